Background: an optimization exercise with open tools, aiming at small area. Do not read the settings as production practice.
Only simulation tests tie the RTL to the original design; equivalence was not proved.
Runs are listed by start time; runs that overlapped did not see each other's results, and the first one shown may already differ from the original design.
Not every run is shown, and edits may drop behaviour that the tests do not exercise.
The flow treats the clock pin as an ideal source, which a real chip does not have.
No activity file was given, so power comes from the tool's default toggle rates.

<file path="design/flow/design.v">
`timescale 1ns / 1ps
module hx711driver (
    input clk,
    input reset,
    input logic ce,  
    input logic [15:0] dvsr,  
    input logic start,
    output logic [23:0] dout,
    output logic hx711_done_tick,
    output logic ready,
    output logic sclk,
    input logic hx711_in
);
typedef enum {idle, cpha_delay, p0, p1, g0, g1} state_type;
state_type state_reg;
state_type state_next;
logic p_clk;
logic [15:0] c_reg;
logic [15:0] c_next;
logic hx711_clk_reg;
logic hx711_clk_next;
logic ready_i;
logic hx711_done_tick_i;
logic [5:0] n_reg;
logic [5:0] n_next;
logic [23:0] si_reg;
logic [23:0] si_next;
always_ff @(posedge clk, posedge reset)
    if (reset) begin
        state_reg <= idle;
        si_reg <= 0;
        n_reg <= 0;
        c_reg <= 0;
        hx711_clk_reg <= 0;
    end
    else if (ce) begin
        state_reg <= state_next;
        si_reg <= si_next;
        n_reg <= n_next;
        c_reg <= c_next;
        hx711_clk_reg <= hx711_clk_next;
    end
always_comb
begin
    state_next = state_reg;  
    ready_i = 0;
    hx711_done_tick_i = 0;
    si_next = si_reg;
    n_next = n_reg;
    c_next = c_reg;
    case (state_reg)
        idle: begin
                ready_i = 1;  
                if (start & !hx711_in) begin  
                    n_next = 0;  
                    c_next =0;   
                    state_next = cpha_delay;  
                end
            end
        cpha_delay: begin
                if (c_reg==dvsr) begin  
                    state_next = p0;  
                    c_next = 0;   
                end
                else
                    c_next = c_reg + 1;  
            end
        p0: begin
                if (c_reg==dvsr) begin  
                    state_next = p1;   
                    si_next = {si_reg[22:0], hx711_in};  
                    c_next = 0;  
                end
                else
                    c_next = c_reg + 1;   
            end
        p1: begin
                if (c_reg==dvsr) begin  
                    if (n_reg==23) begin  
                        state_next = g0;  
                        c_next = 0;  
                    end
                    else begin
                        state_next = p0;   
                        n_next = n_reg + 1;   
                        c_next = 0;   
                    end
                end
                else
                    c_next = c_reg + 1;  
            end
        g0: begin
                if (c_reg==dvsr) begin  
                    state_next = g1;  
                    c_next = 0;  
                end
                else
                    c_next = c_reg + 1;   
            end
        g1: begin
                if (c_reg==dvsr) begin  
                    hx711_done_tick_i = 1;   
                    state_next = idle;   
                end
                else
                    c_next = c_reg + 1;  
            end
     endcase
end
assign ready = ready_i;
assign hx711_done_tick = hx711_done_tick_i;
assign p_clk = (state_next==p0) || (state_next == g0);
assign hx711_clk_next = p_clk;
assign dout = si_reg;
assign sclk = hx711_clk_reg;
endmodule
`timescale 1ns / 1ps
module seven_seg_driver (
    input logic clock,
    input logic reset,
    input logic [23:0] binary_in,
    output logic [7:0] segments_out,  
    output logic [7:0] anodes_out      
);
    logic [15:0] refresh_counter;
    logic refresh_tick;
    always_ff @(posedge clock, posedge reset) begin
        if (reset) begin
            refresh_counter <= '0;
            refresh_tick <= 1'b0;
        end else begin
            refresh_tick <= 1'b0;  
            if (refresh_counter == 16'd1023) begin
                refresh_counter <= '0;
                refresh_tick <= 1'b1;
            end else begin
                refresh_counter <= refresh_counter + 1;
            end
        end
    end
    logic [31:0] bcd_digits;  
    always_comb begin
        logic [23:0] bin_copy;
        logic [31:0] bcd_temp;
        bin_copy = binary_in;
        bcd_temp = '0;
        for (int i = 0; i < 24; i++) begin
            for (int j = 0; j < 8; j++) begin
                if (bcd_temp[ (j*4) +: 4 ] > 4) begin
                bcd_temp[ (j*4) +: 4 ] = bcd_temp[ (j*4) +: 4 ] + 3;
                end
            end
            {bcd_temp, bin_copy} = {bcd_temp, bin_copy} << 1;
        end
        bcd_digits = bcd_temp;  
    end
    logic [2:0] digit_selector;  
    logic [3:0] current_bcd_digit;  
    always_ff @(posedge clock, posedge reset) begin
        if (reset) begin
            digit_selector <= '0;
        end else if (refresh_tick) begin
            digit_selector <= digit_selector + 1;  
        end
    end
    always_comb begin
        case (digit_selector)
            3'd0:    current_bcd_digit = bcd_digits[3:0];    
            3'd1:    current_bcd_digit = bcd_digits[7:4];    
            3'd2:    current_bcd_digit = bcd_digits[11:8];   
            3'd3:    current_bcd_digit = bcd_digits[15:12];  
            3'd4:    current_bcd_digit = bcd_digits[19:16];  
            3'd5:    current_bcd_digit = bcd_digits[23:20];  
            3'd6:    current_bcd_digit = bcd_digits[27:24];  
            3'd7:    current_bcd_digit = bcd_digits[31:28];  
            default: current_bcd_digit = 4'b1111;          
        endcase
    end
    always_comb begin
        case (current_bcd_digit)
            4'd0:    segments_out = 8'b00000011;  
            4'd1:    segments_out = 8'b10011111;  
            4'd2:    segments_out = 8'b00100101;  
            4'd3:    segments_out = 8'b00001101;  
            4'd4:    segments_out = 8'b10011001;  
            4'd5:    segments_out = 8'b01001001;  
            4'd6:    segments_out = 8'b01000001;  
            4'd7:    segments_out = 8'b00011111;  
            4'd8:    segments_out = 8'b00000001;  
            4'd9:    segments_out = 8'b00001001;  
            default: segments_out = 8'b11111111;  
        endcase
    end
    always_comb begin
        case (digit_selector)
            3'd0:    anodes_out = 8'b11111110;  
            3'd1:    anodes_out = 8'b11111101;  
            3'd2:    anodes_out = 8'b11111011;  
            3'd3:    anodes_out = 8'b11110111;  
            3'd4:    anodes_out = 8'b11101111;  
            3'd5:    anodes_out = 8'b11011111;  
            3'd6:    anodes_out = 8'b10111111;  
            3'd7:    anodes_out = 8'b01111111;  
            default: anodes_out = 8'b11111111;  
        endcase
    end
endmodule
`timescale 1ns / 1ps
module top_nexys_a7 (
    input logic clock,       
    input logic reset,
    input logic hx711_data_in,
    output logic hx711_sclk_out,
    output logic [5:0] states_led,
    output logic [7:0] DDP,
    output logic [7:0] AN
);
    logic clock50MHz;
    always_ff @(posedge clock, posedge reset) begin
        if (reset) clock50MHz <= 0;
        else       clock50MHz <= ~clock50MHz;
    end
    logic ce_50;
    assign ce_50 = ~clock50MHz;
    logic hx711_data_sync1, hx711_data_sync2;
    always_ff @(posedge clock) begin
        if (ce_50) begin
            hx711_data_sync1 <= hx711_data_in;
            hx711_data_sync2 <= hx711_data_sync1;
        end
    end
    logic [23:0] s_hx711_raw_bits; 
    logic        s_hx711_tick;     
    hx711driver inst_hx711_driver (
        .clk(clock), 
        .reset(reset), 
        .ce(ce_50),
        .dvsr(16'd50), 
        .start(1'b1), 
        .dout(s_hx711_raw_bits), 
        .hx711_done_tick(s_hx711_tick),
        .ready(), 
        .sclk(hx711_sclk_out), 
        .hx711_in(hx711_data_sync2) 
    );
    logic signed [31:0] data_signed;
    assign data_signed = {{8{s_hx711_raw_bits[23]}}, s_hx711_raw_bits};
    logic s_tick_sync_r, s_tick_rising;
    always_ff @(posedge clock) s_tick_sync_r <= s_hx711_tick;
    assign s_tick_rising = s_hx711_tick && !s_tick_sync_r; 
    localparam int CLOCKS_PER_SECOND = 100_000;
    localparam int THRESHOLD = 50;                      
    localparam int NOISE_LIMIT = 15000; 
    int timer_1sec;
    logic signed [63:0] accumulator_sum; 
    int sample_count;
    int consecutive_outliers;
    logic signed [31:0] current_second_avg;
    logic signed [31:0] previous_second_avg;
    logic signed [31:0] display_stable_val;
    logic signed [31:0] r_sample_captured;  
    typedef enum logic [3:0] {
        ST_IDLE,          
        ST_SAMPLE_CALC,   
        ST_SAMPLE_CHECK,  
        ST_SAMPLE_ACCUM,  
        ST_PREP_DIV,      
        ST_DIVIDE,        
        ST_UPDATE,        
        ST_CLEANUP        
    } state_t;
    state_t state;
    logic [63:0] div_dividend;
    logic [63:0] div_remainder;
    logic [31:0] div_divisor;
    logic [31:0] div_quotient;
    logic [6:0]  div_counter;
    logic        div_sign_bit;
    logic signed [31:0] r_diff;
    logic [31:0] r_abs_diff;
    logic        r_is_valid_sample;
    always_ff @(posedge clock, posedge reset) begin
        if (reset) begin
            timer_1sec <= '0;
            accumulator_sum <= '0;
            sample_count <= '0;
            current_second_avg <= '0;
            previous_second_avg <= '0;
            display_stable_val <= '0;
            states_led <= '0;
            state <= ST_IDLE;
            div_dividend <= 0; 
            div_remainder <= 0; 
            div_divisor <= 0;
            div_quotient <= 0; 
            div_counter <= 0; 
            div_sign_bit <= 0;
            consecutive_outliers <= 0;
            r_sample_captured <= 0;
            r_diff <= 0;
            r_abs_diff <= 0;
            r_is_valid_sample <= 0;
        end
        else begin
            case (state)
                ST_IDLE: begin
                    if (s_tick_rising) begin
                        r_sample_captured <= data_signed;  
                        state <= ST_SAMPLE_CALC;           
                    end 
                    else if (timer_1sec == CLOCKS_PER_SECOND - 1) begin
                        timer_1sec <= 0;
                        state <= ST_PREP_DIV;
                    end 
                    else begin
                        timer_1sec <= timer_1sec + 1;
                    end
                end
                ST_SAMPLE_CALC: begin
                    if (timer_1sec != CLOCKS_PER_SECOND - 1) timer_1sec <= timer_1sec + 1;
                    r_diff <= r_sample_captured - current_second_avg;
                    state <= ST_SAMPLE_CHECK;
                end
                ST_SAMPLE_CHECK: begin
                    if (timer_1sec != CLOCKS_PER_SECOND - 1) timer_1sec <= timer_1sec + 1;
                    if (r_diff < 0) r_abs_diff <= unsigned'(-r_diff);
                    else            r_abs_diff <= unsigned'(r_diff);
                    state <= ST_SAMPLE_ACCUM;
                end
                ST_SAMPLE_ACCUM: begin
                    if (timer_1sec != CLOCKS_PER_SECOND - 1) timer_1sec <= timer_1sec + 1;
                    if (r_abs_diff < NOISE_LIMIT || current_second_avg == 0 || consecutive_outliers >= 3) begin
                        accumulator_sum <= accumulator_sum + r_sample_captured;
                        sample_count <= sample_count + 1;
                        consecutive_outliers <= 0;
                    end else begin
                        consecutive_outliers <= consecutive_outliers + 1;
                    end
                    state <= ST_IDLE;  
                end
                ST_PREP_DIV: begin
                    if (sample_count == 0) begin
                        current_second_avg <= 0;
                        state <= ST_UPDATE;
                    end else begin
                        if (accumulator_sum < 0) begin
                            div_dividend <= unsigned'(-accumulator_sum);
                            div_sign_bit <= 1'b1;
                        end else begin
                            div_dividend <= unsigned'(accumulator_sum);
                            div_sign_bit <= 1'b0;
                        end
                        div_divisor   <= unsigned'(sample_count);
                        div_remainder <= 0;
                        div_quotient  <= 0;
                        div_counter   <= 63; 
                        state <= ST_DIVIDE;
                    end
                end
                ST_DIVIDE: begin
                    div_remainder = (div_remainder << 1) | (div_dividend[div_counter]);
                    if (div_remainder >= div_divisor) begin
                        div_remainder = div_remainder - div_divisor;
                        div_quotient[div_counter] = 1'b1; 
                    end
                    if (div_counter == 0) state <= ST_UPDATE;
                    else div_counter <= div_counter - 1;
                end
                ST_UPDATE: begin
                    logic signed [31:0] temp_avg;
                    if (div_sign_bit) temp_avg = signed'(-div_quotient);
                    else              temp_avg = signed'(div_quotient);
                    current_second_avg <= temp_avg;
                    display_stable_val <= temp_avg;
                    if ((previous_second_avg - temp_avg) > THRESHOLD) states_led <= 6'b101101; 
                    else states_led <= 6'b000000;
                    state <= ST_CLEANUP;
                end
                ST_CLEANUP: begin
                    previous_second_avg <= current_second_avg;
                    accumulator_sum <= 0;
                    sample_count <= 0;
                    state <= ST_IDLE; 
                end
                default: state <= ST_IDLE;
            endcase
        end
    end
    logic [23:0] final_display_number;
    always_comb begin
        if (display_stable_val < 0) final_display_number = unsigned'(-display_stable_val);
        else                        final_display_number = unsigned'(display_stable_val);
    end
    seven_seg_driver inst_display (
        .clock(clock),                  
        .reset(reset),                
        .binary_in(final_display_number),   
        .segments_out(DDP),           
        .anodes_out(AN)               
    );
endmodule
</file>
<file path="design/flow/run.sh">
#!/bin/bash
# synth_recipe.tcl (not shown) runs the flow's synth.tcl, then flattens the netlist and writes it again
# the make line also repeats each setting of config.mk as NAME=value (left out here)
make -C /OpenROAD-flow-scripts/flow DESIGN_CONFIG=/design/flow/config.mk WORK_HOME=/design/flow/orfs CLKGATE_MAP_FILE= SYNTH_SCRIPT=/design/flow/synth_recipe.tcl finish
</file>
<file path="design/flow/constraint.sdc">
create_clock -name core_clock -period 40.0 [get_ports {clock}]
set_input_delay 8.0000 -clock core_clock [delete_from_list [all_inputs] [get_ports {clock}]]
set_output_delay 8.0000 -clock core_clock [all_outputs]
set_load 0.01 [all_outputs]
</file>
<file path="design/flow/config.mk">
export PLATFORM = sky130hd
export DESIGN_NAME = top_nexys_a7
export DESIGN_NICKNAME = top_nexys_a7
export VERILOG_FILES = /design/flow/design.v
export SDC_FILE = /design/flow/constraint.sdc
export NUM_CORES = 4
export LEC_CHECK = 0
export CAP_MARGIN = 20
export CORE_MARGIN = 2
export CORE_UTILIZATION = 40
export SLEW_MARGIN = 20
</file>
==> notes.md, run 1 <==
- Status: finished clean
- Core Rows: around 130
- Endpoints failing hold: 0
- Buf/Inv on CP: 12
- Initial Utilization: 0.402
- Period utilization: 0.899
- Die footprint: 133000 um^2
- Drt first pass iters: 9
- P&R area growth vs syn: 7.38%
- Top flop regs: accumulator_sum x64, div_dividend x64, div_remainder x63
- Initial antenna violation count: 0
- Largest net degree at the start of global routing: around 140
- Critical path startpoint category: register
- Detail-routed via count per cell: ~5.7
- Vias: 44215
- # fillers: roughly 13000
- GRT Total Usage: 0.182
- Max-capacitance violation count: 0
- Cell area after synthesis: approximately 52000 um^2
- CTS Buffer Depth: 3
- Post-route DRC: 0
- CTS Hold Buffers Added: 0
- Antenna diode count: 0
- Final clock skew: between 0.03 and 0.04 ns
- Skew-Pair Late Insertion Delay: approximately 0.63 ns
- Synthesized flop and latch total: 640
- Clk root buf: clkbuf_16
- Crit. End Element: output port
- Min Tclk post-route: approximately 36 ns
- EDFF count, synth: 2
- H-tree levels: 3
- Wire per inst: around 16 um
- Top Ports: 26
- DRT antenna net count: 0
- Most common cell after layout, fill and taps aside: dfrtp_1
- PortBufs: 22
- CTS sink count: 640
- Mapped Cells: roughly 6200
- Setup Buffers After CTS: 0
- GPL Wtd Cong: about 0.85
- Largest fanout on the critical path: 15
- Final WL: 123000 um
- Starting DRT DRC Count: approximately 2900
- Multi-input logic area: around 34000 um^2
- Total negative slack: 0 ns
- Overflow after GRT: 0
- Arr. time, crit path: ~28 ns
- Synth Warn #: 3
- Most frequent cells in the layout: 635 x dfrtp_1, 552 x nand2_1, 513 x o21ai_0
- Main synth FF type: dfrtp_1
- Register area share after synthesis: 0.308
- Hold crit path type: register to register
- Finished Core Util: 0.432
- Vias in the first global route: 41784
- Slowest cell on crit path: nor4b_1
- Worst-Margin Slew: roughly 1.1 ns
- HPWL Detailed: roughly 89000 um
- Headroom to the max-slew limit: 0.290
- Setup Crit Path Kind: register to output port
- Die height: around 360 um
- Post_cts resized: 0
- Critical Path RT: roughly 32 ns
- Sequential Area: between 15000 and 20000 um^2
- Max stage delay on crit path: between 0.6 and 0.7 ns
- Fmax: between 20 and 30 MHz
- Cell repeated most along the worst path: ha_1
- Async SR Flop Fraction: 0.995
- CTS buffer count: 69
- Nets: roughly 6300
- Share of cells above drive strength 1: 0.0800
- Die X: roughly 360 um
- Fin. max-slew vios: 0
- Syn Area/Cell: 8.45 um^2
- Worst-path clk slew: 0.06 ns
- Delay-heaviest family, CP: compound AO/OA/AOI/OAI gates
- CTS tree: yes
- Core area: approximately 130000 um^2
- RSZ-0062 raised after global routing: false
- Setup-failing EPs final: 0
- First-pass GRT wire length: between 200000 and 250000 um
- Netlist cell types: 145
-- final cells by class --
type                    count  share of cell area
inverters                 261              0.0177
repair buffers             60             0.00935
clock inverters            17             0.00377
clock buffers             102              0.0371
multi-input cells        4956               0.606
flip-flops and latches    640               0.287
well taps                1742              0.0390
-- worst paths after layout --
path,startpoint,end,slack [ns],cells after the start
worst max register to register,accumulator_sum[1],accumulator_sum[63],29.44,50
max in group asynchronous,reset,inst_hx711_driver.n_reg[2],29.09,5
min in group asynchronous,reset,div_remainder[22],7.93,2
worst min register to register,inst_hx711_driver.state_reg[22],inst_hx711_driver.state_reg[22],0.37,0
worst max-delay path,display_stable_val[0],DDP[3],4.03,114
worst min-delay path,inst_hx711_driver.state_reg[22],inst_hx711_driver.state_reg[22],0.37,0
-- layer usage --
layer,vias to the layer above,track usage,part of all wire
li1,22284,-,-
met1,21190,0.251,0.49
met2,602,0.306,0.47
met3,139,0.0163,0.026
met4,0,0.0482,0.021
met5,-,0,0
-- worst register-to-register path: cells and delay by family (launching register included) --
family          cells  cell delay, ns
compound gates     45            9.27
xor+xnor            1            0.08
fa+ha+maj           1            0.31
flops               1            0.43
simple gates        3            0.38
-- Yosys cell counts (23+ instances only) --
master | number | area (um^2)
buf_2 | 28 | 140
o211ai_1 | 49 | 368
clkbuf_1 | 233 | 875
nor2b_1 | 29 | 181
inv_1 | 253 | 950
or2_2 | 33 | 206
a211oi_1 | 56 | 420
nand3_1 | 276 | 1380
or4_1 | 31 | 233
mux2_2 | 90 | 1010
xor2_1 | 254 | 2220
or3_1 | 82 | 513
a21oi_1 | 344 | 1720
a31oi_1 | 56 | 350
a31o_2 | 28 | 245
ha_1 | 282 | 3530
o21a_1 | 26 | 195
dfrtp_1 | 637 | 15900
a21o_1 | 193 | 1450
o21ai_0 | 513 | 2570
and2_1 | 54 | 338
mux2i_1 | 80 | 801
nor2_1 | 479 | 1800
nand2b_1 | 74 | 463
nor4_1 | 80 | 500
nor3_1 | 134 | 671
o21ai_1 | 45 | 225
mux4_2 | 23 | 518
nand4_1 | 72 | 450
nand2_1 | 553 | 2080
o22ai_1 | 24 | 150
and3_1 | 79 | 494
xnor2_1 | 233 | 2040
o31ai_1 | 84 | 631
a211o_1 | 25 | 219
-- metrics by stage --
stage               area [um^2]  hold slack (ns)  cells  worst slack (ns)
floorplan                 52000            0.400   6153              9.13
global placement          53500            0.357   7659              5.60
detailed placement        53500            0.360   7659              5.03
CTS                       55800            0.373   7778              4.25
global route              55800            0.379   7778              1.41
finish                    55800            0.367   7778              4.03
-- logic make-up after synthesis --
logic type	share of synthesized area
muxes	0.0496
AOI/OAI and AO/OA	0.245
DFF	0.308
buffers and inverters	0.0425
and+or+nand+nor	0.201
other	0.000144
adders and majority gates	0.0700
xor gates and xnor gates	0.0836
Power of run 1 is not shown: the default activity estimate is doubtful for this run.
==> run 2, diff against run 1 <==
==> design/flow/design.v (replaced) <==
`timescale 1ns / 1ps
module hx711driver (
    input  logic        clk,
    input  logic        reset,
    input  logic        ce,
    input  logic        hx711_in,
    output logic [23:0] dout,
    output logic        hx711_done_tick,
    output logic        sclk
);
    logic [5:0]  ph;
    logic [5:0]  c;
    logic [23:0] si;
    logic c_end, active;
    assign active = |ph;
    assign c_end  = (c == 6'd50);
    always_ff @(posedge clk, posedge reset)
        if (reset) begin
            ph <= '0;
            c  <= '0;
        end else if (ce) begin
            if (!active) begin
                c <= '0;
                if (!hx711_in) ph <= 6'd1;
            end else if (c_end) begin
                c  <= '0;
                ph <= (ph == 6'd51) ? 6'd0 : ph + 6'd1;
            end else
                c <= c + 6'd1;
        end
    always_ff @(posedge clk)
        if (ce && c_end && active && !ph[0] && ph != 6'd50)
            si <= {si[22:0], hx711_in};
    assign dout = si;
    assign hx711_done_tick = (ph == 6'd51) && c_end;
    assign sclk = active && !ph[0];
endmodule
`timescale 1ns / 1ps
module seven_seg_driver (
    input  logic        clock,
    input  logic        reset,
    input  logic [27:0] bcd_in,
    input  logic        load,
    output logic        ce,             
    output logic [7:0]  segments_out,
    output logic [7:0]  anodes_out
);
    logic [9:0]  refresh_counter;
    logic        refresh_tick;
    logic [2:0]  digit_selector;
    logic [27:0] bcd;
    always_ff @(posedge clock, posedge reset)
        if (reset) begin
            refresh_counter <= '0;
            refresh_tick    <= 1'b0;
            digit_selector  <= '0;
            bcd             <= '0;
        end else begin
            refresh_counter <= refresh_counter + 10'd1;
            refresh_tick    <= &refresh_counter;
            if (refresh_tick) digit_selector <= digit_selector + 3'd1;
            if (load) bcd <= bcd_in;
        end
    assign ce = ~refresh_counter[0];
    logic [3:0] digit;
    always_comb
        case (digit_selector)
            3'd0: digit = bcd[3:0];
            3'd1: digit = bcd[7:4];
            3'd2: digit = bcd[11:8];
            3'd3: digit = bcd[15:12];
            3'd4: digit = bcd[19:16];
            3'd5: digit = bcd[23:20];
            3'd6: digit = bcd[27:24];
            default: digit = 4'd0;
        endcase
    always_comb
        case (digit)
            4'd0:    segments_out = 8'b00000011;
            4'd1:    segments_out = 8'b10011111;
            4'd2:    segments_out = 8'b00100101;
            4'd3:    segments_out = 8'b00001101;
            4'd4:    segments_out = 8'b10011001;
            4'd5:    segments_out = 8'b01001001;
            4'd6:    segments_out = 8'b01000001;
            4'd7:    segments_out = 8'b00011111;
            4'd8:    segments_out = 8'b00000001;
            4'd9:    segments_out = 8'b00001001;
            default: segments_out = 8'b11111111;
        endcase
    assign anodes_out = ~(8'd1 << digit_selector);
endmodule
`timescale 1ns / 1ps
module top_nexys_a7 (
    input  logic       clock,
    input  logic       reset,
    input  logic       hx711_data_in,
    output logic       hx711_sclk_out,
    output logic [5:0] states_led,
    output logic [7:0] DDP,
    output logic [7:0] AN
);
    logic ce;
    logic sync1, sync2;
    always_ff @(posedge clock)
        if (ce) begin
            sync1 <= hx711_data_in;
            sync2 <= sync1;
        end
    logic [23:0] si;
    logic        done;
    hx711driver inst_hx711_driver (
        .clk(clock), .reset(reset), .ce(ce), .hx711_in(sync2),
        .dout(si), .hx711_done_tick(done), .sclk(hx711_sclk_out));
    logic tick;
    assign tick = done & ~ce;
    localparam logic [2:0] ST_IDLE = 3'd0, ST_S1 = 3'd1, ST_S2 = 3'd2, ST_S3 = 3'd3,
                           ST_PREP = 3'd4, ST_DIV = 3'd5, ST_UPD = 3'd6, ST_CLN = 3'd7;
    logic [2:0]  state;
    logic [16:0] timer;         
    logic [28:0] acc;           
    logic [4:0]  cnt;           
    logic [1:0]  outl;          
    logic [23:0] mag;           
    logic        sgn;           
    logic        led;
    logic [4:0]  rem;           
    logic signed [6:0] pcmp;    
    logic [27:0] wb;            
    logic tmax;
    assign tmax = timer[16] & timer[15] & timer[10] & timer[9] & timer[7]
                & timer[4] & timer[3] & timer[2] & timer[1] & timer[0];
    wire in_idle = (state == ST_IDLE);
    wire in_smp  = (state == ST_S1) | (state == ST_S2) | (state == ST_S3);
    wire in_s3   = (state == ST_S3);
    wire in_prep = (state == ST_PREP);
    wire in_div  = (state == ST_DIV);
    wire in_upd  = (state == ST_UPD);
    wire in_cln  = (state == ST_CLN);
    logic signed [24:0] diff;
    assign diff = {si[23], si} + ({1'b0, mag} ^ {25{~sgn}}) + {24'd0, ~sgn};
    logic accept;
    assign accept = (diff < 25'sd15000 && diff > -25'sd15000) || (mag == 24'd0) || (&outl);
    logic [28:0] addb, asum;
    assign addb = in_prep ? {29{1'b1}} : {{5{si[23]}}, si};
    assign asum = acc + addb;
    logic [4:0] k;
    assign k = ~timer[4:0];
    logic dbit;
    assign dbit = timer[5] && (timer[4:0] >= 5'd3) && (acc[k] ^ acc[28]);
    logic [5:0] rt;
    assign rt = {rem, dbit};
    logic qbit;
    assign qbit = (rt >= {1'b0, cnt});
    logic [5:0] rsub;
    assign rsub = rt - {1'b0, cnt};
    logic mshift;
    assign mshift = in_div & timer[5] & (timer[4] | timer[3]);
    logic xo;
    assign xo = mag[23];
    logic sn;
    assign sn = acc[28];
    logic signed [2:0] dx, dy, delta;
    assign dx = {2'b0, xo};
    assign dy = {2'b0, qbit};
    assign delta = (sgn ? -dx : dx) + (sn ? dy : -dy);
    logic signed [8:0] pn;
    assign pn = 2 * pcmp + delta;
    function automatic [27:0] dd(input [27:0] w, input b);
        logic [27:0] t;
        t = w;
        for (int j = 0; j < 6; j++)
            if (t[j*4 +: 4] >= 4'd5) t[j*4 +: 4] = t[j*4 +: 4] + 4'd3;
        dd = {t[26:0], b};
    endfunction
    always_ff @(posedge clock, posedge reset)
        if (reset) begin
            state <= ST_IDLE;
            timer <= '0;
            acc   <= '0;
            cnt   <= '0;
            outl  <= '0;
            mag   <= '0;
            sgn   <= 1'b0;
            led   <= 1'b0;
        end else begin
            if ((in_idle & ~tick & tmax) | in_upd)
                timer <= '0;
            else if ((in_idle & ~tick) | (in_smp & ~tmax) | in_div)
                timer <= timer + 17'd1;
            case (state)
                ST_IDLE: if (tick) state <= ST_S1; else if (tmax) state <= ST_PREP;
                ST_S1:   state <= ST_S2;
                ST_S2:   state <= ST_S3;
                ST_S3:   state <= ST_IDLE;
                ST_PREP: state <= (cnt == 5'd0) ? ST_UPD : ST_DIV;
                ST_DIV:  if (timer[5:0] == 6'd63) state <= ST_UPD;
                ST_UPD:  state <= ST_CLN;
                default: state <= ST_IDLE;
            endcase
            if (in_s3) begin
                if (accept) begin
                    acc  <= asum;
                    cnt  <= cnt + 5'd1;
                    outl <= '0;
                end else
                    outl <= outl + 2'd1;
            end
            if (in_prep & acc[28]) acc <= asum;
            if (in_cln) begin
                acc <= '0;
                cnt <= '0;
            end
            if (mshift) mag <= {mag[22:0], qbit};
            if (in_upd) begin
                led <= 1'b0;
                if (cnt != 5'd0) begin
                    sgn <= sn;
                    led <= (pcmp >= 7'sd51);
                end
            end
        end
    always_ff @(posedge clock) begin
        if (in_prep) begin
            rem  <= '0;
            pcmp <= '0;
            wb   <= '0;
        end else begin
            rem <= qbit ? rsub[4:0] : rt[4:0];
            wb  <= dd(wb, qbit);
            if (mshift) begin
                if (pcmp < 0)        pcmp <= -7'sd1;
                else if (pn >= 51)   pcmp <= 7'sd51;
                else if (pn < 0)     pcmp <= -7'sd1;
                else                 pcmp <= pn[6:0];
            end
        end
    end
    assign states_led = {led, 1'b0, led, led, 1'b0, led};
    seven_seg_driver inst_display (
        .clock(clock), .reset(reset), .bcd_in(wb), .load(in_upd && cnt != 5'd0),
        .ce(ce), .segments_out(DDP), .anodes_out(AN));
endmodule
==> notes.md, run 2 <==
- Crit. End Element: output port
- RSZ-0062 raised after global routing: false
- Reg2Reg Setup Slack: between 30 and 40 ns
- Setup Crit Path Kind: register to output port
- Arr. time, crit path: 3.76 ns
- GRT Total Usage: 0.168
- Headroom to the max-slew limit: 0.282
- Top cell type's share of synthesized area: 0.263
- Min Hold Slack: roughly 0.42 ns
- Die height: ~180 um
- Top flop regs: acc x29, inst_display.bcd x28, wb x28
- Nets: between 1000 and 1500
- Starting DRT DRC Count: approximately 600
- Overflow after GRT: 0
- Skew-Pair Late Insertion Delay: about 0.5 ns
- Main synth FF type: dfrtp_1
- Core area: about 32000 um^2
- CTS tree: yes
- Setup Buffers After CTS: 0
- Initial antenna violation count: 0
- Max FFs per register: 29
- Status: finished clean
- CTS sink count: 202
- Synth Warn #: 3
- Die footprint: about 34000 um^2
- Synth top cells by count: 155 x nand2_1, 136 x dfrtp_1, 115 x nor2_1, 100 x ha_1, 91 x a21oi_1
- Wire per inst: about 16 um
- Fin. max-slew vios: 0
- Share of cells above drive strength 1: 0.0956
- Endpoints failing hold: 0
- CP startpoint: inst_display.digit_selector[2]
- GPL Wtd Cong: 0.807
- Most common cell after layout, fill and taps aside: nand2_1
- Final clock skew: approximately 0.010 ns
- First-pass GRT wire length: about 47000 um
- Min Tclk post-route: between 10 and 15 ns
- Worst-path clk slew: about 0.060 ns
- Largest register by flop count: acc
- HPWL Detailed: about 20000 um
- H-tree levels: 1
- Synth area leader: dfrtp_1
- CTS Hold Buffers Added: 0
- Post-route DRC: 0
- Area contributors post-synth: dfrtp_1 26%, ha_1 9.7%, dfxtp_1 6.2%
- Setup-failing EPs final: 0
- Largest net degree at the start of global routing: between 70 and 80
- Critical path startpoint category: register
- # fillers: 2998
- Syn Area/Cell: approximately 9.4 um^2
- Top Ports: 26
- Largest fanout on the critical path: 17
- Clk root buf: clkbuf_16
- Total negative slack: 0 ns
- Initial Utilization: 0.408
- Hold crit path type: register to register
- Path depth of the worst reg2reg path: 30
- End of the worst register-to-register path: pcmp[1]
- Netlist cell types: 85
- CTS Buffer Depth: 3
- Async SR Flop Fraction: 0.673
- CTS buffer count: 24
- PortBufs: 22
- Detail-routed via count per cell: between 5 and 6
- P&R area growth vs syn: 10.6%
- Critical Path RT: 32.00 ns
- EDFF count, synth: 26
- Register area share after synthesis: 0.385
- Mapped Cells: 1376
- Synthesized flop and latch total: approximately 200
- Vias in the first global route: between 9000 and 10000
- Die X: 184 um
- Critical path destination: DDP[4]
- DRT antenna net count: 0
- Period utilization: 0.294
- Most frequent cell after synthesis: nand2_1
- Drt first pass iters: 5
- Max-capacitance violation count: 0
- Cell area after synthesis: around 13000 um^2
- Reg2reg start: timer[0]
- Vias: approximately 9700
- Worst-Margin Slew: between 1 and 1.5 ns
- Most frequent cells in the layout: 155 x nand2_1, 136 x dfrtp_1, 112 x nor2_1
- Post_cts resized: 0
- Fmax: 85.0 MHz
- Multi-input logic area: around 7500 um^2
- Antenna diode count: 0
- Final WL: 28000 um
- Sequential Area: 4980 um^2
- Core Rows: between 60 and 70
==> run 2: layout make-up <==
type | instances | area share
Clock buffer | 32 | 0.0476
Clock inverter | 12 | 0.00786
Inverter | 54 | 0.0145
Multi-Input combinational cell | 1070 | 0.525
Sequential cell | 202 | 0.348
Tap cell | 402 | 0.0351
Timing Repair Buffer | 32 | 0.0213
==> run 2: worst min-delay path by stage <==
stage          cells after the start    end  startpoint  slack, ns
4_1_cts                            0  sync2       sync1       0.42
2_1_floorplan                      0  sync2       sync1       0.40
3_3_place_gp                       0  sync2       sync1       0.41
3_5_place_dp                       0  sync2       sync1       0.41
5_1_grt                            0  sync2       sync1       0.44
6_report                           0  sync2       sync1       0.42
==> run 2: logic make-up (layout without fill, tap and decap cells) <==
| kind of cell | after synthesis | in the layout | synth area share |
|---|---|---|---|
| buffers and inverters | 105 | 130 | 0.0354 |
| flip-flops | 202 | 202 | 0.385 |
| other | 2 | 3 | 0.000580 |
| AND/OR/NAND/NOR | 482 | 482 | 0.180 |
| XOR/XNOR | 110 | 110 | 0.0744 |
| AO/OA/AOI/OAI | 282 | 282 | 0.141 |
| adder cells (fa/ha/maj) | 105 | 105 | 0.104 |
| multiplexers | 88 | 88 | 0.0798 |
==> run 2: layer usage <==
metal,track usage,routed length [um],part of all wire,vias to the layer above
met5,0,0,0,-
met4,0.0326,432,0.015,0
met3,0.0226,868,0.031,27
met2,0.283,13000,0.46,109
met1,0.233,13800,0.49,4607
li1,-,-,-,4910
==> run 2: critical path, cell delays in order (launching register included) <==
cell and delay [ns]:
dfrtp_1 0.69, inv_1 0.20, ha_1 0.32, a221oi_1 0.68, inv_1 0.28, nor2_1 0.25
o21bai_1 0.17, a22oi_1 0.13, clkdlybuf4s50_1 0.52
==> run 2: metrics by stage <==
step	instances	worst slack, ns	utilization	cell area, um^2
floorplan	1377	28.36	-	13000
global placement	1758	28.85	0.426	13500
detailed placement	1758	28.77	0.426	13500
CTS	1802	28.19	0.451	14300
global route	1804	27.88	0.451	14300
finish	1804	28.24	0.451	14300
Power of run 2 is not shown: the default activity estimate is doubtful for this run.
==> run 3, diff against run 2 <==
--- a/design/flow/design.v
+++ b/design/flow/design.v
@@ -12,7 +12,16 @@
     logic [5:0]  c;
     logic [23:0] si;
-    logic c_end, active;
-    assign active = |ph;
-    assign c_end  = (c == 6'd50);
+    logic c_end, active, ph_last;
+    assign active  = |ph;
+    assign c_end   = c[5] & c[4] & c[1];             
+    assign ph_last = ph[5] & ph[4] & ph[1] & ph[0];   
+    logic [6:0] cc, pc;
+    assign cc[0] = 1'b1;
+    assign pc[0] = 1'b1;
+    genvar i;
+    for (i = 0; i < 6; i++) begin : g_inc
+        assign cc[i+1] = cc[i] & c[i];
+        assign pc[i+1] = pc[i] & ph[i];
+    end
     always_ff @(posedge clk, posedge reset)
         if (reset) begin
@@ -25,14 +34,14 @@
             end else if (c_end) begin
                 c  <= '0;
-                ph <= (ph == 6'd51) ? 6'd0 : ph + 6'd1;
+                ph <= ph_last ? 6'd0 : (ph ^ pc[5:0]);
             end else
-                c <= c + 6'd1;
+                c <= c ^ cc[5:0];
         end
     always_ff @(posedge clk)
-        if (ce && c_end && active && !ph[0] && ph != 6'd50)
+        if (ce && c_end && active && !ph[0] && !(ph[5] & ph[4] & ph[1]))
             si <= {si[22:0], hx711_in};
     assign dout = si;
-    assign hx711_done_tick = (ph == 6'd51) && c_end;
-    assign sclk = active && !ph[0];
+    assign hx711_done_tick = ph_last & c_end;
+    assign sclk = active & ~ph[0];
 endmodule
 `timescale 1ns / 1ps
@@ -50,4 +59,15 @@
     logic [2:0]  digit_selector;
     logic [27:0] bcd;
+    logic [10:0] rc;
+    assign rc[0] = 1'b1;
+    genvar i;
+    for (i = 0; i < 10; i++) begin : g_inc
+        assign rc[i+1] = rc[i] & refresh_counter[i];
+    end
+    logic [3:0] dc;
+    assign dc[0] = refresh_tick;
+    for (i = 0; i < 3; i++) begin : g_dinc
+        assign dc[i+1] = dc[i] & digit_selector[i];
+    end
     always_ff @(posedge clock, posedge reset)
         if (reset) begin
@@ -57,7 +77,7 @@
             bcd             <= '0;
         end else begin
-            refresh_counter <= refresh_counter + 10'd1;
-            refresh_tick    <= &refresh_counter;
-            if (refresh_tick) digit_selector <= digit_selector + 3'd1;
+            refresh_counter <= refresh_counter ^ rc[9:0];
+            refresh_tick    <= rc[10];
+            digit_selector  <= digit_selector ^ dc[2:0];
             if (load) bcd <= bcd_in;
         end
@@ -89,7 +109,46 @@
             default: segments_out = 8'b11111111;
         endcase
-    assign anodes_out = ~(8'd1 << digit_selector);
+    always_comb
+        case (digit_selector)
+            3'd0: anodes_out = 8'b11111110;
+            3'd1: anodes_out = 8'b11111101;
+            3'd2: anodes_out = 8'b11111011;
+            3'd3: anodes_out = 8'b11110111;
+            3'd4: anodes_out = 8'b11101111;
+            3'd5: anodes_out = 8'b11011111;
+            3'd6: anodes_out = 8'b10111111;
+            default: anodes_out = 8'b01111111;
+        endcase
 endmodule
 `timescale 1ns / 1ps
+module rca #(parameter int W = 8) (
+    input  logic [W-1:0] a,
+    input  logic [W-1:0] b,
+    input  logic         cin,
+    output logic [W-1:0] s,
+    output logic         cout
+);
+    logic [W:0] c;
+    assign c[0] = cin;
+    genvar i;
+    for (i = 0; i < W; i++) begin : g_bit
+        assign s[i]   = a[i] ^ b[i] ^ c[i];
+        assign c[i+1] = (a[i] & b[i]) | (c[i] & (a[i] ^ b[i]));
+    end
+    assign cout = c[W];
+endmodule
+module rinc #(parameter int W = 8) (
+    input  logic [W-1:0] a,
+    input  logic         cin,
+    output logic [W-1:0] s
+);
+    logic [W:0] c;
+    assign c[0] = cin;
+    genvar i;
+    for (i = 0; i < W; i++) begin : g_bit
+        assign s[i]   = a[i] ^ c[i];
+        assign c[i+1] = a[i] & c[i];
+    end
+endmodule
 module top_nexys_a7 (
     input  logic       clock,
@@ -126,52 +185,93 @@
     logic        led;
     logic [4:0]  rem;           
-    logic signed [6:0] pcmp;    
+    logic [5:0]  pv;            
+    logic        pneg;
     logic [27:0] wb;            
-    logic tmax;
+    logic tmax;                 
     assign tmax = timer[16] & timer[15] & timer[10] & timer[9] & timer[7]
                 & timer[4] & timer[3] & timer[2] & timer[1] & timer[0];
-    wire in_idle = (state == ST_IDLE);
-    wire in_smp  = (state == ST_S1) | (state == ST_S2) | (state == ST_S3);
-    wire in_s3   = (state == ST_S3);
-    wire in_prep = (state == ST_PREP);
-    wire in_div  = (state == ST_DIV);
-    wire in_upd  = (state == ST_UPD);
-    wire in_cln  = (state == ST_CLN);
-    logic signed [24:0] diff;
-    assign diff = {si[23], si} + ({1'b0, mag} ^ {25{~sgn}}) + {24'd0, ~sgn};
+    logic in_idle, in_smp, in_s3, in_prep, in_div, in_upd, in_cln;
+    assign in_idle = (state == ST_IDLE);
+    assign in_smp  = (state == ST_S1) | (state == ST_S2) | (state == ST_S3);
+    assign in_s3   = (state == ST_S3);
+    assign in_prep = (state == ST_PREP);
+    assign in_div  = (state == ST_DIV);
+    assign in_upd  = (state == ST_UPD);
+    assign in_cln  = (state == ST_CLN);
+    logic [24:0] diff;
+    logic        diff_co;
+    rca #(25) u_diff (.a({si[23], si}), .b({1'b0, mag} ^ {25{~sgn}}), .cin(~sgn),
+                      .s(diff), .cout(diff_co));
+    logic [13:0] dlo;
+    assign dlo = diff[13:0];
+    logic lo_lt, lo_gt;
+    assign lo_lt = (dlo < 14'd15000);
+    assign lo_gt = (dlo > 14'd1384);
+    logic d_small;
+    assign d_small = diff[24] ? ((&diff[23:14]) & lo_gt) : (~(|diff[23:14]) & lo_lt);
     logic accept;
-    assign accept = (diff < 25'sd15000 && diff > -25'sd15000) || (mag == 24'd0) || (&outl);
+    assign accept = d_small | ~(|mag) | (&outl);
     logic [28:0] addb, asum;
+    logic        asum_co;
     assign addb = in_prep ? {29{1'b1}} : {{5{si[23]}}, si};
-    assign asum = acc + addb;
+    rca #(29) u_acc (.a(acc), .b(addb), .cin(1'b0), .s(asum), .cout(asum_co));
+    logic t_inc, t_clr;
+    assign t_clr = (in_idle & ~tick & tmax) | in_upd;
+    assign t_inc = (in_idle & ~tick) | (in_smp & ~tmax) | in_div;
+    logic [16:0] timer_n;
+    rinc #(17) u_tinc (.a(timer), .cin(t_inc), .s(timer_n));
+    logic [4:0] cnt_n;
+    rinc #(5) u_cinc (.a(cnt), .cin(1'b1), .s(cnt_n));
     logic [4:0] k;
     assign k = ~timer[4:0];
     logic dbit;
-    assign dbit = timer[5] && (timer[4:0] >= 5'd3) && (acc[k] ^ acc[28]);
-    logic [5:0] rt;
+    assign dbit = timer[5] & (timer[4] | timer[3] | timer[2] | (timer[1] & timer[0]))
+                & (acc[k] ^ acc[28]);
+    logic [5:0] rt, rsub;
     assign rt = {rem, dbit};
     logic qbit;
-    assign qbit = (rt >= {1'b0, cnt});
-    logic [5:0] rsub;
-    assign rsub = rt - {1'b0, cnt};
+    rca #(6) u_dsub (.a(rt), .b(~{1'b0, cnt}), .cin(1'b1), .s(rsub), .cout(qbit));
     logic mshift;
     assign mshift = in_div & timer[5] & (timer[4] | timer[3]);
-    logic xo;
+    logic xo, sn;
     assign xo = mag[23];
-    logic sn;
     assign sn = acc[28];
-    logic signed [2:0] dx, dy, delta;
-    assign dx = {2'b0, xo};
-    assign dy = {2'b0, qbit};
-    assign delta = (sgn ? -dx : dx) + (sn ? dy : -dy);
-    logic signed [8:0] pn;
-    assign pn = 2 * pcmp + delta;
-    function automatic [27:0] dd(input [27:0] w, input b);
-        logic [27:0] t;
-        t = w;
-        for (int j = 0; j < 6; j++)
-            if (t[j*4 +: 4] >= 4'd5) t[j*4 +: 4] = t[j*4 +: 4] + 4'd3;
-        dd = {t[26:0], b};
+    logic [1:0] dpos;   
+    logic       dneg;   
+    always_comb begin
+        if (!sgn && sn) begin         
+            dpos = {1'b0, xo} + {1'b0, qbit};
+            dneg = 1'b0;
+        end else if (!sgn) begin      
+            dpos = {1'b0, xo};
+            dneg = qbit;
+        end else begin                
+            dpos = {1'b0, qbit};
+            dneg = xo;
+        end
+    end
+    logic [7:0] pt;
+    rca #(8) u_pcmp (.a({1'b0, pv, dpos[0]}), .b({8{dneg}}), .cin(1'b0), .s(pt), .cout());
+    logic [7:0] pt2;
+    assign pt2 = dpos[1] ? {pt[7:1] + 7'd1, pt[0]} : pt;
+    logic p_neg_n, p_big_n;
+    assign p_neg_n = pt2[7];
+    assign p_big_n = ~pt2[7] & (pt2[6:0] >= 7'd51);
+    function automatic [3:0] add3(input [3:0] d);
+        case (d)
+            4'd5: add3 = 4'd8;
+            4'd6: add3 = 4'd9;
+            4'd7: add3 = 4'd10;
+            4'd8: add3 = 4'd11;
+            4'd9: add3 = 4'd12;
+            default: add3 = d;
+        endcase
     endfunction
+    logic [27:0] wb_adj;
+    genvar gi;
+    for (gi = 0; gi < 6; gi++) begin : g_dd
+        assign wb_adj[gi*4 +: 4] = add3(wb[gi*4 +: 4]);
+    end
+    assign wb_adj[27:24] = wb[27:24];
     always_ff @(posedge clock, posedge reset)
         if (reset) begin
@@ -185,8 +285,5 @@
             led   <= 1'b0;
         end else begin
-            if ((in_idle & ~tick & tmax) | in_upd)
-                timer <= '0;
-            else if ((in_idle & ~tick) | (in_smp & ~tmax) | in_div)
-                timer <= timer + 17'd1;
+            timer <= t_clr ? 17'd0 : timer_n;
             case (state)
                 ST_IDLE: if (tick) state <= ST_S1; else if (tmax) state <= ST_PREP;
@@ -195,5 +292,5 @@
                 ST_S3:   state <= ST_IDLE;
                 ST_PREP: state <= (cnt == 5'd0) ? ST_UPD : ST_DIV;
-                ST_DIV:  if (timer[5:0] == 6'd63) state <= ST_UPD;
+                ST_DIV:  if (&timer[5:0]) state <= ST_UPD;
                 ST_UPD:  state <= ST_CLN;
                 default: state <= ST_IDLE;
@@ -202,8 +299,8 @@
                 if (accept) begin
                     acc  <= asum;
-                    cnt  <= cnt + 5'd1;
+                    cnt  <= cnt_n;
                     outl <= '0;
                 end else
-                    outl <= outl + 2'd1;
+                    outl <= {outl[1] | outl[0], ~outl[0]};
             end
             if (in_prep & acc[28]) acc <= asum;
@@ -217,5 +314,5 @@
                 if (cnt != 5'd0) begin
                     sgn <= sn;
-                    led <= (pcmp >= 7'sd51);
+                    led <= ~pneg & (pv == 6'd51) & ~(sgn & ~sn);
                 end
             end
@@ -224,14 +321,13 @@
         if (in_prep) begin
             rem  <= '0;
-            pcmp <= '0;
+            pv   <= '0;
+            pneg <= 1'b0;
             wb   <= '0;
         end else begin
             rem <= qbit ? rsub[4:0] : rt[4:0];
-            wb  <= dd(wb, qbit);
-            if (mshift) begin
-                if (pcmp < 0)        pcmp <= -7'sd1;
-                else if (pn >= 51)   pcmp <= 7'sd51;
-                else if (pn < 0)     pcmp <= -7'sd1;
-                else                 pcmp <= pn[6:0];
+            wb  <= {wb_adj[26:0], qbit};
+            if (mshift && !pneg && pv != 6'd51) begin
+                pneg <= p_neg_n;
+                pv   <= p_big_n ? 6'd51 : pt2[5:0];
             end
         end
==> notes.md, run 3 <==
- Status: finished clean
- Die height: approximately 170 um
- Overflow after GRT: 0
- Post_cts resized: 0
- Initial Utilization: 0.403
- Top cell type's share of synthesized area: 0.296
- Total negative slack: 0 ns
- Synth area leader: dfrtp_1
- Wire per inst: roughly 16 um
- Slowest cell on crit path: dfrtp_1
- CTS tree: yes
- Most frequent cells in the layout: 136 x dfrtp_1, 84 x a21oi_1, 60 x fa_1
- H-tree levels: 1
- End of the worst register-to-register path: acc[28]
- DRT antenna net count: 0
- Cell area after synthesis: 11500 um^2
- Setup Crit Path Kind: register to register
- Arr. time, crit path: ~14 ns
- Crit. End Element: register
- CTS Hold Buffers Added: 0
- Die footprint: about 30000 um^2
- Area contributors post-synth: dfrtp_1 30%, fa_1 10%, dfxtp_1 7.0%
- Main synth FF type: dfrtp_1
- CTS Buffer Depth: 3
- Cell repeated most along the worst path: fa_1
- Most frequent cell after synthesis: dfrtp_1
- Largest register by flop count: acc
- Netlist cell types: 79
- Nets: ~1200
- Share of cells above drive strength 1: 0.143
- Setup-failing EPs final: 0
- Register area share after synthesis: 0.433
- P&R area growth vs syn: 11.0%
- Max FFs per register: 29
- Vias: roughly 7500
- Synth top cells by count: 136 x dfrtp_1, 84 x a21oi_1, 60 x fa_1, 58 x mux2_2, 56 x inv_1
- Endpoints failing hold: 0
- Path depth of the worst reg2reg path: 37
- Reg2Reg Setup Slack: around 26 ns
- Initial antenna violation count: 0
- Critical Path RT: 40.42 ns
- Final clock skew: 0.0187 ns
- Max stage delay on crit path: 0.60 ns
- Starting DRT DRC Count: 499
- Async SR Flop Fraction: 0.673
- Delay-heaviest family, CP: adder cells
- CTS buffer count: 24
- Fmax: around 73 MHz
- Top Ports: 26
- Setup Buffers After CTS: 0
- GPL Wtd Cong: slightly below 0.8
- Critical path startpoint category: register
- Headroom to the max-slew limit: 0.280
- Hold wc startpoint: sync1
- # fillers: 2701
- Number of cells on the worst hold path: 0
- Worst-path clk slew: 0.06 ns
- Drt first pass iters: 4
- Post-route DRC: 0
- Most common cell after layout, fill and taps aside: dfrtp_1
- Synthesized flop and latch total: 202
- GRT Total Usage: 0.154
- Reg2reg start: state[2]
- Largest net degree at the start of global routing: 73
- Final WL: between 20000 and 25000 um
- Vias in the first global route: about 7600
- PortBufs: 22
- HPWL Detailed: 15700 um
- Min Tclk post-route: between 10 and 15 ns
- Clk root buf: clkbuf_16
- Skew-Pair Late Insertion Delay: 0.53 ns
- Period utilization: 0.341
- Core Rows: between 60 and 70
- Syn Area/Cell: about 11 um^2
- Detail-routed via count per cell: between 5 and 6
- Synth Warn #: 3
- Core area: around 29000 um^2
- Mapped Cells: roughly 1000
- CTS sink count: just over 200
- EDFF count, synth: 26
- Fin. max-slew vios: 0
- Largest fanout on the critical path: 58
- Worst-Margin Slew: 1.08 ns
- Max-capacitance violation count: 0
- Buf/Inv on CP: 2
- Hold crit path type: register to register
- Hold Path End: sync2
- RSZ-0062 raised after global routing: false
- First-pass GRT wire length: between 30000 and 40000 um
- Top flop regs: acc x29, inst_display.bcd x28, wb x28
- Antenna diode count: 0
- Die X: approximately 170 um
[run 3: changes by cell type after synthesis, sizes merged, moves of 27 or more]
| cell | before | now |
|---|---|---|
| nor2 | 115 | 49 |
| xor2 | 37 | 6 |
| nand2b | 50 | 11 |
| ha | 100 | 50 |
| nor3 | 33 | 6 |
| xnor2 | 73 | 29 |
| fa | 5 | 60 |
| nand2 | 155 | 48 |
[run 3: final cells by class]
cell class | count | area (um^2) | area share
well taps | 384 | 480 | 0.0376
clock buffers | 33 | 684 | 0.0536
multi-input cells | 728 | 6010 | 0.471
clock inverters | 10 | 109 | 0.00852
flip-flops and latches | 202 | 4980 | 0.390
inverters | 58 | 223 | 0.0174
repair buffers | 29 | 280 | 0.0219
[run 3: how the worst max path moves through the flow]
stage / startpoint / endpoint / cells after the start
2_1_floorplan: state[2] / acc[28] / 37
3_3_place_gp: state[2] / acc[28] / 37
3_5_place_dp: state[2] / acc[28] / 37
4_1_cts: state[2] / acc[28] / 37
5_1_grt: state[2] / acc[28] / 37
6_report: state[2] / acc[28] / 37
[run 3: cells by family (layout without fill, tap and decap cells)]
family / after synthesis / in the layout / synth area share
AOI/OAI and AO/OA: 226 / 226 / 0.122
xor gates and xnor gates: 36 / 36 / 0.0286
adders and majority gates: 110 / 110 / 0.159
buffers and inverters: 118 / 130 / 0.0463
DFF: 202 / 202 / 0.433
muxes: 88 / 88 / 0.0843
other: 2 / 3 / 0.000653
and+or+nand+nor: 265 / 265 / 0.126
[run 3: layer usage]
layer  vias to the layer above  track usage  wire, um
met5                         -            0         0
met4                         0       0.0431       496
met3                        40       0.0263       823
met2                       105        0.253     10400
met1                      3726        0.211     10900
li1                       3668            -         -
[run 3: stage by stage]
stage	setup slack, ns	std cells	hold WS (ns)	utilization	instance area (um^2)
4_1_cts	26.26	1443	0.421	0.447	12800
6_report	26.37	1444	0.417	0.447	12800
3_3_place_gp	26.36	1400	0.409	0.419	12000
2_1_floorplan	27.28	1048	0.400	-	11500
3_5_place_dp	26.36	1400	0.408	0.419	12000
5_1_grt	25.77	1444	0.440	0.447	12800
[run 3: worst register-to-register path: cells and delay by family (launching register included)]
kind | cells | cell delay, ns
adders and majority gates | 28 | 11.29
and+or+nand+nor | 3 | 0.71
AOI/OAI and AO/OA | 2 | 0.25
buffers and inverters | 2 | 0.41
xor gates and xnor gates | 2 | 0.28
DFF | 1 | 0.60
Power of run 3 is not shown: the default activity estimate is doubtful for this run.
==> run 4, diff against run 3 <==
--- a/design/flow/design.v
+++ b/design/flow/design.v
@@ -25,16 +25,16 @@
     end
     always_ff @(posedge clk, posedge reset)
-        if (reset) begin
+        if (reset)
             ph <= '0;
-            c  <= '0;
-        end else if (ce) begin
+        else if (ce) begin
             if (!active) begin
-                c <= '0;
                 if (!hx711_in) ph <= 6'd1;
-            end else if (c_end) begin
-                c  <= '0;
+            end else if (c_end)
                 ph <= ph_last ? 6'd0 : (ph ^ pc[5:0]);
-            end else
-                c <= c ^ cc[5:0];
+        end
+    always_ff @(posedge clk)
+        if (ce) begin
+            if (!active || c_end) c <= '0;
+            else                  c <= c ^ cc[5:0];
         end
     always_ff @(posedge clk)
@@ -49,7 +49,11 @@
     input  logic        clock,
     input  logic        reset,
-    input  logic [27:0] bcd_in,
-    input  logic        load,
-    output logic        ce,             
+    input  logic [23:0] om,       
+    input  logic        sgn,
+    input  logic        qbit,     
+    input  logic        conv_q,   
+    input  logic        clr_q,    
+    input  logic        load,     
+    output logic        ce,       
     output logic [7:0]  segments_out,
     output logic [7:0]  anodes_out
@@ -58,5 +62,7 @@
     logic        refresh_tick;
     logic [2:0]  digit_selector;
-    logic [27:0] bcd;
+    logic [27:0] wb;
+    logic        clean;
+    logic [3:0]  cur, nxt;
     logic [10:0] rc;
     assign rc[0] = 1'b1;
@@ -70,4 +76,54 @@
         assign dc[i+1] = dc[i] & digit_selector[i];
     end
+    logic [2:0] dsel_n, dsel_n1;      
+    assign dsel_n = digit_selector ^ dc[2:0];
+    logic [3:0] dc1;
+    assign dc1[0] = 1'b1;
+    for (i = 0; i < 3; i++) begin : g_dinc1
+        assign dc1[i+1] = dc1[i] & dsel_n[i];
+    end
+    assign dsel_n1 = dsel_n ^ dc1[2:0];
+    logic [4:0] j;
+    assign j = refresh_counter[4:0];
+    logic per_clr;
+    assign per_clr = ~(j[4] | j[3]);
+    logic bin;
+    logic [31:0] om_pad;
+    assign om_pad = {8'b0, om};
+    assign bin = conv_q ? qbit : (om_pad[~j] ^ sgn);
+    logic wclr;
+    assign wclr = conv_q ? clr_q : per_clr;
+    logic valid;
+    assign valid = clean & ~(|j);
+    function automatic [3:0] add3(input [3:0] d);
+        case (d)
+            4'd5: add3 = 4'd8;
+            4'd6: add3 = 4'd9;
+            4'd7: add3 = 4'd10;
+            4'd8: add3 = 4'd11;
+            4'd9: add3 = 4'd12;
+            default: add3 = d;
+        endcase
+    endfunction
+    logic [27:0] wb_adj;
+    for (i = 0; i < 6; i++) begin : g_dd
+        assign wb_adj[i*4 +: 4] = add3(wb[i*4 +: 4]);
+    end
+    assign wb_adj[27:24] = wb[27:24];
+    function automatic [3:0] digit_of(input [27:0] w, input [2:0] s);
+        case (s)
+            3'd0: digit_of = w[3:0];
+            3'd1: digit_of = w[7:4];
+            3'd2: digit_of = w[11:8];
+            3'd3: digit_of = w[15:12];
+            3'd4: digit_of = w[19:16];
+            3'd5: digit_of = w[23:20];
+            3'd6: digit_of = w[27:24];
+            default: digit_of = 4'd0;
+        endcase
+    endfunction
+    logic [3:0] dig_a, dig_b;
+    assign dig_a = digit_of(wb, dsel_n);
+    assign dig_b = digit_of(wb, dsel_n1);
     always_ff @(posedge clock, posedge reset)
         if (reset) begin
@@ -75,26 +131,22 @@
             refresh_tick    <= 1'b0;
             digit_selector  <= '0;
-            bcd             <= '0;
+            clean           <= 1'b0;
+            cur             <= '0;
         end else begin
             refresh_counter <= refresh_counter ^ rc[9:0];
             refresh_tick    <= rc[10];
-            digit_selector  <= digit_selector ^ dc[2:0];
-            if (load) bcd <= bcd_in;
+            digit_selector  <= dsel_n;
+            if (conv_q)       clean <= 1'b0;
+            else if (per_clr) clean <= 1'b1;
+            if (load | valid)      cur <= dig_a;
+            else if (refresh_tick) cur <= nxt;
         end
+    always_ff @(posedge clock) begin
+        wb <= wclr ? 28'd0 : {wb_adj[26:0], bin};
+        if (load | valid) nxt <= dig_b;
+    end
     assign ce = ~refresh_counter[0];
-    logic [3:0] digit;
-    always_comb
-        case (digit_selector)
-            3'd0: digit = bcd[3:0];
-            3'd1: digit = bcd[7:4];
-            3'd2: digit = bcd[11:8];
-            3'd3: digit = bcd[15:12];
-            3'd4: digit = bcd[19:16];
-            3'd5: digit = bcd[23:20];
-            3'd6: digit = bcd[27:24];
-            default: digit = 4'd0;
-        endcase
     always_comb
-        case (digit)
+        case (cur)
             4'd0:    segments_out = 8'b00000011;
             4'd1:    segments_out = 8'b10011111;
@@ -151,4 +203,20 @@
     end
 endmodule
+module lt_const #(parameter int W = 8, parameter logic [W-1:0] K = '0) (
+    input  logic [W-1:0] a,
+    output logic         lt
+);
+    logic [W:0] c;
+    assign c[0] = 1'b0;
+    genvar i;
+    for (i = 0; i < W; i++) begin : g_bit
+        if (K[i]) begin : g_one
+            assign c[i+1] = ~a[i] | c[i];
+        end else begin : g_zero
+            assign c[i+1] = ~a[i] & c[i];
+        end
+    end
+    assign lt = c[W];
+endmodule
 module top_nexys_a7 (
     input  logic       clock,
@@ -181,11 +249,11 @@
     logic [4:0]  cnt;           
     logic [1:0]  outl;          
-    logic [23:0] mag;           
+    logic [23:0] om;            
     logic        sgn;           
+    logic        zero;          
     logic        led;
     logic [4:0]  rem;           
     logic [5:0]  pv;            
     logic        pneg;
-    logic [27:0] wb;            
     logic tmax;                 
     assign tmax = timer[16] & timer[15] & timer[10] & timer[9] & timer[7]
@@ -199,21 +267,21 @@
     assign in_upd  = (state == ST_UPD);
     assign in_cln  = (state == ST_CLN);
+    logic cnt_nz;
+    assign cnt_nz = |cnt;
     logic [24:0] diff;
-    logic        diff_co;
-    rca #(25) u_diff (.a({si[23], si}), .b({1'b0, mag} ^ {25{~sgn}}), .cin(~sgn),
-                      .s(diff), .cout(diff_co));
-    logic [13:0] dlo;
-    assign dlo = diff[13:0];
-    logic lo_lt, lo_gt;
-    assign lo_lt = (dlo < 14'd15000);
-    assign lo_gt = (dlo > 14'd1384);
+    rca #(25) u_diff (.a({si[23], si}), .b(~{sgn, om}), .cin(~sgn), .s(diff), .cout());
+    logic lo_lt, lo_le;
+    lt_const #(14, 14'd15000) u_lt (.a(diff[13:0]), .lt(lo_lt));
+    lt_const #(14, 14'd1385)  u_le (.a(diff[13:0]), .lt(lo_le));
     logic d_small;
-    assign d_small = diff[24] ? ((&diff[23:14]) & lo_gt) : (~(|diff[23:14]) & lo_lt);
+    assign d_small = diff[24] ? ((&diff[23:14]) & ~lo_le) : (~(|diff[23:14]) & lo_lt);
     logic accept;
-    assign accept = d_small | ~(|mag) | (&outl);
+    assign accept = d_small | zero | (&outl);
+    logic en_s, en_p;
+    assign en_s = in_s3 & accept;
+    assign en_p = in_prep & acc[28];
     logic [28:0] addb, asum;
-    logic        asum_co;
-    assign addb = in_prep ? {29{1'b1}} : {{5{si[23]}}, si};
-    rca #(29) u_acc (.a(acc), .b(addb), .cin(1'b0), .s(asum), .cout(asum_co));
+    assign addb = ({{5{si[23]}}, si} & {29{en_s}}) | {29{en_p}};
+    rca #(29) u_acc (.a(acc), .b(addb), .cin(1'b0), .s(asum), .cout());
     logic t_inc, t_clr;
     assign t_clr = (in_idle & ~tick & tmax) | in_upd;
@@ -222,10 +290,12 @@
     rinc #(17) u_tinc (.a(timer), .cin(t_inc), .s(timer_n));
     logic [4:0] cnt_n;
-    rinc #(5) u_cinc (.a(cnt), .cin(1'b1), .s(cnt_n));
+    rinc #(5) u_cinc (.a(cnt), .cin(en_s), .s(cnt_n));
     logic [4:0] k;
     assign k = ~timer[4:0];
+    logic [31:0] acc_pad;
+    assign acc_pad = {3'b0, acc};
     logic dbit;
     assign dbit = timer[5] & (timer[4] | timer[3] | timer[2] | (timer[1] & timer[0]))
-                & (acc[k] ^ acc[28]);
+                & (acc_pad[k] ^ acc[28]);
     logic [5:0] rt, rsub;
     assign rt = {rem, dbit};
@@ -235,55 +305,31 @@
     assign mshift = in_div & timer[5] & (timer[4] | timer[3]);
     logic xo, sn;
-    assign xo = mag[23];
+    assign xo = om[23] ^ sgn;
     assign sn = acc[28];
-    logic [1:0] dpos;   
-    logic       dneg;   
-    always_comb begin
-        if (!sgn && sn) begin         
-            dpos = {1'b0, xo} + {1'b0, qbit};
-            dneg = 1'b0;
-        end else if (!sgn) begin      
-            dpos = {1'b0, xo};
-            dneg = qbit;
-        end else begin                
-            dpos = {1'b0, qbit};
-            dneg = xo;
-        end
-    end
-    logic [7:0] pt;
-    rca #(8) u_pcmp (.a({1'b0, pv, dpos[0]}), .b({8{dneg}}), .cin(1'b0), .s(pt), .cout());
+    logic [2:0] delta;
+    always_comb
+        case ({sgn, sn, xo, qbit})
+            4'b0100, 4'b0000, 4'b0011,
+            4'b1000, 4'b1011, 4'b1100, 4'b1111: delta = 3'b000;
+            4'b0110, 4'b0101, 4'b0010,
+            4'b1001, 4'b1101:                   delta = 3'b001;
+            4'b0111:                            delta = 3'b010;
+            default:                            delta = 3'b111;   
+        endcase
     logic [7:0] pt2;
-    assign pt2 = dpos[1] ? {pt[7:1] + 7'd1, pt[0]} : pt;
-    logic p_neg_n, p_big_n;
+    rca #(8) u_pcmp (.a({1'b0, pv, 1'b0}), .b({{5{delta[2]}}, delta}), .cin(1'b0), .s(pt2), .cout());
+    logic p_neg_n, p_big_n, pt_lt51;
+    lt_const #(7, 7'd51) u_p51 (.a(pt2[6:0]), .lt(pt_lt51));
     assign p_neg_n = pt2[7];
-    assign p_big_n = ~pt2[7] & (pt2[6:0] >= 7'd51);
-    function automatic [3:0] add3(input [3:0] d);
-        case (d)
-            4'd5: add3 = 4'd8;
-            4'd6: add3 = 4'd9;
-            4'd7: add3 = 4'd10;
-            4'd8: add3 = 4'd11;
-            4'd9: add3 = 4'd12;
-            default: add3 = d;
-        endcase
-    endfunction
-    logic [27:0] wb_adj;
-    genvar gi;
-    for (gi = 0; gi < 6; gi++) begin : g_dd
-        assign wb_adj[gi*4 +: 4] = add3(wb[gi*4 +: 4]);
-    end
-    assign wb_adj[27:24] = wb[27:24];
+    assign p_big_n = ~pt2[7] & ~pt_lt51;
     always_ff @(posedge clock, posedge reset)
         if (reset) begin
             state <= ST_IDLE;
-            timer <= '0;
-            acc   <= '0;
-            cnt   <= '0;
             outl  <= '0;
-            mag   <= '0;
+            om    <= '0;
             sgn   <= 1'b0;
+            zero  <= 1'b1;
             led   <= 1'b0;
         end else begin
-            timer <= t_clr ? 17'd0 : timer_n;
             case (state)
                 ST_IDLE: if (tick) state <= ST_S1; else if (tmax) state <= ST_PREP;
@@ -291,5 +337,5 @@
                 ST_S2:   state <= ST_S3;
                 ST_S3:   state <= ST_IDLE;
-                ST_PREP: state <= (cnt == 5'd0) ? ST_UPD : ST_DIV;
+                ST_PREP: state <= cnt_nz ? ST_DIV : ST_UPD;
                 ST_DIV:  if (&timer[5:0]) state <= ST_UPD;
                 ST_UPD:  state <= ST_CLN;
@@ -297,20 +343,15 @@
             endcase
             if (in_s3) begin
-                if (accept) begin
-                    acc  <= asum;
-                    cnt  <= cnt_n;
-                    outl <= '0;
-                end else
-                    outl <= {outl[1] | outl[0], ~outl[0]};
+                if (accept) outl <= '0;
+                else        outl <= {outl[1] | outl[0], ~outl[0]};
             end
-            if (in_prep & acc[28]) acc <= asum;
-            if (in_cln) begin
-                acc <= '0;
-                cnt <= '0;
+            if (in_prep & cnt_nz) zero <= 1'b1;
+            if (mshift) begin
+                om   <= {om[22:0], qbit ^ sn};
+                zero <= zero & ~qbit;
             end
-            if (mshift) mag <= {mag[22:0], qbit};
             if (in_upd) begin
                 led <= 1'b0;
-                if (cnt != 5'd0) begin
+                if (cnt_nz) begin
                     sgn <= sn;
                     led <= ~pneg & (pv == 6'd51) & ~(sgn & ~sn);
@@ -319,12 +360,15 @@
         end
     always_ff @(posedge clock) begin
+        timer <= (t_clr | reset) ? 17'd0 : timer_n;
+        acc   <= (in_cln | reset) ? 29'd0 : asum;
+        cnt   <= (in_cln | reset) ? 5'd0 : cnt_n;
+    end
+    always_ff @(posedge clock) begin
         if (in_prep) begin
             rem  <= '0;
             pv   <= '0;
             pneg <= 1'b0;
-            wb   <= '0;
         end else begin
             rem <= qbit ? rsub[4:0] : rt[4:0];
-            wb  <= {wb_adj[26:0], qbit};
             if (mshift && !pneg && pv != 6'd51) begin
                 pneg <= p_neg_n;
@@ -335,5 +379,6 @@
     assign states_led = {led, 1'b0, led, led, 1'b0, led};
     seven_seg_driver inst_display (
-        .clock(clock), .reset(reset), .bcd_in(wb), .load(in_upd && cnt != 5'd0),
+        .clock(clock), .reset(reset), .om(om), .sgn(sgn), .qbit(qbit),
+        .conv_q(in_prep | in_div | in_upd), .clr_q(in_prep), .load(in_upd & cnt_nz),
         .ce(ce), .segments_out(DDP), .anodes_out(AN));
 endmodule
==> notes.md, run 4 <==
- Starting DRT DRC Count: approximately 460
- Top cell type's share of synthesized area: 0.179
- HPWL Detailed: between 10000 and 15000 um
- DRT antenna net count: 0
- Netlist cell types: 67
- Vias in the first global route: about 6600
- Most frequent cells in the layout: 92 x inv_1, 91 x dfxtp_1, 83 x nor2_1
- CTS tree: yes
- Skew-Pair Late Insertion Delay: approximately 0.44 ns
- H-tree levels: 4
- Overflow after GRT: 0
- Most frequent cell after synthesis: inv_1
- Arr. time, crit path: about 25 ns
- Largest net degree at the start of global routing: 58
- Endpoints failing hold: 0
- Synth area leader: dfxtp_1
- Worst-Margin Slew: 1.06 ns
- Worst-path clk slew: roughly 0.07 ns
- Initial antenna violation count: 0
- Antenna diode count: 0
- Async SR Flop Fraction: 0.310
- Die X: roughly 160 um
- Post-route DRC: 0
- CTS buffer count: 17
- Max stage delay on crit path: about 0.68 ns
- Initial Utilization: 0.406
- Mapped Cells: 972
- Core area: ~25000 um^2
- Die footprint: 26700 um^2
- Nets: about 1100
- Hold crit path type: register to register
- Max FFs per register: 29
- Die height: 163 um
- Wire per inst: roughly 15 um
- Synth top cells by count: 93 x inv_1, 91 x dfxtp_1, 83 x nor2_1, 73 x a21oi_1, 70 x o21ai_0
- GPL Wtd Cong: ~0.8
- Final WL: roughly 19000 um
- Main synth FF type: dfxtp_1
- Status: finished clean
- Setup Crit Path Kind: register to register
- CTS Hold Buffers Added: 0
- Syn Area/Cell: between 10 and 15 um^2
- Total negative slack: 0 ns
- Post_cts resized: 0
- Min Tclk post-route: between 20 and 25 ns
- Critical Path RT: around 40 ns
- Synthesized flop and latch total: between 150 and 200
- CTS Buffer Depth: 2
- # fillers: 2381
- Max-capacitance violation count: 0
- RSZ-0062 raised after global routing: false
- Core Rows: just under 60
- Largest fanout on the critical path: 26
- Cell repeated most along the worst path: fa_1
- CTS sink count: between 150 and 200
- Delay-heaviest family, CP: adder cells
- First-pass GRT wire length: approximately 34000 um
- Largest register by flop count: acc
- Most common cell after layout, fill and taps aside: inv_1
- Slowest cell on crit path: and2_1
- Buf/Inv on CP: 6
- Vias: 6630
- PortBufs: 22
- GRT Total Usage: 0.159
- Setup-failing EPs final: 0
- Headroom to the max-slew limit: 0.293
- Fmax: slightly above 40 MHz
- Synth Warn #: 3
- Multi-input logic area: about 5200 um^2
- Clk root buf: clkbuf_16
- EDFF count, synth: 36
- Critical path startpoint category: register
- Detail-routed via count per cell: ~5.1
- Period utilization: 0.608
- Crit. End Element: register
- Final clock skew: around 0.020 ns
- Sequential Area: 4330 um^2
- Drt first pass iters: 5
- Share of cells above drive strength 1: 0.0809
- Setup Buffers After CTS: 0
- Top Ports: 26
- Cell area after synthesis: roughly 10000 um^2
- P&R area growth vs syn: 9.72%
- Area contributors post-synth: dfxtp_1 18%, dfrtp_1 14%, fa_1 12%
- Fin. max-slew vios: 0
- Register area share after synthesis: 0.426
- Top flop regs: acc x29, inst_display.wb x28
run 4: kinds of logic after synthesis:
family	share of synthesized area
flops	0.426
xor+xnor	0.0162
simple gates	0.130
buf+inv	0.0635
other cells	0.000739
compound gates	0.112
mux	0.0688
fa+ha+maj	0.183
run 4: layer usage:
| metal | vias to the layer above | global-route usage | wire, um |
|---|---|---|---|
| li1 | 3290 | - | - |
| met1 | 3241 | 0.224 | 9460 |
| met2 | 88 | 0.255 | 9170 |
| met3 | 11 | 0.0279 | 564 |
| met4 | 0 | 0.0398 | 182 |
| met5 | - | 0 | 0 |
run 4: path summary, 6_finish.rpt:
kind,start,to,slack (ns),cells past startpoint
worst min-delay path,sync1,sync2,0.43,0
min in group asynchronous,reset,led,8.22,3
worst min register to register,sync1,sync2,0.43,0
max in group asynchronous,reset,om[2],31.27,3
worst max-delay path,sgn,acc[28],15.67,66
worst max register to register,sgn,acc[28],15.67,66
run 4: cell type report:
cell class / instances / area share
well taps: 330 / 0.0370
flip-flops and latches: 184 / 0.388
inverters: 94 / 0.0321
multi-input cells: 641 / 0.466
clock inverters: 11 / 0.00886
repair buffers: 26 / 0.0224
clock buffers: 21 / 0.0452
run 4: stage by stage:
| stage | utilization | hold WS [ns] | setup WS, ns | instances | cell area [um^2] |
|---|---|---|---|---|---|
| after detailed placement | 0.422 | 0.416 | 15.73 | 1275 | 10600 |
| after global placement | 0.422 | 0.410 | 16.01 | 1275 | 10600 |
| after global routing | 0.446 | 0.457 | 14.58 | 1307 | 11200 |
| after CTS | 0.446 | 0.434 | 15.57 | 1307 | 11200 |
| final | 0.446 | 0.433 | 15.67 | 1307 | 11200 |
| after floorplan | - | 0.400 | 17.33 | 973 | 10200 |
Power of run 4 is not shown: the default activity estimate is doubtful for this run.
==> run 5, diff against run 4 <==
--- a/design/flow/config.mk
+++ b/design/flow/config.mk
@@ -9,3 +9,4 @@
 export CORE_MARGIN = 2
 export CORE_UTILIZATION = 40
+export CTS_BUF_LIST = sky130_fd_sc_hd__clkbuf_8
 export SLEW_MARGIN = 20
==> notes.md, run 5 <==
- Core area: ~25000 um^2
- Headroom to the max-slew limit: 0.283
- Crit. End Element: register
- Top cell type's share of synthesized area: 0.179
- GRT Total Usage: 0.158
- CTS tree: yes
- Nets: 1080
- Setup Crit Path Kind: register to register
- H-tree levels: 4
- RSZ-0062 raised after global routing: false
- EDFF count, synth: 36
- Cell repeated most along the worst path: fa_1
- Worst setup margin: between 15 and 20 ns
- Initial Utilization: 0.406
- Mapped Cells: about 1000
- PortBufs: 22
- Hold crit path type: register to register
- Final WL: between 15000 and 20000 um
- Synth Area in Compound Gates: 0.112
- GPL Wtd Cong: between 0.8 and 0.9
- Most common cell after layout, fill and taps aside: inv_1
- Post_cts resized: 0
- Period utilization: 0.607
- Vias: 6572
- Setup-failing EPs final: 0
- Fmax: approximately 41 MHz
- P&R area growth vs syn: 7.99%
- Area contributors post-synth: dfxtp_1 18%, dfrtp_1 14%, fa_1 12%
- Antenna diode count: 0
- Synth Warn #: 3
- DRT antenna net count: 0
- HPWL Detailed: about 14000 um
- Die X: 163 um
- Die height: roughly 160 um
- CTS Buffer Depth: 2
- Largest family of logic cells by synthesized area: adder cells
- Post-route DRC: 0
- Most frequent cells in the layout: 93 x inv_1, 91 x dfxtp_1, 83 x nor2_1
- Delay-heaviest family, CP: adder cells
- Mux contribution to synthesized area: 0.0688
- Fin. max-slew vios: 0
- Starting DRT DRC Count: 373
- Pre-CTS setup slack: between 15 and 20 ns
- Overflow after GRT: 0
- Fin cells: between 1000 and 1500
- Core Rows: 58
- Register area share after synthesis: 0.426
- Final clock skew: roughly 0.018 ns
- Finished Core Util: 0.439
- Main synth FF type: dfxtp_1
- Worst-Margin Slew: 1.07 ns
- Setup Buffers After CTS: 0
- Worst-path clk slew: 0.11 ns
- Inst Count DP: approximately 1300
- Total negative slack: 0 ns
- Synthesized flop and latch total: approximately 180
- Critical path startpoint category: register
- Slowest cell on crit path: and2_1
- Largest fanout on the critical path: 26
- CTS Hold Buffers Added: 0
- Skew-Pair Late Insertion Delay: 0.48 ns
- Max stage delay on crit path: between 0.6 and 0.7 ns
- Vias in the first global route: roughly 6600
- Endpoints failing hold: 0
- Die footprint: 26700 um^2
- Critical Path RT: a little over 40 ns
- Top Ports: 26
- CTS sink count: roughly 180
- Netlist cell types: 67
- First-pass GRT wire length: about 34000 um
- Min Tclk post-route: around 24 ns
- Status: finished clean
- Post-synthesis simple-gate area fraction: 0.130
- CTS buffer count: 17
- Wire per inst: between 10 and 15 um
- Top flop regs: acc x29, inst_display.wb x28
- Cell area after synthesis: slightly above 10000 um^2
- Syn Area/Cell: ~10 um^2
- Largest net degree at the start of global routing: 58
- Async SR Flop Fraction: 0.310
- Max FFs per register: 29
- Most frequent cell after synthesis: inv_1
- Synth top cells by count: 93 x inv_1, 91 x dfxtp_1, 83 x nor2_1, 73 x a21oi_1, 70 x o21ai_0
- Detail-routed via count per cell: just over 5
- Share of cells above drive strength 1: 0.0809
- Synth area leader: dfxtp_1
- Max-capacitance violation count: 0
- Initial antenna violation count: 0
- Largest register by flop count: acc
- Clk root buf: clkbuf_8
- Adder-Cell Fraction of Synth Area: 0.183
- Buf/Inv on CP: 6
- Xor and xnor area share after synthesis: 0.0162
- Arr. time, crit path: 24.70 ns
- Drt first pass iters: 4
run 5: final cells by class:
cell class	instances	area [um^2]
fill	2413	14100
multi-input combinational	641	5200
sequential	184	4330
tap	330	413
inverter	94	358
timing repair buffer	26	250
clock buffer	17	234
clock inverter	15	193
run 5: logic make-up (layout without fill, tap and decap cells):
family | after synthesis | count (layout)
and+or+nand+nor | 267 | 267
AOI/OAI and AO/OA | 196 | 196
DFF | 184 | 184
buffers and inverters | 148 | 152
adders and majority gates | 113 | 113
muxes | 47 | 47
xor gates and xnor gates | 15 | 15
other | 2 | 3
run 5: worst paths after layout:
check                      startpoint       to  slack (ns)  depth (start not counted)
hold reg to reg                 sync1    sync2        0.44                          0
setup reg to reg                  sgn  acc[28]       15.72                         66
setup / recovery                  sgn  acc[28]       15.72                         66
max in group asynchronous       reset    om[1]       31.31                          3
min in group asynchronous       reset      led        8.18                          3
hold / removal                  sync1    sync2        0.44                          0
run 5: routing by layer:
metal	share of wire	wire [um]	vias up	global-route usage
met5	0	0	-	0
met4	0.011	214	0	0.0430
met3	0.026	502	14	0.0282
met2	0.47	8960	62	0.250
met1	0.50	9580	3205	0.225
li1	-	-	3291	-
run 5: stage by stage:
step           hold WS (ns)  instance area (um^2)
2_1_floorplan         0.400                 10200
3_3_place_gp          0.410                 10600
3_5_place_dp          0.416                 10600
4_1_cts               0.442                 11000
5_1_grt               0.466                 11000
6_report              0.439                 11000
Power of run 5 is not shown: the default activity estimate is doubtful for this run.
==> run 6, diff against run 5 <==
==> design/flow/flow/run.sh (new file) <==
#!/bin/bash
# Standard layout (standard synthesis unchanged), with three layout options:
# port buffers use the smallest buffer, the clock tree uses clkbuf_8 without
# dummy loads, and global routing recovers area on paths with slack.
set -uo pipefail
bash standard.sh \
  RECOVER_POWER=100 \
  "CTS_ARGS=-sink_clustering_enable -repair_clock_nets -buf_list sky130_fd_sc_hd__clkbuf_8 -dont_use_dummy_load" \
  "BUFFER_PORTS_ARGS=-buffer_cell sky130_fd_sc_hd__buf_1" \
  finish > flow_make.log 2>&1
status=$?
cp -r orfs/logs flow_logs 2>/dev/null || true
exit $status
==> design/flow/standard.sh (new file) <==
#!/bin/bash
# synth_recipe.tcl (not shown) runs the flow's synth.tcl, then flattens the netlist and writes it again
# the make line also repeats each setting of config.mk as NAME=value (left out here)
make -C /OpenROAD-flow-scripts/flow DESIGN_CONFIG=/design/flow/config.mk WORK_HOME=/design/flow/orfs CLKGATE_MAP_FILE= SYNTH_SCRIPT=/design/flow/synth_recipe.tcl "${@:-finish}"
--- a/design/flow/config.mk
+++ b/design/flow/config.mk
@@ -6,7 +6,7 @@
 export NUM_CORES = 4
 export LEC_CHECK = 0
+export ABC_AREA = 1
 export CAP_MARGIN = 20
 export CORE_MARGIN = 2
 export CORE_UTILIZATION = 40
-export CTS_BUF_LIST = sky130_fd_sc_hd__clkbuf_8
 export SLEW_MARGIN = 20
removed: design/flow/run.sh
==> notes.md, run 6 <==
- Status: complete, but fails checks
- Failing Checks: max-capacitance violations, max-slew violations
- Main synth FF type: dfxtp_1
- First-pass GRT wire length: ~34000 um
- Share of cells above drive strength 1: 0.0242
- Fmax: 41.9 MHz
- Adder-Cell Fraction of Synth Area: 0.185
- Nets: approximately 1300
- Final WL: 19700 um
- Syn Area/Cell: just under 9 um^2
- VDD IR max: 0.0145 mV
- Vias: just over 7000
- Initial antenna violation count: 0
- Cell area after synthesis: just over 10000 um^2
- Arr. time, crit path: ~24 ns
- Post-route DRC: 0
- Most frequent cell after synthesis: inv_1
- Die height: between 150 and 200 um
- Initial Utilization: 0.404
- Netlist cell types: 50
- Sequential power share: 0.654
- Synth area leader: dfxtp_1
- Setup-failing EPs final: 0
- H-tree levels: 4
- Die footprint: ~27000 um^2
- Largest fanout on the critical path: 23
- Largest net degree at the start of global routing: 60
- Internal power: between 0.2 and 0.25 mW
- Max-capacitance violation count: 3
- Area contributors post-synth: dfxtp_1 18%, dfrtp_1 14%, fa_1 12%
- Min Tclk post-route: around 24 ns
- Starting DRT DRC Count: between 400 and 500
- Fin. max-slew vios: ~140
- Xor and xnor area share after synthesis: 0.00694
- CTS sink count: around 180
- PwrDens: between 20 and 30 nW/um^2
- Setup Crit Path Kind: register to register
- Drt first pass iters: 5
- Hold crit path type: register to register
- Cell repeated most along the worst path: fa_1
- Top Ports: 26
- Worst setup margin: between 15 and 20 ns
- Max stage delay on crit path: around 0.56 ns
- PortBufs: 22
- CTS tree: yes
- HPWL Detailed: 14900 um
- Wire per inst: around 13 um
- Post_cts resized: 0
- Overflow after GRT: 0
- Async SR Flop Fraction: 0.310
- Top flop regs: acc x29, inst_display.wb x28
- Most common cell after layout, fill and taps aside: inv_1
- Number of cells on the worst hold path: 0
- CTS buffer count: 17
- Worst-path clk slew: approximately 0.080 ns
- Critical path startpoint category: register
- Mux contribution to synthesized area: 0
- Clk root buf: clkbuf_8
- Synth Warn #: 3
- CTS Buffer Depth: 2
- Period utilization: 0.596
- Crit. End Element: register
- Largest family of logic cells by synthesized area: adder cells
- Setup Buffers After CTS: 0
- Endpoints failing hold: 0
- Psw: 0.0625 mW
- Pleak: approximately 4.2 nW
- Core Rows: just under 60
- CTS Hold Buffers Added: 0
- Headroom to the max-slew limit: -1.20
- RSZ-0062 raised after global routing: false
- Synthesized flop and latch total: 184
- Register area share after synthesis: 0.429
- Final clock skew: 0.0452 ns
- Vias in the first global route: around 7000
- Core area: approximately 25000 um^2
- Die X: around 160 um
- Worst-Margin Slew: about 3.3 ns
- DRT antenna net count: 0
- Max FFs per register: 29
- Pre-CTS setup slack: between 15 and 20 ns
- Mapped Cells: roughly 1100
- Top cell type's share of synthesized area: 0.180
- EDFF count, synth: 36
- Critical Path RT: about 40 ns
- GRT Total Usage: 0.161
- P&R area growth vs syn: 5.05%
- Total negative slack: 0 ns
- Combinational power share: 0.018
- GPL Wtd Cong: 0.907
- Post-synthesis simple-gate area fraction: 0.153
- Clock power share: 0.328
- Synth Area in Compound Gates: 0.120
- Most frequent cells in the layout: 224 x inv_1, 152 x nand2_1, 115 x nor2_1
- Antenna diode count: 0
- Largest register by flop count: acc
- Synth top cells by count: 221 x inv_1, 149 x nand2_1, 115 x nor2_1, 91 x dfxtp_1, 90 x o21ai_0
- Detail-routed via count per cell: roughly 5
- Path depth of the worst reg2reg path: between 60 and 70
- Skew-Pair Late Insertion Delay: roughly 0.46 ns
- Switching share of power: 0.215
- Slowest cell on crit path: fa_1
==> run 6: worst paths after layout <==
| check | startpoint | to | slack [ns] |
|---|---|---|---|
| min in group asynchronous | reset | inst_hx711_driver.ph[1] | 8.78 |
| max | sgn | acc[28] | 16.16 |
| max in group asynchronous | reset | om[23] | 29.35 |
| min | sync1 | sync2 | 0.43 |
| max reg2reg | sgn | acc[28] | 16.16 |
| min reg2reg | sync1 | sync2 | 0.43 |
==> run 6: kinds of logic (layout without fill, tap and decap cells) <==
group	after synthesis	count (layout)
simple gates	358	358
buf+inv	264	273
compound gates	217	217
flops	184	184
fa+ha+maj	113	113
xor+xnor	8	8
other cells	2	3
==> run 6: routing by layer <==
| layer | up-vias | wire, um | GRT usage |
|---|---|---|---|
| met4 | 0 | 231 | 0.0463 |
| met2 | 124 | 8790 | 0.249 |
| met5 | - | 0 | 0 |
| li1 | 3696 | - | - |
| met3 | 14 | 658 | 0.0293 |
| met1 | 3395 | 9980 | 0.231 |
==> run 6: power groups by stage <==
stage / clock (mW) / combinational, mW / sequential (mW)
after global placement: 0 / 0.00544 / 0.194
after CTS: 0.100 / 0.00549 / 0.190
after detailed placement: 0 / 0.00548 / 0.194
after floorplan: 0 / 0.00478 / 0.194
final: 0.0953 / 0.00534 / 0.190
after global routing: 0.108 / 0.00624 / 0.190
==> run 6: worst max-delay path, delay by kind of cell, from the launching register on <==
kind | cells | cell delay [ns]
and+or+nand+nor | 9 | 0.92
DFF | 1 | 0.44
AOI/OAI and AO/OA | 1 | 0.14
adders and majority gates | 52 | 21.27
buffers and inverters | 7 | 0.97
==> run 6: stage by stage <==
| stage | hold slack, ns | utilization | instances | total power [mW] | area [um^2] |
|---|---|---|---|---|---|
| finish | 0.429 | 0.425 | 1486 | 0.291 | 10600 |
| floorplan | 0.400 | - | 1147 | 0.198 | 10100 |
| global route | 0.452 | 0.425 | 1486 | 0.304 | 10600 |
| global placement | 0.401 | 0.418 | 1469 | 0.200 | 10400 |
| detailed placement | 0.409 | 0.418 | 1469 | 0.200 | 10400 |
| CTS | 0.436 | 0.427 | 1486 | 0.296 | 10700 |
==> run 6: cell type report <==
type / count / area, um^2
tap: 330 / 413
fill: 2515 / 14400
timing repair buffer: 26 / 101
sequential: 184 / 4330
clock buffer: 17 / 234
multi-input combinational: 699 / 4660
inverter: 230 / 863
==> run 7, diff against run 6 <==
==> design/flow/flow/run.sh (replaced) <==
#!/bin/bash
# Standard layout (standard synthesis unchanged), with three layout options:
# output port buffers use buf_1, the clock tree uses clkbuf_8 without dummy
# loads, and global routing recovers area on paths with slack.
set -uo pipefail
bash standard.sh \
  RECOVER_POWER=100 \
  DONT_BUFFER_PORTS=1 \
  "PRE_GLOBAL_PLACE_TCL=$PWD/flow/pre_gpl.tcl" \
  "CTS_ARGS=-sink_clustering_enable -repair_clock_nets -buf_list sky130_fd_sc_hd__clkbuf_8 -dont_use_dummy_load" \
  finish > flow_make.log 2>&1
status=$?
cp -r orfs/logs flow_logs 2>/dev/null || true
exit $status
==> design/flow/flow/pre_gpl.tcl (new file) <==
# Port buffering in place of the standard step (DONT_BUFFER_PORTS=1):
# every input and output port still gets a buffer; outputs use buf_1.
buffer_ports -inputs
buffer_ports -outputs -buffer_cell sky130_fd_sc_hd__buf_1
==> notes.md, run 7 <==
- Wire per inst: approximately 13 um
- Total chip power: 0.291 mW
- Max-capacitance violation count: 2
- Met3 Routed Length: around 670 um
- Max FFs per register: 29
- Netlist cell types: 50
- Cell repeated most along the worst path: fa_1
- Overflow after GRT: 0
- PwrDens: between 20 and 30 nW/um^2
- Antenna diode count: 0
- Top cell type's share of synthesized area: 0.180
- Post-route DRC: 0
- P&R area growth vs syn: 4.26%
- CTS Buffer Depth: 2
- Hold crit path type: register to register
- CTS buffer count: 17
- Crit. End Element: register
- Worst-path clk slew: around 0.090 ns
- Share of cells above drive strength 1: 0.0247
- Pleak: around 4.2 nW
- Min Tclk post-route: 23.79 ns
- Initial Utilization: 0.404
- Critical path startpoint category: register
- Die height: between 150 and 200 um
- DR top layer: met4
- Hold wc startpoint: sync1
- Most frequent cells in the layout: 225 x inv_1, 152 x nand2_1, 115 x nor2_1
- Worst setup margin: ~16 ns
- Worst-Margin Slew: about 3.3 ns
- Post_cts resized: 0
- Setup Crit Path Kind: register to register
- GPL Wtd Cong: between 0.9 and 1
- Core area: 25000 um^2
- Area contributors post-synth: dfxtp_1 18%, dfrtp_1 14%, fa_1 12%
- Skew-Pair Late Insertion Delay: around 0.48 ns
- GRT Total Usage: 0.158
- Setup-failing EPs final: 0
- Critical Path RT: 40.33 ns
- Die footprint: ~27000 um^2
- First-pass GRT wire length: between 30000 and 40000 um
- Mapped Cells: between 1000 and 1500
- Setup Buffers After CTS: 0
- Core Rows: 58
- VDD IR max: between 0.015 and 0.02 mV
- DRT antenna net count: 0
- Failing Checks: max-capacitance violations, max-slew violations
- Slowest cell on crit path: fa_1
- CTS tree: yes
- Vias in the first global route: between 6000 and 7000
- CTS Hold Buffers Added: 0
- CTS sink count: approximately 180
- Synth area leader: dfxtp_1
- Top Ports: 26
- Most frequent cell after synthesis: inv_1
- EDFF count, synth: 36
- Synth Warn #: 3
- Fin cells: ~1500
- Largest register by flop count: acc
- Starting DRT DRC Count: slightly below 500
- Largest fanout on the critical path: 23
- Initial antenna violation count: 0
- # fillers: 2550
- Fmax: about 42 MHz
- RSZ-0062 raised after global routing: false
- Arr. time, crit path: 24.13 ns
- Most common cell after layout, fill and taps aside: inv_1
- Register area share after synthesis: 0.429
- Pre-CTS setup slack: approximately 16 ns
- Cell area after synthesis: 10100 um^2
- Headroom to the max-slew limit: -1.18
- Reg2reg start: sgn
- Inst Count DP: between 1000 and 1500
- CP startpoint: sgn
- PortBufs: 22
- Detail-routed via count per cell: around 4.9
- Vias: slightly above 7000
- DRT met1 WL: approximately 10000 um
- Nets: approximately 1300
- Period utilization: 0.595
- Synthesized flop and latch total: ~180
- Die X: 163 um
- Clk root buf: clkbuf_8
- Status: complete, but fails checks
- Final WL: 19500 um
- DR WL met2: between 8000 and 9000 um
- Main synth FF type: dfxtp_1
- Endpoints failing hold: 0
- Async SR Flop Fraction: 0.310
- Final clock skew: between 0.04 and 0.05 ns
- Top flop regs: acc x29, inst_display.wb x28
- Largest net degree at the start of global routing: 60
- Drt first pass iters: 5
- Max stage delay on crit path: between 0.5 and 0.6 ns
- Synth top cells by count: 221 x inv_1, 149 x nand2_1, 115 x nor2_1, 91 x dfxtp_1, 90 x o21ai_0
- HPWL Detailed: between 10000 and 15000 um
- Total negative slack: 0 ns
- Syn Area/Cell: around 9 um^2
- H-tree levels: 4
- Fin. max-slew vios: 110
==> run 7: cell counts after synthesis <==
Identical to the previous run, type by type.
==> run 7: logic make-up after synthesis <==
logic type | synth area share
compound gates | 0.120
xor+xnor | 0.00694
fa+ha+maj | 0.185
buf+inv | 0.105
flops | 0.429
other cells | 0.000744
simple gates | 0.153
==> run 7: worst paths after layout <==
check                                                  to  slack (ns)  depth (start not counted)
setup / recovery                                  acc[28]       16.21                         69
max in group asynchronous                        state[2]       29.45                          2
min in group asynchronous  inst_display.digit_selector[2]        8.68                          2
hold / removal                                      sync2        0.44                          0
hold reg to reg                                     sync2        0.44                          0
setup reg to reg                                  acc[28]       16.21                         69
==> run 7: stage by stage <==
stage          hold slack, ns  utilization  area, um^2
3_5_place_dp            0.415        0.415       10400
5_1_grt                 0.460        0.422       10500
4_1_cts                 0.450        0.424       10600
3_3_place_gp            0.404        0.415       10400
6_report                0.445        0.422       10500
2_1_floorplan           0.400            -       10100
==> run 7: report_power, final <==
| group | switching, mW | internal, mW | total [mW] |
|---|---|---|---|
| logic | 0.00386 | 0.00134 | 0.00520 |
| registers | 0.000869 | 0.189 | 0.190 |
| clock network | 0.0585 | 0.0377 | 0.0962 |
==> run 7: layer usage <==
metal  vias to the layer above  global-route usage
met5                         -                   0
met4                         0              0.0451
met3                        24              0.0300
met2                       110               0.240
met1                      3395               0.230
li1                       3638                   -
==> run 7: area by class of cell <==
type / instances / area [um^2] / area share
Clock buffer: 17 / 234 / 0.0222
Sequential cell: 184 / 4330 / 0.411
Inverter: 230 / 863 / 0.0820
Tap cell: 330 / 413 / 0.0392
Timing Repair Buffer: 5 / 22.5 / 0.00214
Multi-Input combinational cell: 699 / 4660 / 0.443
==> run 7: critical path: cells and delay by family (launching register included) <==
kind            cells  cell delay [ns]
compound gates      1             0.13
fa+ha+maj          52            21.24
buf+inv             7             0.96
flops               1             0.43
simple gates        9             0.91
==> run 8, diff against run 7 <==
--- a/design/flow/design.v
+++ b/design/flow/design.v
@@ -7,5 +7,6 @@
     output logic [23:0] dout,
     output logic        hx711_done_tick,
-    output logic        sclk
+    output logic        sclk,
+    output logic        last_phase      
 );
     logic [5:0]  ph;
@@ -44,4 +45,5 @@
     assign hx711_done_tick = ph_last & c_end;
     assign sclk = active & ~ph[0];
+    assign last_phase = ph_last;
 endmodule
 `timescale 1ns / 1ps
@@ -49,6 +51,8 @@
     input  logic        clock,
     input  logic        reset,
-    input  logic [23:0] om,       
+    input  logic        om_msb,   
     input  logic        sgn,
+    input  logic        busy_soon,  
+    output logic        rot,      
     input  logic        qbit,     
     input  logic        conv_q,   
@@ -64,4 +68,5 @@
     logic [27:0] wb;
     logic        clean;
+    logic        rot_go;
     logic [3:0]  cur, nxt;
     logic [10:0] rc;
@@ -89,11 +94,10 @@
     assign per_clr = ~(j[4] | j[3]);
     logic bin;
-    logic [31:0] om_pad;
-    assign om_pad = {8'b0, om};
-    assign bin = conv_q ? qbit : (om_pad[~j] ^ sgn);
+    assign bin = conv_q ? qbit : (om_msb ^ sgn);
+    assign rot = rot_go & ~per_clr;
     logic wclr;
     assign wclr = conv_q ? clr_q : per_clr;
     logic valid;
-    assign valid = clean & ~(|j);
+    assign valid = clean & rot_go & ~(|j);
     function automatic [3:0] add3(input [3:0] d);
         case (d)
@@ -132,4 +136,5 @@
             digit_selector  <= '0;
             clean           <= 1'b0;
+            rot_go          <= 1'b0;
             cur             <= '0;
         end else begin
@@ -139,4 +144,5 @@
             if (conv_q)       clean <= 1'b0;
             else if (per_clr) clean <= 1'b1;
+            if (j == 5'd7)    rot_go <= ~conv_q & ~busy_soon;
             if (load | valid)      cur <= dig_a;
             else if (refresh_tick) cur <= nxt;
@@ -236,8 +242,8 @@
         end
     logic [23:0] si;
-    logic        done;
+    logic        done, last_phase;
     hx711driver inst_hx711_driver (
         .clk(clock), .reset(reset), .ce(ce), .hx711_in(sync2),
-        .dout(si), .hx711_done_tick(done), .sclk(hx711_sclk_out));
+        .dout(si), .hx711_done_tick(done), .sclk(hx711_sclk_out), .last_phase(last_phase));
     logic tick;
     assign tick = done & ~ce;
@@ -247,4 +253,5 @@
     logic [16:0] timer;         
     logic [28:0] acc;           
+    logic        sn;            
     logic [4:0]  cnt;           
     logic [1:0]  outl;          
@@ -278,9 +285,11 @@
     logic accept;
     assign accept = d_small | zero | (&outl);
+    logic dshift;
+    assign dshift = in_div & timer[5] & (timer[4] | timer[3] | timer[2] | (timer[1] & timer[0]));
     logic en_s, en_p;
     assign en_s = in_s3 & accept;
     assign en_p = in_prep & acc[28];
     logic [28:0] addb, asum;
-    assign addb = ({{5{si[23]}}, si} & {29{en_s}}) | {29{en_p}};
+    assign addb = ({{5{si[23]}}, si} & {29{en_s}}) | (acc & {29{dshift}}) | {29{en_p}};
     rca #(29) u_acc (.a(acc), .b(addb), .cin(1'b0), .s(asum), .cout());
     logic t_inc, t_clr;
@@ -291,20 +300,15 @@
     logic [4:0] cnt_n;
     rinc #(5) u_cinc (.a(cnt), .cin(en_s), .s(cnt_n));
-    logic [4:0] k;
-    assign k = ~timer[4:0];
-    logic [31:0] acc_pad;
-    assign acc_pad = {3'b0, acc};
     logic dbit;
-    assign dbit = timer[5] & (timer[4] | timer[3] | timer[2] | (timer[1] & timer[0]))
-                & (acc_pad[k] ^ acc[28]);
+    assign dbit = dshift & (acc[28] ^ sn);
     logic [5:0] rt, rsub;
     assign rt = {rem, dbit};
     logic qbit;
     rca #(6) u_dsub (.a(rt), .b(~{1'b0, cnt}), .cin(1'b1), .s(rsub), .cout(qbit));
+    logic rot;
     logic mshift;
     assign mshift = in_div & timer[5] & (timer[4] | timer[3]);
-    logic xo, sn;
+    logic xo;
     assign xo = om[23] ^ sgn;
-    assign sn = acc[28];
     logic [2:0] delta;
     always_comb
@@ -317,10 +321,20 @@
             default:                            delta = 3'b111;   
         endcase
-    logic [7:0] pt2;
-    rca #(8) u_pcmp (.a({1'b0, pv, 1'b0}), .b({{5{delta[2]}}, delta}), .cin(1'b0), .s(pt2), .cout());
-    logic p_neg_n, p_big_n, pt_lt51;
-    lt_const #(7, 7'd51) u_p51 (.a(pt2[6:0]), .lt(pt_lt51));
-    assign p_neg_n = pt2[7];
-    assign p_big_n = ~pt2[7] & ~pt_lt51;
+    logic p_inc, p_dec, p_f;
+    assign p_inc = ~delta[2] & delta[1];
+    assign p_dec = delta[2];
+    assign p_f   = delta[0];
+    logic [6:0] pc;
+    logic [5:0] pu;
+    assign pc[0] = p_inc | p_dec;
+    genvar gi;
+    for (gi = 0; gi < 6; gi++) begin : g_pu
+        assign pu[gi]   = pv[gi] ^ pc[gi];
+        assign pc[gi+1] = pc[gi] & (pv[gi] ^ p_dec);
+    end
+    logic p_neg_n, p_big_n, pu_lt26;
+    assign p_neg_n = p_dec & pc[6];
+    lt_const #(6, 6'd26) u_p26 (.a(pu), .lt(pu_lt26));
+    assign p_big_n = ~p_neg_n & (~pu_lt26 | (pu == 6'd25 & p_f));
     always_ff @(posedge clock, posedge reset)
         if (reset) begin
@@ -350,5 +364,6 @@
                 om   <= {om[22:0], qbit ^ sn};
                 zero <= zero & ~qbit;
-            end
+            end else if (rot)
+                om   <= {om[22:0], om[23]};
             if (in_upd) begin
                 led <= 1'b0;
@@ -361,5 +376,6 @@
     always_ff @(posedge clock) begin
         timer <= (t_clr | reset) ? 17'd0 : timer_n;
-        acc   <= (in_cln | reset) ? 29'd0 : asum;
+        acc   <= reset ? 29'd0 : asum;      
+        if (in_prep) sn <= acc[28];
         cnt   <= (in_cln | reset) ? 5'd0 : cnt_n;
     end
@@ -373,5 +389,5 @@
             if (mshift && !pneg && pv != 6'd51) begin
                 pneg <= p_neg_n;
-                pv   <= p_big_n ? 6'd51 : pt2[5:0];
+                pv   <= p_big_n ? 6'd51 : {pu[4:0], p_f};
             end
         end
@@ -379,5 +395,6 @@
     assign states_led = {led, 1'b0, led, led, 1'b0, led};
     seven_seg_driver inst_display (
-        .clock(clock), .reset(reset), .om(om), .sgn(sgn), .qbit(qbit),
+        .clock(clock), .reset(reset), .om_msb(om[23]), .sgn(sgn), .qbit(qbit),
+        .busy_soon(last_phase), .rot(rot),
         .conv_q(in_prep | in_div | in_upd), .clr_q(in_prep), .load(in_upd & cnt_nz),
         .ce(ce), .segments_out(DDP), .anodes_out(AN));
==> design/flow/run.sh (new file) <==
#!/bin/bash
# synth_recipe.tcl (not shown) runs the flow's synth.tcl, then flattens the netlist and writes it again
# the make line also repeats each setting of config.mk as NAME=value (left out here)
make -C /OpenROAD-flow-scripts/flow DESIGN_CONFIG=/design/flow/config.mk WORK_HOME=/design/flow/orfs CLKGATE_MAP_FILE= SYNTH_SCRIPT=/design/flow/synth_recipe.tcl finish
--- a/design/flow/config.mk
+++ b/design/flow/config.mk
@@ -6,7 +6,7 @@
 export NUM_CORES = 4
 export LEC_CHECK = 0
-export ABC_AREA = 1
 export CAP_MARGIN = 20
 export CORE_MARGIN = 2
 export CORE_UTILIZATION = 40
+export CTS_BUF_LIST = sky130_fd_sc_hd__clkbuf_8
 export SLEW_MARGIN = 20
removed: design/flow/flow/run.sh
removed: design/flow/flow/pre_gpl.tcl
removed: design/flow/standard.sh
==> notes.md, run 8 <==
- Status: finished clean
- Endpoints failing hold: 0
- Synthesized flop and latch total: between 150 and 200
- Final clock skew: ~0.013 ns
- CTS buffer count: 17
- Clk root buf: clkbuf_8
- Synth area leader: dfxtp_1
- Antenna diode count: 0
- Skew-Pair Late Insertion Delay: about 0.47 ns
- Min Tclk post-route: ~24 ns
- Max-capacitance violation count: 0
- Pre-CTS setup slack: between 15 and 20 ns
- Cell area after synthesis: roughly 10000 um^2
- RSZ-0062 raised after global routing: false
- GPL Wtd Cong: just under 0.8
- Most common cell after layout, fill and taps aside: inv_1
- CTS Buffer Depth: 2
- Register area share after synthesis: 0.441
- Netlist cell types: 71
- Max FFs per register: 29
- Largest register by flop count: acc
- Met2 Usage GRT: 0.232
- Setup-failing EPs final: 0
- Largest fanout on the critical path: 28
- Core area: 24400 um^2
- DRT antenna net count: 0
- Period utilization: 0.599
- Setup Crit Path Kind: register to register
- Async SR Flop Fraction: 0.312
- Mapped Cells: between 900 and 1000
- Drt first pass iters: 4
- Wire per inst: 14.0 um
- Area contributors post-synth: dfxtp_1 18%, dfrtp_1 14%, edfxtp_1 11%
- Top cell type's share of synthesized area: 0.183
- Largest net degree at the start of global routing: 45
- Post_cts resized: 0
- Core Rows: between 50 and 60
- Syn Area/Cell: roughly 10 um^2
- Worst-Margin Slew: about 0.90 ns
- Met1 global-route usage: 0.218
- PortBufs: 22
- Slowest cell on crit path: dfrtp_1
- Main synth FF type: dfxtp_1
- Critical Path RT: slightly above 40 ns
- CTS sink count: between 150 and 200
- Most frequent cell after synthesis: inv_1
- Headroom to the max-slew limit: 0.396
- HPWL Detailed: around 13000 um
- Vias: ~6600
- GR peak layer: met2
- Synth top cells by count: 93 x inv_1, 91 x dfxtp_1, 90 x nor2_1, 74 x nand2_1, 65 x o21ai_0
- CTS tree: yes
- H-tree levels: 4
- Worst setup margin: between 15 and 20 ns
- Detail-routed via count per cell: roughly 5
- Most frequent cells in the layout: 92 x inv_1, 91 x dfxtp_1, 90 x nor2_1
- Max stage delay on crit path: about 0.5 ns
- Hold crit path type: register to register
- Post-route DRC: 0
- Share of cells above drive strength 1: 0.0691
- Crit. End Element: register
- Die footprint: between 20000 and 30000 um^2
- P&R area growth vs syn: 8.70%
- Overflow after GRT: 0
- Die X: between 150 and 200 um
- Setup Buffers After CTS: 0
- CTS Hold Buffers Added: 0
- Vias in the first global route: between 6000 and 7000
- Fin. max-slew vios: 0
- EDFF count, synth: 37
- Initial Utilization: 0.408
- Critical path startpoint category: register
- Total negative slack: 0 ns
- Die height: 162 um
- Fmax: 41.7 MHz
- Worst-path clk slew: approximately 0.1 ns
- Starting DRT DRC Count: approximately 440
- Arr. time, crit path: 24.33 ns
- First-pass GRT wire length: 31800 um
- Cell repeated most along the worst path: fa_1
- Synth Warn #: 3
- # fillers: between 2000 and 2500
- GRT Total Usage: 0.150
- Initial antenna violation count: 0
- Met3 usage: 0.0283
- Top flop regs: acc x29, inst_display.wb x28
- Top Ports: 26
- Final WL: ~18000 um
- Nets: around 1100
==> run 8: cell count changes in the layout (fill, tap and decap cells not counted), sizes merged, moves of 17 or more <==
cell,before,now
inv,227,105
nand2,152,74
nand3,45,11
o21ai,98,66
and2,1,31
a221oi,0,28
nor2,117,90
clkdlybuf4s50,0,22
nand4,26,6
a211oi,1,18
==> run 8: area by class of cell <==
cell class / count / area, um^2 / share of cell area
sequential: 186 / 4390 / 0.406
clock inverter: 15 / 171 / 0.0159
timing repair buffer: 29 / 280 / 0.0259
clock buffer: 17 / 234 / 0.0217
multi-input combinational: 642 / 4970 / 0.460
tap: 324 / 405 / 0.0375
inverter: 95 / 357 / 0.0330
==> run 8: layer usage <==
metal  up-vias  part of all wire
met2        70              0.45
li1       3343                 -
met4         0             0.011
met5         -                 0
met3        15             0.029
met1      3190              0.51
==> run 8: critical path: cells and delay by family, from the launching register on <==
family | cells | cell delay, ns
adders and majority gates | 52 | 21.16
AOI/OAI and AO/OA | 4 | 0.85
buffers and inverters | 7 | 0.79
and+or+nand+nor | 4 | 0.55
DFF | 1 | 0.50
==> run 8: worst paths after layout <==
check / start / to / slack, ns / depth (start not counted)
max: sgn / acc[28] / 16.03 / 67
min: sync1 / sync2 / 0.43 / 0
max reg2reg: sgn / acc[28] / 16.03 / 67
min reg2reg: sync1 / sync2 / 0.43 / 0
max in group asynchronous: reset / om[18] / 30.96 / 4
min in group asynchronous: reset / inst_hx711_driver.ph[5] / 8.11 / 3
==> run 8: cells by family after synthesis <==
| logic type | share of synthesized area |
|---|---|
| and+or+nand+nor | 0.137 |
| AOI/OAI and AO/OA | 0.142 |
| DFF | 0.441 |
| buffers and inverters | 0.0605 |
| adders and majority gates | 0.176 |
| muxes | 0.0272 |
| xor gates and xnor gates | 0.0150 |
| other | 0.000755 |
==> run 8: per-stage QoR <==
| step | hold WS [ns] | util | std cells | cell area, um^2 |
|---|---|---|---|---|
| finish | 0.429 | 0.443 | 1308 | 10800 |
| global route | 0.454 | 0.443 | 1308 | 10800 |
| CTS | 0.432 | 0.442 | 1307 | 10800 |
| detailed placement | 0.407 | 0.426 | 1275 | 10400 |
| global placement | 0.401 | 0.426 | 1275 | 10400 |
| floorplan | 0.400 | - | 980 | 9950 |
Power of run 8 is not shown: the default activity estimate is doubtful for this run.
==> run 9, diff against run 8 <==
==> design/flow/flow/run.sh (new file) <==
#!/bin/bash
# Standard layout (standard synthesis unchanged), with two layout options:
# output port buffers use buf_1, and the clock tree uses clkbuf_8 without
# dummy loads.
set -uo pipefail
bash standard.sh \
  DONT_BUFFER_PORTS=1 \
  "PRE_GLOBAL_PLACE_TCL=$PWD/flow/pre_gpl.tcl" \
  "CTS_ARGS=-sink_clustering_enable -repair_clock_nets -buf_list sky130_fd_sc_hd__clkbuf_8 -dont_use_dummy_load" \
  finish > flow_make.log 2>&1
status=$?
cp -r orfs/logs flow_logs 2>/dev/null || true
exit $status
==> design/flow/flow/pre_gpl.tcl (new file) <==
# Port buffering in place of the standard step (DONT_BUFFER_PORTS=1):
# every input and output port still gets a buffer; outputs use buf_1.
buffer_ports -inputs
buffer_ports -outputs -buffer_cell sky130_fd_sc_hd__buf_1
==> design/flow/standard.sh (new file) <==
#!/bin/bash
# synth_recipe.tcl (not shown) runs the flow's synth.tcl, then flattens the netlist and writes it again
# the make line also repeats each setting of config.mk as NAME=value (left out here)
make -C /OpenROAD-flow-scripts/flow DESIGN_CONFIG=/design/flow/config.mk WORK_HOME=/design/flow/orfs CLKGATE_MAP_FILE= SYNTH_SCRIPT=/design/flow/synth_recipe.tcl "${@:-finish}"
--- a/design/flow/config.mk
+++ b/design/flow/config.mk
@@ -9,4 +9,3 @@
 export CORE_MARGIN = 2
 export CORE_UTILIZATION = 40
-export CTS_BUF_LIST = sky130_fd_sc_hd__clkbuf_8
 export SLEW_MARGIN = 20
removed: design/flow/run.sh
==> notes.md, run 9 <==
- Status: finished clean
- GRT Total Usage: 0.151
- Syn Area/Cell: 10.2 um^2
- Share of cells above drive strength 1: 0.0550
- Worst-path clk slew: around 0.10 ns
- Top flop regs: acc x29, inst_display.wb x28
- Wire per inst: roughly 14 um
- Setup Crit Path Kind: register to register
- Die X: 162 um
- Synthesized flop and latch total: 186
- Async SR Flop Fraction: 0.312
- Most frequent cell after synthesis: inv_1
- Initial antenna violation count: 0
- Starting DRT DRC Count: around 470
- PortBufs: 22
- Register area share after synthesis: 0.441
- Die height: between 150 and 200 um
- Largest net degree at the start of global routing: about 60
- Max stage delay on crit path: 0.50 ns
- Largest register by flop count: acc
- Nets: 1058
- Clk root buf: clkbuf_8
- Post-route DRC: 0
- Initial Utilization: 0.408
- Antenna diode count: 0
- First-pass GRT wire length: between 30000 and 40000 um
- Critical Path RT: slightly above 40 ns
- Top cell type's share of synthesized area: 0.183
- Largest fanout on the critical path: 28
- Hold crit path type: register to register
- Max-capacitance violation count: 0
- Critical path startpoint category: register
- Fin cells: 1270
- Worst-Margin Slew: roughly 0.96 ns
- Mux contribution to synthesized area: 0.0272
- GPL Wtd Cong: just under 0.8
- Vias in the first global route: between 6000 and 7000
- Synth Area in Compound Gates: 0.142
- CTS sink count: about 190
- Arr. time, crit path: roughly 24 ns
- HPWL Detailed: around 13000 um
- Vias: ~6600
- Top Ports: 26
- Inst Count DP: around 1300
- Overflow after GRT: 0
- Detail-routed via count per cell: between 5 and 6
- CTS buffer count: 17
- Adder-Cell Fraction of Synth Area: 0.176
- Main synth FF type: dfxtp_1
- Post_cts resized: 0
- Fmax: 41.9 MHz
- Setup Buffers After CTS: 0
- Netlist cell types: 71
- DRT antenna net count: 0
- EDFF count, synth: 37
- Final WL: approximately 18000 um
- Core area: roughly 24000 um^2
- Skew-Pair Late Insertion Delay: 0.46 ns
- CTS Hold Buffers Added: 0
- Max FFs per register: 29
- Fin. max-slew vios: 0
- Crit. End Element: register
- Xor and xnor area share after synthesis: 0.0150
- Synth top cells by count: 93 x inv_1, 91 x dfxtp_1, 90 x nor2_1, 74 x nand2_1, 65 x o21ai_0
- CTS Buffer Depth: 2
- Headroom to the max-slew limit: 0.358
- Setup-failing EPs final: 0
- Min Tclk post-route: between 20 and 25 ns
- Synth Warn #: 3
- Endpoints failing hold: 0
- Most frequent cells in the layout: 92 x inv_1, 91 x dfxtp_1, 90 x nor2_1
- Number of cells on the worst hold path: 0
- Slowest cell on crit path: dfrtp_1
- Most common cell after layout, fill and taps aside: inv_1
- Cell area after synthesis: 9940 um^2
- Die footprint: roughly 26000 um^2
- Area contributors post-synth: dfxtp_1 18%, dfrtp_1 14%, edfxtp_1 11%
- P&R area growth vs syn: 4.64%
- Drt first pass iters: 5
- H-tree levels: 4
- Cell repeated most along the worst path: fa_1
- RSZ-0062 raised after global routing: false
- Post-synthesis simple-gate area fraction: 0.137
- Total negative slack: 0 ns
- Mapped Cells: slightly below 1000
- CTS tree: yes
- Final clock skew: between 0.03 and 0.04 ns
- Path depth of the worst reg2reg path: 67
- Synth area leader: dfxtp_1
- Core Rows: 57
- Period utilization: 0.597
- Largest family of logic cells by synthesized area: adder cells
[run 9: cell counts after synthesis]
No cell type changed its count.
[run 9: worst max-delay path: cells and delay by family (launching register included)]
| family | cells | cell delay [ns] |
|---|---|---|
| compound gates | 4 | 0.88 |
| fa+ha+maj | 52 | 21.13 |
| buf+inv | 7 | 0.78 |
| flops | 1 | 0.50 |
| simple gates | 4 | 0.51 |
[run 9: path summary, 6_finish.rpt]
path	from	endpoint	slack, ns
max reg2reg	sgn	acc[28]	16.11
min reg2reg	sync1	sync2	0.43
min	sync1	sync2	0.43
min in group asynchronous	reset	inst_hx711_driver.ph[0]	7.65
max in group asynchronous	reset	inst_display.clean	31.79
max	sgn	acc[28]	16.11
[run 9: metrics by stage]
stage	instance area (um^2)	worst slack (ns)	utilization	hold WS (ns)
finish	10400	16.11	0.427	0.430
global route	10400	15.04	0.427	0.471
CTS	10400	15.97	0.426	0.430
detailed placement	10200	16.00	0.416	0.405
global placement	10200	16.21	0.416	0.404
floorplan	9950	17.02	-	0.400
[run 9: cell type report]
class / instances / area [um^2]
clock buffer: 17 / 234
multi-input combinational: 642 / 4970
fill: 2402 / 14000
tap: 324 / 405
timing repair buffer: 6 / 48.8
inverter: 95 / 357
sequential: 186 / 4390
[run 9: cell families after synthesis]
kind of cell,count (synthesis)
other,2
flip-flops,186
XOR/XNOR,17
buffers and inverters,152
adder cells (fa/ha/maj),107
multiplexers,18
AND/OR/NAND/NOR,282
AO/OA/AOI/OAI,215
[run 9: layer usage]
layer	GRT usage	part of all wire	vias up
li1	-	-	3282
met1	0.220	0.52	3180
met2	0.230	0.44	89
met3	0.0304	0.030	17
met4	0.0447	0.012	0
met5	0	0	-
Power of run 9 is not shown: the default activity estimate is doubtful for this run.
==> run 10, diff against run 9 <==
--- a/design/flow/design.v
+++ b/design/flow/design.v
@@ -17,7 +17,11 @@
     assign c_end   = c[5] & c[4] & c[1];             
     assign ph_last = ph[5] & ph[4] & ph[1] & ph[0];   
+    logic c_clr, ph_inc, ph_clr;
+    assign c_clr  = ce & (~active | c_end);
+    assign ph_inc = ce & (active ? c_end : ~hx711_in);
+    assign ph_clr = ce & c_end & ph_last;
     logic [6:0] cc, pc;
-    assign cc[0] = 1'b1;
-    assign pc[0] = 1'b1;
+    assign cc[0] = ce;
+    assign pc[0] = ph_inc;
     genvar i;
     for (i = 0; i < 6; i++) begin : g_inc
@@ -26,17 +30,8 @@
     end
     always_ff @(posedge clk, posedge reset)
-        if (reset)
-            ph <= '0;
-        else if (ce) begin
-            if (!active) begin
-                if (!hx711_in) ph <= 6'd1;
-            end else if (c_end)
-                ph <= ph_last ? 6'd0 : (ph ^ pc[5:0]);
-        end
+        if (reset) ph <= '0;
+        else       ph <= ph_clr ? 6'd0 : (ph ^ pc[5:0]);
     always_ff @(posedge clk)
-        if (ce) begin
-            if (!active || c_end) c <= '0;
-            else                  c <= c ^ cc[5:0];
-        end
+        c <= c_clr ? 6'd0 : (c ^ cc[5:0]);
     always_ff @(posedge clk)
         if (ce && c_end && active && !ph[0] && !(ph[5] & ph[4] & ph[1]))
@@ -81,12 +76,6 @@
         assign dc[i+1] = dc[i] & digit_selector[i];
     end
-    logic [2:0] dsel_n, dsel_n1;      
+    logic [2:0] dsel_n;               
     assign dsel_n = digit_selector ^ dc[2:0];
-    logic [3:0] dc1;
-    assign dc1[0] = 1'b1;
-    for (i = 0; i < 3; i++) begin : g_dinc1
-        assign dc1[i+1] = dc1[i] & dsel_n[i];
-    end
-    assign dsel_n1 = dsel_n ^ dc1[2:0];
     logic [4:0] j;
     assign j = refresh_counter[4:0];
@@ -115,19 +104,16 @@
     end
     assign wb_adj[27:24] = wb[27:24];
-    function automatic [3:0] digit_of(input [27:0] w, input [2:0] s);
-        case (s)
-            3'd0: digit_of = w[3:0];
-            3'd1: digit_of = w[7:4];
-            3'd2: digit_of = w[11:8];
-            3'd3: digit_of = w[15:12];
-            3'd4: digit_of = w[19:16];
-            3'd5: digit_of = w[23:20];
-            3'd6: digit_of = w[27:24];
-            default: digit_of = 4'd0;
+    logic [3:0] ev, od, ev1;
+    always_comb begin
+        case (dsel_n[2:1])
+            2'd0: begin ev = wb[3:0];   od = wb[7:4];   ev1 = wb[11:8];  end
+            2'd1: begin ev = wb[11:8];  od = wb[15:12]; ev1 = wb[19:16]; end
+            2'd2: begin ev = wb[19:16]; od = wb[23:20]; ev1 = wb[27:24]; end
+            default: begin ev = wb[27:24]; od = 4'd0;   ev1 = wb[3:0];   end
         endcase
-    endfunction
+    end
     logic [3:0] dig_a, dig_b;
-    assign dig_a = digit_of(wb, dsel_n);
-    assign dig_b = digit_of(wb, dsel_n1);
+    assign dig_a = dsel_n[0] ? od : ev;
+    assign dig_b = dsel_n[0] ? ev1 : od;
     always_ff @(posedge clock, posedge reset)
         if (reset) begin
==> notes.md, run 10 <==
- Total negative slack: 0 ns
- Worst-Margin Slew: between 0.9 and 1 ns
- Setup Buffers After CTS: 0
- Headroom to the max-slew limit: 0.362
- Slowest cell on crit path: fa_1
- Final clock skew: roughly 0.032 ns
- Max-capacitance violation count: 0
- PortBufs: 22
- Largest register by flop count: acc
- Post-route DRC: 0
- Skew-Pair Late Insertion Delay: between 0.4 and 0.5 ns
- Path depth of the worst reg2reg path: 67
- Arr. time, crit path: between 20 and 25 ns
- Top cell type's share of synthesized area: 0.200
- Register area share after synthesis: 0.446
- Synth area leader: dfxtp_1
- Status: finished clean
- Vias in the first global route: just over 6000
- Largest net degree at the start of global routing: just over 60
- Main synth FF type: dfxtp_1
- Core Rows: 56
- Die height: ~160 um
- Top Ports: 26
- EDFF count, synth: 31
- Starting DRT DRC Count: between 400 and 500
- GPL Wtd Cong: 0.786
- Period utilization: 0.598
- Reg2reg start: sgn
- Die footprint: 25500 um^2
- Synthesized flop and latch total: around 190
- Antenna diode count: 0
- Drt first pass iters: 5
- Core area: roughly 24000 um^2
- Cell area after synthesis: 9690 um^2
- Area contributors post-synth: dfxtp_1 20%, dfrtp_1 15%, fa_1 11%
- Most frequent cells in the layout: 97 x dfxtp_1, 89 x nor2_1, 83 x inv_1
- HPWL Detailed: between 10000 and 15000 um
- Fin. max-slew vios: 0
- Setup-failing EPs final: 0
- Async SR Flop Fraction: 0.312
- Critical path destination: acc[28]
- First-pass GRT wire length: approximately 30000 um
- Synth top cells by count: 97 x dfxtp_1, 90 x nor2_1, 84 x inv_1, 62 x o21ai_0, 57 x dfrtp_1
- Most frequent cell after synthesis: dfxtp_1
- Crit. End Element: register
- CTS Hold Buffers Added: 0
- Initial Utilization: 0.411
- Synth Warn #: 3
- Reg2Reg Setup Slack: approximately 16 ns
- Most common cell after layout, fill and taps aside: dfxtp_1
- Post_cts resized: 0
- Final WL: 17200 um
- CP startpoint: sgn
- Mapped Cells: 936
- Largest fanout on the critical path: 28
- H-tree levels: 4
- Worst-path clk slew: 0.09 ns
- Endpoints failing hold: 0
- Setup Crit Path Kind: register to register
- DRT antenna net count: 0
- Netlist cell types: 68
- Initial antenna violation count: 0
- CTS Buffer Depth: 2
- Overflow after GRT: 0
- Max FFs per register: 29
- Wire per inst: 14.0 um
- Critical path startpoint category: register
- Syn Area/Cell: between 10 and 15 um^2
- Share of cells above drive strength 1: 0.0673
- Min Tclk post-route: approximately 24 ns
- Hold crit path type: register to register
- Detail-routed via count per cell: a little over 5
- Nets: between 1000 and 1500
- CTS tree: yes
- Critical Path RT: between 40 and 50 ns
- Clk root buf: clkbuf_8
- Vias: 6264
- Fmax: 41.8 MHz
- End of the worst register-to-register path: acc[28]
- RSZ-0062 raised after global routing: false
- P&R area growth vs syn: 4.76%
- Cell repeated most along the worst path: fa_1
- Max stage delay on crit path: 0.51 ns
- Top flop regs: acc x29, inst_display.wb x28
- CTS sink count: ~190
- CTS buffer count: 17
- GRT Total Usage: 0.144
- Die X: 160 um
[run 10: worst min-delay path by stage]
stage                     slack, ns  depth (start not counted)  endpoint  start
after CTS                      0.43                          0     sync2  sync1
after floorplan                0.40                          0     sync2  sync1
final                          0.43                          0     sync2  sync1
after detailed placement       0.41                          0     sync2  sync1
after global routing           0.44                          0     sync2  sync1
after global placement         0.41                          0     sync2  sync1
[run 10: cell families after synthesis]
logic type | Yosys count | share of synthesized area
AOI/OAI and AO/OA | 192 | 0.125
xor gates and xnor gates | 16 | 0.0145
adders and majority gates | 107 | 0.181
buffers and inverters | 140 | 0.0590
DFF | 186 | 0.446
muxes | 24 | 0.0360
other | 2 | 0.000775
and+or+nand+nor | 269 | 0.138
[run 10: cell type report]
cell class              instances  area (um^2)
repair buffers                  7         56.3
flip-flops and latches        186         4330
multi-input cells             611         4820
inverters                      86          323
well taps                     319          399
fillers                      2247        13500
clock buffers                  17          234
[run 10: worst max-delay path, delay by kind of cell, from the launching register on]
family,cells,cell delay (ns)
adders and majority gates,52,21.23
buffers and inverters,7,0.79
and+or+nand+nor,4,0.52
DFF,1,0.48
AOI/OAI and AO/OA,4,0.85
[run 10: metal layers]
metal,vias up,share of wire,global-route usage
met3,11,0.037,0.0361
met2,89,0.45,0.223
met4,0,0.0097,0.0360
met5,-,0,0
met1,3035,0.51,0.202
li1,3129,-,-
[run 10: stage by stage]
stage	std cells	hold slack [ns]	setup slack [ns]	instance area [um^2]	util
2_1_floorplan	937	0.400	16.93	9700	-
3_3_place_gp	1208	0.410	16.20	9910	0.420
3_5_place_dp	1209	0.405	15.93	9920	0.420
4_1_cts	1226	0.429	15.94	10200	0.430
5_1_grt	1226	0.443	15.08	10200	0.430
6_report	1226	0.429	16.06	10200	0.430
Power of run 10 is not shown: the default activity estimate is doubtful for this run.
==> run 11, diff against run 10 <==
==> design/flow/flow/run.sh (replaced) <==
#!/bin/bash
# Standard layout (standard synthesis unchanged), with these layout options:
# ABC's buffers are removed and combinational cells set to their lowest drive
# after floorplan (placement's repair_design fixes slew/cap), output port
# buffers use buf_1, and the clock tree uses clkbuf_8 without dummy loads.
set -uo pipefail
bash standard.sh \
  REMOVE_ABC_BUFFERS=1 \
  "POST_FLOORPLAN_TCL=$PWD/flow/post_fp.tcl" \
  DONT_BUFFER_PORTS=1 \
  "PRE_GLOBAL_PLACE_TCL=$PWD/flow/pre_gpl.tcl" \
  "CTS_ARGS=-sink_clustering_enable -repair_clock_nets -buf_list sky130_fd_sc_hd__clkbuf_8 -dont_use_dummy_load" \
  finish > flow_make.log 2>&1
status=$?
cp -r orfs/logs flow_logs 2>/dev/null || true
exit $status
==> design/flow/flow/post_fp.tcl (new file) <==
# After floorplan (ABC's buffers already removed): set every combinational cell
# to its lowest drive strength; the placement step's repair_design then fixes
# any slew or capacitance violation.
set n 0
foreach inst [get_cells *] {
  set m [get_property $inst ref_name]
  if {[regexp {^sky130_fd_sc_hd__(df|edf|sdf|dl|tap|fill|decap|conb|clk|lpflow|probe)} $m]} { continue }
  if {![regexp {^(sky130_fd_sc_hd__.+)_([0-9]+)$} $m -> base drv]} { continue }
  foreach d {0 1 2} {
    if {$d >= $drv} { break }
    set cand [get_lib_cells -quiet ${base}_$d]
    if {[llength $cand] > 0} {
      replace_cell $inst [lindex $cand 0]
      incr n
      break
    }
  }
}
puts "post_fp: downsized $n cells"
==> notes.md, run 11 <==
- Status: finished clean
- Reg2Reg Setup Slack: around 15 ns
- Largest net degree at the start of global routing: between 50 and 60
- RSZ-0062 raised after global routing: false
- Worst setup margin: about 15 ns
- DRT antenna net count: 0
- Worst-path clk slew: 0.09 ns
- GRT Total Usage: 0.141
- Die footprint: between 20000 and 30000 um^2
- CTS tree: yes
- First-pass GRT wire length: 29600 um
- Max-capacitance violation count: 0
- Netlist cell types: between 60 and 70
- Total negative slack: 0 ns
- Post-route DRC: 0
- Top flop regs: acc x29, inst_display.wb x28
- Synth top cells by count: 97 x dfxtp_1, 90 x nor2_1, 84 x inv_1, 62 x o21ai_0, 57 x dfrtp_1
- Min Tclk post-route: roughly 25 ns
- CTS Hold Buffers Added: 0
- Nets: slightly above 1000
- Hold crit path type: register to register
- Area contributors post-synth: dfxtp_1 20%, dfrtp_1 15%, fa_1 11%
- Skew-Pair Late Insertion Delay: between 0.4 and 0.5 ns
- EDFF count, synth: 31
- Post_cts resized: 0
- Share of cells above drive strength 1: 0.0341
- Core area: between 20000 and 25000 um^2
- Most common cell after layout, fill and taps aside: dfxtp_1
- Overflow after GRT: 0
- Most frequent cells in the layout: 97 x dfxtp_1, 89 x nor2_1, 83 x inv_1
- Worst-Margin Slew: about 1.0 ns
- CTS Buffer Depth: 2
- Starting DRT DRC Count: between 300 and 400
- Register area share after synthesis: 0.446
- Min Hold Slack: 0.429 ns
- Die height: about 160 um
- Initial antenna violation count: 0
- Setup Buffers After CTS: 0
- Largest register by flop count: acc
- Top cell type's share of synthesized area: 0.200
- Vias: approximately 6300
- Fin. max-slew vios: 0
- CTS sink count: around 190
- Async SR Flop Fraction: 0.312
- Pre-CTS setup slack: around 15 ns
- Most frequent cell after synthesis: dfxtp_1
- Endpoints failing hold: 0
- Clk root buf: clkbuf_8
- Top Ports: 26
- Mapped Cells: around 940
- Synth Warn #: 3
- Synthesized flop and latch total: 186
- PortBufs: 22
- Max FFs per register: 29
- CTS buffer count: 17
- Fmax: ~41 MHz
- GPL Wtd Cong: about 0.8
- Headroom to the max-slew limit: 0.330
- Period utilization: 0.613
- Antenna diode count: 0
- Cell repeated most along the worst path: fa_1
- Cell area after synthesis: ~9700 um^2
- Path depth of the worst reg2reg path: 67
- Die X: about 160 um
- P&R area growth vs syn: 5.03%
- Critical Path RT: approximately 40 ns
- Drt first pass iters: 4
- Syn Area/Cell: about 10 um^2
- Wire per inst: around 14 um
- Largest fanout on the critical path: 16
- Arr. time, crit path: 24.83 ns
- Final WL: about 17000 um
- Core Rows: 56
- Critical path startpoint category: register
- Initial Utilization: 0.411
- Vias in the first global route: ~6000
- Main synth FF type: dfxtp_1
- H-tree levels: 4
- Synth area leader: dfxtp_1
- Setup Crit Path Kind: register to register
- Max stage delay on crit path: approximately 0.67 ns
- Detail-routed via count per cell: 5.13
- HPWL Detailed: about 12000 um
- Number of cells on the worst hold path: 0
- Setup-failing EPs final: 0
- Slowest cell on crit path: a31oi_2
- Final clock skew: 0.0381 ns
- Crit. End Element: register
[run 11: final timing paths]
kind / start / end
min in group asynchronous: reset / om[20]
max in group asynchronous: reset / om[10]
worst max-delay path: sgn / acc[28]
worst min register to register: sync1 / sync2
worst max register to register: sgn / acc[28]
worst min-delay path: sync1 / sync2
[run 11: cells by family (layout without fill, tap and decap cells)]
kind of cell,Yosys count,count (layout),share of synthesized area
AOI/OAI and AO/OA,192,192,0.125
xor gates and xnor gates,16,16,0.0145
adders and majority gates,107,107,0.181
buffers and inverters,140,112,0.0590
DFF,186,186,0.446
muxes,24,24,0.0360
other,2,3,0.000775
and+or+nand+nor,269,269,0.138
[run 11: stage by stage]
stage | std cells | area (um^2) | util
finish | 1228 | 10200 | 0.431
global route | 1228 | 10200 | 0.431
CTS | 1228 | 10200 | 0.431
detailed placement | 1211 | 9950 | 0.421
global placement | 1210 | 9940 | 0.421
floorplan | 883 | 9450 | -
[run 11: routing by layer]
| metal | up-vias | routed length, um | GRT usage | share of wire |
|---|---|---|---|---|
| met2 | 51 | 7730 | 0.225 | 0.46 |
| met3 | 12 | 355 | 0.0270 | 0.021 |
| met5 | - | 0 | 0 | 0 |
| li1 | 3147 | - | - | - |
| met1 | 3095 | 8620 | 0.195 | 0.51 |
| met4 | 0 | 178 | 0.0421 | 0.011 |
[run 11: cell type report]
type / count / area (um^2)
inverters: 86 / 323
multi-input cells: 611 / 4830
fillers: 2324 / 13400
clock buffers: 17 / 234
repair buffers: 9 / 71.3
well taps: 319 / 399
flip-flops and latches: 186 / 4330
[run 11: critical path, delay by kind of cell (launching register included)]
kind / cells / cell delay [ns]
simple gates: 4 / 0.53
flops: 1 / 0.46
compound gates: 4 / 1.32
buf+inv: 7 / 0.80
fa+ha+maj: 52 / 21.25
Power of run 11 is not shown: the default activity estimate is doubtful for this run.
==> run 12, diff against run 11 <==
--- a/design/flow/design.v
+++ b/design/flow/design.v
@@ -51,6 +51,7 @@
     output logic        rot,      
     input  logic        qbit,     
-    input  logic        conv_q,   
-    input  logic        clr_q,    
+    input  logic        wend,     
+    input  logic        q_mode,   
+    input  logic        q_clr,    
     input  logic        load,     
     output logic        ce,       
@@ -62,5 +63,4 @@
     logic [2:0]  digit_selector;
     logic [27:0] wb;
-    logic        clean;
     logic        rot_go;
     logic [3:0]  cur, nxt;
@@ -83,10 +83,10 @@
     assign per_clr = ~(j[4] | j[3]);
     logic bin;
-    assign bin = conv_q ? qbit : (om_msb ^ sgn);
+    assign bin = q_mode ? qbit : (om_msb ^ sgn);
     assign rot = rot_go & ~per_clr;
     logic wclr;
-    assign wclr = conv_q ? clr_q : per_clr;
+    assign wclr = q_mode ? q_clr : per_clr;
     logic valid;
-    assign valid = clean & rot_go & ~(|j);
+    assign valid = rot_go & ~(|j);
     function automatic [3:0] add3(input [3:0] d);
         case (d)
@@ -121,5 +121,4 @@
             refresh_tick    <= 1'b0;
             digit_selector  <= '0;
-            clean           <= 1'b0;
             rot_go          <= 1'b0;
             cur             <= '0;
@@ -128,7 +127,5 @@
             refresh_tick    <= rc[10];
             digit_selector  <= dsel_n;
-            if (conv_q)       clean <= 1'b0;
-            else if (per_clr) clean <= 1'b1;
-            if (j == 5'd7)    rot_go <= ~conv_q & ~busy_soon;
+            if (j == 5'd7) rot_go <= ~wend & ~busy_soon;
             if (load | valid)      cur <= dig_a;
             else if (refresh_tick) cur <= nxt;
@@ -295,20 +292,11 @@
     logic mshift;
     assign mshift = in_div & timer[5] & (timer[4] | timer[3]);
-    logic xo;
-    assign xo = om[23] ^ sgn;
-    logic [2:0] delta;
-    always_comb
-        case ({sgn, sn, xo, qbit})
-            4'b0100, 4'b0000, 4'b0011,
-            4'b1000, 4'b1011, 4'b1100, 4'b1111: delta = 3'b000;
-            4'b0110, 4'b0101, 4'b0010,
-            4'b1001, 4'b1101:                   delta = 3'b001;
-            4'b0111:                            delta = 3'b010;
-            default:                            delta = 3'b111;   
-        endcase
-    logic p_inc, p_dec, p_f;
-    assign p_inc = ~delta[2] & delta[1];
-    assign p_dec = delta[2];
-    assign p_f   = delta[0];
+    logic xg, yg;
+    assign xg = (om[23] ^ sgn) & mshift;
+    assign yg = qbit & mshift;
+    logic p_f, p_inc, p_dec;
+    assign p_f   = xg ^ yg;
+    assign p_inc = ~sgn & sn & xg & yg;
+    assign p_dec = sgn ? (sn ? (xg & ~yg) : (xg | yg)) : (~sn & ~xg & yg);
     logic [6:0] pc;
     logic [5:0] pu;
@@ -319,8 +307,9 @@
         assign pc[gi+1] = pc[gi] & (pv[gi] ^ p_dec);
     end
-    logic p_neg_n, p_big_n, pu_lt26;
-    assign p_neg_n = p_dec & pc[6];
-    lt_const #(6, 6'd26) u_p26 (.a(pu), .lt(pu_lt26));
-    assign p_big_n = ~p_neg_n & (~pu_lt26 | (pu == 6'd25 & p_f));
+    logic p_borrow, p_clamp;
+    assign p_borrow = p_dec & pc[6];
+    assign p_clamp  = mshift & ~p_borrow & (pu[5] | (p_inc & pc[6]));
+    logic pv_lt51;
+    lt_const #(6, 6'd51) u_p51 (.a(pv), .lt(pv_lt51));
     always_ff @(posedge clock, posedge reset)
         if (reset) begin
@@ -356,5 +345,5 @@
                 if (cnt_nz) begin
                     sgn <= sn;
-                    led <= ~pneg & (pv == 6'd51) & ~(sgn & ~sn);
+                    led <= ~pneg & ~pv_lt51;
                 end
             end
@@ -367,15 +356,7 @@
     end
     always_ff @(posedge clock) begin
-        if (in_prep) begin
-            rem  <= '0;
-            pv   <= '0;
-            pneg <= 1'b0;
-        end else begin
-            rem <= qbit ? rsub[4:0] : rt[4:0];
-            if (mshift && !pneg && pv != 6'd51) begin
-                pneg <= p_neg_n;
-                pv   <= p_big_n ? 6'd51 : {pu[4:0], p_f};
-            end
-        end
+        rem  <= in_prep ? 5'd0 : (qbit ? rsub[4:0] : rt[4:0]);
+        pv   <= p_clamp ? 6'd63 : {pu[4:0], p_f};
+        pneg <= mshift & (pneg | p_borrow);
     end
     assign states_led = {led, 1'b0, led, led, 1'b0, led};
@@ -383,5 +364,6 @@
         .clock(clock), .reset(reset), .om_msb(om[23]), .sgn(sgn), .qbit(qbit),
         .busy_soon(last_phase), .rot(rot),
-        .conv_q(in_prep | in_div | in_upd), .clr_q(in_prep), .load(in_upd & cnt_nz),
+        .wend(in_prep | in_div | in_upd), .q_mode(in_div & timer[5]),
+        .q_clr(in_div & timer[5] & ~timer[4] & ~timer[3]), .load(in_upd & cnt_nz),
         .ce(ce), .segments_out(DDP), .anodes_out(AN));
 endmodule
==> design/flow/flow/run.sh (replaced) <==
#!/bin/bash
# Standard layout (standard synthesis unchanged), with two layout options:
# output port buffers use buf_1, and the clock tree uses clkbuf_8 without
# dummy loads.
set -uo pipefail
bash standard.sh \
  DONT_BUFFER_PORTS=1 \
  "PRE_GLOBAL_PLACE_TCL=$PWD/flow/pre_gpl.tcl" \
  "CTS_ARGS=-sink_clustering_enable -repair_clock_nets -buf_list sky130_fd_sc_hd__clkbuf_8 -dont_use_dummy_load" \
  finish > flow_make.log 2>&1
status=$?
cp -r orfs/logs flow_logs 2>/dev/null || true
exit $status
removed: design/flow/flow/post_fp.tcl
==> notes.md, run 12 <==
- Min Tclk post-route: approximately 24 ns
- Worst-path clk slew: between 0.1 and 0.15 ns
- Drt first pass iters: 5
- Status: finished clean
- CTS Hold Buffers Added: 0
- Area contributors post-synth: dfxtp_1 20%, dfrtp_1 15%, fa_1 11%
- Min Hold Slack: 0.404 ns
- Max FFs per register: 29
- Overflow after GRT: 0
- Core Rows: 56
- Nets: roughly 1000
- Setup Buffers After CTS: 0
- Synthesized flop and latch total: approximately 190
- Max stage delay on crit path: 0.56 ns
- Met3 Routed Length: 603 um
- Top cell type's share of synthesized area: 0.202
- Fin. max-slew vios: 0
- RSZ-0062 raised after global routing: false
- Most frequent cells in the layout: 97 x dfxtp_1, 84 x nor2_1, 81 x inv_1
- CTS buffer count: 17
- Headroom to the max-slew limit: 0.354
- DRT met1 WL: around 8600 um
- Clk root buf: clkbuf_8
- Setup Crit Path Kind: register to register
- GPL Wtd Cong: 0.744
- DR top layer: met4
- DR WL met2: just under 8000 um
- Setup-failing EPs final: 0
- Hold crit path type: register to register
- Register area share after synthesis: 0.448
- Final clock skew: roughly 0.053 ns
- Largest fanout on the critical path: 27
- Most frequent cell after synthesis: dfxtp_1
- Cell repeated most along the worst path: fa_1
- Synth Warn #: 3
- Top flop regs: acc x29, inst_display.wb x28
- PortBufs: 22
- Final WL: roughly 17000 um
- Starting DRT DRC Count: slightly above 300
- GRT Total Usage: 0.148
- Initial Utilization: 0.408
- Mapped Cells: a little over 900
- DRT antenna net count: 0
- Arr. time, crit path: around 24 ns
- Total negative slack: 0 ns
- Synth area leader: dfxtp_1
- CTS tree: yes
- First-pass GRT wire length: 30900 um
- Die X: approximately 160 um
- Main synth FF type: dfxtp_1
- H-tree levels: 4
- Die footprint: 25200 um^2
- Slowest cell on crit path: fa_1
- Post-route DRC: 0
- Max-capacitance violation count: 0
- Die height: between 150 and 200 um
- CTS Buffer Depth: 2
- Wire per inst: around 14 um
- Fmax: about 42 MHz
- P&R area growth vs syn: 4.94%
- Inst Count DP: roughly 1200
- Vias: a little over 6000
- EDFF count, synth: 31
- HPWL Detailed: 12200 um
- Async SR Flop Fraction: 0.308
- Cell area after synthesis: 9600 um^2
- Post_cts resized: 0
- Endpoints failing hold: 0
- Most common cell after layout, fill and taps aside: dfxtp_1
- Critical Path RT: slightly above 40 ns
- Detail-routed via count per cell: just over 5
- Skew-Pair Late Insertion Delay: around 0.47 ns
- Period utilization: 0.598
- Synth top cells by count: 97 x dfxtp_1, 85 x nor2_1, 82 x inv_1, 67 x o21ai_0, 58 x nand2_1
- Syn Area/Cell: 10.5 um^2
- Top Ports: 26
- Critical path startpoint category: register
- Share of cells above drive strength 1: 0.0661
- Antenna diode count: 0
- # fillers: between 2000 and 2500
- Worst-Margin Slew: around 0.97 ns
- Initial antenna violation count: 0
- Vias in the first global route: 6280
- CTS sink count: 185
- Netlist cell types: between 60 and 70
- Largest register by flop count: acc
- Fin cells: 1212
- Crit. End Element: register
- Largest net degree at the start of global routing: 47
- Core area: 23500 um^2
[run 12: kinds of logic after synthesis]
family          Yosys count  synth area share
simple gates            263             0.136
compound gates          191             0.127
flops                   185             0.448
buf+inv                 129            0.0540
fa+ha+maj               104             0.179
mux                      27            0.0398
xor+xnor                 15            0.0159
other cells               2          0.000783
[run 12: worst max-delay path, delay by kind of cell (launching register included)]
kind,cells,cell delay (ns)
AOI/OAI and AO/OA,6,1.32
and+or+nand+nor,2,0.14
buffers and inverters,6,0.73
DFF,1,0.54
adders and majority gates,51,21.19
[run 12: path summary, 6_finish.rpt]
path,endpoint,start,slack [ns],cells past startpoint
setup / recovery,acc[28],sgn,16.08,65
setup reg to reg,acc[28],sgn,16.08,65
hold reg to reg,sync2,sync1,0.40,0
max in group asynchronous,om[13],reset,31.62,2
min in group asynchronous,om[6],reset,7.47,1
hold / removal,sync2,sync1,0.40,0
[run 12: cell type report]
cell class,count,area [um^2],area share
clock buffers,17,234,0.0232
multi-input cells,603,4780,0.475
well taps,319,399,0.0396
flip-flops and latches,185,4300,0.427
inverters,82,308,0.0306
repair buffers,6,45.0,0.00447
[run 12: per-stage QoR]
stage          setup slack (ns)  utilization  cell area [um^2]
3_3_place_gp              16.28        0.418              9840
5_1_grt                   14.98        0.428             10100
6_report                  16.08        0.428             10100
3_5_place_dp              15.97        0.418              9840
2_1_floorplan             16.94            -              9600
4_1_cts                   15.95        0.428             10100
[run 12: metal layers]
metal	vias to the layer above	GRT usage
met1	3003	0.208
met3	9	0.0327
met5	-	0
met2	86	0.235
li1	3073	-
met4	0	0.0347
Power of run 12 is not shown: the default activity estimate is doubtful for this run.
==> run 13, diff against run 12 <==
--- a/design/flow/flow/run.sh
+++ b/design/flow/flow/run.sh
@@ -7,5 +7,5 @@
   DONT_BUFFER_PORTS=1 \
   "PRE_GLOBAL_PLACE_TCL=$PWD/flow/pre_gpl.tcl" \
-  "CTS_ARGS=-sink_clustering_enable -repair_clock_nets -buf_list sky130_fd_sc_hd__clkbuf_8 -dont_use_dummy_load" \
+  "CTS_ARGS=-sink_clustering_enable -repair_clock_nets -buf_list sky130_fd_sc_hd__clkbuf_8 -dont_use_dummy_load -sink_clustering_size 10" \
   finish > flow_make.log 2>&1
 status=$?
==> notes.md, run 13 <==
- Status: finished clean
- Largest fanout on the critical path: 27
- Buf/Inv on CP: 6
- Arr. time, crit path: between 20 and 25 ns
- Die height: approximately 160 um
- Worst-Margin Slew: approximately 0.97 ns
- CTS sink count: 185
- Clk root buf: clkbuf_8
- Reg2Reg Setup Slack: 16.08 ns
- Fmax: approximately 42 MHz
- Period utilization: 0.598
- Netlist cell types: 67
- Post_cts resized: 0
- Headroom to the max-slew limit: 0.354
- GPL Wtd Cong: around 0.74
- DRT antenna net count: 0
- CTS tree: yes
- Antenna diode count: 0
- Initial Utilization: 0.408
- Initial antenna violation count: 0
- Cell repeated most along the worst path: fa_1
- Final clock skew: ~0.053 ns
- Most common cell after layout, fill and taps aside: dfxtp_1
- CTS Buffer Depth: 2
- Area contributors post-synth: dfxtp_1 20%, dfrtp_1 15%, fa_1 11%
- Main synth FF type: dfxtp_1
- Synth area leader: dfxtp_1
- RSZ-0062 raised after global routing: false
- Die X: 159 um
- Die footprint: approximately 25000 um^2
- Min Tclk post-route: ~24 ns
- Overflow after GRT: 0
- Synthesized flop and latch total: 185
- Mapped Cells: around 920
- Top Ports: 26
- CTS buffer count: 17
- Setup-failing EPs final: 0
- CTS Hold Buffers Added: 0
- Setup Crit Path Kind: register to register
- Detail-routed via count per cell: just over 5
- Max stage delay on crit path: 0.56 ns
- Hold crit path type: register to register
- Largest register by flop count: acc
- Syn Area/Cell: around 10 um^2
- Drt first pass iters: 5
- HPWL Detailed: between 10000 and 15000 um
- Fin cells: around 1200
- Synth top cells by count: 97 x dfxtp_1, 85 x nor2_1, 82 x inv_1, 67 x o21ai_0, 58 x nand2_1
- Fin. max-slew vios: 0
- Core area: ~24000 um^2
- Nets: ~1000
- Largest net degree at the start of global routing: 47
- Vias in the first global route: around 6300
- Inst Count DP: 1195
- Max FFs per register: 29
- Async SR Flop Fraction: 0.308
- Worst-path clk slew: approximately 0.11 ns
- PortBufs: 22
- Post-route DRC: 0
- Register area share after synthesis: 0.448
- Vias: roughly 6200
- Top flop regs: acc x29, inst_display.wb x28
- Max-capacitance violation count: 0
- Endpoints failing hold: 0
- P&R area growth vs syn: 4.94%
- Critical Path RT: between 40 and 50 ns
- Synth Warn #: 3
- Delay-heaviest family, CP: adder cells
- Crit. End Element: register
- GRT Total Usage: 0.148
- Core Rows: 56
- Slowest cell on crit path: fa_1
- Critical path startpoint category: register
- H-tree levels: 4
- First-pass GRT wire length: ~31000 um
- Most frequent cell after synthesis: dfxtp_1
- Wire per inst: between 10 and 15 um
- Top cell type's share of synthesized area: 0.202
- Most frequent cells in the layout: 97 x dfxtp_1, 84 x nor2_1, 81 x inv_1
- EDFF count, synth: 31
- Skew-Pair Late Insertion Delay: ~0.47 ns
- Total negative slack: 0 ns
- Starting DRT DRC Count: just over 300
- Cell area after synthesis: 9600 um^2
- Setup Buffers After CTS: 0
- Final WL: between 15000 and 20000 um
- Share of cells above drive strength 1: 0.0661
- Min Hold Slack: between 0.4 and 0.5 ns
run 13: cell counts in the layout (fill, tap and decap cells not counted):
No cell type changed its count.
run 13: kinds of logic after synthesis:
group,share of synthesized area
fa+ha+maj,0.179
xor+xnor,0.0159
buf+inv,0.0540
other cells,0.000783
mux,0.0398
compound gates,0.127
flops,0.448
simple gates,0.136
run 13: routing by layer:
metal,global-route usage,up-vias,wire length (um)
met2,0.235,86,7890
li1,-,3073,-
met4,0.0347,0,156
met1,0.208,3003,8590
met3,0.0327,9,603
met5,0,-,0
run 13: path summary, 6_finish.rpt:
kind / to / cells after the start / startpoint
worst max-delay path: acc[28] / 65 / sgn
worst min-delay path: sync2 / 0 / sync1
worst max register to register: acc[28] / 65 / sgn
worst min register to register: sync2 / 0 / sync1
max in group asynchronous: om[13] / 2 / reset
min in group asynchronous: om[6] / 1 / reset
run 13: per-stage QoR:
step	cell area (um^2)	utilization	setup WS, ns
3_3_place_gp	9840	0.418	16.28
6_report	10100	0.428	16.08
3_5_place_dp	9840	0.418	15.97
4_1_cts	10100	0.428	15.95
5_1_grt	10100	0.428	14.98
2_1_floorplan	9600	-	16.94
run 13: worst register-to-register path: cells and delay by family, from the launching register on:
| kind | cells | cell delay (ns) |
|---|---|---|
| and+or+nand+nor | 2 | 0.14 |
| adders and majority gates | 51 | 21.19 |
| AOI/OAI and AO/OA | 6 | 1.32 |
| buffers and inverters | 6 | 0.73 |
| DFF | 1 | 0.54 |
run 13: cell type report:
type | instances | area (um^2)
fillers | 2292 | 13500
multi-input cells | 603 | 4780
flip-flops and latches | 185 | 4300
well taps | 319 | 399
inverters | 82 | 308
clock buffers | 17 | 234
repair buffers | 6 | 45.0
Power of run 13 is not shown: the default activity estimate is doubtful for this run.
==> run 14, diff against run 13 <==
--- a/design/flow/flow/run.sh
+++ b/design/flow/flow/run.sh
@@ -7,5 +7,5 @@
   DONT_BUFFER_PORTS=1 \
   "PRE_GLOBAL_PLACE_TCL=$PWD/flow/pre_gpl.tcl" \
-  "CTS_ARGS=-sink_clustering_enable -repair_clock_nets -buf_list sky130_fd_sc_hd__clkbuf_8 -dont_use_dummy_load -sink_clustering_size 10" \
+  "CTS_ARGS=-sink_clustering_enable -repair_clock_nets -buf_list sky130_fd_sc_hd__clkbuf_8 -dont_use_dummy_load -sink_clustering_max_diameter 40" \
   finish > flow_make.log 2>&1
 status=$?
==> notes.md, run 14 <==
- Setup-failing EPs final: 0
- Die height: 159 um
- Largest register by flop count: acc
- Max FFs per register: 29
- Post-route DRC: 0
- Critical Path RT: about 40 ns
- Core area: roughly 24000 um^2
- Min Tclk post-route: between 20 and 25 ns
- Netlist cell types: 67
- H-tree levels: 4
- Worst-Margin Slew: just under 1 ns
- DRT antenna net count: 0
- Post_cts resized: 0
- Fin. max-slew vios: 0
- RSZ-0062 raised after global routing: false
- Top cell type's share of synthesized area: 0.202
- Top flop regs: acc x29, inst_display.wb x28
- Die footprint: roughly 25000 um^2
- Mapped Cells: between 900 and 1000
- Setup Buffers After CTS: 0
- HPWL Detailed: about 12000 um
- CTS Buffer Depth: 2
- Synth area leader: dfxtp_1
- Status: finished clean
- CP startpoint: sgn
- Endpoints failing hold: 0
- Max-capacitance violation count: 0
- Fmax: 41.8 MHz
- CTS sink count: 185
- Register area share after synthesis: 0.448
- Pre-CTS setup slack: approximately 16 ns
- Synthesized flop and latch total: around 190
- Share of cells above drive strength 1: 0.0661
- Hold wc startpoint: sync1
- Core Rows: 56
- Initial Utilization: 0.408
- Skew-Pair Late Insertion Delay: between 0.4 and 0.5 ns
- Min Hold Slack: slightly above 0.4 ns
- Largest net degree at the start of global routing: 47
- Most frequent cell after synthesis: dfxtp_1
- Most common cell after layout, fill and taps aside: dfxtp_1
- Wire per inst: between 10 and 15 um
- Overflow after GRT: 0
- Final clock skew: about 0.053 ns
- Starting DRT DRC Count: 304
- Final WL: roughly 17000 um
- Main synth FF type: dfxtp_1
- Arr. time, crit path: roughly 24 ns
- Syn Area/Cell: between 10 and 15 um^2
- Async SR Flop Fraction: 0.308
- CTS tree: yes
- Worst setup margin: 16.08 ns
- Drt first pass iters: 5
- Period utilization: 0.598
- Vias: 6171
- Reg2reg start: sgn
- GRT Total Usage: 0.148
- Nets: around 1000
- P&R area growth vs syn: 4.94%
- CTS Hold Buffers Added: 0
- Crit. End Element: register
- Most frequent cells in the layout: 97 x dfxtp_1, 84 x nor2_1, 81 x inv_1
- Cell repeated most along the worst path: fa_1
- GPL Wtd Cong: roughly 0.74
- Cell area after synthesis: between 9000 and 10000 um^2
- PortBufs: 22
- DP Area: 9840 um^2
- Antenna diode count: 0
- Hold crit path type: register to register
- Vias in the first global route: about 6300
- Area contributors post-synth: dfxtp_1 20%, dfrtp_1 15%, fa_1 11%
- CTS buffer count: 17
- Initial antenna violation count: 0
- First-pass GRT wire length: 30900 um
- Slowest cell on crit path: fa_1
- EDFF count, synth: 31
- Synth top cells by count: 97 x dfxtp_1, 85 x nor2_1, 82 x inv_1, 67 x o21ai_0, 58 x nand2_1
- Largest fanout on the critical path: 27
- Final instance area: just over 10000 um^2
- Setup Crit Path Kind: register to register
- Top Ports: 26
- Detail-routed via count per cell: 5.09
- Die X: roughly 160 um
- Max stage delay on crit path: between 0.5 and 0.6 ns
- Reg2Reg Setup Slack: 16.08 ns
- Total negative slack: 0 ns
- Critical path startpoint category: register
- Synth Warn #: 3
- Headroom to the max-slew limit: 0.354
- Clk root buf: clkbuf_8
- Worst-path clk slew: 0.11 ns
run 14: area by class of cell:
| class | count | area [um^2] |
|---|---|---|
| multi-input combinational | 603 | 4780 |
| timing repair buffer | 6 | 45.0 |
| clock buffer | 17 | 234 |
| inverter | 82 | 308 |
| sequential | 185 | 4300 |
| fill | 2292 | 13500 |
| tap | 319 | 399 |
run 14: worst paths after layout:
path,endpoint,cells after the start
worst max-delay path,acc[28],65
worst min-delay path,sync2,0
worst max register to register,acc[28],65
worst min register to register,sync2,0
max in group asynchronous,om[13],2
min in group asynchronous,om[6],1
run 14: stage by stage:
stage,cells,util
floorplan,917,-
CTS,1212,0.428
finish,1212,0.428
global placement,1195,0.418
detailed placement,1195,0.418
global route,1212,0.428
run 14: critical path: cells and delay by family, from the launching register on:
kind / cells / cell delay [ns]
adder cells (fa/ha/maj): 51 / 21.19
AO/OA/AOI/OAI: 6 / 1.32
flip-flops: 1 / 0.54
AND/OR/NAND/NOR: 2 / 0.14
buffers and inverters: 6 / 0.73
run 14: cells by family (layout without fill, tap and decap cells):
group / count (synthesis) / in the layout / share of synthesized area
AO/OA/AOI/OAI: 191 / 191 / 0.127
XOR/XNOR: 15 / 15 / 0.0159
adder cells (fa/ha/maj): 104 / 104 / 0.179
buffers and inverters: 129 / 105 / 0.0540
flip-flops: 185 / 185 / 0.448
multiplexers: 27 / 27 / 0.0398
other: 2 / 3 / 0.000783
AND/OR/NAND/NOR: 263 / 263 / 0.136
run 14: routing by layer:
| layer | up-vias | wire length [um] | share of wire | GRT usage |
|---|---|---|---|---|
| li1 | 3073 | - | - | - |
| met1 | 3003 | 8590 | 0.50 | 0.208 |
| met2 | 86 | 7890 | 0.46 | 0.235 |
| met3 | 9 | 603 | 0.035 | 0.0327 |
| met4 | 0 | 156 | 0.0091 | 0.0347 |
| met5 | - | 0 | 0 | 0 |
Power of run 14 is not shown: the default activity estimate is doubtful for this run.
==> run 15, diff against run 14 <==
--- a/design/flow/flow/run.sh
+++ b/design/flow/flow/run.sh
@@ -7,5 +7,5 @@
   DONT_BUFFER_PORTS=1 \
   "PRE_GLOBAL_PLACE_TCL=$PWD/flow/pre_gpl.tcl" \
-  "CTS_ARGS=-sink_clustering_enable -repair_clock_nets -buf_list sky130_fd_sc_hd__clkbuf_8 -dont_use_dummy_load -sink_clustering_max_diameter 40" \
+  "CTS_ARGS=-sink_clustering_enable -repair_clock_nets -buf_list sky130_fd_sc_hd__clkbuf_8 -dont_use_dummy_load" \
   finish > flow_make.log 2>&1
 status=$?
--- a/design/flow/config.mk
+++ b/design/flow/config.mk
@@ -8,4 +8,4 @@
 export CAP_MARGIN = 20
 export CORE_MARGIN = 2
-export CORE_UTILIZATION = 40
+export CORE_UTILIZATION = 75
 export SLEW_MARGIN = 20
==> notes.md, run 15 <==
- Most frequent cells in the layout: 97 x dfxtp_1, 84 x nor2_1, 81 x inv_1
- GPL Wtd Cong: between 0.8 and 0.9
- EDFF count, synth: 31
- Die X: between 100 and 150 um
- Cell repeated most along the worst path: fa_1
- CTS Buffer Depth: 2
- Period utilization: 0.609
- Register area share after synthesis: 0.448
- Synth top cells by count: 97 x dfxtp_1, 85 x nor2_1, 82 x inv_1, 67 x o21ai_0, 58 x nand2_1
- Die footprint: 13700 um^2
- Hold wc startpoint: sync1
- Number of cells on the worst hold path: 0
- Post_cts resized: 0
- Wire per inst: ~17 um
- Syn Area/Cell: ~10 um^2
- CTS tree: yes
- Core area: between 10000 and 15000 um^2
- Main synth FF type: dfxtp_1
- Worst-Margin Slew: 0.865 ns
- Starting DRT DRC Count: roughly 400
- CTS Hold Buffers Added: 0
- Mapped Cells: 916
- Top flop regs: acc x29, inst_display.wb x28
- Total negative slack: 0 ns
- Area contributors post-synth: dfxtp_1 20%, dfrtp_1 15%, fa_1 11%
- PortBufs: 22
- Vias: 6519
- End of the worst register-to-register path: acc[28]
- Hold Path End: sync2
- Nets: 1001
- HPWL Detailed: 13000 um
- P&R area growth vs syn: 2.96%
- Fmax: just over 40 MHz
- Post-route DRC: 0
- Fin. max-slew vios: 0
- RSZ-0062 raised after global routing: false
- Critical Path RT: a little over 40 ns
- Arr. time, crit path: ~25 ns
- Largest fanout on the critical path: 14
- Initial antenna violation count: 0
- Max stage delay on crit path: a little under 0.6 ns
- Largest net degree at the start of global routing: 47
- Final WL: about 18000 um
- GRT Total Usage: 0.282
- Sequential Area: about 4300 um^2
- DP Area: 9640 um^2
- Share of cells above drive strength 1: 0.0661
- Detail-routed via count per cell: between 6 and 7
- Overflow after GRT: 0
- CTS buffer count: 17
- Vias in the first global route: about 6400
- Synthesized flop and latch total: 185
- Hold crit path type: register to register
- Core Rows: between 40 and 50
- Most common cell after layout, fill and taps aside: dfxtp_1
- # fillers: around 840
- Die height: ~120 um
- First-pass GRT wire length: roughly 30000 um
- Synth Warn #: 3
- Async SR Flop Fraction: 0.308
- Antenna diode count: 0
- H-tree levels: 4
- Netlist cell types: 67
- Reg2Reg Setup Slack: roughly 16 ns
- Worst-path clk slew: around 0.080 ns
- DRT antenna net count: 0
- Slowest cell on crit path: a21oi_2
- Critical path startpoint category: register
- Final clock skew: about 0.022 ns
- Reg2reg start: sgn
- Largest register by flop count: acc
- Drt first pass iters: 5
- Min Tclk post-route: 24.36 ns
- Most frequent cell after synthesis: dfxtp_1
- Status: finished clean
- Clk root buf: clkbuf_8
- Skew-Pair Late Insertion Delay: about 0.47 ns
- Final instance area: roughly 9900 um^2
- Setup Crit Path Kind: register to register
- Synth area leader: dfxtp_1
- Crit. End Element: register
- CTS sink count: 185
- Max FFs per register: 29
- Top cell type's share of synthesized area: 0.202
- Multi-input logic area: approximately 4800 um^2
- Path depth of the worst reg2reg path: 66
- Endpoints failing hold: 0
- Setup-failing EPs final: 0
- Max-capacitance violation count: 0
- Initial Utilization: 0.763
- Setup Buffers After CTS: 0
- Top Ports: 26
- Cell area after synthesis: approximately 9600 um^2
- Headroom to the max-slew limit: 0.423
-- run 15: logic make-up (layout without fill, tap and decap cells) --
family                     after synthesis  after routing  share of synthesized area
adders and majority gates              104            104                      0.179
other                                    2              3                   0.000783
muxes                                   27             27                     0.0398
and+or+nand+nor                        263            263                      0.136
buffers and inverters                  129            104                     0.0540
AOI/OAI and AO/OA                      191            191                      0.127
DFF                                    185            185                      0.448
xor gates and xnor gates                15             15                     0.0159
-- run 15: how the worst max path moves through the flow --
stage                     from      end  slack [ns]  cells past startpoint
after floorplan            sgn  acc[28]       16.94                     66
after global placement     sgn  acc[28]       16.17                     66
after detailed placement   sgn  acc[28]       15.63                     66
after CTS                  sgn  acc[28]       15.58                     66
after global routing       sgn  acc[28]       14.69                     66
final                      sgn  acc[28]       15.64                     66
-- run 15: metal layers --
metal	vias up	part of all wire	GRT usage
li1	3069	-	-
met1	3242	0.43	0.360
met2	176	0.50	0.476
met3	32	0.055	0.0680
met4	0	0.017	0.0965
met5	-	0	0
-- run 15: final cells by class --
class                      instances  area share
timing repair buffer               5     0.00380
clock buffer                      17      0.0237
sequential                       185       0.435
inverter                          82      0.0312
multi-input combinational        603       0.484
tap                              172      0.0218
-- run 15: stage by stage --
stage	hold slack, ns	instances	setup WS, ns	utilization
detailed placement	0.406	1047	15.63	0.767
CTS	0.426	1064	15.58	0.786
global placement	0.401	1047	16.17	0.767
floorplan	0.400	917	16.94	-
global route	0.447	1064	14.69	0.786
finish	0.423	1064	15.64	0.786
-- run 15: worst max-delay path: cells and delay by family (launching register included) --
kind                     cells  cell delay (ns)
buffers and inverters        6             0.46
AND/OR/NAND/NOR              2             0.15
flip-flops                   1             0.55
AO/OA/AOI/OAI                6             1.77
adder cells (fa/ha/maj)     52            21.43
Power of run 15 is not shown: the default activity estimate is doubtful for this run.
==> run 16, diff against run 15 <==
--- a/design/flow/config.mk
+++ b/design/flow/config.mk
@@ -8,4 +8,4 @@
 export CAP_MARGIN = 20
 export CORE_MARGIN = 2
-export CORE_UTILIZATION = 75
+export CORE_UTILIZATION = 60
 export SLEW_MARGIN = 20
==> notes.md, run 16 <==
- Top Ports: 26
- Path depth of the worst reg2reg path: 66
- Largest net degree at the start of global routing: 47
- Hold crit path type: register to register
- Endpoints failing hold: 0
- Fin. max-slew vios: 0
- DRT antenna net count: 0
- Share of cells above drive strength 1: 0.0661
- CTS Buffer Depth: 2
- HPWL Detailed: roughly 13000 um
- CTS tree: yes
- Arr. time, crit path: between 20 and 25 ns
- Starting DRT DRC Count: about 330
- Core Rows: 46
- Netlist cell types: 67
- Top cell type's share of synthesized area: 0.202
- Largest register by flop count: acc
- Syn Area/Cell: about 10 um^2
- Main synth FF type: dfxtp_1
- Vias in the first global route: 6182
- Top flop regs: acc x29, inst_display.wb x28
- Wire per inst: about 16 um
- CTS Hold Buffers Added: 0
- Slowest cell on crit path: fa_1
- Setup-failing EPs final: 0
- Total negative slack: 0 ns
- Antenna diode count: 0
- Async SR Flop Fraction: 0.308
- Hold wc startpoint: sync1
- Status: finished clean
- Post-route DRC: 0
- Die height: 130 um
- Core area: between 15000 and 20000 um^2
- Synth Warn #: 3
- Worst-Margin Slew: about 0.9 ns
- Area contributors post-synth: dfxtp_1 20%, dfrtp_1 15%, fa_1 11%
- Reg2reg start: sgn
- Max FFs per register: 29
- Die footprint: around 17000 um^2
- Mapped Cells: just over 900
- Delay-heaviest family, CP: adder cells
- EDFF count, synth: 31
- PortBufs: 22
- Post_cts resized: 0
- Hold Path End: sync2
- Period utilization: 0.611
- # fillers: approximately 1300
- Nets: roughly 1000
- Cell area after synthesis: between 9000 and 10000 um^2
- CTS buffer count: 17
- Synthesized flop and latch total: 185
- GPL Wtd Cong: roughly 0.83
- Critical Path RT: approximately 40 ns
- End of the worst register-to-register path: acc[28]
- Final clock skew: 0.0221 ns
- Critical path startpoint category: register
- Clk root buf: clkbuf_8
- Overflow after GRT: 0
- Detail-routed via count per cell: between 5 and 6
- Initial Utilization: 0.608
- RSZ-0062 raised after global routing: false
- Setup Crit Path Kind: register to register
- Reg2Reg Setup Slack: roughly 16 ns
- Cell repeated most along the worst path: fa_1
- P&R area growth vs syn: 3.53%
- Buf/Inv on CP: 6
- Multi-input logic area: roughly 4800 um^2
- Register area share after synthesis: 0.448
- Most common cell after layout, fill and taps aside: dfxtp_1
- Most frequent cell after synthesis: dfxtp_1
- Drt first pass iters: 4
- Worst-path clk slew: around 0.09 ns
- Crit. End Element: register
- Most frequent cells in the layout: 97 x dfxtp_1, 84 x nor2_1, 81 x inv_1
- Headroom to the max-slew limit: 0.407
- Initial antenna violation count: 0
- H-tree levels: 4
- Largest fanout on the critical path: 12
- Final WL: between 15000 and 20000 um
- Skew-Pair Late Insertion Delay: about 0.46 ns
- Max stage delay on crit path: between 0.5 and 0.6 ns
- GRT Total Usage: 0.228
- Synth area leader: dfxtp_1
- CP startpoint: sgn
- Setup Buffers After CTS: 0
- Max-capacitance violation count: 0
- Min Tclk post-route: 24.43 ns
- Sequential Area: 4300 um^2
- Synth top cells by count: 97 x dfxtp_1, 85 x nor2_1, 82 x inv_1, 67 x o21ai_0, 58 x nand2_1
- CTS sink count: roughly 190
- Fmax: approximately 41 MHz
- Number of cells on the worst hold path: 0
- Vias: around 6300
- First-pass GRT wire length: 30100 um
- Die X: approximately 130 um
## run 16: cell counts after synthesis
Identical to the previous run, type by type.
## run 16: cell families after synthesis
kind of cell	Yosys count	synth area share
XOR/XNOR	15	0.0159
flip-flops	185	0.448
multiplexers	27	0.0398
AO/OA/AOI/OAI	191	0.127
AND/OR/NAND/NOR	263	0.136
buffers and inverters	129	0.0540
adder cells (fa/ha/maj)	104	0.179
other	2	0.000783
## run 16: worst max-delay path by stage
stage                          to  cells after the start
final                     acc[28]                     66
after CTS                 acc[28]                     66
after floorplan           acc[28]                     66
after detailed placement  acc[28]                     66
after global placement    acc[28]                     66
after global routing      acc[28]                     66
## run 16: layout make-up
class                   count  area share
clock buffers              17      0.0236
multi-input cells         603       0.482
inverters                  82      0.0310
repair buffers              5     0.00378
well taps                 216      0.0272
flip-flops and latches    185       0.433
## run 16: worst register-to-register path: cells and delay by family, from the launching register on
| family | cells | cell delay, ns |
|---|---|---|
| and+or+nand+nor | 2 | 0.16 |
| adders and majority gates | 52 | 21.45 |
| DFF | 1 | 0.55 |
| buffers and inverters | 6 | 0.49 |
| AOI/OAI and AO/OA | 6 | 1.73 |
## run 16: routing by layer
| layer | GRT usage | wire, um | share of wire | vias to the layer above |
|---|---|---|---|---|
| li1 | - | - | - | 3074 |
| met1 | 0.320 | 8280 | 0.47 | 3104 |
| met2 | 0.364 | 8380 | 0.47 | 128 |
| met3 | 0.0554 | 835 | 0.047 | 18 |
| met4 | 0.0544 | 191 | 0.011 | 0 |
| met5 | 0 | 0 | 0 | - |
## run 16: per-stage QoR
step                utilization  hold WS [ns]  instance area, um^2  cells  setup slack, ns
floorplan                     -         0.400                 9600    917            16.94
global placement          0.615         0.405                 9700   1091            16.15
detailed placement        0.615         0.419                 9700   1091            15.57
CTS                       0.630         0.438                 9930   1108            15.53
global route              0.630         0.459                 9930   1108            14.71
finish                    0.630         0.452                 9930   1108            15.57
Power of run 16 is not shown: the default activity estimate is doubtful for this run.
==> run 17, diff against run 16 <==
--- a/design/flow/design.v
+++ b/design/flow/design.v
@@ -244,6 +244,9 @@
     logic        led;
     logic [4:0]  rem;           
-    logic [5:0]  pv;            
-    logic        pneg;
+    logic [4:0]  pv;            
+    logic        pflag;         
+    assign rem   = timer[10:6];
+    assign pv    = timer[15:11];
+    assign pflag = timer[16];
     logic tmax;                 
     assign tmax = timer[16] & timer[15] & timer[10] & timer[9] & timer[7]
@@ -299,17 +302,21 @@
     assign p_inc = ~sgn & sn & xg & yg;
     assign p_dec = sgn ? (sn ? (xg & ~yg) : (xg | yg)) : (~sn & ~xg & yg);
-    logic [6:0] pc;
-    logic [5:0] pu;
+    logic [5:0] pc;
+    logic [4:0] pu;             
     assign pc[0] = p_inc | p_dec;
     genvar gi;
-    for (gi = 0; gi < 6; gi++) begin : g_pu
+    for (gi = 0; gi < 5; gi++) begin : g_pu
         assign pu[gi]   = pv[gi] ^ pc[gi];
         assign pc[gi+1] = pc[gi] & (pv[gi] ^ p_dec);
     end
-    logic p_borrow, p_clamp;
-    assign p_borrow = p_dec & pc[6];
-    assign p_clamp  = mshift & ~p_borrow & (pu[5] | (p_inc & pc[6]));
-    logic pv_lt51;
-    lt_const #(6, 6'd51) u_p51 (.a(pv), .lt(pv_lt51));
+    logic p_borrow, p_ovf, p_neg;
+    assign p_borrow = p_dec & pc[5];           
+    assign p_ovf    = p_inc & pc[5];           
+    assign p_neg    = pflag | p_borrow;
+    logic [4:0] pv_n;
+    assign pv_n = (pu[4] | p_ovf) ? 5'd31 : {pu[3:0], p_f};
+    logic pu_lt26, p_alert;
+    lt_const #(5, 5'd26) u_p26 (.a(pu), .lt(pu_lt26));
+    assign p_alert = ~p_neg & (p_ovf | ~pu_lt26 | ((pu == 5'd25) & p_f));
     always_ff @(posedge clock, posedge reset)
         if (reset) begin
@@ -345,5 +352,5 @@
                 if (cnt_nz) begin
                     sgn <= sn;
-                    led <= ~pneg & ~pv_lt51;
+                    led <= pflag;
                 end
             end
@@ -351,13 +358,11 @@
     always_ff @(posedge clock) begin
         timer <= (t_clr | reset) ? 17'd0 : timer_n;
+        if (in_div)
+            timer[16:6] <= {(&timer[5:0]) ? p_alert : p_neg, pv_n,
+                            qbit ? rsub[4:0] : rt[4:0]};
         acc   <= reset ? 29'd0 : asum;      
         if (in_prep) sn <= acc[28];
         cnt   <= (in_cln | reset) ? 5'd0 : cnt_n;
     end
-    always_ff @(posedge clock) begin
-        rem  <= in_prep ? 5'd0 : (qbit ? rsub[4:0] : rt[4:0]);
-        pv   <= p_clamp ? 6'd63 : {pu[4:0], p_f};
-        pneg <= mshift & (pneg | p_borrow);
-    end
     assign states_led = {led, 1'b0, led, led, 1'b0, led};
     seven_seg_driver inst_display (
==> notes.md, run 17 <==
- Cell repeated most along the worst path: fa_1
- Sequential Area: about 4100 um^2
- Crit. End Element: register
- Most frequent cell after synthesis: nor2_1
- Max FFs per register: 29
- Die height: 129 um
- Area contributors post-synth: dfxtp_1 18%, dfrtp_1 15%, fa_1 12%
- CTS buffer count: 17
- CTS Buffer Depth: 2
- Endpoints failing hold: 0
- Total negative slack: 0 ns
- Max stage delay on crit path: 0.60 ns
- Top Ports: 26
- Final instance area: between 9000 and 10000 um^2
- Critical path startpoint category: register
- DP Area: 9460 um^2
- Status: finished clean
- DRT antenna net count: 0
- Slowest cell on crit path: dfrtp_1
- Fin. max-slew vios: 0
- GPL Wtd Cong: slightly above 0.8
- Post_cts resized: 0
- Most common cell after layout, fill and taps aside: nor2_1
- CTS Hold Buffers Added: 0
- EDFF count, synth: 31
- Post-route DRC: 0
- Main synth FF type: dfxtp_1
- Cell area after synthesis: roughly 9400 um^2
- Netlist cell types: ~70
- Setup-failing EPs final: 0
- Vias in the first global route: between 6000 and 7000
- Clk root buf: clkbuf_8
- Multi-input logic area: 4800 um^2
- Setup Buffers After CTS: 0
- Core Rows: 45
- # fillers: ~1300
- Worst-Margin Slew: about 1.1 ns
- Final WL: 17900 um
- PortBufs: 21
- Synth Warn #: 3
- Min Tclk post-route: roughly 24 ns
- HPWL Detailed: 13200 um
- Top cell type's share of synthesized area: 0.181
- Largest net degree at the start of global routing: slightly below 60
- Mapped Cells: slightly above 900
- Wire per inst: about 16 um
- Overflow after GRT: 0
- Core area: roughly 15000 um^2
- Hold crit path type: register to register
- P&R area growth vs syn: 3.37%
- Largest register by flop count: acc
- Finished Core Util: 0.636
- Initial Utilization: 0.615
- CTS sink count: between 150 and 200
- Headroom to the max-slew limit: 0.259
- Share of cells above drive strength 1: 0.0623
- Max-capacitance violation count: 0
- Vias: around 6300
- First-pass GRT wire length: 31000 um
- Delay-heaviest family, CP: adder cells
- Synth top cells by count: 93 x nor2_1, 85 x dfxtp_1, 78 x inv_1, 66 x o21ai_0, 56 x dfrtp_1
- Drt first pass iters: 5
- Fmax: ~41 MHz
- Most frequent cells in the layout: 92 x nor2_1, 85 x dfxtp_1, 77 x inv_1
- Antenna diode count: 0
- Setup Crit Path Kind: register to register
- Starting DRT DRC Count: 410
- Nets: ~1000
- CTS tree: yes
- Die X: 129 um
- Buf/Inv on CP: 7
- Arr. time, crit path: 24.52 ns
- H-tree levels: 4
- GRT Total Usage: 0.236
- Critical Path RT: between 40 and 50 ns
- Detail-routed via count per cell: around 5.8
- Period utilization: 0.604
- Worst-path clk slew: roughly 0.1 ns
- Initial antenna violation count: 0
- Register area share after synthesis: 0.433
- Synthesized flop and latch total: ~170
- Syn Area/Cell: between 10 and 15 um^2
- RSZ-0062 raised after global routing: false
- Synth area leader: dfxtp_1
- Top flop regs: acc x29, inst_display.wb x28
- Skew-Pair Late Insertion Delay: 0.46 ns
- Final clock skew: between 0.03 and 0.04 ns
- Largest fanout on the critical path: 28
- Async SR Flop Fraction: 0.329
- Die footprint: between 15000 and 20000 um^2
-- run 17: final cells by class --
cell class,count,area share
clock buffers,17,0.0241
multi-input cells,608,0.495
inverters,79,0.0306
flip-flops and latches,173,0.419
repair buffers,6,0.00464
well taps,211,0.0272
-- run 17: logic make-up after synthesis --
| logic type | Yosys count | share of synthesized area |
|---|---|---|
| compound gates | 201 | 0.135 |
| buf+inv | 133 | 0.0565 |
| other cells | 2 | 0.000800 |
| flops | 173 | 0.433 |
| mux | 24 | 0.0372 |
| simple gates | 257 | 0.136 |
| xor+xnor | 19 | 0.0192 |
| fa+ha+maj | 104 | 0.183 |
-- run 17: metal layers --
layer / wire [um] / up-vias / part of all wire / GRT usage
met5: 0 / - / 0 / 0
met4: 441 / 0 / 0.025 / 0.0844
met3: 586 / 29 / 0.033 / 0.0570
met2: 8610 / 96 / 0.48 / 0.378
met1: 8260 / 3141 / 0.46 / 0.319
li1: - / 3066 / - / -
-- run 17: final timing paths --
path / startpoint / endpoint / slack (ns) / cells after the start
hold reg to reg: sync1 / sync2 / 0.44 / 0
min in group asynchronous: reset / inst_hx711_driver.ph[3] / 7.62 / 2
max in group asynchronous: reset / inst_display.refresh_tick / 31.83 / 2
setup reg to reg: sgn / acc[28] / 15.84 / 67
setup / recovery: sgn / acc[28] / 15.84 / 67
hold / removal: sync1 / sync2 / 0.44 / 0
-- run 17: worst reg2reg max path, delay by kind of cell (launching register included) --
| kind | cells | cell delay, ns |
|---|---|---|
| fa+ha+maj | 52 | 21.35 |
| simple gates | 3 | 0.32 |
| buf+inv | 7 | 0.74 |
| compound gates | 5 | 1.10 |
| flops | 1 | 0.60 |
-- run 17: stage by stage --
| stage | setup WS, ns | hold slack, ns | cells |
|---|---|---|---|
| floorplan | 16.83 | 0.400 | 914 |
| global placement | 16.26 | 0.408 | 1077 |
| CTS | 15.71 | 0.439 | 1094 |
| global route | 14.88 | 0.453 | 1094 |
| finish | 15.84 | 0.441 | 1094 |
| detailed placement | 15.70 | 0.417 | 1077 |
Power of run 17 is not shown: the default activity estimate is doubtful for this run.
==> run 18, diff against run 17 <==
--- a/design/flow/flow/run.sh
+++ b/design/flow/flow/run.sh
@@ -6,4 +6,5 @@
 bash standard.sh \
   DONT_BUFFER_PORTS=1 \
+  REMOVE_ABC_BUFFERS=1 \
   "PRE_GLOBAL_PLACE_TCL=$PWD/flow/pre_gpl.tcl" \
   "CTS_ARGS=-sink_clustering_enable -repair_clock_nets -buf_list sky130_fd_sc_hd__clkbuf_8 -dont_use_dummy_load" \
==> notes.md, run 18 <==
- H-tree levels: 4
- Setup-failing EPs final: 0
- Top flop regs: acc x29, inst_display.wb x28
- Reg2Reg Setup Slack: ~16 ns
- Final WL: 17500 um
- First-pass GRT wire length: 29500 um
- Synth Area in Compound Gates: 0.135
- Vias: about 6300
- Drt first pass iters: 5
- Core area: about 15000 um^2
- Die footprint: ~17000 um^2
- Clk root buf: clkbuf_8
- Largest family of logic cells by synthesized area: adder cells
- Post-route DRC: 0
- Antenna diode count: 0
- Xor and xnor area share after synthesis: 0.0192
- Crit. End Element: register
- Largest fanout on the critical path: 11
- Detail-routed via count per cell: approximately 5.7
- Max-capacitance violation count: 0
- Post-synthesis simple-gate area fraction: 0.136
- Synth top cells by count: 93 x nor2_1, 85 x dfxtp_1, 78 x inv_1, 66 x o21ai_0, 56 x dfrtp_1
- Most common cell after layout, fill and taps aside: nor2_1
- CTS buffer count: 17
- Worst-Margin Slew: between 0.9 and 1 ns
- Wire per inst: approximately 16 um
- HPWL Detailed: approximately 12000 um
- GRT Total Usage: 0.225
- Fin. max-slew vios: 0
- Syn Area/Cell: between 10 and 15 um^2
- GPL Wtd Cong: between 0.8 and 0.9
- Most frequent cells in the layout: 92 x nor2_1, 85 x dfxtp_1, 77 x inv_1
- Period utilization: 0.603
- P&R area growth vs syn: 3.37%
- CTS Hold Buffers Added: 0
- CTS sink count: 173
- Largest register by flop count: acc
- Setup Buffers After CTS: 0
- Die X: 129 um
- RSZ-0062 raised after global routing: false
- Overflow after GRT: 0
- Max stage delay on crit path: between 0.5 and 0.6 ns
- Mapped Cells: 913
- Vias in the first global route: 6103
- Area contributors post-synth: dfxtp_1 18%, dfrtp_1 15%, fa_1 12%
- Die height: approximately 130 um
- Slowest cell on crit path: dfrtp_1
- Worst-path clk slew: 0.07 ns
- Headroom to the max-slew limit: 0.341
- Synth Warn #: 3
- Arr. time, crit path: about 24 ns
- Hold crit path type: register to register
- DRT antenna net count: 0
- Netlist cell types: a little over 70
- Synthesized flop and latch total: approximately 170
- Endpoints failing hold: 0
- CTS Buffer Depth: 2
- Max FFs per register: 29
- Initial Utilization: 0.615
- EDFF count, synth: 31
- Register area share after synthesis: 0.433
- Critical path startpoint category: register
- Share of cells above drive strength 1: 0.0623
- Final clock skew: roughly 0.023 ns
- Main synth FF type: dfxtp_1
- Adder-Cell Fraction of Synth Area: 0.183
- Async SR Flop Fraction: 0.329
- PortBufs: 22
- Top Ports: 26
- Total negative slack: 0 ns
- Fmax: between 40 and 50 MHz
- Initial antenna violation count: 0
- Min Tclk post-route: ~24 ns
- Setup Crit Path Kind: register to register
- Status: finished clean
- Post_cts resized: 0
- Top cell type's share of synthesized area: 0.181
- Cell area after synthesis: approximately 9400 um^2
- CTS tree: yes
- Skew-Pair Late Insertion Delay: about 0.45 ns
- Nets: ~990
- Cell repeated most along the worst path: fa_1
- Largest net degree at the start of global routing: 58
- Most frequent cell after synthesis: nor2_1
- Core Rows: between 40 and 50
- Starting DRT DRC Count: between 400 and 500
- Critical Path RT: 40.34 ns
- Synth area leader: dfxtp_1
- Mux contribution to synthesized area: 0.0372
==> run 18: worst paths after layout <==
kind	from	to	cells past startpoint
hold reg to reg	sync1	sync2	0
hold / removal	sync1	sync2	0
setup / recovery	sgn	acc[28]	66
min in group asynchronous	reset	inst_display.refresh_counter[1]	2
setup reg to reg	sgn	acc[28]	66
max in group asynchronous	reset	inst_hx711_driver.ph[4]	2
==> run 18: cell type report <==
| cell class | count | area (um^2) |
|---|---|---|
| fill | 1247 | 5560 |
| multi-input combinational | 608 | 4800 |
| sequential | 173 | 4060 |
| inverter | 79 | 297 |
| tap | 211 | 264 |
| clock buffer | 17 | 234 |
| timing repair buffer | 6 | 45.0 |
==> run 18: routing by layer <==
metal	vias up	global-route usage	share of wire
li1	3061	-	-
met1	3102	0.325	0.49
met2	105	0.348	0.46
met3	19	0.0500	0.039
met4	0	0.0607	0.011
met5	-	0	0
==> run 18: logic make-up after synthesis <==
kind of cell,count (synthesis)
mux,24
simple gates,257
fa+ha+maj,104
buf+inv,133
flops,173
other cells,2
compound gates,201
xor+xnor,19
==> run 18: worst max-delay path, delay by kind of cell, from the launching register on <==
| kind | cells | cell delay (ns) |
|---|---|---|
| AND/OR/NAND/NOR | 4 | 0.77 |
| flip-flops | 1 | 0.53 |
| buffers and inverters | 6 | 0.43 |
| AO/OA/AOI/OAI | 4 | 0.98 |
| adder cells (fa/ha/maj) | 52 | 21.29 |
==> run 18: stage by stage <==
stage	hold slack, ns	worst slack [ns]	util	area [um^2]	std cells
finish	0.421	15.87	0.636	9700	1094
global route	0.425	14.82	0.636	9700	1094
global placement	0.407	16.29	0.620	9460	1077
CTS	0.423	15.75	0.636	9700	1094
detailed placement	0.407	15.77	0.620	9460	1077
floorplan	0.400	16.59	-	9150	860
Power of run 18 is not shown: the default activity estimate is doubtful for this run.
==> run 19, diff against run 18 <==
--- a/design/flow/flow/run.sh
+++ b/design/flow/flow/run.sh
@@ -6,7 +6,6 @@
 bash standard.sh \
   DONT_BUFFER_PORTS=1 \
-  REMOVE_ABC_BUFFERS=1 \
   "PRE_GLOBAL_PLACE_TCL=$PWD/flow/pre_gpl.tcl" \
-  "CTS_ARGS=-sink_clustering_enable -repair_clock_nets -buf_list sky130_fd_sc_hd__clkbuf_8 -dont_use_dummy_load" \
+  "CTS_ARGS=-sink_clustering_enable -repair_clock_nets -buf_list {sky130_fd_sc_hd__clkbuf_4 sky130_fd_sc_hd__clkbuf_8} -dont_use_dummy_load" \
   finish > flow_make.log 2>&1
 status=$?
==> notes.md, run 19 <==
- Worst-path clk slew: around 0.10 ns
- Detail-routed via count per cell: between 5 and 6
- Nets: just under 1000
- Max FFs per register: 29
- Hold wc startpoint: sync1
- Critical path startpoint category: register
- Post-route DRC: 0
- Max-capacitance violation count: 0
- GRT Total Usage: 0.236
- Setup Buffers After CTS: 0
- Top flop regs: acc x29, inst_display.wb x28
- PortBufs: 21
- Cell repeated most along the worst path: fa_1
- CTS tree: yes
- End of the worst register-to-register path: acc[28]
- GPL Wtd Cong: 0.824
- Min Tclk post-route: roughly 24 ns
- Initial Utilization: 0.615
- Starting DRT DRC Count: 410
- Sequential Area: approximately 4100 um^2
- DRT antenna net count: 0
- RSZ-0062 raised after global routing: false
- Post_cts resized: 0
- Worst-Margin Slew: 1.10 ns
- Status: finished clean
- Die height: 129 um
- Path depth of the worst reg2reg path: 67
- Top cell type's share of synthesized area: 0.181
- Slowest cell on crit path: dfrtp_1
- Overflow after GRT: 0
- HPWL Detailed: about 13000 um
- Multi-input logic area: roughly 4800 um^2
- CTS Buffer Depth: 2
- Die footprint: roughly 17000 um^2
- Min Hold Slack: 0.441 ns
- Synth Warn #: 3
- Reg2Reg Setup Slack: between 15 and 20 ns
- Core Rows: 45
- Drt first pass iters: 5
- First-pass GRT wire length: about 31000 um
- Synth top cells by count: 93 x nor2_1, 85 x dfxtp_1, 78 x inv_1, 66 x o21ai_0, 56 x dfrtp_1
- Syn Area/Cell: approximately 10 um^2
- Async SR Flop Fraction: 0.329
- P&R area growth vs syn: 3.37%
- CTS sink count: 173
- Total negative slack: 0 ns
- CP startpoint: sgn
- Final clock skew: just over 0.03 ns
- Hold crit path type: register to register
- Largest fanout on the critical path: 28
- Area contributors post-synth: dfxtp_1 18%, dfrtp_1 15%, fa_1 12%
- Setup Crit Path Kind: register to register
- Wire per inst: between 15 and 20 um
- Die X: between 100 and 150 um
- Fin. max-slew vios: 0
- Final WL: between 15000 and 20000 um
- EDFF count, synth: 31
- Largest register by flop count: acc
- Largest net degree at the start of global routing: 58
- Skew-Pair Late Insertion Delay: about 0.46 ns
- Core area: ~15000 um^2
- Vias: about 6300
- Endpoints failing hold: 0
- CTS Hold Buffers Added: 0
- H-tree levels: 4
- Setup-failing EPs final: 0
- # fillers: around 1300
- Critical path destination: acc[28]
- Share of cells above drive strength 1: 0.0623
- Clk root buf: clkbuf_8
- Most frequent cell after synthesis: nor2_1
- Reg2reg start: sgn
- Most frequent cells in the layout: 92 x nor2_1, 85 x dfxtp_1, 77 x inv_1
- Fmax: 41.4 MHz
- Synth area leader: dfxtp_1
- Period utilization: 0.604
- Headroom to the max-slew limit: 0.259
- Most common cell after layout, fill and taps aside: nor2_1
- CTS buffer count: 17
- Antenna diode count: 0
- Arr. time, crit path: about 25 ns
- Netlist cell types: approximately 70
- Register area share after synthesis: 0.433
- Synthesized flop and latch total: around 170
- Crit. End Element: register
- Critical Path RT: 40.37 ns
- Top Ports: 26
- Max stage delay on crit path: around 0.60 ns
- Mapped Cells: 913
- Cell area after synthesis: around 9400 um^2
- Main synth FF type: dfxtp_1
- Initial antenna violation count: 0
- Vias in the first global route: 6334
[run 19: cells by family (layout without fill, tap and decap cells)]
group / Yosys count / in the layout / share of synthesized area
buffers and inverters: 133 / 102 / 0.0565
adders and majority gates: 104 / 104 / 0.183
AOI/OAI and AO/OA: 201 / 201 / 0.135
other: 2 / 3 / 0.000800
and+or+nand+nor: 257 / 257 / 0.136
DFF: 173 / 173 / 0.433
xor gates and xnor gates: 19 / 19 / 0.0192
muxes: 24 / 24 / 0.0372
[run 19: layout make-up]
| class | instances | share of cell area |
|---|---|---|
| multi-input cells | 608 | 0.495 |
| flip-flops and latches | 173 | 0.419 |
| inverters | 79 | 0.0306 |
| well taps | 211 | 0.0272 |
| clock buffers | 17 | 0.0241 |
| repair buffers | 6 | 0.00464 |
[run 19: worst min path at each step]
stage | end | slack, ns | cells after the start
after floorplan | sync2 | 0.40 | 0
after global placement | sync2 | 0.41 | 0
after detailed placement | sync2 | 0.42 | 0
after CTS | sync2 | 0.44 | 0
after global routing | sync2 | 0.45 | 0
final | sync2 | 0.44 | 0
[run 19: routing by layer]
| layer | track usage | up-vias | wire, um |
|---|---|---|---|
| met5 | 0 | - | 0 |
| met4 | 0.0844 | 0 | 441 |
| met3 | 0.0570 | 29 | 586 |
| met2 | 0.378 | 96 | 8610 |
| met1 | 0.319 | 3141 | 8260 |
| li1 | - | 3066 | - |
[run 19: critical path, delay by kind of cell (launching register included)]
family | cells | cell delay (ns)
flip-flops | 1 | 0.60
buffers and inverters | 7 | 0.74
AO/OA/AOI/OAI | 5 | 1.08
AND/OR/NAND/NOR | 3 | 0.31
adder cells (fa/ha/maj) | 52 | 21.35
[run 19: metrics by stage]
step / instance area [um^2] / setup WS [ns] / utilization / instances
after CTS: 9700 / 15.71 / 0.636 / 1094
final: 9700 / 15.84 / 0.636 / 1094
after global routing: 9700 / 14.88 / 0.636 / 1094
after global placement: 9460 / 16.26 / 0.620 / 1077
after detailed placement: 9460 / 15.70 / 0.620 / 1077
after floorplan: 9390 / 16.83 / - / 914
Power of run 19 is not shown: the default activity estimate is doubtful for this run.
==> run 20, diff against run 19 <==
--- a/design/flow/flow/run.sh
+++ b/design/flow/flow/run.sh
@@ -7,5 +7,6 @@
   DONT_BUFFER_PORTS=1 \
   "PRE_GLOBAL_PLACE_TCL=$PWD/flow/pre_gpl.tcl" \
-  "CTS_ARGS=-sink_clustering_enable -repair_clock_nets -buf_list {sky130_fd_sc_hd__clkbuf_4 sky130_fd_sc_hd__clkbuf_8} -dont_use_dummy_load" \
+  "POST_CTS_TCL=$PWD/flow/post_cts.tcl" \
+  "CTS_ARGS=-sink_clustering_enable -repair_clock_nets -buf_list sky130_fd_sc_hd__clkbuf_4 -dont_use_dummy_load" \
   finish > flow_make.log 2>&1
 status=$?
==> design/flow/flow/post_cts.tcl (new file) <==
# The clock tree is built from clkbuf_4; any clock buffer driving 10 or more
# pins (the root and the fuller leaves) is then set to clkbuf_8, so that every
# flip-flop clock pin keeps a fast slew, and the placement legalised again.
set big [get_lib_cells sky130_fd_sc_hd__clkbuf_8]
set n 0
foreach inst [get_cells clkbuf_*] {
  if {[get_property $inst ref_name] ne "sky130_fd_sc_hd__clkbuf_4"} { continue }
  set out [get_pins -of_objects $inst -filter "direction==output"]
  set fo [llength [get_pins -of_objects [get_nets -of_objects $out] -filter "direction==input"]]
  if {$fo >= 10} {
    replace_cell $inst $big
    incr n
  }
}
puts "post_cts: $n clock buffers set to clkbuf_8"
detailed_placement
check_placement -verbose
==> notes.md, run 20 <==
- Initial Utilization: 0.615
- GRT Total Usage: 0.237
- Most common cell after layout, fill and taps aside: nor2_1
- Largest fanout on the critical path: 28
- Synth area leader: dfxtp_1
- Largest net degree at the start of global routing: 58
- Post-synthesis simple-gate area fraction: 0.136
- Core Rows: 45
- Fmax: 41.3 MHz
- Crit. End Element: register
- P&R area growth vs syn: 2.91%
- Final instance area: approximately 9700 um^2
- Vias in the first global route: roughly 6400
- Largest register by flop count: acc
- RSZ-0062 raised after global routing: false
- Post-route DRC: 0
- Min Tclk post-route: between 20 and 25 ns
- Overflow after GRT: 0
- Die X: between 100 and 150 um
- Final clock skew: just over 0.03 ns
- Setup-failing EPs final: 0
- CTS tree: yes
- Initial antenna violation count: 0
- Register area share after synthesis: 0.433
- Cell area after synthesis: 9380 um^2
- Top Ports: 26
- Total negative slack: 0 ns
- EDFF count, synth: 31
- HPWL Detailed: about 13000 um
- Synthesized flop and latch total: between 150 and 200
- Final WL: about 18000 um
- Largest family of logic cells by synthesized area: adder cells
- Period utilization: 0.605
- DRT antenna net count: 0
- Fin. max-slew vios: 0
- Antenna diode count: 0
- PortBufs: 21
- Finished Core Util: 0.633
- Area contributors post-synth: dfxtp_1 18%, dfrtp_1 15%, fa_1 12%
- Syn Area/Cell: approximately 10 um^2
- GPL Wtd Cong: 0.824
- Setup Crit Path Kind: register to register
- Arr. time, crit path: ~25 ns
- Most frequent cell after synthesis: nor2_1
- Mapped Cells: 913
- Xor and xnor area share after synthesis: 0.0192
- Starting DRT DRC Count: around 320
- Max stage delay on crit path: 0.60 ns
- Top flop regs: acc x29, inst_display.wb x28
- CTS sink count: 173
- Hold crit path type: register to register
- DP Area: roughly 9500 um^2
- Core area: between 15000 and 20000 um^2
- Min Hold Slack: 0.440 ns
- Die height: around 130 um
- Status: finished clean
- Synth Area in Compound Gates: 0.135
- Drt first pass iters: 4
- Slowest cell on crit path: dfrtp_1
- Die footprint: about 17000 um^2
- Cell repeated most along the worst path: fa_1
- Headroom to the max-slew limit: 0.260
- Netlist cell types: 71
- Max-capacitance violation count: 0
- Vias: 6340
- Synth Warn #: 3
- Critical Path RT: a little over 40 ns
- Most frequent cells in the layout: 92 x nor2_1, 85 x dfxtp_1, 77 x inv_1
- Worst-path clk slew: around 0.1 ns
- # fillers: around 1300
- Top cell type's share of synthesized area: 0.181
- Wire per inst: 16.4 um
- Max FFs per register: 29
- Mux contribution to synthesized area: 0.0372
- Synth top cells by count: 93 x nor2_1, 85 x dfxtp_1, 78 x inv_1, 66 x o21ai_0, 56 x dfrtp_1
- Main synth FF type: dfxtp_1
- Endpoints failing hold: 0
- Share of cells above drive strength 1: 0.0623
- Detail-routed via count per cell: ~5.8
- Nets: around 990
- First-pass GRT wire length: 31100 um
- Async SR Flop Fraction: 0.329
- Worst-Margin Slew: roughly 1.1 ns
- Critical path startpoint category: register
- Skew-Pair Late Insertion Delay: 0.44 ns
- Adder-Cell Fraction of Synth Area: 0.183
[run 20: cell counts after synthesis]
No cell type changed its count.
[run 20: final cells by class]
type | count | area (um^2) | area share
sequential | 173 | 4060 | 0.420
clock buffer | 17 | 190 | 0.0197
tap | 211 | 264 | 0.0273
timing repair buffer | 6 | 45.0 | 0.00467
multi-input combinational | 608 | 4800 | 0.497
inverter | 79 | 297 | 0.0307
[run 20: final timing paths]
kind | from | endpoint | slack, ns | cells past startpoint
hold / removal | sync1 | sync2 | 0.44 | 0
min in group asynchronous | reset | inst_hx711_driver.ph[4] | 7.65 | 2
setup reg to reg | sgn | acc[28] | 15.80 | 67
setup / recovery | sgn | acc[28] | 15.80 | 67
max in group asynchronous | reset | om[22] | 31.81 | 2
hold reg to reg | sync1 | sync2 | 0.44 | 0
[run 20: metrics by stage]
step / setup WS, ns / instances
after floorplan: 16.83 / 914
after global placement: 16.26 / 1077
after detailed placement: 15.70 / 1077
after global routing: 14.83 / 1094
final: 15.80 / 1094
[run 20: kinds of logic after synthesis]
family,count (synthesis)
AOI/OAI and AO/OA,201
xor gates and xnor gates,19
adders and majority gates,104
buffers and inverters,133
DFF,173
muxes,24
other,2
and+or+nand+nor,257
[run 20: critical path: cells and delay by family, from the launching register on]
family,cells,cell delay [ns]
buf+inv,7,0.74
simple gates,3,0.32
flops,1,0.60
fa+ha+maj,52,21.33
compound gates,5,1.08
[run 20: routing by layer]
layer	track usage	wire length, um	vias up
li1	-	-	3070
met1	0.320	8090	3121
met2	0.381	8720	120
met3	0.0570	674	29
met4	0.0844	427	0
met5	0	0	-
Power of run 20 is not shown: the default activity estimate is doubtful for this run.
==> run 21, diff against run 20 <==
--- a/design/flow/flow/run.sh
+++ b/design/flow/flow/run.sh
@@ -1,6 +1,8 @@
 #!/bin/bash
-# Standard layout (standard synthesis unchanged), with two layout options:
-# output port buffers use buf_1, and the clock tree uses clkbuf_8 without
-# dummy loads.
+# Standard layout (standard synthesis unchanged), with these layout options:
+# output port buffers use buf_1 (pre_gpl.tcl); the clock tree is built from
+# clkbuf_4 without dummy loads, and clock buffers driving 10 or more pins are
+# then set to clkbuf_8 (post_cts.tcl). Each tool's full log stays under
+# orfs/logs (copied to flow_logs); make's own output goes to flow_make.log.
 set -uo pipefail
 bash standard.sh \
==> notes.md, run 21 <==
- Reg2reg start: sgn
- Cell repeated most along the worst path: fa_1
- Nets: 992
- First-pass GRT wire length: about 31000 um
- Die footprint: ~17000 um^2
- Drt first pass iters: 4
- Final clock skew: slightly above 0.03 ns
- Period utilization: 0.605
- Headroom to the max-slew limit: 0.260
- Main synth FF type: dfxtp_1
- Stages on worst setup path: between 60 and 70
- GRT Total Usage: 0.237
- Largest register by flop count: acc
- Max FFs per register: 29
- Cell area after synthesis: between 9000 and 10000 um^2
- Path depth of the worst reg2reg path: 67
- Fin. max-slew vios: 0
- Total negative slack: 0 ns
- Hold crit path type: register to register
- RSZ-0062 raised after global routing: false
- Initial antenna violation count: 0
- Top Ports: 26
- Vias in the first global route: 6352
- CTS sink count: roughly 170
- Starting DRT DRC Count: approximately 320
- Crit. End Element: register
- Post-route DRC: 0
- Initial Utilization: 0.615
- Number of cells on the worst hold path: 0
- Wire per inst: 16.4 um
- Xor and xnor area share after synthesis: 0.0192
- Synthesized flop and latch total: roughly 170
- Status: finished clean
- PortBufs: 21
- Core area: 15300 um^2
- Antenna diode count: 0
- Mapped Cells: between 900 and 1000
- Max stage delay on crit path: approximately 0.6 ns
- Most frequent cell after synthesis: nor2_1
- Worst-path clk slew: around 0.1 ns
- Vias: roughly 6300
- Largest fanout on the critical path: 28
- EDFF count, synth: 31
- Register area share after synthesis: 0.433
- Adder-Cell Fraction of Synth Area: 0.183
- DP Area: between 9000 and 10000 um^2
- Critical Path RT: slightly above 40 ns
- Critical path startpoint category: register
- P&R area growth vs syn: 2.91%
- Synth top cells by count: 93 x nor2_1, 85 x dfxtp_1, 78 x inv_1, 66 x o21ai_0, 56 x dfrtp_1
- Die X: 129 um
- Mux contribution to synthesized area: 0.0372
- Top cell type's share of synthesized area: 0.181
- Final WL: around 18000 um
- Pre-CTS setup slack: approximately 16 ns
- Skew-Pair Late Insertion Delay: approximately 0.44 ns
- CP startpoint: sgn
- Netlist cell types: just over 70
- Die height: ~130 um
- Min Tclk post-route: 24.20 ns
- Setup-failing EPs final: 0
- Post-synthesis simple-gate area fraction: 0.136
- Worst setup margin: between 15 and 20 ns
- GPL Wtd Cong: slightly above 0.8
- Fmax: a little over 40 MHz
- Synth area leader: dfxtp_1
- Delay-heaviest family, CP: adder cells
- CTS tree: yes
- Area contributors post-synth: dfxtp_1 18%, dfrtp_1 15%, fa_1 12%
- Most frequent cells in the layout: 92 x nor2_1, 85 x dfxtp_1, 77 x inv_1
- Async SR Flop Fraction: 0.329
- Most common cell after layout, fill and taps aside: nor2_1
- Worst-Margin Slew: 1.10 ns
- Max-capacitance violation count: 0
- Top flop regs: acc x29, inst_display.wb x28
- Syn Area/Cell: ~10 um^2
- DRT antenna net count: 0
- Detail-routed via count per cell: ~5.8
- Setup Crit Path Kind: register to register
- Slowest cell on crit path: dfrtp_1
- Core Rows: 45
- # fillers: approximately 1300
- Overflow after GRT: 0
- Synth Warn #: 3
- Endpoints failing hold: 0
- Arr. time, crit path: about 25 ns
- Largest family of logic cells by synthesized area: adder cells
- Synth Area in Compound Gates: 0.135
- Buf/Inv on CP: 7
- HPWL Detailed: between 10000 and 15000 um
- Largest net degree at the start of global routing: 58
- Final instance area: between 9000 and 10000 um^2
- Share of cells above drive strength 1: 0.0623
- Hold wc startpoint: sync1
## run 21: cell counts in the layout (fill, tap and decap cells not counted)
Identical to the previous run, type by type.
## run 21: cell type report
| type | instances | area [um^2] | area share |
|---|---|---|---|
| Inverter | 79 | 297 | 0.0307 |
| Clock buffer | 17 | 190 | 0.0197 |
| Timing Repair Buffer | 6 | 45.0 | 0.00467 |
| Sequential cell | 173 | 4060 | 0.420 |
| Tap cell | 211 | 264 | 0.0273 |
| Multi-Input combinational cell | 608 | 4800 | 0.497 |
## run 21: metal layers
layer	share of wire	routed length, um	track usage	vias up
li1	-	-	-	3070
met1	0.45	8090	0.320	3121
met4	0.024	427	0.0844	0
met5	0	0	0	-
met2	0.49	8720	0.381	120
met3	0.038	674	0.0570	29
## run 21: kinds of logic (layout without fill, tap and decap cells)
logic type,Yosys count,in the layout
muxes,24,24
AOI/OAI and AO/OA,201,201
and+or+nand+nor,257,257
xor gates and xnor gates,19,19
buffers and inverters,133,102
DFF,173,173
adders and majority gates,104,104
other,2,3
## run 21: worst paths after layout
kind / end / slack (ns)
min in group asynchronous: inst_hx711_driver.ph[4] / 7.65
max: acc[28] / 15.80
max reg2reg: acc[28] / 15.80
min reg2reg: sync2 / 0.44
max in group asynchronous: om[22] / 31.81
min: sync2 / 0.44
## run 21: metrics by stage
step                      utilization  hold slack, ns  std cells
after floorplan                     -           0.400        914
after global placement          0.620           0.408       1077
after detailed placement        0.620           0.417       1077
after global routing            0.633           0.453       1094
final                           0.633           0.440       1094
Power of run 21 is not shown: the default activity estimate is doubtful for this run.
==> run 22, diff against run 21 <==
--- a/design/flow/flow/post_cts.tcl
+++ b/design/flow/flow/post_cts.tcl
@@ -8,5 +8,5 @@
   set out [get_pins -of_objects $inst -filter "direction==output"]
   set fo [llength [get_pins -of_objects [get_nets -of_objects $out] -filter "direction==input"]]
-  if {$fo >= 10} {
+  if {$fo >= 12} {
     replace_cell $inst $big
     incr n
--- a/design/flow/config.mk
+++ b/design/flow/config.mk
@@ -8,4 +8,4 @@
 export CAP_MARGIN = 20
 export CORE_MARGIN = 2
-export CORE_UTILIZATION = 60
+export CORE_UTILIZATION = 75
 export SLEW_MARGIN = 20
==> notes.md, run 22 <==
- Status: finished clean
- Fin. max-slew vios: 0
- Critical path startpoint category: register
- GPL Wtd Cong: roughly 0.85
- Starting DRT DRC Count: about 470
- Detail-routed via count per cell: slightly above 6
- Die X: between 100 and 150 um
- Async SR Flop Fraction: 0.329
- Top cell type's share of synthesized area: 0.181
- Core Rows: 40
- Endpoints failing hold: 0
- Synth top cells by count: 93 x nor2_1, 85 x dfxtp_1, 78 x inv_1, 66 x o21ai_0, 56 x dfrtp_1
- Antenna diode count: 0
- Area contributors post-synth: dfxtp_1 18%, dfrtp_1 15%, fa_1 12%
- Setup-failing EPs final: 0
- HPWL Detailed: approximately 13000 um
- Finished Core Util: 0.791
- Worst-Margin Slew: between 1 and 1.5 ns
- Syn Area/Cell: slightly above 10 um^2
- Critical Path RT: about 40 ns
- EDFF count, synth: 31
- Top flop regs: acc x29, inst_display.wb x28
- Final instance area: approximately 9600 um^2
- Headroom to the max-slew limit: 0.244
- Total negative slack: 0 ns
- Period utilization: 0.610
- Initial antenna violation count: 0
- Cell area after synthesis: between 9000 and 10000 um^2
- Max-capacitance violation count: 0
- Initial Utilization: 0.775
- Overflow after GRT: 0
- Wire per inst: around 17 um
- Largest fanout on the critical path: 13
- PortBufs: 21
- CTS tree: yes
- Max stage delay on crit path: roughly 0.56 ns
- Register area share after synthesis: 0.433
- Synth Warn #: 3
- Hold crit path type: register to register
- Final WL: about 18000 um
- Top Ports: 26
- Mapped Cells: just over 900
- Worst-path clk slew: 0.08 ns
- Delay-heaviest family, CP: adder cells
- Netlist cell types: approximately 70
- Crit. End Element: register
- Drt first pass iters: 6
- First-pass GRT wire length: about 30000 um
- Die height: approximately 120 um
- Share of cells above drive strength 1: 0.0623
- P&R area growth vs syn: 2.13%
- Largest register by flop count: acc
- Main synth FF type: dfxtp_1
- Max FFs per register: 29
- Fin cells: between 1000 and 1500
- DP Area: between 9000 and 10000 um^2
- Most frequent cells in the layout: 92 x nor2_1, 85 x dfxtp_1, 77 x inv_1
- Inst Count DP: about 1000
- Synth area leader: dfxtp_1
- Vias in the first global route: between 6000 and 7000
- Slowest cell on crit path: fa_1
- Fmax: slightly above 40 MHz
- Nets: around 990
- Final clock skew: around 0.036 ns
- Most common cell after layout, fill and taps aside: nor2_1
- Vias: around 6500
- Min Tclk post-route: 24.38 ns
- Setup Crit Path Kind: register to register
- GRT Total Usage: 0.293
- Arr. time, crit path: about 25 ns
- Synthesized flop and latch total: 173
- Largest net degree at the start of global routing: 45
- CTS sink count: roughly 170
- Post-route DRC: 0
- Buf/Inv on CP: 6
- Die footprint: approximately 13000 um^2
- DRT antenna net count: 0
- Core area: about 12000 um^2
- Skew-Pair Late Insertion Delay: around 0.46 ns
- RSZ-0062 raised after global routing: false
- Cell repeated most along the worst path: fa_1
- Most frequent cell after synthesis: nor2_1
## run 22: logic make-up after synthesis
family,count (synthesis),synth area share
AOI/OAI and AO/OA,201,0.135
xor gates and xnor gates,19,0.0192
adders and majority gates,104,0.183
buffers and inverters,133,0.0565
DFF,173,0.433
muxes,24,0.0372
other,2,0.000800
and+or+nand+nor,257,0.136
## run 22: area by class of cell
| cell class | instances | area (um^2) |
|---|---|---|
| tap | 168 | 210 |
| multi-input combinational | 608 | 4800 |
| sequential | 173 | 4060 |
| timing repair buffer | 6 | 45.0 |
| clock buffer | 17 | 171 |
| fill | 811 | 2530 |
| inverter | 79 | 297 |
## run 22: final timing paths
path	cells past startpoint	end	from	slack [ns]
worst max-delay path	66	acc[28]	sgn	15.62
worst min-delay path	0	sync2	sync1	0.43
worst max register to register	66	acc[28]	sgn	15.62
worst min register to register	0	sync2	sync1	0.43
max in group asynchronous	2	zero	reset	31.65
min in group asynchronous	1	inst_display.refresh_counter[6]	reset	7.44
## run 22: per-layer routing
metal  share of wire  GRT usage
met3           0.048     0.0628
met5               0          0
met2            0.50      0.494
met1            0.43      0.392
met4           0.018     0.0762
## run 22: through the flow
step / setup WS, ns / hold slack (ns)
2_1_floorplan: 16.83 / 0.400
5_1_grt: 14.73 / 0.436
3_3_place_gp: 16.21 / 0.408
3_5_place_dp: 15.62 / 0.407
6_report: 15.62 / 0.429
Power of run 22 is not shown: the default activity estimate is doubtful for this run.
==> run 23, diff against run 22 <==
--- a/design/flow/flow/post_cts.tcl
+++ b/design/flow/flow/post_cts.tcl
@@ -8,5 +8,5 @@
   set out [get_pins -of_objects $inst -filter "direction==output"]
   set fo [llength [get_pins -of_objects [get_nets -of_objects $out] -filter "direction==input"]]
-  if {$fo >= 12} {
+  if {$fo >= 10} {
     replace_cell $inst $big
     incr n
==> notes.md, run 23 <==
- Status: finished clean
- Most frequent cells in the layout: 92 x nor2_1, 85 x dfxtp_1, 77 x inv_1
- Setup-failing EPs final: 0
- Endpoints failing hold: 0
- Min Hold Slack: 0.426 ns
- Largest register by flop count: acc
- Detail-routed via count per cell: roughly 6.1
- Top Ports: 26
- Final clock skew: between 0.03 and 0.04 ns
- Main synth FF type: dfxtp_1
- Worst setup margin: around 16 ns
- Most frequent cell after synthesis: nor2_1
- CTS sink count: 173
- First-pass GRT wire length: roughly 31000 um
- HPWL Detailed: 13000 um
- Die X: around 120 um
- Post-synthesis simple-gate area fraction: 0.136
- Cell area after synthesis: 9380 um^2
- Synth area leader: dfxtp_1
- Setup Crit Path Kind: register to register
- Share of cells above drive strength 1: 0.0623
- Headroom to the max-slew limit: 0.275
- Vias in the first global route: 6302
- Overflow after GRT: 0
- Crit. End Element: register
- Async SR Flop Fraction: 0.329
- P&R area growth vs syn: 2.60%
- Synth top cells by count: 93 x nor2_1, 85 x dfxtp_1, 78 x inv_1, 66 x o21ai_0, 56 x dfrtp_1
- RSZ-0062 raised after global routing: false
- Final WL: ~18000 um
- DRT antenna net count: 0
- Finished Core Util: 0.795
- Initial Utilization: 0.775
- Met3 usage: 0.0649
- Pre-CTS setup slack: between 15 and 20 ns
- Fin. max-slew vios: 0
- Mapped Cells: slightly above 900
- Register area share after synthesis: 0.433
- GR peak layer: met2
- GPL Wtd Cong: 0.853
- Cell repeated most along the worst path: fa_1
- Critical Path RT: between 40 and 50 ns
- Initial antenna violation count: 0
- Syn Area/Cell: 10.3 um^2
- Met2 Usage GRT: 0.495
- Buf/Inv on CP: 6
- Max FFs per register: 29
- Largest net degree at the start of global routing: between 40 and 50
- Top cell type's share of synthesized area: 0.181
- Most common cell after layout, fill and taps aside: nor2_1
- Max stage delay on crit path: around 0.56 ns
- Wire per inst: roughly 17 um
- Antenna diode count: 0
- Post-route DRC: 0
- Critical path startpoint category: register
- EDFF count, synth: 31
- Largest fanout on the critical path: 13
- Met1 global-route usage: 0.393
- Vias: ~6400
- Netlist cell types: 71
- Synth Warn #: 3
- Top flop regs: acc x29, inst_display.wb x28
- Drt first pass iters: 5
- PortBufs: 21
- CTS tree: yes
- Fmax: 41.1 MHz
- Synthesized flop and latch total: about 170
- Die height: between 100 and 150 um
- Adder-Cell Fraction of Synth Area: 0.183
- Starting DRT DRC Count: 479
- GRT Total Usage: 0.294
- Xor and xnor area share after synthesis: 0.0192
- Area contributors post-synth: dfxtp_1 18%, dfrtp_1 15%, fa_1 12%
- Delay-heaviest family, CP: adder cells
- Worst-path clk slew: around 0.08 ns
- Synth Area in Compound Gates: 0.135
- Slowest cell on crit path: fa_1
- Min Tclk post-route: between 20 and 25 ns
- Worst-Margin Slew: 1.08 ns
- Core area: about 12000 um^2
- # fillers: around 800
- Skew-Pair Late Insertion Delay: approximately 0.47 ns
- Nets: about 990
- Hold crit path type: register to register
- Die footprint: around 13000 um^2
- Max-capacitance violation count: 0
- Total negative slack: 0 ns
- Period utilization: 0.609
- Arr. time, crit path: ~25 ns
- Core Rows: 40
- Largest family of logic cells by synthesized area: adder cells
- Mux contribution to synthesized area: 0.0372
[run 23: cell types whose count changed in the layout (fill, tap and decap cells not counted)]
cell      previous run  this run
clkbuf_8             7        14
clkbuf_4            10         3
[run 23: path summary, 6_finish.rpt]
| check | start | end | slack (ns) | cells after the start |
|---|---|---|---|---|
| setup / recovery | sgn | acc[28] | 15.65 | 66 |
| hold / removal | sync1 | sync2 | 0.43 | 0 |
| setup reg to reg | sgn | acc[28] | 15.65 | 66 |
| hold reg to reg | sync1 | sync2 | 0.43 | 0 |
| max in group asynchronous | reset | om[2] | 31.65 | 2 |
| min in group asynchronous | reset | state[2] | 7.44 | 1 |
[run 23: metrics by stage]
step / std cells / cell area (um^2)
after floorplan: 914 / 9390
after global placement: 1034 / 9410
after detailed placement: 1034 / 9410
after global routing: 1051 / 9630
final: 1051 / 9630
[run 23: final cells by class]
cell class | instances | area, um^2 | area share
inverter | 79 | 297 | 0.0308
sequential | 173 | 4060 | 0.422
clock buffer | 17 | 215 | 0.0224
multi-input combinational | 608 | 4800 | 0.499
tap | 168 | 210 | 0.0218
timing repair buffer | 6 | 45.0 | 0.00468
[run 23: cells by family after synthesis]
family,Yosys count
AOI/OAI and AO/OA,201
xor gates and xnor gates,19
adders and majority gates,104
buffers and inverters,133
DFF,173
muxes,24
other,2
and+or+nand+nor,257
[run 23: routing by layer]
| layer | vias to the layer above | part of all wire |
|---|---|---|
| li1 | 3071 | - |
| met1 | 3189 | 0.44 |
| met2 | 158 | 0.50 |
| met3 | 28 | 0.047 |
| met4 | 0 | 0.014 |
| met5 | - | 0 |
[run 23: worst reg2reg max path: cells and delay by family, from the launching register on]
kind,cells,cell delay [ns]
DFF,1,0.55
buffers and inverters,6,0.47
and+or+nand+nor,3,0.34
adders and majority gates,52,21.42
AOI/OAI and AO/OA,5,1.51
Power of run 23 is not shown: the default activity estimate is doubtful for this run.
==> run 24, diff against run 23 <==
==> design/flow/run.sh (new file) <==
#!/bin/bash
# synth_recipe.tcl (not shown) runs the flow's synth.tcl, then flattens the netlist and writes it again
# the make line also repeats each setting of config.mk as NAME=value (left out here)
make -C /OpenROAD-flow-scripts/flow DESIGN_CONFIG=/design/flow/config.mk WORK_HOME=/design/flow/orfs CLKGATE_MAP_FILE= SYNTH_SCRIPT=/design/flow/synth_recipe.tcl finish
--- a/design/flow/config.mk
+++ b/design/flow/config.mk
@@ -8,4 +8,5 @@
 export CAP_MARGIN = 20
 export CORE_MARGIN = 2
-export CORE_UTILIZATION = 75
+export CORE_UTILIZATION = 60
+export CTS_BUF_LIST = sky130_fd_sc_hd__clkbuf_8
 export SLEW_MARGIN = 20
removed: design/flow/flow/run.sh
removed: design/flow/flow/post_cts.tcl
removed: design/flow/flow/pre_gpl.tcl
removed: design/flow/standard.sh
==> notes.md, run 24 <==
- Path depth of the worst reg2reg path: 65
- Vias in the first global route: around 6700
- Sequential Area: between 4000 and 5000 um^2
- Top cell type's share of synthesized area: 0.181
- Fin. max-slew vios: 0
- P&R area growth vs syn: 7.88%
- GPL Wtd Cong: between 0.8 and 0.9
- Overflow after GRT: 0
- First-pass GRT wire length: around 33000 um
- Hold wc startpoint: sync1
- Min Tclk post-route: roughly 24 ns
- Top Ports: 26
- Most frequent cell after synthesis: nor2_1
- Setup Buffers After CTS: 0
- Main synth FF type: dfxtp_1
- CTS Buffer Depth: 2
- Critical path startpoint category: register
- Synth Warn #: 3
- Clk root buf: clkbuf_8
- Post_cts resized: 0
- Largest register by flop count: acc
- Vias: between 6000 and 7000
- Hold Path End: sync2
- Post-route DRC: 0
- CTS sink count: about 170
- Initial antenna violation count: 0
- Cell repeated most along the worst path: fa_1
- Max stage delay on crit path: ~0.57 ns
- Detail-routed via count per cell: 5.78
- Max-capacitance violation count: 0
- Die X: around 130 um
- Most frequent cells in the layout: 92 x nor2_1, 85 x dfxtp_1, 78 x inv_1
- HPWL Detailed: between 10000 and 15000 um
- Headroom to the max-slew limit: 0.308
- Hold crit path type: register to register
- Die height: between 100 and 150 um
- Crit. End Element: register
- Die footprint: between 15000 and 20000 um^2
- Syn Area/Cell: around 10 um^2
- Synth area leader: dfxtp_1
- Largest fanout on the critical path: 27
- # fillers: around 1200
- Initial Utilization: 0.615
- CTS buffer count: 17
- CP startpoint: sgn
- Share of cells above drive strength 1: 0.0738
- Synth top cells by count: 93 x nor2_1, 85 x dfxtp_1, 78 x inv_1, 66 x o21ai_0, 56 x dfrtp_1
- Cell area after synthesis: approximately 9400 um^2
- CTS Hold Buffers Added: 0
- Endpoints failing hold: 0
- Status: finished clean
- Final WL: between 15000 and 20000 um
- CTS tree: yes
- Number of cells on the worst hold path: 0
- Top flop regs: acc x29, inst_display.wb x28
- Reg2reg start: sgn
- Netlist cell types: ~70
- Core area: between 15000 and 20000 um^2
- End of the worst register-to-register path: acc[28]
- Core Rows: 45
- Critical Path RT: approximately 40 ns
- Worst-path clk slew: about 0.09 ns
- Fmax: 41.4 MHz
- EDFF count, synth: 31
- Synthesized flop and latch total: approximately 170
- Antenna diode count: 0
- Nets: about 1000
- H-tree levels: 4
- Largest net degree at the start of global routing: 48
- Max FFs per register: 29
- Slowest cell on crit path: dfrtp_1
- Skew-Pair Late Insertion Delay: 0.46 ns
- Total negative slack: 0 ns
- Register area share after synthesis: 0.433
- DRT antenna net count: 0
- GRT Total Usage: 0.250
- Worst setup margin: 15.84 ns
- Async SR Flop Fraction: 0.329
- Final clock skew: approximately 0.014 ns
- Setup-failing EPs final: 0
- Most common cell after layout, fill and taps aside: nor2_1
- Reg2Reg Setup Slack: 15.84 ns
- Mapped Cells: around 900
- PortBufs: 22
- Worst-Margin Slew: 1.03 ns
- Multi-input logic area: 4800 um^2
- Period utilization: 0.604
- Arr. time, crit path: ~25 ns
- Pre-CTS setup slack: between 15 and 20 ns
- Starting DRT DRC Count: between 400 and 500
- Setup Crit Path Kind: register to register
- Wire per inst: about 17 um
- Drt first pass iters: 4
- Area contributors post-synth: dfxtp_1 18%, dfrtp_1 15%, fa_1 12%
- Min Hold Slack: about 0.44 ns
- RSZ-0062 raised after global routing: false
==> run 24: through the flow <==
stage | instance area, um^2 | util | cells
after floorplan | 9390 | - | 914
after global placement | 9690 | 0.635 | 1100
after detailed placement | 9690 | 0.635 | 1100
after CTS | 10100 | 0.663 | 1132
after global routing | 10100 | 0.663 | 1132
final | 10100 | 0.663 | 1132
==> run 24: per-layer routing <==
| metal | vias to the layer above | wire length, um | GRT usage |
|---|---|---|---|
| li1 | 3133 | - | - |
| met1 | 3281 | 8370 | 0.324 |
| met2 | 103 | 9640 | 0.434 |
| met3 | 22 | 564 | 0.0405 |
| met4 | 0 | 252 | 0.0806 |
| met5 | - | 0 | 0 |
==> run 24: cell families after synthesis <==
logic type      count (synthesis)  share of synthesized area
simple gates                  257                      0.136
compound gates                201                      0.135
flops                         173                      0.433
buf+inv                       133                     0.0565
fa+ha+maj                     104                      0.183
mux                            24                     0.0372
xor+xnor                       19                     0.0192
other cells                     2                   0.000800
==> run 24: worst max path at each step <==
stage	to	slack, ns	cells after the start
detailed placement	acc[28]	15.79	65
CTS	acc[28]	15.74	65
global route	acc[28]	14.78	65
floorplan	acc[28]	16.83	66
global placement	acc[28]	16.29	65
finish	acc[28]	15.84	65
==> run 24: critical path: cells and delay by family (launching register included) <==
| kind | cells | cell delay, ns |
|---|---|---|
| simple gates | 3 | 0.33 |
| buf+inv | 6 | 0.74 |
| fa+ha+maj | 51 | 21.37 |
| compound gates | 5 | 1.05 |
| flops | 1 | 0.57 |
==> run 24: cell type report <==
class	instances	share of cell area
multi-input cells	608	0.474
flip-flops and latches	173	0.401
inverters	79	0.0293
repair buffers	29	0.0269
well taps	211	0.0261
clock buffers	17	0.0231
clock inverters	15	0.0193
Power of run 24 is not shown: the default activity estimate is doubtful for this run.
==> run 25, diff against run 24 <==
==> design/flow/flow/run.sh (new file) <==
#!/bin/bash
# Standard layout (standard synthesis unchanged), with these layout options:
# output port buffers use buf_1 (pre_gpl.tcl); the clock tree is built from
# clkbuf_4 without dummy loads, and clock buffers driving 10 or more pins are
# then set to clkbuf_8 (post_cts.tcl). Each tool's full log stays under
# orfs/logs (copied to flow_logs); make's own output goes to flow_make.log.
set -uo pipefail
bash standard.sh \
  DONT_BUFFER_PORTS=1 \
  "PRE_GLOBAL_PLACE_TCL=$PWD/flow/pre_gpl.tcl" \
  "POST_CTS_TCL=$PWD/flow/post_cts.tcl" \
  "CTS_ARGS=-sink_clustering_enable -repair_clock_nets -buf_list sky130_fd_sc_hd__clkbuf_4 -dont_use_dummy_load" \
  finish > flow_make.log 2>&1
status=$?
cp -r orfs/logs flow_logs 2>/dev/null || true
exit $status
==> design/flow/flow/post_cts.tcl (new file) <==
# The clock tree is built from clkbuf_4; any clock buffer driving 10 or more
# pins (the root and the fuller leaves) is then set to clkbuf_8, so that every
# flip-flop clock pin keeps a fast slew, and the placement legalised again.
set big [get_lib_cells sky130_fd_sc_hd__clkbuf_8]
set n 0
foreach inst [get_cells clkbuf_*] {
  if {[get_property $inst ref_name] ne "sky130_fd_sc_hd__clkbuf_4"} { continue }
  set out [get_pins -of_objects $inst -filter "direction==output"]
  set fo [llength [get_pins -of_objects [get_nets -of_objects $out] -filter "direction==input"]]
  if {$fo >= 10} {
    replace_cell $inst $big
    incr n
  }
}
puts "post_cts: $n clock buffers set to clkbuf_8"
detailed_placement
check_placement -verbose
==> design/flow/flow/pre_gpl.tcl (new file) <==
# Port buffering in place of the standard step (DONT_BUFFER_PORTS=1):
# every input and output port still gets a buffer; outputs use buf_1.
buffer_ports -inputs
buffer_ports -outputs -buffer_cell sky130_fd_sc_hd__buf_1
==> design/flow/standard.sh (new file) <==
#!/bin/bash
# synth_recipe.tcl (not shown) runs the flow's synth.tcl, then flattens the netlist and writes it again
# the make line also repeats each setting of config.mk as NAME=value (left out here)
make -C /OpenROAD-flow-scripts/flow DESIGN_CONFIG=/design/flow/config.mk WORK_HOME=/design/flow/orfs CLKGATE_MAP_FILE= SYNTH_SCRIPT=/design/flow/synth_recipe.tcl "${@:-finish}"
--- a/design/flow/config.mk
+++ b/design/flow/config.mk
@@ -6,7 +6,6 @@
 export NUM_CORES = 4
 export LEC_CHECK = 0
-export CAP_MARGIN = 20
+export CAP_MARGIN = 0
 export CORE_MARGIN = 2
 export CORE_UTILIZATION = 60
-export CTS_BUF_LIST = sky130_fd_sc_hd__clkbuf_8
-export SLEW_MARGIN = 20
+export SLEW_MARGIN = 0
removed: design/flow/run.sh
==> notes.md, run 25 <==
- Cell repeated most along the worst path: fa_1
- EDFF count, synth: 31
- Adder-Cell Fraction of Synth Area: 0.183
- Min Hold Slack: ~0.44 ns
- Most frequent cell after synthesis: nor2_1
- Initial antenna violation count: 0
- Min Tclk post-route: around 24 ns
- Die footprint: between 15000 and 20000 um^2
- Mapped Cells: 913
- Largest net degree at the start of global routing: between 50 and 60
- Syn Area/Cell: 10.3 um^2
- Starting DRT DRC Count: roughly 320
- Post-synthesis simple-gate area fraction: 0.136
- Worst-Margin Slew: roughly 1.1 ns
- Share of cells above drive strength 1: 0.0612
- Synth Area in Compound Gates: 0.135
- Max FFs per register: 29
- P&R area growth vs syn: 2.89%
- Register area share after synthesis: 0.433
- RSZ-0062 raised after global routing: false
- Arr. time, crit path: ~25 ns
- GRT Total Usage: 0.237
- Core Rows: 45
- Multi-input logic area: between 4000 and 5000 um^2
- CTS sink count: between 150 and 200
- Skew-Pair Late Insertion Delay: roughly 0.44 ns
- Synth Warn #: 3
- Area contributors post-synth: dfxtp_1 18%, dfrtp_1 15%, fa_1 12%
- Synthesized flop and latch total: 173
- Synth top cells by count: 93 x nor2_1, 85 x dfxtp_1, 78 x inv_1, 66 x o21ai_0, 56 x dfrtp_1
- Main synth FF type: dfxtp_1
- Async SR Flop Fraction: 0.329
- Most frequent cells in the layout: 92 x nor2_1, 85 x dfxtp_1, 77 x inv_1
- Initial Utilization: 0.615
- Endpoints failing hold: 0
- Core area: 15300 um^2
- Setup Crit Path Kind: register to register
- HPWL Detailed: approximately 13000 um
- Antenna diode count: 0
- Most common cell after layout, fill and taps aside: nor2_1
- Crit. End Element: register
- Overflow after GRT: 0
- # fillers: about 1300
- Drt first pass iters: 4
- Critical path startpoint category: register
- Hold crit path type: register to register
- Period utilization: 0.605
- Top flop regs: acc x29, inst_display.wb x28
- GPL Wtd Cong: around 0.82
- First-pass GRT wire length: 31100 um
- Largest fanout on the critical path: 28
- Post-route DRC: 0
- Cell area after synthesis: 9380 um^2
- Final WL: around 18000 um
- Max-capacitance violation count: 0
- Final clock skew: 0.0305 ns
- Die height: 129 um
- Detail-routed via count per cell: about 5.8
- Vias: approximately 6400
- Vias in the first global route: 6352
- Slowest cell on crit path: dfrtp_1
- Nets: between 900 and 1000
- PortBufs: 21
- Mux contribution to synthesized area: 0.0372
- Sequential Area: 4060 um^2
- DRT antenna net count: 0
- Largest register by flop count: acc
- Setup-failing EPs final: 0
- Finished Core Util: 0.633
- Status: finished clean
- Die X: approximately 130 um
- Top Ports: 26
- Synth area leader: dfxtp_1
- Wire per inst: ~16 um
- Headroom to the max-slew limit: 0.259
- Top cell type's share of synthesized area: 0.181
- Netlist cell types: 71
- CTS tree: yes
- Xor and xnor area share after synthesis: 0.0192
- Fin. max-slew vios: 0
- Fmax: just over 40 MHz
- Total negative slack: 0 ns
- Critical Path RT: between 40 and 50 ns
- Worst-path clk slew: about 0.1 ns
- Max stage delay on crit path: a little over 0.6 ns
- Largest family of logic cells by synthesized area: adder cells
## run 25: cell counts after synthesis
Identical to the previous run, type by type.
## run 25: final timing paths
path / end / slack [ns] / from / cells after the start
worst max-delay path: acc[28] / 15.80 / sgn / 67
worst min-delay path: sync2 / 0.44 / sync1 / 0
worst min register to register: sync2 / 0.44 / sync1 / 0
min in group asynchronous: inst_hx711_driver.ph[4] / 7.65 / reset / 2
worst max register to register: acc[28] / 15.80 / sgn / 67
max in group asynchronous: om[22] / 31.81 / reset / 2
## run 25: per-stage QoR
stage	instances	cell area, um^2	setup WS [ns]
3_5_place_dp	1077	9460	15.70
5_1_grt	1094	9650	14.83
3_3_place_gp	1077	9460	16.26
2_1_floorplan	914	9390	16.83
6_report	1094	9650	15.80
## run 25: layout make-up
| class | count | area share |
|---|---|---|
| Multi-Input combinational cell | 608 | 0.497 |
| Sequential cell | 173 | 0.421 |
| Inverter | 79 | 0.0307 |
| Tap cell | 211 | 0.0273 |
| Clock buffer | 17 | 0.0197 |
| Timing Repair Buffer | 6 | 0.00467 |
## run 25: cells by family after synthesis
| family | count (synthesis) |
|---|---|
| AO/OA/AOI/OAI | 201 |
| XOR/XNOR | 19 |
| adder cells (fa/ha/maj) | 104 |
| buffers and inverters | 133 |
| flip-flops | 173 |
| multiplexers | 24 |
| other | 2 |
| AND/OR/NAND/NOR | 257 |
## run 25: metal layers
| layer | share of wire | track usage |
|---|---|---|
| met5 | 0 | 0 |
| met3 | 0.040 | 0.0570 |
| met2 | 0.49 | 0.381 |
| met1 | 0.45 | 0.320 |
| met4 | 0.024 | 0.0844 |
## run 25: critical path, delay by kind of cell (launching register included)
family	cells	cell delay, ns
buffers and inverters	7	0.74
and+or+nand+nor	3	0.32
AOI/OAI and AO/OA	5	1.08
adders and majority gates	52	21.34
DFF	1	0.61
Power of run 25 is not shown: the default activity estimate is doubtful for this run.

## afterwards: timing with drivers on the ports
Ports are ideal in the flow. The routed layouts listed here were re-timed in OpenROAD.
Step 1, drivers: a clkbuf_16 drives clock and a buf_2 each remaining input, both assumed.
Step 2 times the ports against the registers' clock, not the clock port: input delays grow and output delays shrink by t, the midpoint of the rising clock arrivals with the driver on.
Slacks: ideal / step 1 / step 2; pairs: ideal / step 1.
| run | shift t [ns] | setup WS [ns] | latest minus earliest clock arrival (ns) | worst register clock-pin slew, ns | cell pins on the clock port's net |
|---|---|---|---|---|---|
| run 1 | 0.677 | 4.026 / 3.964 / 4.642 | 0.035 / 0.035 | 0.07 / 0.07 | 1 |
| run 2 | 0.557 | 28.240 / 28.192 / 28.749 | 0.010 / 0.010 | 0.06 / 0.06 | 1 |
| run 3 | 0.565 | 26.373 / 26.373 / 26.373 | 0.019 / 0.018 | 0.06 / 0.06 | 1 |
| run 4 | 0.476 | 15.670 / 15.670 / 15.670 | 0.020 / 0.020 | 0.08 / 0.08 | 1 |
| run 5 | 0.514 | 15.720 / 15.720 / 15.720 | 0.018 / 0.018 | 0.11 / 0.11 | 1 |
| run 6 | 0.486 | 16.158 / 16.158 / 16.158 | 0.050 / 0.050 | 0.11 / 0.11 | 1 |
| run 7 | 0.495 | 16.207 / 16.207 / 16.207 | 0.043 / 0.042 | 0.11 / 0.11 | 1 |
| run 8 | 0.502 | 16.028 / 16.028 / 16.028 | 0.014 / 0.013 | 0.11 / 0.11 | 1 |
| run 9 | 0.482 | 16.111 / 16.111 / 16.111 | 0.036 / 0.036 | 0.10 / 0.10 | 1 |
| run 10 | 0.488 | 16.063 / 16.063 / 16.063 | 0.032 / 0.033 | 0.09 / 0.09 | 1 |
| run 11 | 0.493 | 15.499 / 15.499 / 15.499 | 0.041 / 0.041 | 0.11 / 0.11 | 1 |
| run 12 | 0.490 | 16.080 / 16.080 / 16.080 | 0.058 / 0.059 | 0.12 / 0.12 | 1 |
| run 13 | 0.490 | 16.080 / 16.080 / 16.080 | 0.058 / 0.059 | 0.12 / 0.12 | 1 |
| run 14 | 0.490 | 16.080 / 16.080 / 16.080 | 0.058 / 0.059 | 0.12 / 0.12 | 1 |
| run 15 | 0.493 | 15.637 / 15.637 / 15.637 | 0.022 / 0.022 | 0.09 / 0.09 | 1 |
| run 16 | 0.488 | 15.568 / 15.568 / 15.568 | 0.022 / 0.022 | 0.09 / 0.09 | 1 |
| run 17 | 0.486 | 15.844 / 15.821 / 15.821 | 0.031 / 0.031 | 0.10 / 0.10 | 1 |
| run 18 | 0.478 | 15.874 / 15.847 / 15.847 | 0.024 / 0.024 | 0.09 / 0.09 | 1 |
| run 19 | 0.486 | 15.844 / 15.821 / 15.821 | 0.031 / 0.031 | 0.10 / 0.10 | 1 |
| run 20 | 0.467 | 15.805 / 15.782 / 15.782 | 0.031 / 0.031 | 0.10 / 0.10 | 1 |
| run 21 | 0.467 | 15.805 / 15.782 / 15.782 | 0.031 / 0.031 | 0.10 / 0.10 | 1 |
| run 22 | 0.482 | 15.620 / 15.595 / 15.595 | 0.036 / 0.036 | 0.12 / 0.12 | 1 |
| run 23 | 0.490 | 15.648 / 15.624 / 15.624 | 0.033 / 0.034 | 0.10 / 0.10 | 1 |
| run 24 | 0.497 | 15.841 / 15.841 / 15.841 | 0.014 / 0.014 | 0.09 / 0.09 | 1 |
| run 25 | 0.465 | 15.804 / 15.780 / 15.780 | 0.031 / 0.031 | 0.10 / 0.10 | 1 |
The setup slack of run 18, which loses most, moves by -0.027 ns with the drivers and by -0.027 ns with both steps.
